What follows belongs to an exercise in optimizing a design on an open flow for small area; a production flow would make more cautious choices. In this exercise RTL edits were held to simulation tests only and were not proved equivalent to the original. Order is by start time. A run may have started before the one above it ended, and the first run may already hold edits. Some runs may be left out. An edit can pass the tests and still lose a function that they never use. Power figures rest on the tool's default switching activity, not on a simulated workload.

===== flow/run.sh =====
#!/bin/bash
# synth_recipe.tcl (not shown) runs the flow's synth.tcl, then flattens the netlist and writes it again
# the make line also repeats each setting of config.mk as NAME=value (left out here)
make -C /OpenROAD-flow-scripts/flow DESIGN_CONFIG=/design/flow/config.mk WORK_HOME=/design/flow/orfs CLKGATE_MAP_FILE= SYNTH_SCRIPT=/design/flow/synth_recipe.tcl finish

===== flow/config.mk =====
export PLATFORM = sky130hd
export DESIGN_NAME = addatone
export DESIGN_NICKNAME = addatone
export VERILOG_FILES = /design/flow/design.v
export SDC_FILE = /design/flow/constraint.sdc
export NUM_CORES = 4
export LEC_CHECK = 0
export CAP_MARGIN = 20
export CORE_MARGIN = 2
export CORE_UTILIZATION = 35
export PLACE_DENSITY = 0.5
export SLEW_MARGIN = 20
export SYNTH_MEMORY_MAX_BITS = 65536

===== flow/design.v =====
module SamplePos_RAM
	(
		input wire clk_i,
		input wire rst_i,
		input wire wr_en_i,
		input wire [15:0] wr_data_i,
		input wire [7:0] addr_i,
		input wire [1:0] i_Phase,
		output wire [15:0] rd_data_o
	);
	reg [15:0] Word0;
	always @(posedge clk_i) begin
		if (rst_i)
			Word0 <= 16'h0000;
		else if (wr_en_i && addr_i == 8'd0)
			Word0 <= wr_data_i;
	end
	reg [7:0] Write_Addr;
	reg [2:0] Write_Count;
	reg [7:0] Written;
	always @(posedge clk_i) begin
		if (rst_i) begin
			Write_Count <= 3'd0;
			Written <= 8'd0;
		end
		else if (wr_en_i && addr_i != 8'd0) begin
			Write_Addr <= addr_i;
			Write_Count <= 3'd4;
			if (addr_i > Written)
				Written <= addr_i;
		end
		else if (Write_Count != 3'd0)
			Write_Count <= Write_Count - 1'b1;
	end
	wire Writing = (Write_Count != 3'd0);
	reg [3:0] Write_Nibble;
	always @* begin
		case (i_Phase)
			2'd0: Write_Nibble = wr_data_i[3:0];
			2'd1: Write_Nibble = wr_data_i[7:4];
			2'd2: Write_Nibble = wr_data_i[11:8];
			default: Write_Nibble = wr_data_i[15:12];
		endcase
	end
	wire [7:0] Next_Addr = addr_i + 1'b1;
	wire [3:0] head_terms [0:255];
	assign head_terms[0] = 4'd0;
	genvar k;
	generate for (k = 1; k < 256; k = k + 1) begin : word
		reg [3:0] Slot0, Slot1, Slot2, Slot3;
		wire Put = Writing && (Write_Addr == k);
		always @(posedge clk_i) begin
			Slot0 <= Slot1;
			Slot1 <= Slot2;
			Slot2 <= Slot3;
			Slot3 <= Put ? Write_Nibble : Slot0;
		end
		assign head_terms[k] = head_terms[k - 1] | (Slot0 & {4{addr_i == k - 1}});
	end endgenerate
	wire [3:0] Head = Writing && (Write_Addr == Next_Addr) ? Write_Nibble : head_terms[255];
	reg [15:0] Buffer0, Buffer1;
	always @(posedge clk_i) begin
		if (Next_Addr[0])
			case (i_Phase)
				2'd0: Buffer1[3:0] <= Head;
				2'd1: Buffer1[7:4] <= Head;
				2'd2: Buffer1[11:8] <= Head;
				default: Buffer1[15:12] <= Head;
			endcase
		else
			case (i_Phase)
				2'd0: Buffer0[3:0] <= Head;
				2'd1: Buffer0[7:4] <= Head;
				2'd2: Buffer0[11:8] <= Head;
				default: Buffer0[15:12] <= Head;
			endcase
	end
	reg [15:0] Init_Word;
	always @* begin
		case (addr_i)
			8'd1: Init_Word = 16'h2000;
			8'd2: Init_Word = 16'h0000;
			8'd3: Init_Word = 16'h3000;
			8'd4: Init_Word = 16'h0000;
			8'd5: Init_Word = 16'hA000;
			8'd6: Init_Word = 16'h0000;
			8'd7: Init_Word = 16'h67AE;
			8'd8: Init_Word = 16'h55C2;
			8'd9: Init_Word = 16'h4666;
			8'd10: Init_Word = 16'h2333;
			8'd11: Init_Word = 16'h9AE1;
			8'd12: Init_Word = 16'h58F5;
			8'd13: Init_Word = 16'hB28F;
			8'd14: Init_Word = 16'h451E;
			8'd15: Init_Word = 16'h8C28;
			8'd16: Init_Word = 16'hE51E;
			8'd17: Init_Word = 16'hA999;
			8'd18: Init_Word = 16'h6C28;
			8'd19: Init_Word = 16'hCE14;
			8'd20: Init_Word = 16'h13D7;
			8'd21: Init_Word = 16'h50A3;
			8'd22: Init_Word = 16'h81EB;
			8'd23: Init_Word = 16'h3EB8;
			8'd24: Init_Word = 16'h98F5;
			8'd25: Init_Word = 16'hD28F;
			8'd26: Init_Word = 16'h2F5C;
			8'd27: Init_Word = 16'hF70A;
			8'd28: Init_Word = 16'h3999;
			8'd29: Init_Word = 16'h8EB8;
			8'd30: Init_Word = 16'h10A3;
			8'd31: Init_Word = 16'hD5C2;
			8'd32: Init_Word = 16'h2C28;
			8'd33: Init_Word = 16'hB1EB;
			8'd34: Init_Word = 16'h447A;
			8'd35: Init_Word = 16'h25C2;
			8'd36: Init_Word = 16'h0999;
			8'd37: Init_Word = 16'hE0A3;
			8'd38: Init_Word = 16'hAA3D;
			8'd39: Init_Word = 16'h7F5C;
			8'd40: Init_Word = 16'h3AE1;
			8'd41: Init_Word = 16'hFB85;
			8'd42: Init_Word = 16'hB70A;
			8'd43: Init_Word = 16'h551E;
			8'd44: Init_Word = 16'hCC28;
			8'd45: Init_Word = 16'h27AE;
			8'd46: Init_Word = 16'h6147;
			8'd47: Init_Word = 16'h4AE1;
			8'd48: Init_Word = 16'hCB85;
			8'd49: Init_Word = 16'hF0A3;
			8'd50: Init_Word = 16'h50A3;
			8'd51: Init_Word = 16'h6CCC;
			8'd52: Init_Word = 16'h15C2;
			8'd53: Init_Word = 16'hAEB8;
			8'd54: Init_Word = 16'h1A3D;
			8'd55: Init_Word = 16'hA8F5;
			8'd56: Init_Word = 16'h0147;
			8'd57: Init_Word = 16'h347A;
			8'd58: Init_Word = 16'h1666;
			8'd59: Init_Word = 16'h4F5C;
			8'd60: Init_Word = 16'h428F;
			8'd61: Init_Word = 16'h27AE;
			8'd62: Init_Word = 16'h5666;
			8'd63: Init_Word = 16'h847A;
			8'd64: Init_Word = 16'hA51E;
			8'd65: Init_Word = 16'h4000;
			8'd66: Init_Word = 16'h0A3D;
			8'd67: Init_Word = 16'hF47A;
			8'd68: Init_Word = 16'h7333;
			8'd69: Init_Word = 16'h1999;
			8'd70: Init_Word = 16'hB8F5;
			8'd71: Init_Word = 16'h0147;
			8'd72: Init_Word = 16'h2000;
			8'd73: Init_Word = 16'h97AE;
			8'd74: Init_Word = 16'hCF5C;
			8'd75: Init_Word = 16'h5AE1;
			8'd76: Init_Word = 16'h65C2;
			8'd77: Init_Word = 16'h947A;
			8'd78: Init_Word = 16'h8CCC;
			8'd79: Init_Word = 16'hD28F;
			8'd80: Init_Word = 16'hC5C2;
			8'd81: Init_Word = 16'h9E14;
			8'd82: Init_Word = 16'h1B85;
			8'd83: Init_Word = 16'hB47A;
			8'd84: Init_Word = 16'hFAE1;
			8'd85: Init_Word = 16'h2851;
			8'd86: Init_Word = 16'h1D70;
			8'd87: Init_Word = 16'h4F5C;
			8'd88: Init_Word = 16'hEA3D;
			8'd89: Init_Word = 16'hB8F5;
			8'd90: Init_Word = 16'h847A;
			8'd91: Init_Word = 16'h0147;
			8'd92: Init_Word = 16'h128F;
			8'd93: Init_Word = 16'h7851;
			8'd94: Init_Word = 16'h2999;
			8'd95: Init_Word = 16'h9999;
			8'd96: Init_Word = 16'hB666;
			8'd97: Init_Word = 16'h5CCC;
			8'd98: Init_Word = 16'h8C28;
			8'd99: Init_Word = 16'hCEB8;
			8'd100: Init_Word = 16'h3666;
			8'd101: Init_Word = 16'h3666;
			8'd102: Init_Word = 16'h7E14;
			8'd103: Init_Word = 16'hE3D7;
			8'd104: Init_Word = 16'hC851;
			8'd105: Init_Word = 16'hB47A;
			8'd106: Init_Word = 16'hBB85;
			8'd107: Init_Word = 16'hD147;
			8'd108: Init_Word = 16'hCCCC;
			8'd109: Init_Word = 16'h1F5C;
			8'd110: Init_Word = 16'h951E;
			8'd111: Init_Word = 16'h95C2;
			8'd112: Init_Word = 16'h851E;
			8'd113: Init_Word = 16'hB0A3;
			8'd114: Init_Word = 16'hA666;
			8'd115: Init_Word = 16'h0AE1;
			8'd116: Init_Word = 16'hC666;
			8'd117: Init_Word = 16'h347A;
			8'd118: Init_Word = 16'hB47A;
			8'd119: Init_Word = 16'h8851;
			8'd120: Init_Word = 16'h2666;
			8'd121: Init_Word = 16'hAE14;
			8'd122: Init_Word = 16'h7AE1;
			8'd123: Init_Word = 16'h28F5;
			8'd124: Init_Word = 16'h6EB8;
			8'd125: Init_Word = 16'h7333;
			8'd126: Init_Word = 16'h95C2;
			8'd127: Init_Word = 16'hE147;
			8'd128: Init_Word = 16'h71EB;
			8'd129: Init_Word = 16'hC333;
			8'd130: Init_Word = 16'hC666;
			8'd131: Init_Word = 16'hFE14;
			8'd132: Init_Word = 16'h7000;
			8'd133: Init_Word = 16'h4A3D;
			8'd134: Init_Word = 16'hE51E;
			8'd135: Init_Word = 16'hEC28;
			8'd136: Init_Word = 16'h53D7;
			8'd137: Init_Word = 16'hA7AE;
			8'd138: Init_Word = 16'h047A;
			8'd139: Init_Word = 16'hF147;
			8'd140: Init_Word = 16'h151E;
			8'd141: Init_Word = 16'h2E14;
			8'd142: Init_Word = 16'hE8F5;
			8'd143: Init_Word = 16'h528F;
			8'd144: Init_Word = 16'h71EB;
			8'd145: Init_Word = 16'h30A3;
			8'd146: Init_Word = 16'hFAE1;
			8'd147: Init_Word = 16'hBC28;
			8'd148: Init_Word = 16'h8666;
			8'd149: Init_Word = 16'hB5C2;
			8'd150: Init_Word = 16'hE7AE;
			8'd151: Init_Word = 16'hF1EB;
			8'd152: Init_Word = 16'hF851;
			8'd153: Init_Word = 16'h1851;
			8'd154: Init_Word = 16'hE7AE;
			8'd155: Init_Word = 16'hD8F5;
			8'd156: Init_Word = 16'h1EB8;
			8'd157: Init_Word = 16'h6000;
			8'd158: Init_Word = 16'hB5C2;
			8'd159: Init_Word = 16'hE70A;
			8'd160: Init_Word = 16'h0C28;
			8'd161: Init_Word = 16'h4CCC;
			8'd162: Init_Word = 16'hA5C2;
			8'd163: Init_Word = 16'h8AE1;
			8'd164: Init_Word = 16'h2C28;
			8'd165: Init_Word = 16'h1333;
			8'd166: Init_Word = 16'h1EB8;
			8'd167: Init_Word = 16'hE3D7;
			8'd168: Init_Word = 16'hD0A3;
			8'd169: Init_Word = 16'hB851;
			8'd170: Init_Word = 16'h61EB;
			8'd171: Init_Word = 16'h5AE1;
			8'd172: Init_Word = 16'h4EB8;
			8'd173: Init_Word = 16'hFD70;
			8'd174: Init_Word = 16'h9000;
			8'd175: Init_Word = 16'hDA3D;
			8'd176: Init_Word = 16'h63D7;
			8'd177: Init_Word = 16'h3AE1;
			8'd178: Init_Word = 16'h751E;
			8'd179: Init_Word = 16'h8E14;
			8'd180: Init_Word = 16'h6999;
			8'd181: Init_Word = 16'hA1EB;
			8'd182: Init_Word = 16'h9C28;
			8'd183: Init_Word = 16'hC1EB;
			8'd184: Init_Word = 16'hE000;
			8'd185: Init_Word = 16'h00A3;
			8'd186: Init_Word = 16'h0A3D;
			8'd187: Init_Word = 16'hCD70;
			8'd188: Init_Word = 16'hA28F;
			8'd189: Init_Word = 16'h5000;
			8'd190: Init_Word = 16'hFA3D;
			8'd191: Init_Word = 16'hFCCC;
			8'd192: Init_Word = 16'hC147;
			8'd193: Init_Word = 16'hE333;
			8'd194: Init_Word = 16'hD70A;
			8'd195: Init_Word = 16'hF999;
			8'd196: Init_Word = 16'h15C2;
			8'd197: Init_Word = 16'hB999;
			8'd198: Init_Word = 16'h3E14;
			8'd199: Init_Word = 16'h9F5C;
			8'd200: Init_Word = 16'hB851;
			8'd201: Init_Word = 16'h728F;
			8'd202: Init_Word = 16'h670A;
			8'd203: Init_Word = 16'h70A3;
			8'd204: Init_Word = 16'hD28F;
			8'd205: Init_Word = 16'hF7AE;
			8'd206: Init_Word = 16'h128F;
			8'd207: Init_Word = 16'hCE14;
			8'd208: Init_Word = 16'h0C28;
			8'd209: Init_Word = 16'hD999;
			8'd210: Init_Word = 16'hE5C2;
			8'd211: Init_Word = 16'h247A;
			8'd212: Init_Word = 16'h7EB8;
			8'd213: Init_Word = 16'h147A;
			8'd214: Init_Word = 16'hC5C2;
			8'd215: Init_Word = 16'h9147;
			8'd216: Init_Word = 16'h0999;
			8'd217: Init_Word = 16'h970A;
			8'd218: Init_Word = 16'hBEB8;
			8'd219: Init_Word = 16'hC70A;
			8'd220: Init_Word = 16'h4333;
			8'd221: Init_Word = 16'hB999;
			8'd222: Init_Word = 16'hCD70;
			8'd223: Init_Word = 16'hD147;
			8'd224: Init_Word = 16'hD51E;
			8'd225: Init_Word = 16'hB999;
			8'd226: Init_Word = 16'hDB85;
			8'd227: Init_Word = 16'h98F5;
			8'd228: Init_Word = 16'hCCCC;
			8'd229: Init_Word = 16'h5AE1;
			8'd230: Init_Word = 16'hEA3D;
			8'd231: Init_Word = 16'hA851;
			8'd232: Init_Word = 16'h628F;
			8'd233: Init_Word = 16'h0A3D;
			8'd234: Init_Word = 16'h370A;
			8'd235: Init_Word = 16'hA47A;
			8'd236: Init_Word = 16'hF28F;
			8'd237: Init_Word = 16'h48F5;
			8'd238: Init_Word = 16'h151E;
			8'd239: Init_Word = 16'hC0A3;
			8'd240: Init_Word = 16'h53D7;
			8'd241: Init_Word = 16'h4EB8;
			8'd242: Init_Word = 16'hD51E;
			8'd243: Init_Word = 16'hE000;
			8'd244: Init_Word = 16'h4AE1;
			8'd245: Init_Word = 16'hD8F5;
			8'd246: Init_Word = 16'hD000;
			8'd247: Init_Word = 16'hB333;
			8'd248: Init_Word = 16'h751E;
			8'd249: Init_Word = 16'h90A3;
			8'd250: Init_Word = 16'hEA3D;
			8'd251: Init_Word = 16'hD28F;
			8'd252: Init_Word = 16'h9333;
			8'd253: Init_Word = 16'h0F5C;
			8'd254: Init_Word = 16'h07AE;
			8'd255: Init_Word = 16'h851E;
			default: Init_Word = 16'h0000;
		endcase
	end
	assign rd_data_o = (addr_i == 8'd0) ? Word0 : (addr_i <= Written) ? (addr_i[0] ? Buffer1 : Buffer0) : Init_Word;
endmodule
module Sine_LUT
	(
		input wire [10:0] rd_addr_i,
		output wire [15:0] rd_data_o
	);
	wire [9:0] idx = rd_addr_i[9] ? (10'd0 - rd_addr_i[9:0]) : rd_addr_i[9:0];
	reg [14:0] mag;
	always @* begin
		case (idx)
			10'd0: mag = 15'd0;
			10'd1: mag = 15'd101;
			10'd2: mag = 15'd201;
			10'd3: mag = 15'd302;
			10'd4: mag = 15'd402;
			10'd5: mag = 15'd503;
			10'd6: mag = 15'd603;
			10'd7: mag = 15'd704;
			10'd8: mag = 15'd804;
			10'd9: mag = 15'd905;
			10'd10: mag = 15'd1005;
			10'd11: mag = 15'd1106;
			10'd12: mag = 15'd1206;
			10'd13: mag = 15'd1307;
			10'd14: mag = 15'd1407;
			10'd15: mag = 15'd1507;
			10'd16: mag = 15'd1608;
			10'd17: mag = 15'd1708;
			10'd18: mag = 15'd1809;
			10'd19: mag = 15'd1909;
			10'd20: mag = 15'd2009;
			10'd21: mag = 15'd2110;
			10'd22: mag = 15'd2210;
			10'd23: mag = 15'd2310;
			10'd24: mag = 15'd2410;
			10'd25: mag = 15'd2511;
			10'd26: mag = 15'd2611;
			10'd27: mag = 15'd2711;
			10'd28: mag = 15'd2811;
			10'd29: mag = 15'd2911;
			10'd30: mag = 15'd3012;
			10'd31: mag = 15'd3112;
			10'd32: mag = 15'd3212;
			10'd33: mag = 15'd3312;
			10'd34: mag = 15'd3412;
			10'd35: mag = 15'd3512;
			10'd36: mag = 15'd3612;
			10'd37: mag = 15'd3712;
			10'd38: mag = 15'd3811;
			10'd39: mag = 15'd3911;
			10'd40: mag = 15'd4011;
			10'd41: mag = 15'd4111;
			10'd42: mag = 15'd4210;
			10'd43: mag = 15'd4310;
			10'd44: mag = 15'd4410;
			10'd45: mag = 15'd4509;
			10'd46: mag = 15'd4609;
			10'd47: mag = 15'd4708;
			10'd48: mag = 15'd4808;
			10'd49: mag = 15'd4907;
			10'd50: mag = 15'd5007;
			10'd51: mag = 15'd5106;
			10'd52: mag = 15'd5205;
			10'd53: mag = 15'd5305;
			10'd54: mag = 15'd5404;
			10'd55: mag = 15'd5503;
			10'd56: mag = 15'd5602;
			10'd57: mag = 15'd5701;
			10'd58: mag = 15'd5800;
			10'd59: mag = 15'd5899;
			10'd60: mag = 15'd5998;
			10'd61: mag = 15'd6096;
			10'd62: mag = 15'd6195;
			10'd63: mag = 15'd6294;
			10'd64: mag = 15'd6393;
			10'd65: mag = 15'd6491;
			10'd66: mag = 15'd6590;
			10'd67: mag = 15'd6688;
			10'd68: mag = 15'd6786;
			10'd69: mag = 15'd6885;
			10'd70: mag = 15'd6983;
			10'd71: mag = 15'd7081;
			10'd72: mag = 15'd7179;
			10'd73: mag = 15'd7277;
			10'd74: mag = 15'd7375;
			10'd75: mag = 15'd7473;
			10'd76: mag = 15'd7571;
			10'd77: mag = 15'd7669;
			10'd78: mag = 15'd7767;
			10'd79: mag = 15'd7864;
			10'd80: mag = 15'd7962;
			10'd81: mag = 15'd8059;
			10'd82: mag = 15'd8157;
			10'd83: mag = 15'd8254;
			10'd84: mag = 15'd8351;
			10'd85: mag = 15'd8448;
			10'd86: mag = 15'd8545;
			10'd87: mag = 15'd8642;
			10'd88: mag = 15'd8739;
			10'd89: mag = 15'd8836;
			10'd90: mag = 15'd8933;
			10'd91: mag = 15'd9030;
			10'd92: mag = 15'd9126;
			10'd93: mag = 15'd9223;
			10'd94: mag = 15'd9319;
			10'd95: mag = 15'd9416;
			10'd96: mag = 15'd9512;
			10'd97: mag = 15'd9608;
			10'd98: mag = 15'd9704;
			10'd99: mag = 15'd9800;
			10'd100: mag = 15'd9896;
			10'd101: mag = 15'd9992;
			10'd102: mag = 15'd10087;
			10'd103: mag = 15'd10183;
			10'd104: mag = 15'd10278;
			10'd105: mag = 15'd10374;
			10'd106: mag = 15'd10469;
			10'd107: mag = 15'd10564;
			10'd108: mag = 15'd10659;
			10'd109: mag = 15'd10754;
			10'd110: mag = 15'd10849;
			10'd111: mag = 15'd10944;
			10'd112: mag = 15'd11039;
			10'd113: mag = 15'd11133;
			10'd114: mag = 15'd11228;
			10'd115: mag = 15'd11322;
			10'd116: mag = 15'd11417;
			10'd117: mag = 15'd11511;
			10'd118: mag = 15'd11605;
			10'd119: mag = 15'd11699;
			10'd120: mag = 15'd11793;
			10'd121: mag = 15'd11886;
			10'd122: mag = 15'd11980;
			10'd123: mag = 15'd12074;
			10'd124: mag = 15'd12167;
			10'd125: mag = 15'd12260;
			10'd126: mag = 15'd12353;
			10'd127: mag = 15'd12446;
			10'd128: mag = 15'd12539;
			10'd129: mag = 15'd12632;
			10'd130: mag = 15'd12725;
			10'd131: mag = 15'd12817;
			10'd132: mag = 15'd12910;
			10'd133: mag = 15'd13002;
			10'd134: mag = 15'd13094;
			10'd135: mag = 15'd13187;
			10'd136: mag = 15'd13279;
			10'd137: mag = 15'd13370;
			10'd138: mag = 15'd13462;
			10'd139: mag = 15'd13554;
			10'd140: mag = 15'd13645;
			10'd141: mag = 15'd13736;
			10'd142: mag = 15'd13828;
			10'd143: mag = 15'd13919;
			10'd144: mag = 15'd14010;
			10'd145: mag = 15'd14101;
			10'd146: mag = 15'd14191;
			10'd147: mag = 15'd14282;
			10'd148: mag = 15'd14372;
			10'd149: mag = 15'd14462;
			10'd150: mag = 15'd14553;
			10'd151: mag = 15'd14643;
			10'd152: mag = 15'd14732;
			10'd153: mag = 15'd14822;
			10'd154: mag = 15'd14912;
			10'd155: mag = 15'd15001;
			10'd156: mag = 15'd15090;
			10'd157: mag = 15'd15180;
			10'd158: mag = 15'd15269;
			10'd159: mag = 15'd15358;
			10'd160: mag = 15'd15446;
			10'd161: mag = 15'd15535;
			10'd162: mag = 15'd15623;
			10'd163: mag = 15'd15712;
			10'd164: mag = 15'd15800;
			10'd165: mag = 15'd15888;
			10'd166: mag = 15'd15976;
			10'd167: mag = 15'd16063;
			10'd168: mag = 15'd16151;
			10'd169: mag = 15'd16238;
			10'd170: mag = 15'd16325;
			10'd171: mag = 15'd16413;
			10'd172: mag = 15'd16499;
			10'd173: mag = 15'd16586;
			10'd174: mag = 15'd16673;
			10'd175: mag = 15'd16759;
			10'd176: mag = 15'd16846;
			10'd177: mag = 15'd16932;
			10'd178: mag = 15'd17018;
			10'd179: mag = 15'd17104;
			10'd180: mag = 15'd17189;
			10'd181: mag = 15'd17275;
			10'd182: mag = 15'd17360;
			10'd183: mag = 15'd17445;
			10'd184: mag = 15'd17530;
			10'd185: mag = 15'd17615;
			10'd186: mag = 15'd17700;
			10'd187: mag = 15'd17784;
			10'd188: mag = 15'd17869;
			10'd189: mag = 15'd17953;
			10'd190: mag = 15'd18037;
			10'd191: mag = 15'd18121;
			10'd192: mag = 15'd18204;
			10'd193: mag = 15'd18288;
			10'd194: mag = 15'd18371;
			10'd195: mag = 15'd18454;
			10'd196: mag = 15'd18537;
			10'd197: mag = 15'd18620;
			10'd198: mag = 15'd18703;
			10'd199: mag = 15'd18785;
			10'd200: mag = 15'd18868;
			10'd201: mag = 15'd18950;
			10'd202: mag = 15'd19032;
			10'd203: mag = 15'd19113;
			10'd204: mag = 15'd19195;
			10'd205: mag = 15'd19276;
			10'd206: mag = 15'd19357;
			10'd207: mag = 15'd19438;
			10'd208: mag = 15'd19519;
			10'd209: mag = 15'd19600;
			10'd210: mag = 15'd19680;
			10'd211: mag = 15'd19761;
			10'd212: mag = 15'd19841;
			10'd213: mag = 15'd19921;
			10'd214: mag = 15'd20000;
			10'd215: mag = 15'd20080;
			10'd216: mag = 15'd20159;
			10'd217: mag = 15'd20238;
			10'd218: mag = 15'd20317;
			10'd219: mag = 15'd20396;
			10'd220: mag = 15'd20475;
			10'd221: mag = 15'd20553;
			10'd222: mag = 15'd20631;
			10'd223: mag = 15'd20709;
			10'd224: mag = 15'd20787;
			10'd225: mag = 15'd20865;
			10'd226: mag = 15'd20942;
			10'd227: mag = 15'd21019;
			10'd228: mag = 15'd21096;
			10'd229: mag = 15'd21173;
			10'd230: mag = 15'd21250;
			10'd231: mag = 15'd21326;
			10'd232: mag = 15'd21403;
			10'd233: mag = 15'd21479;
			10'd234: mag = 15'd21554;
			10'd235: mag = 15'd21630;
			10'd236: mag = 15'd21705;
			10'd237: mag = 15'd21781;
			10'd238: mag = 15'd21856;
			10'd239: mag = 15'd21930;
			10'd240: mag = 15'd22005;
			10'd241: mag = 15'd22079;
			10'd242: mag = 15'd22154;
			10'd243: mag = 15'd22227;
			10'd244: mag = 15'd22301;
			10'd245: mag = 15'd22375;
			10'd246: mag = 15'd22448;
			10'd247: mag = 15'd22521;
			10'd248: mag = 15'd22594;
			10'd249: mag = 15'd22667;
			10'd250: mag = 15'd22739;
			10'd251: mag = 15'd22812;
			10'd252: mag = 15'd22884;
			10'd253: mag = 15'd22956;
			10'd254: mag = 15'd23027;
			10'd255: mag = 15'd23099;
			10'd256: mag = 15'd23170;
			10'd257: mag = 15'd23241;
			10'd258: mag = 15'd23311;
			10'd259: mag = 15'd23382;
			10'd260: mag = 15'd23452;
			10'd261: mag = 15'd23522;
			10'd262: mag = 15'd23592;
			10'd263: mag = 15'd23662;
			10'd264: mag = 15'd23731;
			10'd265: mag = 15'd23801;
			10'd266: mag = 15'd23870;
			10'd267: mag = 15'd23938;
			10'd268: mag = 15'd24007;
			10'd269: mag = 15'd24075;
			10'd270: mag = 15'd24143;
			10'd271: mag = 15'd24211;
			10'd272: mag = 15'd24279;
			10'd273: mag = 15'd24346;
			10'd274: mag = 15'd24413;
			10'd275: mag = 15'd24480;
			10'd276: mag = 15'd24547;
			10'd277: mag = 15'd24613;
			10'd278: mag = 15'd24680;
			10'd279: mag = 15'd24746;
			10'd280: mag = 15'd24811;
			10'd281: mag = 15'd24877;
			10'd282: mag = 15'd24942;
			10'd283: mag = 15'd25007;
			10'd284: mag = 15'd25072;
			10'd285: mag = 15'd25137;
			10'd286: mag = 15'd25201;
			10'd287: mag = 15'd25265;
			10'd288: mag = 15'd25329;
			10'd289: mag = 15'd25393;
			10'd290: mag = 15'd25456;
			10'd291: mag = 15'd25519;
			10'd292: mag = 15'd25582;
			10'd293: mag = 15'd25645;
			10'd294: mag = 15'd25708;
			10'd295: mag = 15'd25770;
			10'd296: mag = 15'd25832;
			10'd297: mag = 15'd25893;
			10'd298: mag = 15'd25955;
			10'd299: mag = 15'd26016;
			10'd300: mag = 15'd26077;
			10'd301: mag = 15'd26138;
			10'd302: mag = 15'd26198;
			10'd303: mag = 15'd26259;
			10'd304: mag = 15'd26319;
			10'd305: mag = 15'd26378;
			10'd306: mag = 15'd26438;
			10'd307: mag = 15'd26497;
			10'd308: mag = 15'd26556;
			10'd309: mag = 15'd26615;
			10'd310: mag = 15'd26674;
			10'd311: mag = 15'd26732;
			10'd312: mag = 15'd26790;
			10'd313: mag = 15'd26848;
			10'd314: mag = 15'd26905;
			10'd315: mag = 15'd26962;
			10'd316: mag = 15'd27019;
			10'd317: mag = 15'd27076;
			10'd318: mag = 15'd27133;
			10'd319: mag = 15'd27189;
			10'd320: mag = 15'd27245;
			10'd321: mag = 15'd27300;
			10'd322: mag = 15'd27356;
			10'd323: mag = 15'd27411;
			10'd324: mag = 15'd27466;
			10'd325: mag = 15'd27521;
			10'd326: mag = 15'd27575;
			10'd327: mag = 15'd27629;
			10'd328: mag = 15'd27683;
			10'd329: mag = 15'd27737;
			10'd330: mag = 15'd27790;
			10'd331: mag = 15'd27843;
			10'd332: mag = 15'd27896;
			10'd333: mag = 15'd27949;
			10'd334: mag = 15'd28001;
			10'd335: mag = 15'd28053;
			10'd336: mag = 15'd28105;
			10'd337: mag = 15'd28157;
			10'd338: mag = 15'd28208;
			10'd339: mag = 15'd28259;
			10'd340: mag = 15'd28310;
			10'd341: mag = 15'd28360;
			10'd342: mag = 15'd28411;
			10'd343: mag = 15'd28460;
			10'd344: mag = 15'd28510;
			10'd345: mag = 15'd28560;
			10'd346: mag = 15'd28609;
			10'd347: mag = 15'd28658;
			10'd348: mag = 15'd28706;
			10'd349: mag = 15'd28755;
			10'd350: mag = 15'd28803;
			10'd351: mag = 15'd28850;
			10'd352: mag = 15'd28898;
			10'd353: mag = 15'd28945;
			10'd354: mag = 15'd28992;
			10'd355: mag = 15'd29039;
			10'd356: mag = 15'd29085;
			10'd357: mag = 15'd29131;
			10'd358: mag = 15'd29177;
			10'd359: mag = 15'd29223;
			10'd360: mag = 15'd29268;
			10'd361: mag = 15'd29313;
			10'd362: mag = 15'd29358;
			10'd363: mag = 15'd29403;
			10'd364: mag = 15'd29447;
			10'd365: mag = 15'd29491;
			10'd366: mag = 15'd29534;
			10'd367: mag = 15'd29578;
			10'd368: mag = 15'd29621;
			10'd369: mag = 15'd29664;
			10'd370: mag = 15'd29706;
			10'd371: mag = 15'd29749;
			10'd372: mag = 15'd29791;
			10'd373: mag = 15'd29832;
			10'd374: mag = 15'd29874;
			10'd375: mag = 15'd29915;
			10'd376: mag = 15'd29956;
			10'd377: mag = 15'd29997;
			10'd378: mag = 15'd30037;
			10'd379: mag = 15'd30077;
			10'd380: mag = 15'd30117;
			10'd381: mag = 15'd30156;
			10'd382: mag = 15'd30195;
			10'd383: mag = 15'd30234;
			10'd384: mag = 15'd30273;
			10'd385: mag = 15'd30311;
			10'd386: mag = 15'd30349;
			10'd387: mag = 15'd30387;
			10'd388: mag = 15'd30424;
			10'd389: mag = 15'd30462;
			10'd390: mag = 15'd30498;
			10'd391: mag = 15'd30535;
			10'd392: mag = 15'd30571;
			10'd393: mag = 15'd30607;
			10'd394: mag = 15'd30643;
			10'd395: mag = 15'd30679;
			10'd396: mag = 15'd30714;
			10'd397: mag = 15'd30749;
			10'd398: mag = 15'd30783;
			10'd399: mag = 15'd30818;
			10'd400: mag = 15'd30852;
			10'd401: mag = 15'd30885;
			10'd402: mag = 15'd30919;
			10'd403: mag = 15'd30952;
			10'd404: mag = 15'd30985;
			10'd405: mag = 15'd31017;
			10'd406: mag = 15'd31050;
			10'd407: mag = 15'd31082;
			10'd408: mag = 15'd31113;
			10'd409: mag = 15'd31145;
			10'd410: mag = 15'd31176;
			10'd411: mag = 15'd31206;
			10'd412: mag = 15'd31237;
			10'd413: mag = 15'd31267;
			10'd414: mag = 15'd31297;
			10'd415: mag = 15'd31327;
			10'd416: mag = 15'd31356;
			10'd417: mag = 15'd31385;
			10'd418: mag = 15'd31414;
			10'd419: mag = 15'd31442;
			10'd420: mag = 15'd31470;
			10'd421: mag = 15'd31498;
			10'd422: mag = 15'd31526;
			10'd423: mag = 15'd31553;
			10'd424: mag = 15'd31580;
			10'd425: mag = 15'd31607;
			10'd426: mag = 15'd31633;
			10'd427: mag = 15'd31659;
			10'd428: mag = 15'd31685;
			10'd429: mag = 15'd31710;
			10'd430: mag = 15'd31736;
			10'd431: mag = 15'd31760;
			10'd432: mag = 15'd31785;
			10'd433: mag = 15'd31809;
			10'd434: mag = 15'd31833;
			10'd435: mag = 15'd31857;
			10'd436: mag = 15'd31880;
			10'd437: mag = 15'd31903;
			10'd438: mag = 15'd31926;
			10'd439: mag = 15'd31949;
			10'd440: mag = 15'd31971;
			10'd441: mag = 15'd31993;
			10'd442: mag = 15'd32014;
			10'd443: mag = 15'd32036;
			10'd444: mag = 15'd32057;
			10'd445: mag = 15'd32077;
			10'd446: mag = 15'd32098;
			10'd447: mag = 15'd32118;
			10'd448: mag = 15'd32137;
			10'd449: mag = 15'd32157;
			10'd450: mag = 15'd32176;
			10'd451: mag = 15'd32195;
			10'd452: mag = 15'd32213;
			10'd453: mag = 15'd32232;
			10'd454: mag = 15'd32250;
			10'd455: mag = 15'd32267;
			10'd456: mag = 15'd32285;
			10'd457: mag = 15'd32302;
			10'd458: mag = 15'd32318;
			10'd459: mag = 15'd32335;
			10'd460: mag = 15'd32351;
			10'd461: mag = 15'd32367;
			10'd462: mag = 15'd32382;
			10'd463: mag = 15'd32397;
			10'd464: mag = 15'd32412;
			10'd465: mag = 15'd32427;
			10'd466: mag = 15'd32441;
			10'd467: mag = 15'd32455;
			10'd468: mag = 15'd32469;
			10'd469: mag = 15'd32482;
			10'd470: mag = 15'd32495;
			10'd471: mag = 15'd32508;
			10'd472: mag = 15'd32521;
			10'd473: mag = 15'd32533;
			10'd474: mag = 15'd32545;
			10'd475: mag = 15'd32556;
			10'd476: mag = 15'd32567;
			10'd477: mag = 15'd32578;
			10'd478: mag = 15'd32589;
			10'd479: mag = 15'd32599;
			10'd480: mag = 15'd32609;
			10'd481: mag = 15'd32619;
			10'd482: mag = 15'd32628;
			10'd483: mag = 15'd32637;
			10'd484: mag = 15'd32646;
			10'd485: mag = 15'd32655;
			10'd486: mag = 15'd32663;
			10'd487: mag = 15'd32671;
			10'd488: mag = 15'd32678;
			10'd489: mag = 15'd32685;
			10'd490: mag = 15'd32692;
			10'd491: mag = 15'd32699;
			10'd492: mag = 15'd32705;
			10'd493: mag = 15'd32711;
			10'd494: mag = 15'd32717;
			10'd495: mag = 15'd32722;
			10'd496: mag = 15'd32728;
			10'd497: mag = 15'd32732;
			10'd498: mag = 15'd32737;
			10'd499: mag = 15'd32741;
			10'd500: mag = 15'd32745;
			10'd501: mag = 15'd32748;
			10'd502: mag = 15'd32752;
			10'd503: mag = 15'd32755;
			10'd504: mag = 15'd32757;
			10'd505: mag = 15'd32759;
			10'd506: mag = 15'd32761;
			10'd507: mag = 15'd32763;
			10'd508: mag = 15'd32765;
			10'd509: mag = 15'd32766;
			10'd510: mag = 15'd32766;
			10'd511: mag = 15'd32767;
			10'd512: mag = 15'd32767;
			default: mag = 15'd0;
		endcase
	end
	assign rd_data_o = rd_addr_i[10] ? -{1'b0, mag} : {1'b0, mag};
endmodule
module Sample_Position
	(
		input wire i_Reset,
		input wire i_Clock,
		input wire [15:0] i_Frequency,
		input wire [15:0] i_Freq_Offset,				 
		input wire [7:0] i_Harmonic,
		input wire [1:0] i_Phase,						 
		output wire o_Sample_Ready,			 
		input wire i_Next_Sample,						 
		output wire [15:0] o_Sample_Value,
		output reg o_Freq_Too_High
	);
	localparam [2:0] sm_init = 3'd0;
	localparam [2:0] sm_sample_pos = 3'd1;
	localparam [2:0] sm_sine_lut = 3'd2;
	localparam [2:0] sm_offset = 3'd3;
	localparam [2:0] sm_waiting = 3'd4;
	reg [2:0] SM_Sample_Position;
	wire [15:0] Sample_Pos_Read;
	reg [15:0] Sample_Position;
	SamplePos_RAM sp_ram (
		.clk_i(i_Clock),
		.rst_i(i_Reset),
		.wr_en_i(SM_Sample_Position == sm_sine_lut),
		.wr_data_i(Sample_Position),
		.addr_i(i_Harmonic),
		.i_Phase(i_Phase),
		.rd_data_o(Sample_Pos_Read)
	);
	Sine_LUT sin_lut (
		.rd_addr_i(Sample_Position[15:5]),
		.rd_data_o(o_Sample_Value)
	);
	assign o_Sample_Ready = (SM_Sample_Position == sm_offset) || (SM_Sample_Position == sm_waiting);
	reg [15:0] Accumulated_Frequency;
	reg [15:0] Accumulated_Freq_Offset;
	reg Offset_Up;						 
	always @(posedge i_Clock) begin
		if (i_Reset) begin
			Sample_Position <= 1'b0;
			o_Freq_Too_High <= 1'b0;
			Accumulated_Frequency <= 1'b0;
			Accumulated_Freq_Offset <= 1'b0;
			SM_Sample_Position <= sm_init;
		end
		else begin
			case (SM_Sample_Position)
				sm_init:
					begin
						Accumulated_Frequency <= i_Frequency;
						Accumulated_Freq_Offset <= 1'b0;
						o_Freq_Too_High <= 1'b0;
						SM_Sample_Position <= sm_sample_pos;
					end
				sm_sample_pos:
					begin
						Sample_Position <= Sample_Pos_Read + Accumulated_Frequency;
						SM_Sample_Position <= sm_sine_lut;
					end
				sm_sine_lut:
					begin
						SM_Sample_Position <= sm_offset;
						Accumulated_Frequency <= Accumulated_Frequency + i_Frequency;
					end
				sm_offset:
					SM_Sample_Position <= sm_waiting;
				default:	 
					begin
						if (Accumulated_Frequency > 20000)
							o_Freq_Too_High <= 1'b1;
						if (i_Next_Sample) begin
							Accumulated_Frequency <= Offset_Up ? Accumulated_Frequency + Accumulated_Freq_Offset : Accumulated_Frequency - Accumulated_Freq_Offset;
							Accumulated_Freq_Offset <= Accumulated_Freq_Offset + i_Freq_Offset;
							SM_Sample_Position <= (i_Harmonic == 1'b0) ? sm_init : sm_sample_pos;
						end
					end
			endcase
		end
	end
	always @(posedge i_Clock)
		if (SM_Sample_Position == sm_offset)
			Offset_Up <= i_Harmonic[0];
endmodule
module Adder
	#(parameter DIVISOR_BITS = 11)
	(
		input wire i_Clock, i_Reset, i_Start, i_Clear_Accumulator, i_Last_Harmonic, i_Channel,
		input wire [DIVISOR_BITS - 1:0] i_Multiple,
		input wire signed [15:0] i_Sample,
		output reg [21:0] o_Accumulator0,
		output reg [21:0] o_Accumulator1
	);
	wire [DIVISOR_BITS - 1:0] Multiple = i_Last_Harmonic ? {i_Multiple[DIVISOR_BITS - 1], i_Multiple[DIVISOR_BITS - 1:1]} : i_Multiple;
	wire signed [27:0] Working_Total = i_Sample * $signed({1'b0, Multiple});
	wire [21:0] Scaled = {{DIVISOR_BITS - 6{Working_Total[27]}}, Working_Total[27:DIVISOR_BITS]};	 
	wire [21:0] Sum = (i_Channel ? o_Accumulator1 : o_Accumulator0) + Scaled;
	always @(posedge i_Clock) begin
		if (i_Reset || i_Clear_Accumulator) begin
			o_Accumulator0 <= 1'b0;
			o_Accumulator1 <= 1'b0;
		end
		else if (i_Start) begin
			if (i_Channel)
				o_Accumulator1 <= Sum;
			else
				o_Accumulator0 <= Sum;
		end
	end
endmodule
module Scale_Mult
	#(parameter DIV_BIT = 11)
	(
		input i_Clock,
		input wire i_Reset,
		input wire i_Start,
		input wire i_Restart,
		input wire [DIV_BIT - 1:0] i_Scale,
		input wire [DIV_BIT - 1:0] i_Initial,
		output reg [DIV_BIT - 1:0] o_Mult
	);
	always @(posedge i_Clock) begin
		if (i_Reset)
			o_Mult <= 1'b0;
		else if (i_Restart)
			o_Mult <= i_Initial;
		else if (i_Start) begin
			if (o_Mult >= i_Scale)
				o_Mult <= o_Mult - i_Scale;
			else
				o_Mult <= 1'b0;
		end
	end
endmodule
module Ring_Mod
	#(parameter SAMPLE_OFFSET = 20'sh7FFF)
	(
		input wire i_Clock,
		input wire i_Reset,
		input wire i_Load,
		input wire i_Ring,
		input wire [15:0] i_Value,
		input wire signed [19:0] i_Sample1,
		input wire signed [19:0] i_Sample2,
		output reg [15:0] o_Result
	);
	function [15:0] limit;
		input signed [19:0] x;
		limit = x > SAMPLE_OFFSET ? SAMPLE_OFFSET[15:0] : x < -SAMPLE_OFFSET ? -SAMPLE_OFFSET[15:0] : x[15:0];
	endfunction
	reg signed [15:0] Sample1_Scaled;		 
	reg signed [16:0] Calc_High;			 
	reg [4:0] Step;
	reg Busy;
	wire Last_Step = (Step == 5'd15);
	wire signed [16:0] Addend = o_Result[0] ? (Last_Step ? -Sample1_Scaled : Sample1_Scaled) : 17'sd0;	 
	wire signed [16:0] Partial = Calc_High + Addend;
	wire signed [19:0] Calc_Scaled = {{1{Calc_High[13]}}, Calc_High[13:0], o_Result[15:11]};	 
	always @(posedge i_Clock) begin
		if (i_Reset) begin
			o_Result <= 1'b0;
			Busy <= 1'b0;
		end
		else if (i_Load) begin
			if (i_Ring) begin
				Sample1_Scaled <= limit(i_Sample1);
				o_Result <= limit(i_Sample2);
				Calc_High <= 1'b0;
				Step <= 1'b0;
				Busy <= 1'b1;
			end
			else
				o_Result <= i_Value;
		end
		else if (Busy) begin
			if (Step == 5'd16) begin
				o_Result <= limit(Calc_Scaled);
				Busy <= 1'b0;
			end
			else begin
				Calc_High <= Partial >>> 1;
				o_Result <= {Partial[0], o_Result[15:1]};
				Step <= Step + 1'b1;
			end
		end
	end
endmodule
module DAC_I2S
	(
		input wire i_Clock,
		input wire i_Reset,
		input wire [15:0] i_Data_Odd,
		input wire [15:0] i_Data_Even,
		output reg o_LR_Clock,
		output wire o_Bit_Clock,
		output reg o_Data,
		output wire o_Frame_End,
		output wire [1:0] o_Phase
	);
	reg [3:0] Clock_Counter;
	reg [5:0] Bit_Counter;
	reg [15:0] Send_Odd;
	assign o_Bit_Clock = Clock_Counter[3];
	assign o_Phase = Clock_Counter[1:0];
	assign o_Frame_End = (Clock_Counter == 4'd15) && (Bit_Counter == 6'd63);
	always @(posedge i_Clock) begin
		if (i_Reset) begin
			Clock_Counter <= 1'b0;
			Bit_Counter <= 1'b0;
			o_LR_Clock <= 1'b0;					 
			Send_Odd <= 1'b0;
			o_Data <= 1'b0;
		end
		else begin
			Clock_Counter <= Clock_Counter + 1'b1;
			if (Clock_Counter == 4'd15) begin
				Bit_Counter <= Bit_Counter + 1'b1;
				if (Bit_Counter == 6'd30 || Bit_Counter == 6'd62)
					o_LR_Clock <= ~o_LR_Clock;
				if (Bit_Counter == 6'd63)
					Send_Odd <= i_Data_Odd;
			end
			case (Bit_Counter[5:4])
				2'd0: o_Data <= Send_Odd[~Bit_Counter[3:0]];
				2'd2: o_Data <= i_Data_Even[~Bit_Counter[3:0]];
				default: o_Data <= 1'b0;
			endcase
		end
	end
endmodule
module Sample_Output
	#(parameter SAMPLE_LIMIT = 20'sd20000)
	(
		input wire i_Clock,
		input wire i_Reset,
		input wire i_Start,
		input wire [21:0] i_Sample_L,
		input wire [21:0] i_Sample_R,
		input wire i_Mix,
		input wire i_Ring_Mod,
		output wire o_I2S_LR_Clock,
		output wire o_I2S_Bit_Clock,
		output wire o_I2S_Data,
		output wire o_Frame_End,
		output wire [1:0] o_Phase
	);
	function [15:0] limit;
		input signed [19:0] x;
		limit = x < -SAMPLE_LIMIT ? -SAMPLE_LIMIT : x > SAMPLE_LIMIT ? SAMPLE_LIMIT : x[15:0];
	endfunction
	wire signed [19:0] Sample_L = i_Sample_L[21:2];
	wire signed [19:0] Sample_R = i_Sample_R[21:2];
	wire signed [19:0] Sample_Mix = Sample_L + Sample_R;
	reg [15:0] Output_Odd;
	wire [15:0] Output_Even;
	always @(posedge i_Clock) begin
		if (i_Reset)
			Output_Odd <= 1'b0;
		else if (i_Start)
			Output_Odd <= limit(i_Mix ? Sample_Mix : Sample_L);
	end
	Ring_Mod rm(.i_Clock(i_Clock), .i_Reset(i_Reset), .i_Load(i_Start), .i_Ring(i_Ring_Mod), .i_Value(limit(Sample_R)),
		.i_Sample1(Sample_L), .i_Sample2(Sample_R), .o_Result(Output_Even));
	DAC_I2S dac2(.i_Clock(i_Clock), .i_Reset(i_Reset), .i_Data_Odd(Output_Odd), .i_Data_Even(Output_Even),
		.o_LR_Clock(o_I2S_LR_Clock), .o_Bit_Clock(o_I2S_Bit_Clock), .o_Data(o_I2S_Data), .o_Frame_End(o_Frame_End), .o_Phase(o_Phase));
endmodule
module ADC_SPI_In
	(
		input wire i_Reset,
		input wire i_Clock,
		input wire i_SPI_CS,
		input wire i_SPI_Clock,
		input wire i_SPI_Data,
		output reg [83:0] o_Bits,
		output reg o_Data_Received
	);
	localparam sm_waiting = 1'b0;
	localparam sm_receiving = 1'b1;
	reg SM_ADC_In;
	reg [6:0] Receive_Pos;				 
	reg Clock_State;
	reg Clock_Stable;
	reg CS_State;
	reg CS_Stable;
	reg Data_State;
	reg [1:0] Count_Stable;				 
	always @(posedge i_Clock) begin
		if (i_Reset) begin
			CS_Stable <= 1'b1;
			Clock_State <= 1'b0;
			Clock_Stable <= 1'b0;
			CS_State <= 1'b0;
			Data_State <= 1'b0;
			Count_Stable <= 1'b0;
		end
		else begin
			Clock_State <= i_SPI_Clock;
			Data_State <= i_SPI_Data;
			CS_State <= i_SPI_CS;
			if (i_SPI_Clock == Clock_State && i_SPI_Data == Data_State && i_SPI_CS == CS_State) begin
				if (Count_Stable != 2'd3)
					Count_Stable <= Count_Stable + 1'b1;
				if (Count_Stable == 2'd2) begin
					CS_Stable <= i_SPI_CS;
					Clock_Stable <= i_SPI_Clock;
				end
			end
			else begin
				Count_Stable <= 1'b0;
			end
		end
	end
	reg Clock_Stable_Last;
	always @(posedge i_Clock) begin
		if (i_Reset)
			Clock_Stable_Last <= 1'b0;
		else
			Clock_Stable_Last <= Clock_Stable;
	end
	wire Bit_In = !CS_Stable && Clock_Stable && !Clock_Stable_Last;
	wire [2:0] Word = Receive_Pos[6:4];
	wire [3:0] Bit = Receive_Pos[3:0];
	wire Used = (Word == 3'd0 || Word == 3'd5) || (Word == 3'd6 ? Bit >= 4'd8 : Bit >= 4'd5);
	always @(posedge i_Clock) begin
		if (i_Reset) begin
			SM_ADC_In <= sm_waiting;
			Receive_Pos <= 1'b0;
			o_Data_Received <= 1'b0;
		end
		else if (CS_Stable) begin
			SM_ADC_In <= sm_waiting;
		end
		else if (Bit_In) begin
			if (SM_ADC_In == sm_waiting) begin
				SM_ADC_In <= sm_receiving;
				Receive_Pos <= 7'd1;
				o_Data_Received <= 1'b0;
			end
			else begin
				Receive_Pos <= Receive_Pos + 1'b1;
				if (Receive_Pos == 7'd111) begin		 
					o_Data_Received <= 1'b1;
					SM_ADC_In <= sm_waiting;
				end
			end
		end
	end
	always @(posedge i_Clock)
		if (Bit_In && (SM_ADC_In == sm_waiting || Used))
			o_Bits <= {o_Bits[82:0], Data_State};
endmodule
module addatone
	(
		input wire i_Clock,
		input wire reset_n,
		output reg test,
		input wire i_ADC_Data,
		input wire i_ADC_Clock,
		input wire i_ADC_CS,
		input wire i_Mix,
		input wire i_Ring_Mod,
		output wire o_DAC_Data,
		output wire o_DAC_Bit_Clock,
		output wire o_DAC_LR_Clock
	);
	wire Reset;
	assign Reset = ~reset_n;
	wire Main_Clock;
	assign Main_Clock = i_Clock;
	localparam sm_init = 3'd0;
	localparam sm_adder_mult = 3'd1;
	localparam sm_check_mute = 3'd2;
	localparam sm_adder_start = 3'd3;
	localparam sm_adder_wait = 3'd4;
	localparam sm_next_harmonic = 3'd5;
	localparam sm_calc_done = 3'd6;
	localparam sm_ready_to_send = 3'd7;
	reg [2:0] SM_Top;
	reg [5:0] Sample_Timer_High;
	wire [1:0] Phase;									 
	wire Frame_End;										 
	wire Timer_Done = Frame_End && (Sample_Timer_High == 6'd0);
	reg [7:0] Harmonic;							 
	reg [7:0] Harmonic_Count;							 
	reg DAC_Send;										 
	wire Next_Sample = (SM_Top == sm_adder_mult) || (SM_Top == sm_calc_done) || DAC_Send;
	wire signed [15:0] Sample_Value;
	reg [15:0] Frequency;
	reg [15:0] Freq_Scale;
	wire Sample_Ready, Freq_Too_High;
	Sample_Position sample_position(
		.i_Reset(Reset),
		.i_Clock(Main_Clock),
		.i_Frequency(Frequency),
		.i_Freq_Offset(Freq_Scale),
		.i_Harmonic(Harmonic),
		.i_Phase(Phase),
		.o_Sample_Ready(Sample_Ready),
		.i_Next_Sample(Next_Sample),
		.o_Sample_Value(Sample_Value),
		.o_Freq_Too_High(Freq_Too_High)
	);
	wire [83:0] ADC_Bits;
	wire ADC_Data_Received;
	ADC_SPI_In adc (
		.i_Reset(Reset),
		.i_Clock(Main_Clock),
		.i_SPI_CS(i_ADC_CS),
		.i_SPI_Clock(i_ADC_Clock),
		.i_SPI_Data(i_ADC_Data),
		.o_Bits(ADC_Bits),
		.o_Data_Received(ADC_Data_Received)
	);
	parameter DIV_BIT = 11;
	reg [DIV_BIT - 1:0] Harmonic_Scale[1:0];			 
	reg [DIV_BIT - 1:0] Scale_Initial[1:0];
	wire [DIV_BIT - 1:0] Adder_Mult[1:0];
	wire [21:0] Adder_Total[1:0];
	wire Adder_Start = (SM_Top == sm_adder_start) && Sample_Ready;
	wire Last_Harmonic = (Harmonic == Harmonic_Count - 1);
	Adder #(.DIVISOR_BITS(DIV_BIT)) adder (
		.i_Clock(Main_Clock),
		.i_Reset(Reset),
		.i_Start(Adder_Start),
		.i_Clear_Accumulator(DAC_Send),			 
		.i_Last_Harmonic(Last_Harmonic),
		.i_Channel(Harmonic[0]),
		.i_Multiple(Adder_Mult[Harmonic[0]]),
		.i_Sample(Sample_Value),
		.o_Accumulator0(Adder_Total[0]),
		.o_Accumulator1(Adder_Total[1])
	);
	genvar s;
	for (s = 0; s < 2; s = s + 1) begin:genscaler
		Scale_Mult #(.DIV_BIT(DIV_BIT)) scaler (
			.i_Clock(Main_Clock),
			.i_Reset(Reset),
			.i_Start((SM_Top == sm_check_mute) && (Harmonic[0] == s)),
			.i_Restart(DAC_Send),
			.i_Scale(Harmonic_Scale[s]),
			.i_Initial(Scale_Initial[s]),
			.o_Mult(Adder_Mult[s])
		);
	end
	Sample_Output sample_output (
		.i_Clock(Main_Clock),
		.i_Reset(Reset),
		.i_Start(DAC_Send),
		.i_Sample_L(Adder_Total[0]),
		.i_Sample_R(Adder_Total[1]),
		.i_Mix(i_Mix),
		.i_Ring_Mod(i_Ring_Mod),
		.o_I2S_LR_Clock(o_DAC_LR_Clock),
		.o_I2S_Bit_Clock(o_DAC_Bit_Clock),
		.o_I2S_Data(o_DAC_Data),
		.o_Frame_End(Frame_End),
		.o_Phase(Phase)
	);
	reg ADC_Data_Received_Last;
	always @(posedge Main_Clock) begin
		if (Reset)
			ADC_Data_Received_Last <= 1'b0;
		else
			ADC_Data_Received_Last <= ADC_Data_Received;
	end
	always @(posedge Main_Clock) begin
		if (Reset) begin
			Frequency <= 16'd90;
			Harmonic_Scale[0] <= 1'b0;
			Scale_Initial[0] <= 1'b0;
			Harmonic_Scale[1] <= 1'b0;
			Scale_Initial[1] <= 1'b0;
			Freq_Scale <= 16'd0;
			Harmonic_Count <= 1'b0;
		end
		else if (ADC_Data_Received && !ADC_Data_Received_Last) begin
			Frequency <= ADC_Bits[83:68];
			Harmonic_Scale[0] <= ADC_Bits[67:57];			 
			Scale_Initial[0] <= ADC_Bits[56:46];			 
			Harmonic_Scale[1] <= ADC_Bits[45:35];			 
			Scale_Initial[1] <= ADC_Bits[34:24];			 
			Freq_Scale <= ADC_Bits[23:8];					 
			Harmonic_Count <= ADC_Bits[7:0];				 
		end
	end
	always @(posedge Main_Clock) begin
		if (Reset) begin
			Sample_Timer_High <= 1'b0;
			DAC_Send <= 1'b0;
			Harmonic <= 8'b0;
			test <= 1'b0;
			SM_Top <= sm_init;
		end
		else begin
			if (Frame_End)
				Sample_Timer_High <= Sample_Timer_High + 1'b1;
			case (SM_Top)
				sm_init:
					begin
						DAC_Send <= 1'b0;
						SM_Top <= sm_adder_start;
					end
				sm_adder_mult:
					SM_Top <= sm_check_mute;
				sm_check_mute:
					SM_Top <= sm_adder_start;
				sm_adder_start:
					begin
						if (Sample_Ready)
							SM_Top <= sm_adder_wait;
					end
				sm_adder_wait:
					begin
						test <= 1'b0;
						SM_Top <= sm_next_harmonic;
					end
				sm_next_harmonic:
					begin
						Harmonic <= Harmonic + 2'b1;						 
						SM_Top <= (Harmonic >= Harmonic_Count || Freq_Too_High) ? sm_calc_done : sm_adder_mult;
					end
				sm_calc_done:
					SM_Top <= sm_ready_to_send;
				sm_ready_to_send:
					if (Timer_Done) begin
						test <= 1'b1;
						DAC_Send <= 1'b1;
						Sample_Timer_High <= 1'b0;
						Harmonic <= 8'b0;
						SM_Top <= sm_init;
					end
			endcase
		end
	end
endmodule

===== flow/constraint.sdc =====
create_clock -name core_clock -period 20.0 [get_ports {i_Clock}]
set_input_delay 4.0000 -clock core_clock [delete_from_list [all_inputs] [get_ports {i_Clock}]]
set_output_delay 4.0000 -clock core_clock [all_outputs]
set_load 0.01 [all_outputs]

==> results_dict.tcl, run 1 <==
set metrics [dict create \
    h-tree-depth 5 \
    cts_buffer_depth 4 \
    synth-simple-area-share_pct 10.20 \
    fillCellCount 41620 \
    ioPinCount 11 \
    fin_worst_skew_ns 0.1136 \
    drtAntennaViolNets 0 \
    synth-edff-count 162 \
    path_max_fanout 39 \
    grt_pass1_wl_um 807500 \
    synth-adder-area-share_pct 4.491 \
    fin_tns_setup_ns 0 \
    drt-vias-per-instance 5.486 \
    crit_top_cell "fa_1" \
    rows 241 \
    powerDensity_nw_per_um2 109.4 \
    rsz0062_at_grt "false" \
    wl_um 586600 \
    cts_setup_buffers 0 \
    required_ns 20.85 \
    critPathKind "reg2reg" \
    whs_path_depth 0 \
    numCtsBuffers 438 \
    grt.overflow.total 0 \
    initial_core_util_pct 35.08 \
    cts_tree "done" \
    hold_class "reg2reg" \
    r2r_end "adder.o_Accumulator0[21]" \
    synth_top_family_by_area "compound AO/OA/AOI/OAI gates" \
    hold-worst-slack_ns 0.2614 \
    setup_violations 0 \
    critPathSlowestCell "xor2_1" \
    synth.most_common_cell "dfxtp_1" \
    reg2reg_from "sample_position.Sample_Position[5]" \
    synth-compound-area-share_pct 14.41 \
    yosys_warnings 14 \
    synth_mux_area_share_pct 4.695 \
    max_freq_ghz 0.06978 \
    synth_top_cell_by_area "dfxtp_1" \
    synth-main-ff-cell "dfxtp_1" \
    reg2regPathDepth 47 \
    die_area_um2 436600 \
    power.leakage_nw 65.35 \
    fin_crit_sh_pct 71.66 \
    synth_area_per_cell_um2 10.90 \
    track_usage_pct 25.97 \
    cpPeakStageDelay_ns 0.83 \
    nNetsFinal 14290 \
    ys_seq_area_share_pct 61.88 \
    synth_common_cells "dfxtp_1, nand2_1, o21ai_0" \
    grt_pass1_vias 101300 \
    cts_root_buf "clkbuf_16" \
    finalMaxSlewViolations 0 \
    die_w_um 660.7 \
    grt_max_degree 99 \
    drtIter0Drc 13780 \
    numPortBuffers 10 \
    path_clk_slew_ns 0.06 \
    finalHoldViolCount 0 \
    arrival_ns 15.18 \
    syn-cell-area_um2 150900 \
    hpwl_um 402200 \
    ys_async_sr_fraction_pct 0 \
    fin_crit_ns 14.33 \
    gp_congestion 0.9975 \
    wire_per_inst_um 29.44 \
    min_to "sample_position.sp_ram.word[188].Slot2[3]" \
    fp.dieH_um 660.7 \
    cts_resized 0 \
    r2r_slack_ns 5.67 \
    synth_xor_area_share_pct 1.213 \
    firstDrtPassIters 10 \
    area_delta_synth_final_pct 14.68 \
    worst_pin_slew_ns 1.340 \
    vias 109300 \
    slew_headroom_pct 10.65 \
    synth_top_area_share_pct 58.66 \
    yosys-top-cells-area "dfxtp_1, nand2_1, mux2_2" \
    start_kind "flop" \
    synth-seq-cells 4585 \
    core-area_um2 430300 \
    drcViolationCount 0 \
    min-delay-start "sample_position.sp_ram.word[188].Slot3[3]" \
    cap_violations 0 \
    clock_latency_ns 1.05 \
    antenna_found_initial 56 \
    netlist_instances 13850 \
    cts_hold_buf 0 \
    drive_above_1_share_pct 12.28 \
    ir_drop_v 0.00008283 \
    end_kind "flop" \
    cts_sinks 4585 \
    ys_types 106 \
    final.setup.worst_slack_ns 5.669 \
    status "complete, no violations" \
    syn_nets 14300 \
    dp_slack_ns 5.832 \
]
power breakdown:
group,leakage (nW),switching [W],internal [W]
registers,37.0,0.0000417,0.00924
logic,21.0,0.000915,0.000293
clock network,7.30,0.00360,0.00485
worst max-delay path: cells and delay by family, from the launching register on:
kind / cells / cell delay (ns)
adder cells (fa/ha/maj): 10 / 4.23
AO/OA/AOI/OAI: 12 / 3.67
AND/OR/NAND/NOR: 15 / 2.97
buffers and inverters: 8 / 1.65
XOR/XNOR: 1 / 0.83
flip-flops: 1 / 0.65
multiplexers: 1 / 0.15
how the worst max path moves through the flow:
stage | start | endpoint | slack [ns] | cells after the start
finish | sample_position.Sample_Position[5] | adder.o_Accumulator0[21] | 5.67 | 47
global route | sample_position.Sample_Position[5] | adder.o_Accumulator1[21] | 4.78 | 51
CTS | sample_position.Sample_Position[5] | adder.o_Accumulator1[21] | 5.80 | 48
detailed placement | sample_position.Sample_Position[5] | adder.o_Accumulator1[21] | 5.83 | 48
global placement | sample_position.Sample_Position[5] | adder.o_Accumulator1[21] | 5.82 | 49
floorplan | sample_position.Sample_Position[5] | adder.o_Accumulator0[21] | 7.46 | 53
through the flow:
step	util, %	total power, W	instances	cell area [um^2]
CTS	40.21	0.01900	19900	173000
finish	40.23	0.01894	19920	173100
global route	40.22	0.01946	19910	173100
floorplan	-	0.01018	13850	151000
global placement	36.76	0.01066	19100	158200
detailed placement	36.78	0.01064	19110	158200
registers in the layout, indices dropped and copies added (netlist names), 84 cells and up:
name	cells
sample_position.sp_ram.word.Slot2	1020
sample_position.sp_ram.word.Slot3	1020
sample_position.sp_ram.word.Slot0	1020
sample_position.sp_ram.word.Slot1	1020
adc.o_Bits	84
layer usage:
metal | GRT usage (%) | up-vias | routed length (um)
met5 | 0 | - | 75
met4 | 12.54 | 12 | 33930
met3 | 5.672 | 1402 | 52110
met2 | 38.83 | 5557 | 247800
met1 | 35.47 | 53670 | 252700
li1 | - | 48670 | -
layout by cell type (no fill, tap or decap), drive strengths merged, types with 203 or more instances in the layout:
master / count
nor3: 203
buf: 347
clkbuf: 645
o21ai: 1026
a22oi: 291
nor2: 762
inv: 391
nand2: 1632
mux2: 496
a21oi: 616
dfxtp: 4423
nand3: 252
ha: 273
cell type report:
cell class              count  area, um^2  area share (%)
flip-flops and latches   4585       93430           53.97
inverters                 381        1440          0.8319
clock buffers             643       12760           7.370
diodes                     17       42.54         0.02457
well taps                5710        7144           4.127
clock inverters           156        2034           1.175
repair buffers            358        2769           1.599
multi-input cells        8074       53500           30.90
cell families after synthesis:
group / after synthesis
multiplexers: 616
XOR/XNOR: 209
flip-flops: 4585
buffers and inverters: 1195
AO/OA/AOI/OAI: 3335
AND/OR/NAND/NOR: 3473
adder cells (fa/ha/maj): 441
==> run 2: changes to the inputs <==
--- a/flow/design.v
+++ b/flow/design.v
@@ -35,2 +35,6 @@
 	wire Writing = (Write_Count != 3'd0);
+	reg Flip;
+	always @(posedge clk_i)
+		if (i_Phase == 2'd3)
+			Flip <= ~Flip;
 	reg [3:0] Write_Nibble;
@@ -44,2 +48,3 @@
 	end
+	wire [3:0] Write_Stored = Write_Nibble ^ {4{Flip}};
 	wire [7:0] Next_Addr = addr_i + 1'b1;
@@ -55,3 +60,3 @@
 			Slot2 <= Slot3;
-			Slot3 <= Put ? Write_Nibble : Slot0;
+			Slot3 <= ~((Write_Stored & {4{Put}}) | (Slot0 & {4{~Put}}));
 		end
@@ -59,3 +64,3 @@
 	end endgenerate
-	wire [3:0] Head = Writing && (Write_Addr == Next_Addr) ? Write_Nibble : head_terms[255];
+	wire [3:0] Head = Writing && (Write_Addr == Next_Addr) ? Write_Nibble : (head_terms[255] ^ {4{Flip}});
 	reg [15:0] Buffer0, Buffer1;
@@ -346,521 +351,594 @@
 	wire [9:0] idx = rd_addr_i[9] ? (10'd0 - rd_addr_i[9:0]) : rd_addr_i[9:0];
-	reg [14:0] mag;
+	reg [14:0] Base;
+	reg [6:0] Slope;
+	reg [2:0] Corr;
+	always @* begin
+		case (idx[9:3])
+			7'd0: begin Base = 15'd0; Slope = 7'd100; end
+			7'd1: begin Base = 15'd804; Slope = 7'd100; end
+			7'd2: begin Base = 15'd1608; Slope = 7'd100; end
+			7'd3: begin Base = 15'd2410; Slope = 7'd100; end
+			7'd4: begin Base = 15'd3212; Slope = 7'd99; end
+			7'd5: begin Base = 15'd4011; Slope = 7'd99; end
+			7'd6: begin Base = 15'd4808; Slope = 7'd99; end
+			7'd7: begin Base = 15'd5602; Slope = 7'd98; end
+			7'd8: begin Base = 15'd6393; Slope = 7'd98; end
+			7'd9: begin Base = 15'd7179; Slope = 7'd97; end
+			7'd10: begin Base = 15'd7962; Slope = 7'd97; end
+			7'd11: begin Base = 15'd8739; Slope = 7'd96; end
+			7'd12: begin Base = 15'd9512; Slope = 7'd95; end
+			7'd13: begin Base = 15'd10278; Slope = 7'd95; end
+			7'd14: begin Base = 15'd11039; Slope = 7'd94; end
+			7'd15: begin Base = 15'd11793; Slope = 7'd93; end
+			7'd16: begin Base = 15'd12539; Slope = 7'd92; end
+			7'd17: begin Base = 15'd13279; Slope = 7'd91; end
+			7'd18: begin Base = 15'd14010; Slope = 7'd90; end
+			7'd19: begin Base = 15'd14732; Slope = 7'd89; end
+			7'd20: begin Base = 15'd15446; Slope = 7'd88; end
+			7'd21: begin Base = 15'd16151; Slope = 7'd86; end
+			7'd22: begin Base = 15'd16846; Slope = 7'd85; end
+			7'd23: begin Base = 15'd17530; Slope = 7'd84; end
+			7'd24: begin Base = 15'd18204; Slope = 7'd83; end
+			7'd25: begin Base = 15'd18868; Slope = 7'd81; end
+			7'd26: begin Base = 15'd19519; Slope = 7'd80; end
+			7'd27: begin Base = 15'd20159; Slope = 7'd78; end
+			7'd28: begin Base = 15'd20787; Slope = 7'd77; end
+			7'd29: begin Base = 15'd21403; Slope = 7'd75; end
+			7'd30: begin Base = 15'd22005; Slope = 7'd73; end
+			7'd31: begin Base = 15'd22594; Slope = 7'd72; end
+			7'd32: begin Base = 15'd23170; Slope = 7'd70; end
+			7'd33: begin Base = 15'd23731; Slope = 7'd68; end
+			7'd34: begin Base = 15'd24279; Slope = 7'd66; end
+			7'd35: begin Base = 15'd24811; Slope = 7'd64; end
+			7'd36: begin Base = 15'd25329; Slope = 7'd62; end
+			7'd37: begin Base = 15'd25832; Slope = 7'd60; end
+			7'd38: begin Base = 15'd26319; Slope = 7'd58; end
+			7'd39: begin Base = 15'd26790; Slope = 7'd56; end
+			7'd40: begin Base = 15'd27245; Slope = 7'd54; end
+			7'd41: begin Base = 15'd27683; Slope = 7'd52; end
+			7'd42: begin Base = 15'd28105; Slope = 7'd50; end
+			7'd43: begin Base = 15'd28510; Slope = 7'd48; end
+			7'd44: begin Base = 15'd28898; Slope = 7'd46; end
+			7'd45: begin Base = 15'd29268; Slope = 7'd44; end
+			7'd46: begin Base = 15'd29621; Slope = 7'd41; end
+			7'd47: begin Base = 15'd29956; Slope = 7'd39; end
+			7'd48: begin Base = 15'd30273; Slope = 7'd37; end
+			7'd49: begin Base = 15'd30571; Slope = 7'd35; end
+			7'd50: begin Base = 15'd30852; Slope = 7'd32; end
+			7'd51: begin Base = 15'd31113; Slope = 7'd30; end
+			7'd52: begin Base = 15'd31356; Slope = 7'd28; end
+			7'd53: begin Base = 15'd31580; Slope = 7'd25; end
+			7'd54: begin Base = 15'd31785; Slope = 7'd23; end
+			7'd55: begin Base = 15'd31971; Slope = 7'd20; end
+			7'd56: begin Base = 15'd32137; Slope = 7'd18; end
+			7'd57: begin Base = 15'd32285; Slope = 7'd15; end
+			7'd58: begin Base = 15'd32412; Slope = 7'd13; end
+			7'd59: begin Base = 15'd32521; Slope = 7'd11; end
+			7'd60: begin Base = 15'd32609; Slope = 7'd8; end
+			7'd61: begin Base = 15'd32678; Slope = 7'd6; end
+			7'd62: begin Base = 15'd32728; Slope = 7'd3; end
+			7'd63: begin Base = 15'd32757; Slope = 7'd1; end
+			7'd64: begin Base = 15'd32767; Slope = 7'd0; end
+			default: begin Base = 15'd0; Slope = 7'd0; end
+		endcase
+	end
 	always @* begin
 		case (idx)
-			10'd0: mag = 15'd0;
-			10'd1: mag = 15'd101;
-			10'd2: mag = 15'd201;
-			10'd3: mag = 15'd302;
-			10'd4: mag = 15'd402;
-			10'd5: mag = 15'd503;
-			10'd6: mag = 15'd603;
-			10'd7: mag = 15'd704;
-			10'd8: mag = 15'd804;
-			10'd9: mag = 15'd905;
-			10'd10: mag = 15'd1005;
-			10'd11: mag = 15'd1106;
-			10'd12: mag = 15'd1206;
-			10'd13: mag = 15'd1307;
-			10'd14: mag = 15'd1407;
-			10'd15: mag = 15'd1507;
-			10'd16: mag = 15'd1608;
-			10'd17: mag = 15'd1708;
-			10'd18: mag = 15'd1809;
-			10'd19: mag = 15'd1909;
-			10'd20: mag = 15'd2009;
-			10'd21: mag = 15'd2110;
-			10'd22: mag = 15'd2210;
-			10'd23: mag = 15'd2310;
-			10'd24: mag = 15'd2410;
-			10'd25: mag = 15'd2511;
-			10'd26: mag = 15'd2611;
-			10'd27: mag = 15'd2711;
-			10'd28: mag = 15'd2811;
-			10'd29: mag = 15'd2911;
-			10'd30: mag = 15'd3012;
-			10'd31: mag = 15'd3112;
-			10'd32: mag = 15'd3212;
-			10'd33: mag = 15'd3312;
-			10'd34: mag = 15'd3412;
-			10'd35: mag = 15'd3512;
-			10'd36: mag = 15'd3612;
-			10'd37: mag = 15'd3712;
-			10'd38: mag = 15'd3811;
-			10'd39: mag = 15'd3911;
-			10'd40: mag = 15'd4011;
-			10'd41: mag = 15'd4111;
-			10'd42: mag = 15'd4210;
-			10'd43: mag = 15'd4310;
-			10'd44: mag = 15'd4410;
-			10'd45: mag = 15'd4509;
-			10'd46: mag = 15'd4609;
-			10'd47: mag = 15'd4708;
-			10'd48: mag = 15'd4808;
-			10'd49: mag = 15'd4907;
-			10'd50: mag = 15'd5007;
-			10'd51: mag = 15'd5106;
-			10'd52: mag = 15'd5205;
-			10'd53: mag = 15'd5305;
-			10'd54: mag = 15'd5404;
-			10'd55: mag = 15'd5503;
-			10'd56: mag = 15'd5602;
-			10'd57: mag = 15'd5701;
-			10'd58: mag = 15'd5800;
-			10'd59: mag = 15'd5899;
-			10'd60: mag = 15'd5998;
-			10'd61: mag = 15'd6096;
-			10'd62: mag = 15'd6195;
-			10'd63: mag = 15'd6294;
-			10'd64: mag = 15'd6393;
-			10'd65: mag = 15'd6491;
-			10'd66: mag = 15'd6590;
-			10'd67: mag = 15'd6688;
-			10'd68: mag = 15'd6786;
-			10'd69: mag = 15'd6885;
-			10'd70: mag = 15'd6983;
-			10'd71: mag = 15'd7081;
-			10'd72: mag = 15'd7179;
-			10'd73: mag = 15'd7277;
-			10'd74: mag = 15'd7375;
-			10'd75: mag = 15'd7473;
-			10'd76: mag = 15'd7571;
-			10'd77: mag = 15'd7669;
-			10'd78: mag = 15'd7767;
-			10'd79: mag = 15'd7864;
-			10'd80: mag = 15'd7962;
-			10'd81: mag = 15'd8059;
-			10'd82: mag = 15'd8157;
-			10'd83: mag = 15'd8254;
-			10'd84: mag = 15'd8351;
-			10'd85: mag = 15'd8448;
-			10'd86: mag = 15'd8545;
-			10'd87: mag = 15'd8642;
-			10'd88: mag = 15'd8739;
-			10'd89: mag = 15'd8836;
-			10'd90: mag = 15'd8933;
-			10'd91: mag = 15'd9030;
-			10'd92: mag = 15'd9126;
-			10'd93: mag = 15'd9223;
-			10'd94: mag = 15'd9319;
-			10'd95: mag = 15'd9416;
-			10'd96: mag = 15'd9512;
-			10'd97: mag = 15'd9608;
-			10'd98: mag = 15'd9704;
-			10'd99: mag = 15'd9800;
-			10'd100: mag = 15'd9896;
-			10'd101: mag = 15'd9992;
-			10'd102: mag = 15'd10087;
-			10'd103: mag = 15'd10183;
-			10'd104: mag = 15'd10278;
-			10'd105: mag = 15'd10374;
-			10'd106: mag = 15'd10469;
-			10'd107: mag = 15'd10564;
-			10'd108: mag = 15'd10659;
-			10'd109: mag = 15'd10754;
-			10'd110: mag = 15'd10849;
-			10'd111: mag = 15'd10944;
-			10'd112: mag = 15'd11039;
-			10'd113: mag = 15'd11133;
-			10'd114: mag = 15'd11228;
-			10'd115: mag = 15'd11322;
-			10'd116: mag = 15'd11417;
-			10'd117: mag = 15'd11511;
-			10'd118: mag = 15'd11605;
-			10'd119: mag = 15'd11699;
-			10'd120: mag = 15'd11793;
-			10'd121: mag = 15'd11886;
-			10'd122: mag = 15'd11980;
-			10'd123: mag = 15'd12074;
-			10'd124: mag = 15'd12167;
-			10'd125: mag = 15'd12260;
-			10'd126: mag = 15'd12353;
-			10'd127: mag = 15'd12446;
-			10'd128: mag = 15'd12539;
-			10'd129: mag = 15'd12632;
-			10'd130: mag = 15'd12725;
-			10'd131: mag = 15'd12817;
-			10'd132: mag = 15'd12910;
-			10'd133: mag = 15'd13002;
-			10'd134: mag = 15'd13094;
-			10'd135: mag = 15'd13187;
-			10'd136: mag = 15'd13279;
-			10'd137: mag = 15'd13370;
-			10'd138: mag = 15'd13462;
-			10'd139: mag = 15'd13554;
-			10'd140: mag = 15'd13645;
-			10'd141: mag = 15'd13736;
-			10'd142: mag = 15'd13828;
-			10'd143: mag = 15'd13919;
-			10'd144: mag = 15'd14010;
-			10'd145: mag = 15'd14101;
-			10'd146: mag = 15'd14191;
-			10'd147: mag = 15'd14282;
-			10'd148: mag = 15'd14372;
-			10'd149: mag = 15'd14462;
-			10'd150: mag = 15'd14553;
-			10'd151: mag = 15'd14643;
-			10'd152: mag = 15'd14732;
-			10'd153: mag = 15'd14822;
-			10'd154: mag = 15'd14912;
-			10'd155: mag = 15'd15001;
-			10'd156: mag = 15'd15090;
-			10'd157: mag = 15'd15180;
-			10'd158: mag = 15'd15269;
-			10'd159: mag = 15'd15358;
-			10'd160: mag = 15'd15446;
-			10'd161: mag = 15'd15535;
-			10'd162: mag = 15'd15623;
-			10'd163: mag = 15'd15712;
-			10'd164: mag = 15'd15800;
-			10'd165: mag = 15'd15888;
-			10'd166: mag = 15'd15976;
-			10'd167: mag = 15'd16063;
-			10'd168: mag = 15'd16151;
-			10'd169: mag = 15'd16238;
-			10'd170: mag = 15'd16325;
-			10'd171: mag = 15'd16413;
-			10'd172: mag = 15'd16499;
-			10'd173: mag = 15'd16586;
-			10'd174: mag = 15'd16673;
-			10'd175: mag = 15'd16759;
-			10'd176: mag = 15'd16846;
-			10'd177: mag = 15'd16932;
-			10'd178: mag = 15'd17018;
-			10'd179: mag = 15'd17104;
-			10'd180: mag = 15'd17189;
-			10'd181: mag = 15'd17275;
-			10'd182: mag = 15'd17360;
-			10'd183: mag = 15'd17445;
-			10'd184: mag = 15'd17530;
-			10'd185: mag = 15'd17615;
-			10'd186: mag = 15'd17700;
-			10'd187: mag = 15'd17784;
-			10'd188: mag = 15'd17869;
-			10'd189: mag = 15'd17953;
-			10'd190: mag = 15'd18037;
-			10'd191: mag = 15'd18121;
-			10'd192: mag = 15'd18204;
-			10'd193: mag = 15'd18288;
-			10'd194: mag = 15'd18371;
-			10'd195: mag = 15'd18454;
-			10'd196: mag = 15'd18537;
-			10'd197: mag = 15'd18620;
-			10'd198: mag = 15'd18703;
-			10'd199: mag = 15'd18785;
-			10'd200: mag = 15'd18868;
-			10'd201: mag = 15'd18950;
-			10'd202: mag = 15'd19032;
-			10'd203: mag = 15'd19113;
-			10'd204: mag = 15'd19195;
-			10'd205: mag = 15'd19276;
-			10'd206: mag = 15'd19357;
-			10'd207: mag = 15'd19438;
-			10'd208: mag = 15'd19519;
-			10'd209: mag = 15'd19600;
-			10'd210: mag = 15'd19680;
-			10'd211: mag = 15'd19761;
-			10'd212: mag = 15'd19841;
-			10'd213: mag = 15'd19921;
-			10'd214: mag = 15'd20000;
-			10'd215: mag = 15'd20080;
-			10'd216: mag = 15'd20159;
-			10'd217: mag = 15'd20238;
-			10'd218: mag = 15'd20317;
-			10'd219: mag = 15'd20396;
-			10'd220: mag = 15'd20475;
-			10'd221: mag = 15'd20553;
-			10'd222: mag = 15'd20631;
-			10'd223: mag = 15'd20709;
-			10'd224: mag = 15'd20787;
-			10'd225: mag = 15'd20865;
-			10'd226: mag = 15'd20942;
-			10'd227: mag = 15'd21019;
-			10'd228: mag = 15'd21096;
-			10'd229: mag = 15'd21173;
-			10'd230: mag = 15'd21250;
-			10'd231: mag = 15'd21326;
-			10'd232: mag = 15'd21403;
-			10'd233: mag = 15'd21479;
-			10'd234: mag = 15'd21554;
-			10'd235: mag = 15'd21630;
-			10'd236: mag = 15'd21705;
-			10'd237: mag = 15'd21781;
-			10'd238: mag = 15'd21856;
-			10'd239: mag = 15'd21930;
-			10'd240: mag = 15'd22005;
-			10'd241: mag = 15'd22079;
-			10'd242: mag = 15'd22154;
-			10'd243: mag = 15'd22227;
-			10'd244: mag = 15'd22301;
-			10'd245: mag = 15'd22375;
-			10'd246: mag = 15'd22448;
-			10'd247: mag = 15'd22521;
-			10'd248: mag = 15'd22594;
-			10'd249: mag = 15'd22667;
-			10'd250: mag = 15'd22739;
-			10'd251: mag = 15'd22812;
-			10'd252: mag = 15'd22884;
-			10'd253: mag = 15'd22956;
-			10'd254: mag = 15'd23027;
-			10'd255: mag = 15'd23099;
-			10'd256: mag = 15'd23170;
-			10'd257: mag = 15'd23241;
-			10'd258: mag = 15'd23311;
-			10'd259: mag = 15'd23382;
-			10'd260: mag = 15'd23452;
-			10'd261: mag = 15'd23522;
-			10'd262: mag = 15'd23592;
-			10'd263: mag = 15'd23662;
-			10'd264: mag = 15'd23731;
-			10'd265: mag = 15'd23801;
-			10'd266: mag = 15'd23870;
-			10'd267: mag = 15'd23938;
-			10'd268: mag = 15'd24007;
-			10'd269: mag = 15'd24075;
-			10'd270: mag = 15'd24143;
-			10'd271: mag = 15'd24211;
-			10'd272: mag = 15'd24279;
-			10'd273: mag = 15'd24346;
-			10'd274: mag = 15'd24413;
-			10'd275: mag = 15'd24480;
-			10'd276: mag = 15'd24547;
-			10'd277: mag = 15'd24613;
-			10'd278: mag = 15'd24680;
-			10'd279: mag = 15'd24746;
-			10'd280: mag = 15'd24811;
-			10'd281: mag = 15'd24877;
-			10'd282: mag = 15'd24942;
-			10'd283: mag = 15'd25007;
-			10'd284: mag = 15'd25072;
-			10'd285: mag = 15'd25137;
-			10'd286: mag = 15'd25201;
-			10'd287: mag = 15'd25265;
-			10'd288: mag = 15'd25329;
-			10'd289: mag = 15'd25393;
-			10'd290: mag = 15'd25456;
-			10'd291: mag = 15'd25519;
-			10'd292: mag = 15'd25582;
-			10'd293: mag = 15'd25645;
-			10'd294: mag = 15'd25708;
-			10'd295: mag = 15'd25770;
-			10'd296: mag = 15'd25832;
-			10'd297: mag = 15'd25893;
-			10'd298: mag = 15'd25955;
-			10'd299: mag = 15'd26016;
-			10'd300: mag = 15'd26077;
-			10'd301: mag = 15'd26138;
-			10'd302: mag = 15'd26198;
-			10'd303: mag = 15'd26259;
-			10'd304: mag = 15'd26319;
-			10'd305: mag = 15'd26378;
-			10'd306: mag = 15'd26438;
-			10'd307: mag = 15'd26497;
-			10'd308: mag = 15'd26556;
-			10'd309: mag = 15'd26615;
-			10'd310: mag = 15'd26674;
-			10'd311: mag = 15'd26732;
-			10'd312: mag = 15'd26790;
-			10'd313: mag = 15'd26848;
-			10'd314: mag = 15'd26905;
-			10'd315: mag = 15'd26962;
-			10'd316: mag = 15'd27019;
-			10'd317: mag = 15'd27076;
-			10'd318: mag = 15'd27133;
-			10'd319: mag = 15'd27189;
-			10'd320: mag = 15'd27245;
-			10'd321: mag = 15'd27300;
-			10'd322: mag = 15'd27356;
-			10'd323: mag = 15'd27411;
-			10'd324: mag = 15'd27466;
-			10'd325: mag = 15'd27521;
-			10'd326: mag = 15'd27575;
-			10'd327: mag = 15'd27629;
-			10'd328: mag = 15'd27683;
-			10'd329: mag = 15'd27737;
-			10'd330: mag = 15'd27790;
-			10'd331: mag = 15'd27843;
-			10'd332: mag = 15'd27896;
-			10'd333: mag = 15'd27949;
-			10'd334: mag = 15'd28001;
-			10'd335: mag = 15'd28053;
-			10'd336: mag = 15'd28105;
-			10'd337: mag = 15'd28157;
-			10'd338: mag = 15'd28208;
-			10'd339: mag = 15'd28259;
-			10'd340: mag = 15'd28310;
-			10'd341: mag = 15'd28360;
-			10'd342: mag = 15'd28411;
-			10'd343: mag = 15'd28460;
-			10'd344: mag = 15'd28510;
-			10'd345: mag = 15'd28560;
-			10'd346: mag = 15'd28609;
-			10'd347: mag = 15'd28658;
-			10'd348: mag = 15'd28706;
-			10'd349: mag = 15'd28755;
-			10'd350: mag = 15'd28803;
-			10'd351: mag = 15'd28850;
-			10'd352: mag = 15'd28898;
-			10'd353: mag = 15'd28945;
-			10'd354: mag = 15'd28992;
-			10'd355: mag = 15'd29039;
-			10'd356: mag = 15'd29085;
-			10'd357: mag = 15'd29131;
-			10'd358: mag = 15'd29177;
-			10'd359: mag = 15'd29223;
-			10'd360: mag = 15'd29268;
-			10'd361: mag = 15'd29313;
-			10'd362: mag = 15'd29358;
-			10'd363: mag = 15'd29403;
-			10'd364: mag = 15'd29447;
-			10'd365: mag = 15'd29491;
-			10'd366: mag = 15'd29534;
-			10'd367: mag = 15'd29578;
-			10'd368: mag = 15'd29621;
-			10'd369: mag = 15'd29664;
-			10'd370: mag = 15'd29706;
-			10'd371: mag = 15'd29749;
-			10'd372: mag = 15'd29791;
-			10'd373: mag = 15'd29832;
-			10'd374: mag = 15'd29874;
-			10'd375: mag = 15'd29915;
-			10'd376: mag = 15'd29956;
-			10'd377: mag = 15'd29997;
-			10'd378: mag = 15'd30037;
-			10'd379: mag = 15'd30077;
-			10'd380: mag = 15'd30117;
-			10'd381: mag = 15'd30156;
-			10'd382: mag = 15'd30195;
-			10'd383: mag = 15'd30234;
-			10'd384: mag = 15'd30273;
-			10'd385: mag = 15'd30311;
-			10'd386: mag = 15'd30349;
-			10'd387: mag = 15'd30387;
-			10'd388: mag = 15'd30424;
-			10'd389: mag = 15'd30462;
-			10'd390: mag = 15'd30498;
-			10'd391: mag = 15'd30535;
-			10'd392: mag = 15'd30571;
-			10'd393: mag = 15'd30607;
-			10'd394: mag = 15'd30643;
-			10'd395: mag = 15'd30679;
-			10'd396: mag = 15'd30714;
-			10'd397: mag = 15'd30749;
-			10'd398: mag = 15'd30783;
-			10'd399: mag = 15'd30818;
-			10'd400: mag = 15'd30852;
-			10'd401: mag = 15'd30885;
-			10'd402: mag = 15'd30919;
-			10'd403: mag = 15'd30952;
-			10'd404: mag = 15'd30985;
-			10'd405: mag = 15'd31017;
-			10'd406: mag = 15'd31050;
-			10'd407: mag = 15'd31082;
-			10'd408: mag = 15'd31113;
-			10'd409: mag = 15'd31145;
-			10'd410: mag = 15'd31176;
-			10'd411: mag = 15'd31206;
-			10'd412: mag = 15'd31237;
-			10'd413: mag = 15'd31267;
-			10'd414: mag = 15'd31297;
-			10'd415: mag = 15'd31327;
-			10'd416: mag = 15'd31356;
-			10'd417: mag = 15'd31385;
-			10'd418: mag = 15'd31414;
-			10'd419: mag = 15'd31442;
-			10'd420: mag = 15'd31470;
-			10'd421: mag = 15'd31498;
-			10'd422: mag = 15'd31526;
-			10'd423: mag = 15'd31553;
-			10'd424: mag = 15'd31580;
-			10'd425: mag = 15'd31607;
-			10'd426: mag = 15'd31633;
-			10'd427: mag = 15'd31659;
-			10'd428: mag = 15'd31685;
-			10'd429: mag = 15'd31710;
-			10'd430: mag = 15'd31736;
-			10'd431: mag = 15'd31760;
-			10'd432: mag = 15'd31785;
-			10'd433: mag = 15'd31809;
-			10'd434: mag = 15'd31833;
-			10'd435: mag = 15'd31857;
-			10'd436: mag = 15'd31880;
-			10'd437: mag = 15'd31903;
-			10'd438: mag = 15'd31926;
-			10'd439: mag = 15'd31949;
-			10'd440: mag = 15'd31971;
-			10'd441: mag = 15'd31993;
-			10'd442: mag = 15'd32014;
-			10'd443: mag = 15'd32036;
-			10'd444: mag = 15'd32057;
-			10'd445: mag = 15'd32077;
-			10'd446: mag = 15'd32098;
-			10'd447: mag = 15'd32118;
-			10'd448: mag = 15'd32137;
-			10'd449: mag = 15'd32157;
-			10'd450: mag = 15'd32176;
-			10'd451: mag = 15'd32195;
-			10'd452: mag = 15'd32213;
-			10'd453: mag = 15'd32232;
-			10'd454: mag = 15'd32250;
-			10'd455: mag = 15'd32267;
-			10'd456: mag = 15'd32285;
-			10'd457: mag = 15'd32302;
-			10'd458: mag = 15'd32318;
-			10'd459: mag = 15'd32335;
-			10'd460: mag = 15'd32351;
-			10'd461: mag = 15'd32367;
-			10'd462: mag = 15'd32382;
-			10'd463: mag = 15'd32397;
-			10'd464: mag = 15'd32412;
-			10'd465: mag = 15'd32427;
-			10'd466: mag = 15'd32441;
-			10'd467: mag = 15'd32455;
-			10'd468: mag = 15'd32469;
-			10'd469: mag = 15'd32482;
-			10'd470: mag = 15'd32495;
-			10'd471: mag = 15'd32508;
-			10'd472: mag = 15'd32521;
-			10'd473: mag = 15'd32533;
-			10'd474: mag = 15'd32545;
-			10'd475: mag = 15'd32556;
-			10'd476: mag = 15'd32567;
-			10'd477: mag = 15'd32578;
-			10'd478: mag = 15'd32589;
-			10'd479: mag = 15'd32599;
-			10'd480: mag = 15'd32609;
-			10'd481: mag = 15'd32619;
-			10'd482: mag = 15'd32628;
-			10'd483: mag = 15'd32637;
-			10'd484: mag = 15'd32646;
-			10'd485: mag = 15'd32655;
-			10'd486: mag = 15'd32663;
-			10'd487: mag = 15'd32671;
-			10'd488: mag = 15'd32678;
-			10'd489: mag = 15'd32685;
-			10'd490: mag = 15'd32692;
-			10'd491: mag = 15'd32699;
-			10'd492: mag = 15'd32705;
-			10'd493: mag = 15'd32711;
-			10'd494: mag = 15'd32717;
-			10'd495: mag = 15'd32722;
-			10'd496: mag = 15'd32728;
-			10'd497: mag = 15'd32732;
-			10'd498: mag = 15'd32737;
-			10'd499: mag = 15'd32741;
-			10'd500: mag = 15'd32745;
-			10'd501: mag = 15'd32748;
-			10'd502: mag = 15'd32752;
-			10'd503: mag = 15'd32755;
-			10'd504: mag = 15'd32757;
-			10'd505: mag = 15'd32759;
-			10'd506: mag = 15'd32761;
-			10'd507: mag = 15'd32763;
-			10'd508: mag = 15'd32765;
-			10'd509: mag = 15'd32766;
-			10'd510: mag = 15'd32766;
-			10'd511: mag = 15'd32767;
-			10'd512: mag = 15'd32767;
-			default: mag = 15'd0;
+			10'd0: Corr = 3'd0;
+			10'd1: Corr = 3'd1;
+			10'd2: Corr = 3'd1;
+			10'd3: Corr = 3'd2;
+			10'd4: Corr = 3'd2;
+			10'd5: Corr = 3'd3;
+			10'd6: Corr = 3'd3;
+			10'd7: Corr = 3'd4;
+			10'd8: Corr = 3'd0;
+			10'd9: Corr = 3'd1;
+			10'd10: Corr = 3'd1;
+			10'd11: Corr = 3'd2;
+			10'd12: Corr = 3'd2;
+			10'd13: Corr = 3'd3;
+			10'd14: Corr = 3'd3;
+			10'd15: Corr = 3'd3;
+			10'd16: Corr = 3'd0;
+			10'd17: Corr = 3'd0;
+			10'd18: Corr = 3'd1;
+			10'd19: Corr = 3'd1;
+			10'd20: Corr = 3'd1;
+			10'd21: Corr = 3'd2;
+			10'd22: Corr = 3'd2;
+			10'd23: Corr = 3'd2;
+			10'd24: Corr = 3'd0;
+			10'd25: Corr = 3'd1;
+			10'd26: Corr = 3'd1;
+			10'd27: Corr = 3'd1;
+			10'd28: Corr = 3'd1;
+			10'd29: Corr = 3'd1;
+			10'd30: Corr = 3'd2;
+			10'd31: Corr = 3'd2;
+			10'd32: Corr = 3'd0;
+			10'd33: Corr = 3'd1;
+			10'd34: Corr = 3'd2;
+			10'd35: Corr = 3'd3;
+			10'd36: Corr = 3'd4;
+			10'd37: Corr = 3'd5;
+			10'd38: Corr = 3'd5;
+			10'd39: Corr = 3'd6;
+			10'd40: Corr = 3'd0;
+			10'd41: Corr = 3'd1;
+			10'd42: Corr = 3'd1;
+			10'd43: Corr = 3'd2;
+			10'd44: Corr = 3'd3;
+			10'd45: Corr = 3'd3;
+			10'd46: Corr = 3'd4;
+			10'd47: Corr = 3'd4;
+			10'd48: Corr = 3'd0;
+			10'd49: Corr = 3'd0;
+			10'd50: Corr = 3'd1;
+			10'd51: Corr = 3'd1;
+			10'd52: Corr = 3'd1;
+			10'd53: Corr = 3'd2;
+			10'd54: Corr = 3'd2;
+			10'd55: Corr = 3'd2;
+			10'd56: Corr = 3'd0;
+			10'd57: Corr = 3'd1;
+			10'd58: Corr = 3'd2;
+			10'd59: Corr = 3'd3;
+			10'd60: Corr = 3'd4;
+			10'd61: Corr = 3'd4;
+			10'd62: Corr = 3'd5;
+			10'd63: Corr = 3'd6;
+			10'd64: Corr = 3'd0;
+			10'd65: Corr = 3'd0;
+			10'd66: Corr = 3'd1;
+			10'd67: Corr = 3'd1;
+			10'd68: Corr = 3'd1;
+			10'd69: Corr = 3'd2;
+			10'd70: Corr = 3'd2;
+			10'd71: Corr = 3'd2;
+			10'd72: Corr = 3'd0;
+			10'd73: Corr = 3'd1;
+			10'd74: Corr = 3'd2;
+			10'd75: Corr = 3'd3;
+			10'd76: Corr = 3'd4;
+			10'd77: Corr = 3'd5;
+			10'd78: Corr = 3'd6;
+			10'd79: Corr = 3'd6;
+			10'd80: Corr = 3'd0;
+			10'd81: Corr = 3'd0;
+			10'd82: Corr = 3'd1;
+			10'd83: Corr = 3'd1;
+			10'd84: Corr = 3'd1;
+			10'd85: Corr = 3'd1;
+			10'd86: Corr = 3'd1;
+			10'd87: Corr = 3'd1;
+			10'd88: Corr = 3'd0;
+			10'd89: Corr = 3'd1;
+			10'd90: Corr = 3'd2;
+			10'd91: Corr = 3'd3;
+			10'd92: Corr = 3'd3;
+			10'd93: Corr = 3'd4;
+			10'd94: Corr = 3'd4;
+			10'd95: Corr = 3'd5;
+			10'd96: Corr = 3'd0;
+			10'd97: Corr = 3'd1;
+			10'd98: Corr = 3'd2;
+			10'd99: Corr = 3'd3;
+			10'd100: Corr = 3'd4;
+			10'd101: Corr = 3'd5;
+			10'd102: Corr = 3'd5;
+			10'd103: Corr = 3'd6;
+			10'd104: Corr = 3'd0;
+			10'd105: Corr = 3'd1;
+			10'd106: Corr = 3'd1;
+			10'd107: Corr = 3'd1;
+			10'd108: Corr = 3'd1;
+			10'd109: Corr = 3'd1;
+			10'd110: Corr = 3'd1;
+			10'd111: Corr = 3'd1;
+			10'd112: Corr = 3'd0;
+			10'd113: Corr = 3'd0;
+			10'd114: Corr = 3'd1;
+			10'd115: Corr = 3'd1;
+			10'd116: Corr = 3'd2;
+			10'd117: Corr = 3'd2;
+			10'd118: Corr = 3'd2;
+			10'd119: Corr = 3'd2;
+			10'd120: Corr = 3'd0;
+			10'd121: Corr = 3'd0;
+			10'd122: Corr = 3'd1;
+			10'd123: Corr = 3'd2;
+			10'd124: Corr = 3'd2;
+			10'd125: Corr = 3'd2;
+			10'd126: Corr = 3'd2;
+			10'd127: Corr = 3'd2;
+			10'd128: Corr = 3'd0;
+			10'd129: Corr = 3'd1;
+			10'd130: Corr = 3'd2;
+			10'd131: Corr = 3'd2;
+			10'd132: Corr = 3'd3;
+			10'd133: Corr = 3'd3;
+			10'd134: Corr = 3'd3;
+			10'd135: Corr = 3'd4;
+			10'd136: Corr = 3'd0;
+			10'd137: Corr = 3'd0;
+			10'd138: Corr = 3'd1;
+			10'd139: Corr = 3'd2;
+			10'd140: Corr = 3'd2;
+			10'd141: Corr = 3'd2;
+			10'd142: Corr = 3'd3;
+			10'd143: Corr = 3'd3;
+			10'd144: Corr = 3'd0;
+			10'd145: Corr = 3'd1;
+			10'd146: Corr = 3'd1;
+			10'd147: Corr = 3'd2;
+			10'd148: Corr = 3'd2;
+			10'd149: Corr = 3'd2;
+			10'd150: Corr = 3'd3;
+			10'd151: Corr = 3'd3;
+			10'd152: Corr = 3'd0;
+			10'd153: Corr = 3'd1;
+			10'd154: Corr = 3'd2;
+			10'd155: Corr = 3'd2;
+			10'd156: Corr = 3'd2;
+			10'd157: Corr = 3'd3;
+			10'd158: Corr = 3'd3;
+			10'd159: Corr = 3'd3;
+			10'd160: Corr = 3'd0;
+			10'd161: Corr = 3'd1;
+			10'd162: Corr = 3'd1;
+			10'd163: Corr = 3'd2;
+			10'd164: Corr = 3'd2;
+			10'd165: Corr = 3'd2;
+			10'd166: Corr = 3'd2;
+			10'd167: Corr = 3'd1;
+			10'd168: Corr = 3'd0;
+			10'd169: Corr = 3'd1;
+			10'd170: Corr = 3'd2;
+			10'd171: Corr = 3'd4;
+			10'd172: Corr = 3'd4;
+			10'd173: Corr = 3'd5;
+			10'd174: Corr = 3'd6;
+			10'd175: Corr = 3'd6;
+			10'd176: Corr = 3'd0;
+			10'd177: Corr = 3'd1;
+			10'd178: Corr = 3'd2;
+			10'd179: Corr = 3'd3;
+			10'd180: Corr = 3'd3;
+			10'd181: Corr = 3'd4;
+			10'd182: Corr = 3'd4;
+			10'd183: Corr = 3'd4;
+			10'd184: Corr = 3'd0;
+			10'd185: Corr = 3'd1;
+			10'd186: Corr = 3'd2;
+			10'd187: Corr = 3'd2;
+			10'd188: Corr = 3'd3;
+			10'd189: Corr = 3'd3;
+			10'd190: Corr = 3'd3;
+			10'd191: Corr = 3'd3;
+			10'd192: Corr = 3'd0;
+			10'd193: Corr = 3'd1;
+			10'd194: Corr = 3'd1;
+			10'd195: Corr = 3'd1;
+			10'd196: Corr = 3'd1;
+			10'd197: Corr = 3'd1;
+			10'd198: Corr = 3'd1;
+			10'd199: Corr = 3'd0;
+			10'd200: Corr = 3'd0;
+			10'd201: Corr = 3'd1;
+			10'd202: Corr = 3'd2;
+			10'd203: Corr = 3'd2;
+			10'd204: Corr = 3'd3;
+			10'd205: Corr = 3'd3;
+			10'd206: Corr = 3'd3;
+			10'd207: Corr = 3'd3;
+			10'd208: Corr = 3'd0;
+			10'd209: Corr = 3'd1;
+			10'd210: Corr = 3'd1;
+			10'd211: Corr = 3'd2;
+			10'd212: Corr = 3'd2;
+			10'd213: Corr = 3'd2;
+			10'd214: Corr = 3'd1;
+			10'd215: Corr = 3'd1;
+			10'd216: Corr = 3'd0;
+			10'd217: Corr = 3'd1;
+			10'd218: Corr = 3'd2;
+			10'd219: Corr = 3'd3;
+			10'd220: Corr = 3'd4;
+			10'd221: Corr = 3'd4;
+			10'd222: Corr = 3'd4;
+			10'd223: Corr = 3'd4;
+			10'd224: Corr = 3'd0;
+			10'd225: Corr = 3'd1;
+			10'd226: Corr = 3'd1;
+			10'd227: Corr = 3'd1;
+			10'd228: Corr = 3'd1;
+			10'd229: Corr = 3'd1;
+			10'd230: Corr = 3'd1;
+			10'd231: Corr = 3'd0;
+			10'd232: Corr = 3'd0;
+			10'd233: Corr = 3'd1;
+			10'd234: Corr = 3'd1;
+			10'd235: Corr = 3'd2;
+			10'd236: Corr = 3'd2;
+			10'd237: Corr = 3'd3;
+			10'd238: Corr = 3'd3;
+			10'd239: Corr = 3'd2;
+			10'd240: Corr = 3'd0;
+			10'd241: Corr = 3'd1;
+			10'd242: Corr = 3'd3;
+			10'd243: Corr = 3'd3;
+			10'd244: Corr = 3'd4;
+			10'd245: Corr = 3'd5;
+			10'd246: Corr = 3'd5;
+			10'd247: Corr = 3'd5;
+			10'd248: Corr = 3'd0;
+			10'd249: Corr = 3'd1;
+			10'd250: Corr = 3'd1;
+			10'd251: Corr = 3'd2;
+			10'd252: Corr = 3'd2;
+			10'd253: Corr = 3'd2;
+			10'd254: Corr = 3'd1;
+			10'd255: Corr = 3'd1;
+			10'd256: Corr = 3'd0;
+			10'd257: Corr = 3'd1;
+			10'd258: Corr = 3'd1;
+			10'd259: Corr = 3'd2;
+			10'd260: Corr = 3'd2;
+			10'd261: Corr = 3'd2;
+			10'd262: Corr = 3'd2;
+			10'd263: Corr = 3'd2;
+			10'd264: Corr = 3'd0;
+			10'd265: Corr = 3'd2;
+			10'd266: Corr = 3'd3;
+			10'd267: Corr = 3'd3;
+			10'd268: Corr = 3'd4;
+			10'd269: Corr = 3'd4;
+			10'd270: Corr = 3'd4;
+			10'd271: Corr = 3'd4;
+			10'd272: Corr = 3'd0;
+			10'd273: Corr = 3'd1;
+			10'd274: Corr = 3'd2;
+			10'd275: Corr = 3'd3;
+			10'd276: Corr = 3'd4;
+			10'd277: Corr = 3'd4;
+			10'd278: Corr = 3'd5;
+			10'd279: Corr = 3'd5;
+			10'd280: Corr = 3'd0;
+			10'd281: Corr = 3'd2;
+			10'd282: Corr = 3'd3;
+			10'd283: Corr = 3'd4;
+			10'd284: Corr = 3'd5;
+			10'd285: Corr = 3'd6;
+			10'd286: Corr = 3'd6;
+			10'd287: Corr = 3'd6;
+			10'd288: Corr = 3'd0;
+			10'd289: Corr = 3'd2;
+			10'd290: Corr = 3'd3;
+			10'd291: Corr = 3'd4;
+			10'd292: Corr = 3'd5;
+			10'd293: Corr = 3'd6;
+			10'd294: Corr = 3'd7;
+			10'd295: Corr = 3'd7;
+			10'd296: Corr = 3'd0;
+			10'd297: Corr = 3'd1;
+			10'd298: Corr = 3'd3;
+			10'd299: Corr = 3'd4;
+			10'd300: Corr = 3'd5;
+			10'd301: Corr = 3'd6;
+			10'd302: Corr = 3'd6;
+			10'd303: Corr = 3'd7;
+			10'd304: Corr = 3'd0;
+			10'd305: Corr = 3'd1;
+			10'd306: Corr = 3'd3;
+			10'd307: Corr = 3'd4;
+			10'd308: Corr = 3'd5;
+			10'd309: Corr = 3'd6;
+			10'd310: Corr = 3'd7;
+			10'd311: Corr = 3'd7;
+			10'd312: Corr = 3'd0;
+			10'd313: Corr = 3'd2;
+			10'd314: Corr = 3'd3;
+			10'd315: Corr = 3'd4;
+			10'd316: Corr = 3'd5;
+			10'd317: Corr = 3'd6;
+			10'd318: Corr = 3'd7;
+			10'd319: Corr = 3'd7;
+			10'd320: Corr = 3'd0;
+			10'd321: Corr = 3'd1;
+			10'd322: Corr = 3'd3;
+			10'd323: Corr = 3'd4;
+			10'd324: Corr = 3'd5;
+			10'd325: Corr = 3'd6;
+			10'd326: Corr = 3'd6;
+			10'd327: Corr = 3'd6;
+			10'd328: Corr = 3'd0;
+			10'd329: Corr = 3'd2;
+			10'd330: Corr = 3'd3;
+			10'd331: Corr = 3'd4;
+			10'd332: Corr = 3'd5;
+			10'd333: Corr = 3'd6;
+			10'd334: Corr = 3'd6;
+			10'd335: Corr = 3'd6;
+			10'd336: Corr = 3'd0;
+			10'd337: Corr = 3'd2;
+			10'd338: Corr = 3'd3;
+			10'd339: Corr = 3'd4;
+			10'd340: Corr = 3'd5;
+			10'd341: Corr = 3'd5;
+			10'd342: Corr = 3'd6;
+			10'd343: Corr = 3'd5;
+			10'd344: Corr = 3'd0;
+			10'd345: Corr = 3'd2;
+			10'd346: Corr = 3'd3;
+			10'd347: Corr = 3'd4;
+			10'd348: Corr = 3'd4;
+			10'd349: Corr = 3'd5;
+			10'd350: Corr = 3'd5;
+			10'd351: Corr = 3'd4;
+			10'd352: Corr = 3'd0;
+			10'd353: Corr = 3'd1;
+			10'd354: Corr = 3'd2;
+			10'd355: Corr = 3'd3;
+			10'd356: Corr = 3'd3;
+			10'd357: Corr = 3'd3;
+			10'd358: Corr = 3'd3;
+			10'd359: Corr = 3'd3;
+			10'd360: Corr = 3'd0;
+			10'd361: Corr = 3'd1;
+			10'd362: Corr = 3'd2;
+			10'd363: Corr = 3'd3;
+			10'd364: Corr = 3'd3;
+			10'd365: Corr = 3'd3;
+			10'd366: Corr = 3'd2;
+			10'd367: Corr = 3'd2;
+			10'd368: Corr = 3'd0;
+			10'd369: Corr = 3'd2;
+			10'd370: Corr = 3'd3;
+			10'd371: Corr = 3'd5;
+			10'd372: Corr = 3'd6;
+			10'd373: Corr = 3'd6;
+			10'd374: Corr = 3'd7;
+			10'd375: Corr = 3'd7;
+			10'd376: Corr = 3'd0;
+			10'd377: Corr = 3'd2;
+			10'd378: Corr = 3'd3;
+			10'd379: Corr = 3'd4;
+			10'd380: Corr = 3'd5;
+			10'd381: Corr = 3'd5;
+			10'd382: Corr = 3'd5;
+			10'd383: Corr = 3'd5;
+			10'd384: Corr = 3'd0;
+			10'd385: Corr = 3'd1;
+			10'd386: Corr = 3'd2;
+			10'd387: Corr = 3'd3;
+			10'd388: Corr = 3'd3;
+			10'd389: Corr = 3'd4;
+			10'd390: Corr = 3'd3;
+			10'd391: Corr = 3'd3;
+			10'd392: Corr = 3'd0;
+			10'd393: Corr = 3'd1;
+			10'd394: Corr = 3'd2;
+			10'd395: Corr = 3'd3;
+			10'd396: Corr = 3'd3;
+			10'd397: Corr = 3'd3;
+			10'd398: Corr = 3'd2;
+			10'd399: Corr = 3'd2;
+			10'd400: Corr = 3'd0;
+			10'd401: Corr = 3'd1;
+			10'd402: Corr = 3'd3;
+			10'd403: Corr = 3'd4;
+			10'd404: Corr = 3'd5;
+			10'd405: Corr = 3'd5;
+			10'd406: Corr = 3'd6;
+			10'd407: Corr = 3'd6;
+			10'd408: Corr = 3'd0;
+			10'd409: Corr = 3'd2;
+			10'd410: Corr = 3'd3;
+			10'd411: Corr = 3'd3;
+			10'd412: Corr = 3'd4;
+			10'd413: Corr = 3'd4;
+			10'd414: Corr = 3'd4;
+			10'd415: Corr = 3'd4;
+			10'd416: Corr = 3'd0;
+			10'd417: Corr = 3'd1;
+			10'd418: Corr = 3'd2;
+			10'd419: Corr = 3'd2;
+			10'd420: Corr = 3'd2;
+			10'd421: Corr = 3'd2;
+			10'd422: Corr = 3'd2;
+			10'd423: Corr = 3'd1;
+			10'd424: Corr = 3'd0;
+			10'd425: Corr = 3'd2;
+			10'd426: Corr = 3'd3;
+			10'd427: Corr = 3'd4;
+			10'd428: Corr = 3'd5;
+			10'd429: Corr = 3'd5;
+			10'd430: Corr = 3'd6;
+			10'd431: Corr = 3'd5;
+			10'd432: Corr = 3'd0;
+			10'd433: Corr = 3'd1;
+			10'd434: Corr = 3'd2;
+			10'd435: Corr = 3'd3;
+			10'd436: Corr = 3'd3;
+			10'd437: Corr = 3'd3;
+			10'd438: Corr = 3'd3;
+			10'd439: Corr = 3'd3;
+			10'd440: Corr = 3'd0;
+			10'd441: Corr = 3'd2;
+			10'd442: Corr = 3'd3;
+			10'd443: Corr = 3'd5;
+			10'd444: Corr = 3'd6;
+			10'd445: Corr = 3'd6;
+			10'd446: Corr = 3'd7;
+			10'd447: Corr = 3'd7;
+			10'd448: Corr = 3'd0;
+			10'd449: Corr = 3'd2;
+			10'd450: Corr = 3'd3;
+			10'd451: Corr = 3'd4;
+			10'd452: Corr = 3'd4;
+			10'd453: Corr = 3'd5;
+			10'd454: Corr = 3'd5;
+			10'd455: Corr = 3'd4;
+			10'd456: Corr = 3'd0;
+			10'd457: Corr = 3'd2;
+			10'd458: Corr = 3'd3;
+			10'd459: Corr = 3'd5;
+			10'd460: Corr = 3'd6;
+			10'd461: Corr = 3'd7;
+			10'd462: Corr = 3'd7;
+			10'd463: Corr = 3'd7;
+			10'd464: Corr = 3'd0;
+			10'd465: Corr = 3'd2;
+			10'd466: Corr = 3'd3;
+			10'd467: Corr = 3'd4;
+			10'd468: Corr = 3'd5;
+			10'd469: Corr = 3'd5;
+			10'd470: Corr = 3'd5;
+			10'd471: Corr = 3'd5;
+			10'd472: Corr = 3'd0;
+			10'd473: Corr = 3'd1;
+			10'd474: Corr = 3'd2;
+			10'd475: Corr = 3'd2;
+			10'd476: Corr = 3'd2;
+			10'd477: Corr = 3'd2;
+			10'd478: Corr = 3'd2;
+			10'd479: Corr = 3'd1;
+			10'd480: Corr = 3'd0;
+			10'd481: Corr = 3'd2;
+			10'd482: Corr = 3'd3;
+			10'd483: Corr = 3'd4;
+			10'd484: Corr = 3'd5;
+			10'd485: Corr = 3'd6;
+			10'd486: Corr = 3'd6;
+			10'd487: Corr = 3'd6;
+			10'd488: Corr = 3'd0;
+			10'd489: Corr = 3'd1;
+			10'd490: Corr = 3'd2;
+			10'd491: Corr = 3'd3;
+			10'd492: Corr = 3'd3;
+			10'd493: Corr = 3'd3;
+			10'd494: Corr = 3'd3;
+			10'd495: Corr = 3'd2;
+			10'd496: Corr = 3'd0;
+			10'd497: Corr = 3'd1;
+			10'd498: Corr = 3'd3;
+			10'd499: Corr = 3'd4;
+			10'd500: Corr = 3'd5;
+			10'd501: Corr = 3'd5;
+			10'd502: Corr = 3'd6;
+			10'd503: Corr = 3'd6;
+			10'd504: Corr = 3'd0;
+			10'd505: Corr = 3'd1;
+			10'd506: Corr = 3'd2;
+			10'd507: Corr = 3'd3;
+			10'd508: Corr = 3'd4;
+			10'd509: Corr = 3'd4;
+			10'd510: Corr = 3'd3;
+			10'd511: Corr = 3'd3;
+			10'd512: Corr = 3'd0;
+			default: Corr = 3'd0;
 		endcase
 	end
+	wire [14:0] mag = Base + Slope * idx[2:0] + Corr;
 	assign rd_data_o = rd_addr_i[10] ? -{1'b0, mag} : {1'b0, mag};
@@ -905,2 +983,5 @@
 	reg Offset_Up;						 
+	wire Add_Frequency = (SM_Sample_Position == sm_sine_lut);
+	wire [15:0] Freq_Step = Add_Frequency ? i_Frequency : (Offset_Up ? Accumulated_Freq_Offset : ~Accumulated_Freq_Offset);
+	wire [15:0] Freq_Sum = Accumulated_Frequency + Freq_Step + (!Add_Frequency && !Offset_Up);
 	always @(posedge i_Clock) begin
@@ -930,3 +1011,3 @@
 						SM_Sample_Position <= sm_offset;
-						Accumulated_Frequency <= Accumulated_Frequency + i_Frequency;
+						Accumulated_Frequency <= Freq_Sum;
 					end
@@ -939,3 +1020,3 @@
 						if (i_Next_Sample) begin
-							Accumulated_Frequency <= Offset_Up ? Accumulated_Frequency + Accumulated_Freq_Offset : Accumulated_Frequency - Accumulated_Freq_Offset;
+							Accumulated_Frequency <= Freq_Sum;
 							Accumulated_Freq_Offset <= Accumulated_Freq_Offset + i_Freq_Offset;
@@ -955,3 +1036,4 @@
 		input wire i_Clock, i_Reset, i_Start, i_Clear_Accumulator, i_Last_Harmonic, i_Channel,
-		input wire [DIVISOR_BITS - 1:0] i_Multiple,
+		input wire [DIVISOR_BITS - 1:0] i_Multiple0,
+		input wire [DIVISOR_BITS - 1:0] i_Multiple1,
 		input wire signed [15:0] i_Sample,
@@ -960,6 +1042,36 @@
 	);
-	wire [DIVISOR_BITS - 1:0] Multiple = i_Last_Harmonic ? {i_Multiple[DIVISOR_BITS - 1], i_Multiple[DIVISOR_BITS - 1:1]} : i_Multiple;
-	wire signed [27:0] Working_Total = i_Sample * $signed({1'b0, Multiple});
-	wire [21:0] Scaled = {{DIVISOR_BITS - 6{Working_Total[27]}}, Working_Total[27:DIVISOR_BITS]};	 
-	wire [21:0] Sum = (i_Channel ? o_Accumulator1 : o_Accumulator0) + Scaled;
+	reg [2:0] Step;					 
+	reg Channel, Last;
+	wire Use_Channel = i_Start ? i_Channel : Channel;
+	wire Use_Last = i_Start ? i_Last_Harmonic : Last;
+	wire [10:0] Mult_In = Use_Channel ? i_Multiple1 : i_Multiple0;
+	wire [10:0] Multiple = Use_Last ? {Mult_In[10], Mult_In[10:1]} : Mult_In;
+	reg [2:0] Chunk;
+	always @* begin
+		case (Step[1:0])
+			2'd0: Chunk = Multiple[2:0];
+			2'd1: Chunk = Multiple[5:3];
+			2'd2: Chunk = Multiple[8:6];
+			default: Chunk = {1'b0, Multiple[10:9]};
+		endcase
+	end
+	reg signed [19:0] Partial;		 
+	wire signed [19:0] Product = i_Sample * $signed({1'b0, Chunk});
+	wire signed [19:0] Partial_Next = (i_Start ? 20'sd0 : (Partial >>> 3)) + Product;
+	wire [21:0] Scaled = {{4{Partial[19]}}, Partial[19:2]};		 
+	wire [21:0] Sum = (Channel ? o_Accumulator1 : o_Accumulator0) + Scaled;
+	always @(posedge i_Clock) begin
+		if (i_Reset)
+			Step <= 3'd0;
+		else if (i_Start) begin
+			Step <= 3'd1;
+			Channel <= i_Channel;
+			Last <= i_Last_Harmonic;
+		end
+		else if (Step != 3'd0)
+			Step <= (Step == 3'd4) ? 3'd0 : Step + 1'b1;
+	end
+	always @(posedge i_Clock)
+		if (i_Start || (Step != 3'd0 && Step != 3'd4))
+			Partial <= Partial_Next;
 	always @(posedge i_Clock) begin
@@ -969,4 +1081,4 @@
 		end
-		else if (i_Start) begin
-			if (i_Channel)
+		else if (Step == 3'd4) begin
+			if (Channel)
 				o_Accumulator1 <= Sum;
@@ -1294,3 +1406,4 @@
 		.i_Channel(Harmonic[0]),
-		.i_Multiple(Adder_Mult[Harmonic[0]]),
+		.i_Multiple0(Adder_Mult[0]),
+		.i_Multiple1(Adder_Mult[1]),
 		.i_Sample(Sample_Value),
--- a/flow/config.mk
+++ b/flow/config.mk
@@ -7,7 +7,9 @@
 export LEC_CHECK = 0
-export CAP_MARGIN = 20
+export CAP_MARGIN = 10
 export CORE_MARGIN = 2
 export CORE_UTILIZATION = 35
+export CTS_BUF_LIST = sky130_fd_sc_hd__clkbuf_4 sky130_fd_sc_hd__clkbuf_8
+export GPL_TIMING_DRIVEN = 0
 export PLACE_DENSITY = 0.5
-export SLEW_MARGIN = 20
+export SLEW_MARGIN = 10
 export SYNTH_MEMORY_MAX_BITS = 65536
==> results_dict.tcl, run 2 <==
set metrics [dict create \
    end_kind "flop" \
    wire_per_inst_um 34.80 \
    wl_met3_um 55290 \
    setup_violations 0 \
    final_area_um2 164700 \
    netlist_instances 12970 \
    cts_tree "done" \
    ys_seq_area_share_pct 66.92 \
    drtIter0Drc 12460 \
    internal_power_w 0.01476 \
    area_delta_synth_final_pct 17.13 \
    powerDensity_nw_per_um2 121.5 \
    wl_met2_um 285600 \
    critPathSlowestCell "clkbuf_1" \
    cts_hold_buf 0 \
    finalNonFillerCells 19630 \
    grt_max_degree 27 \
    dpl_cell_area_um2 148800 \
    initial_core_util_pct 35.18 \
    required_ns 20.95 \
    cts_root_buf "clkbuf_8" \
    drcViolationCount 0 \
    syn-cell-area_um2 140600 \
    synth_top_cell_by_area "dfxtp_1" \
    cpPeakStageDelay_ns 0.75 \
    fin_worst_skew_ns 0.1545 \
    worst_pin_slew_ns 1.513 \
    drtAntennaViolNets 0 \
    gp_congestion 1.083 \
    critPathKind "reg2reg" \
    ir_drop_v 0.00007893 \
    arrival_ns 15.96 \
    drive_above_1_share_pct 11.62 \
    synth_top_area_share_pct 63.01 \
    slew_headroom_pct -0.8483 \
    crit_top_cell "clkbuf_1" \
    synth-seq-cells 4609 \
    yosys_warnings 14 \
    synth-edff-count 183 \
    comb_power_share_pct 8.9 \
    cts_setup_buffers 0 \
    max_freq_ghz 0.06666 \
    switching_share_pct 26.25 \
    numPortBuffers 9 \
    grt.overflow.total 0 \
    path_buf_inv 11 \
    hpwl_um 514600 \
    cts_buffer_depth 4 \
    status "failed layout checks" \
    clock_latency_ns 1.34 \
    p_clk_share_pct 42.6 \
    nNetsFinal 14110 \
    grt_pass1_wl_um 894600 \
    h-tree-depth 6 \
    fillCellCount 38650 \
    ys_async_sr_fraction_pct 0 \
    path_clk_slew_ns 0.06 \
    die_area_um2 406800 \
    rsz0062_at_grt "false" \
    cts_resized 0 \
    ys_types 113 \
    firstDrtPassIters 9 \
    layout_common_cells "dfxtp_1, nand2_1, nor2_1" \
    ioPinCount 11 \
    syn_nets 13310 \
    fin_crit_sh_pct 75.01 \
    crit_family "adder cells" \
    finalMaxSlewViolations 22 \
    hold_class "reg2reg" \
    dp.cells 18320 \
    synth.most_common_cell "dfxtp_1" \
    track_usage_pct 32.61 \
    wl_um 683100 \
    fin_crit_ns 15.00 \
    grt_pass1_vias 98740 \
    power.switching_w 0.005253 \
    drt-met1-wl_um 281600 \
    path_max_fanout 12 \
    highest_layer "met5" \
    drt-vias-per-instance 5.395 \
    cap_violations 4 \
    failed_checks "capacitance limit, slew limit" \
    cts_sinks 4609 \
    pwr-share-seq_pct 48.5 \
    vias 105900 \
    power.leakage_nw 62.60 \
    core-area_um2 399700 \
    start_kind "flop" \
    synth_common_cells "dfxtp_1, nand2_1, nor2_1" \
    fin_tns_setup_ns 0 \
    synth_area_per_cell_um2 10.84 \
    fp.dieH_um 637.8 \
    synth-main-ff-cell "dfxtp_1" \
    numCtsBuffers 714 \
    yosys-top-cells-area "dfxtp_1, nand2_1, a21oi_1" \
    final_common_cell "dfxtp_1" \
    rows 232 \
    finalHoldViolCount 0 \
    antenna_found_initial 67 \
    die_w_um 637.8 \
]
## run 2: cell count changes after synthesis, moves of 65 or more
| cell | previous run | this run |
|---|---|---|
| nand2_1 | 1632 | 1484 |
| mux2_2 | 496 | 31 |
| nor2_1 | 761 | 1242 |
| a21oi_1 | 614 | 1098 |
| inv_1 | 373 | 264 |
| clkbuf_1 | 602 | 537 |
| buf_2 | 115 | 33 |
| o21ai_0 | 1005 | 893 |
| fa_1 | 168 | 57 |
| nand3_1 | 250 | 157 |
## run 2: per-stage QoR
step	utilization (%)	hold slack (ns)	power, W	setup slack [ns]
global route	41.19	0.2697	0.02069	4.207
CTS	41.17	0.2474	0.02010	5.244
floorplan	-	0.3096	0.01087	8.806
global placement	36.85	0.3095	0.01164	4.964
detailed placement	37.23	0.3121	0.01164	5.307
finish	41.20	0.2383	0.02001	4.998
## run 2: logic make-up (layout without fill, tap and decap cells)
kind of cell / Yosys count / count (layout) / share of synthesized area (%)
compound gates: 3319 / 3319 / 14.60
xor+xnor: 218 / 218 / 1.387
fa+ha+maj: 329 / 329 / 3.231
buf+inv: 917 / 2278 / 2.509
flops: 4609 / 4609 / 66.92
mux: 105 / 105 / 0.8943
other cells: 0 / 32 / 0
simple gates: 3475 / 3475 / 10.46
## run 2: final timing paths
check                                               to  slack (ns)                                       from  cells after the start
min reg2reg  sample_position.sp_ram.word[239].Slot1[1]        0.24  sample_position.sp_ram.word[239].Slot2[1]                      0
max                                  adder.Partial[19]        5.00         sample_position.Sample_Position[5]                     47
min          sample_position.sp_ram.word[239].Slot1[1]        0.24  sample_position.sp_ram.word[239].Slot2[1]                      0
max reg2reg                          adder.Partial[19]        5.00         sample_position.Sample_Position[5]                     47
## run 2: per-layer routing
layer	vias to the layer above	global-route usage, %
li1	46880	-
met1	51630	41.47
met2	5601	48.16
met3	1763	7.488
met4	20	24.45
met5	-	0.4017
## run 2: power by group through the flow
stage               clock network, W  logic [W]  registers [W]
floorplan                          0    0.00108        0.00979
global placement                   0    0.00174        0.00990
finish                       0.00852    0.00178        0.00971
detailed placement                 0    0.00174        0.00990
CTS                          0.00864    0.00175        0.00971
global route                 0.00906    0.00192        0.00972
## run 2: layout make-up
class | count | area (um^2) | area share (%)
Sequential cell | 4609 | 94100 | 57.13
Multi-Input combinational cell | 7446 | 43220 | 26.24
Clock buffer | 1132 | 14090 | 8.556
Tap cell | 5265 | 6588 | 4.000
Buffer | 644 | 2650 | 1.609
Clock inverter | 147 | 1683 | 1.022
Timing Repair Buffer | 82 | 1264 | 0.7673
Inverter | 273 | 1025 | 0.6222
Antenna cell | 32 | 80.08 | 0.04862
## run 2: worst reg2reg max path, delay by kind of cell, from the launching register on
family	cells	cell delay (ns)
AOI/OAI and AO/OA	15	3.92
xor gates and xnor gates	3	0.64
adders and majority gates	10	4.23
buffers and inverters	11	4.13
DFF	1	0.29
and+or+nand+nor	8	1.49
==> run 3: changes to the inputs <==
==> flow/config.mk (replaced) <==
export PLATFORM = sky130hd
export DESIGN_NAME = addatone
export DESIGN_NICKNAME = addatone
export VERILOG_FILES = /design/flow/design.v
export SDC_FILE = /design/flow/constraint.sdc
export NUM_CORES = 4
export LEC_CHECK = 0
export CAP_MARGIN = 40
export CORE_MARGIN = 2
export CORE_UTILIZATION = 35
export PLACE_DENSITY = 0.5
export SLEW_MARGIN = 40
export SYNTH_MEMORY_MAX_BITS = 65536
==> results_dict.tcl, run 3 <==
set metrics [dict create \
    multi_input_area_um2 43790 \
    grt_max_degree 122 \
    fin_worst_skew_ns 0.1035 \
    grt_pass1_vias 90720 \
    numPortBuffers 10 \
    ys_seq_area_share_pct 66.92 \
    ys_async_sr_fraction_pct 0 \
    comb_power_share_pct 7.8 \
    wire_per_inst_um 27.76 \
    initial_core_util_pct 35.18 \
    cpPeakStageDelay_ns 0.69 \
    fin_crit_sh_pct 65.12 \
    finalMaxSlewViolations 0 \
    cts_root_buf "clkbuf_16" \
    utilization_pct 40.83 \
    numCtsBuffers 444 \
    min-delay-start "sample_position.sp_ram.word[183].Slot3[3]" \
    critPathSlowestCell "ha_1" \
    internal_power_w 0.01494 \
    vias 99180 \
    yosys-top-cells-area "dfxtp_1, nand2_1, a21oi_1" \
    path_max_fanout 60 \
    ir_drop_v 0.00008500 \
    netlist_instances 12970 \
    slew_headroom_pct 30.27 \
    synth_common_cells "dfxtp_1, nand2_1, nor2_1" \
    clock_latency_ns 1.03 \
    grt_pass1_wl_um 719300 \
    reg2reg_from "sample_position.Sample_Position[5]" \
    status "complete, no violations" \
    finalHoldViolCount 0 \
    start_kind "flop" \
    area_delta_synth_final_pct 16.06 \
    crit_family "adder cells" \
    path_buf_inv 8 \
    ff_latch_area_um2 94110 \
    synth-main-ff-cell "dfxtp_1" \
    final_common_cell "dfxtp_1" \
    h-tree-depth 5 \
    die_w_um 637.8 \
    ys_types 113 \
    ioPinCount 11 \
    syn_nets 13310 \
    setup_violations 0 \
    final_area_um2 163200 \
    worst_pin_slew_ns 1.036 \
    required_ns 20.66 \
    synth_top_cell_by_area "dfxtp_1" \
    power.leakage_nw 61.50 \
    hpwl_um 351600 \
    antenna_found_initial 28 \
    switching_share_pct 24.50 \
    cts_setup_buffers 0 \
    synth_area_per_cell_um2 10.84 \
    die_area_um2 406800 \
    gp_congestion 0.9970 \
    firstDrtPassIters 8 \
    drive_above_1_share_pct 9.715 \
    path_clk_slew_ns 0.06 \
    r2r_slack_ns 6.98 \
    nNetsFinal 13430 \
    whs_path_depth 0 \
    fin_tns_setup_ns 0 \
    fp.dieH_um 637.8 \
    synth-edff-count 183 \
    end_kind "flop" \
    max_freq_ghz 0.07678 \
    drtIter0Drc 12250 \
    powerDensity_nw_per_um2 121.2 \
    crit_top_cell "a21oi_1" \
    p_clk_share_pct 43.4 \
    fillCellCount 38390 \
    fin_crit_ns 13.02 \
    dpl_cell_area_um2 147900 \
    grt.overflow.total 0 \
    drcViolationCount 0 \
    synth-seq-cells 4609 \
    drtAntennaViolNets 0 \
    rsz0062_at_grt "false" \
    hold_class "reg2reg" \
    pwr-share-seq_pct 48.8 \
    yosys_warnings 14 \
    synth.most_common_cell "dfxtp_1" \
    wl_um 520200 \
    synth_top_area_share_pct 63.01 \
    cap_violations 0 \
    power.switching_w 0.004847 \
    min_to "sample_position.sp_ram.word[183].Slot2[3]" \
    drt-vias-per-instance 5.293 \
    cts_resized 0 \
    cts_sinks 4609 \
    core-area_um2 399700 \
    track_usage_pct 24.71 \
    cts_hold_buf 0 \
    syn-cell-area_um2 140600 \
    rows 232 \
    layout_common_cells "dfxtp_1, nand2_1, nor2_1" \
    r2r_end "adder.Partial[18]" \
    reg2regPathDepth 46 \
    cts_tree "done" \
    arrival_ns 13.68 \
    critPathKind "reg2reg" \
    cts_buffer_depth 4 \
]
==> run 3: power by group through the flow <==
stage	Sequential (W)	Combinational (W)	Clock (W)
after floorplan	0.00979	0.00108	0
after global placement	0.00985	0.00152	0
after detailed placement	0.00986	0.00153	0
after CTS	0.00966	0.00154	0.00870
after global routing	0.00968	0.00171	0.00907
final	0.00966	0.00155	0.00858
==> run 3: cell families (layout without fill, tap and decap cells) <==
family	count (synthesis)	after routing	synth area share, %
AO/OA/AOI/OAI	3319	3319	14.60
XOR/XNOR	218	218	1.387
adder cells (fa/ha/maj)	329	329	3.231
buffers and inverters	917	1409	2.509
flip-flops	4609	4609	66.92
multiplexers	105	105	0.8943
other	0	10	0
AND/OR/NAND/NOR	3475	3475	10.46
==> run 3: worst max-delay path by stage <==
stage                                                  start           endpoint  cells past startpoint
after floorplan           sample_position.Sample_Position[5]  adder.Partial[18]                     48
after global placement    sample_position.Sample_Position[5]  adder.Partial[18]                     46
after detailed placement  sample_position.Sample_Position[5]  adder.Partial[18]                     46
after CTS                 sample_position.Sample_Position[5]  adder.Partial[18]                     46
after global routing      sample_position.Sample_Position[5]  adder.Partial[18]                     46
final                     sample_position.Sample_Position[5]  adder.Partial[18]                     46
==> run 3: stage by stage <==
stage | hold slack, ns | setup WS [ns] | cells | power [W]
after detailed placement | 0.3121 | 7.059 | 17910 | 0.01139
final | 0.2797 | 6.976 | 18740 | 0.01978
after global placement | 0.3095 | 7.059 | 17890 | 0.01138
after global routing | 0.2858 | 5.926 | 18730 | 0.02045
after floorplan | 0.3096 | 8.806 | 12970 | 0.01087
after CTS | 0.2745 | 7.020 | 18730 | 0.01989
==> run 3: metal layers <==
layer	global-route usage [%]	routed length, um	vias to the layer above
met5	0	42	-
li1	-	-	45300
met3	5.651	46000	1171
met1	33.81	226200	47930
met4	12.04	29770	8
met2	36.66	218200	4780
==> run 3: area by class of cell <==
cell class	count	share of cell area, %
flip-flops and latches	4609	57.66
multi-input cells	7446	26.83
clock buffers	660	8.039
well taps	5265	4.037
repair buffers	316	1.549
clock inverters	160	1.231
inverters	273	0.6317
diodes	10	0.01533
==> run 3: worst reg2reg max path: cells and delay by family, from the launching register on <==
family / cells / cell delay [ns]
AND/OR/NAND/NOR: 9 / 1.67
XOR/XNOR: 3 / 0.53
flip-flops: 1 / 0.29
AO/OA/AOI/OAI: 17 / 4.02
adder cells (fa/ha/maj): 9 / 4.20
buffers and inverters: 8 / 2.03
==> run 4: changes to the inputs <==
--- a/flow/design.v
+++ b/flow/design.v
@@ -7,3 +7,6 @@
 		input wire [7:0] addr_i,
+		input wire [7:0] i_Next_Addr,			 
 		input wire [1:0] i_Phase,
+		input wire i_Step,					 
+		input wire i_Read,					 
 		output wire [15:0] rd_data_o
@@ -20,2 +23,4 @@
 	reg [7:0] Written;
+	wire Addr_Written;					 
+	Ripple_Add #(.W(8)) cmp_written (.a(Written), .b(~addr_i), .ci(1'b1), .s(), .co(Addr_Written));
 	always @(posedge clk_i) begin
@@ -28,3 +33,3 @@
 			Write_Count <= 3'd4;
-			if (addr_i > Written)
+			if (!Addr_Written)
 				Written <= addr_i;
@@ -49,3 +54,3 @@
 	wire [3:0] Write_Stored = Write_Nibble ^ {4{Flip}};
-	wire [7:0] Next_Addr = addr_i + 1'b1;
+	wire [7:0] Next_Addr = i_Next_Addr;
 	wire [3:0] head_terms [0:255];
@@ -65,17 +70,19 @@
 	wire [3:0] Head = Writing && (Write_Addr == Next_Addr) ? Write_Nibble : (head_terms[255] ^ {4{Flip}});
-	reg [15:0] Buffer0, Buffer1;
+	reg [15:0] Buffer;
+	reg Hold;							 
 	always @(posedge clk_i) begin
-		if (Next_Addr[0])
-			case (i_Phase)
-				2'd0: Buffer1[3:0] <= Head;
-				2'd1: Buffer1[7:4] <= Head;
-				2'd2: Buffer1[11:8] <= Head;
-				default: Buffer1[15:12] <= Head;
-			endcase
-		else
+		if (rst_i)
+			Hold <= 1'b0;
+		else if (i_Step)
+			Hold <= 1'b1;
+		else if (i_Read)
+			Hold <= 1'b0;
+	end
+	always @(posedge clk_i) begin
+		if (!Hold)
 			case (i_Phase)
-				2'd0: Buffer0[3:0] <= Head;
-				2'd1: Buffer0[7:4] <= Head;
-				2'd2: Buffer0[11:8] <= Head;
-				default: Buffer0[15:12] <= Head;
+				2'd0: Buffer[3:0] <= Head;
+				2'd1: Buffer[7:4] <= Head;
+				2'd2: Buffer[11:8] <= Head;
+				default: Buffer[15:12] <= Head;
 			endcase
@@ -343,3 +350,3 @@
 	end
-	assign rd_data_o = (addr_i == 8'd0) ? Word0 : (addr_i <= Written) ? (addr_i[0] ? Buffer1 : Buffer0) : Init_Word;
+	assign rd_data_o = (addr_i == 8'd0) ? Word0 : Addr_Written ? Buffer : Init_Word;
 endmodule
@@ -350,3 +357,5 @@
 	);
-	wire [9:0] idx = rd_addr_i[9] ? (10'd0 - rd_addr_i[9:0]) : rd_addr_i[9:0];
+	wire [9:0] neg_addr;
+	Ripple_Add #(.W(10)) add_neg (.a(~rd_addr_i[9:0]), .b(10'd0), .ci(1'b1), .s(neg_addr), .co());
+	wire [9:0] idx = rd_addr_i[9] ? neg_addr : rd_addr_i[9:0];
 	reg [14:0] Base;
@@ -942,4 +951,11 @@
 	end
-	wire [14:0] mag = Base + Slope * idx[2:0] + Corr;
-	assign rd_data_o = rd_addr_i[10] ? -{1'b0, mag} : {1'b0, mag};
+	wire [14:0] Step1 = idx[0] ? {8'd0, Slope} : 15'd0;
+	wire [14:0] Step2 = idx[1] ? {7'd0, Slope, 1'b0} : 15'd0;
+	wire [14:0] Step4 = idx[2] ? {6'd0, Slope, 2'b0} : 15'd0;
+	wire [14:0] Sum12, Sum124, Sum_Base, mag;
+	Ripple_Add #(.W(15)) add_s12 (.a(Step1), .b(Step2), .ci(1'b0), .s(Sum12), .co());
+	Ripple_Add #(.W(15)) add_s4 (.a(Sum12), .b(Step4), .ci(1'b0), .s(Sum124), .co());
+	Ripple_Add #(.W(15)) add_base (.a(Sum124), .b(Base), .ci(1'b0), .s(Sum_Base), .co());
+	Ripple_Add #(.W(15)) add_corr (.a(Sum_Base), .b({12'd0, Corr}), .ci(1'b0), .s(mag), .co());
+	Ripple_Add #(.W(16)) add_sign (.a({1'b0, mag} ^ {16{rd_addr_i[10]}}), .b(16'd0), .ci(rd_addr_i[10]), .s(rd_data_o), .co());
 endmodule
@@ -952,2 +968,4 @@
 		input wire [7:0] i_Harmonic,
+		input wire [7:0] i_Harmonic_Next,				 
+		input wire i_Harmonic_Step,						 
 		input wire [1:0] i_Phase,						 
@@ -972,2 +990,5 @@
 		.addr_i(i_Harmonic),
+		.i_Next_Addr(i_Harmonic_Next),
+		.i_Step(i_Harmonic_Step && i_Harmonic_Next != 8'd0),
+		.i_Read(SM_Sample_Position == sm_sample_pos),
 		.i_Phase(i_Phase),
@@ -985,3 +1006,6 @@
 	wire [15:0] Freq_Step = Add_Frequency ? i_Frequency : (Offset_Up ? Accumulated_Freq_Offset : ~Accumulated_Freq_Offset);
-	wire [15:0] Freq_Sum = Accumulated_Frequency + Freq_Step + (!Add_Frequency && !Offset_Up);
+	wire [15:0] Freq_Sum, Offset_Sum, Position_Sum;
+	Ripple_Add #(.W(16)) add_freq (.a(Accumulated_Frequency), .b(Freq_Step), .ci(!Add_Frequency && !Offset_Up), .s(Freq_Sum), .co());
+	Ripple_Add #(.W(16)) add_offset (.a(Accumulated_Freq_Offset), .b(i_Freq_Offset), .ci(1'b0), .s(Offset_Sum), .co());
+	Ripple_Add #(.W(16)) add_position (.a(Sample_Pos_Read), .b(Accumulated_Frequency), .ci(1'b0), .s(Position_Sum), .co());
 	always @(posedge i_Clock) begin
@@ -1005,3 +1029,3 @@
 					begin
-						Sample_Position <= Sample_Pos_Read + Accumulated_Frequency;
+						Sample_Position <= Position_Sum;
 						SM_Sample_Position <= sm_sine_lut;
@@ -1021,3 +1045,3 @@
 							Accumulated_Frequency <= Freq_Sum;
-							Accumulated_Freq_Offset <= Accumulated_Freq_Offset + i_Freq_Offset;
+							Accumulated_Freq_Offset <= Offset_Sum;
 							SM_Sample_Position <= (i_Harmonic == 1'b0) ? sm_init : sm_sample_pos;
@@ -1057,7 +1081,14 @@
 	end
-	reg signed [19:0] Partial;		 
-	wire signed [19:0] Product = i_Sample * $signed({1'b0, Chunk});
-	wire signed [19:0] Partial_Next = (i_Start ? 20'sd0 : (Partial >>> 3)) + Product;
+	reg [19:0] Partial;				 
+	wire [19:0] Copy0 = Chunk[0] ? {{4{i_Sample[15]}}, i_Sample} : 20'd0;
+	wire [19:0] Copy1 = Chunk[1] ? {{3{i_Sample[15]}}, i_Sample, 1'b0} : 20'd0;
+	wire [19:0] Copy2 = Chunk[2] ? {{2{i_Sample[15]}}, i_Sample, 2'b0} : 20'd0;
+	wire [19:0] Partial_Shifted = i_Start ? 20'd0 : {{3{Partial[19]}}, Partial[19:3]};
+	wire [19:0] Sum01, Sum012, Partial_Next;
+	Ripple_Add #(.W(20)) add_copy01 (.a(Copy0), .b(Copy1), .ci(1'b0), .s(Sum01), .co());
+	Ripple_Add #(.W(20)) add_copy2 (.a(Sum01), .b(Copy2), .ci(1'b0), .s(Sum012), .co());
+	Ripple_Add #(.W(20)) add_partial (.a(Sum012), .b(Partial_Shifted), .ci(1'b0), .s(Partial_Next), .co());
 	wire [21:0] Scaled = {{4{Partial[19]}}, Partial[19:2]};		 
-	wire [21:0] Sum = (Channel ? o_Accumulator1 : o_Accumulator0) + Scaled;
+	wire [21:0] Sum;
+	Ripple_Add #(.W(22)) add_total (.a(Channel ? o_Accumulator1 : o_Accumulator0), .b(Scaled), .ci(1'b0), .s(Sum), .co());
 	always @(posedge i_Clock) begin
@@ -1089,2 +1120,20 @@
 endmodule
+module Ripple_Add
+	#(parameter W = 16)
+	(
+		input wire [W - 1:0] a,
+		input wire [W - 1:0] b,
+		input wire ci,
+		output wire [W - 1:0] s,
+		output wire co
+	);
+	wire [W:0] c;
+	assign c[0] = ci;
+	genvar i;
+	generate for (i = 0; i < W; i = i + 1) begin : bit_add
+		assign s[i] = a[i] ^ b[i] ^ c[i];
+		assign c[i + 1] = (a[i] & b[i]) | (c[i] & (a[i] ^ b[i]));
+	end endgenerate
+	assign co = c[W];
+endmodule
 module Scale_Mult
@@ -1100,2 +1149,5 @@
 	);
+	wire [DIV_BIT - 1:0] Difference;
+	wire Not_Below;						 
+	Ripple_Add #(.W(DIV_BIT)) sub (.a(o_Mult), .b(~i_Scale), .ci(1'b1), .s(Difference), .co(Not_Below));
 	always @(posedge i_Clock) begin
@@ -1106,4 +1158,4 @@
 		else if (i_Start) begin
-			if (o_Mult >= i_Scale)
-				o_Mult <= o_Mult - i_Scale;
+			if (Not_Below)
+				o_Mult <= Difference;
 			else
@@ -1134,4 +1186,8 @@
 	wire Last_Step = (Step == 5'd15);
-	wire signed [16:0] Addend = o_Result[0] ? (Last_Step ? -Sample1_Scaled : Sample1_Scaled) : 17'sd0;	 
-	wire signed [16:0] Partial = Calc_High + Addend;
+	wire Subtract = o_Result[0] && Last_Step;
+	wire [16:0] Addend = o_Result[0] ? ({Sample1_Scaled[15], Sample1_Scaled} ^ {17{Last_Step}}) : 17'd0;
+	wire signed [16:0] Partial;
+	Ripple_Add #(.W(17)) add_partial (.a(Calc_High), .b(Addend), .ci(Subtract), .s(Partial), .co());
+	wire [4:0] Step_Next;
+	Ripple_Add #(.W(5)) add_step (.a(Step), .b(5'd0), .ci(1'b1), .s(Step_Next), .co());
 	wire signed [19:0] Calc_Scaled = {{1{Calc_High[13]}}, Calc_High[13:0], o_Result[15:11]};	 
@@ -1161,3 +1217,3 @@
 				o_Result <= {Partial[0], o_Result[15:1]};
-				Step <= Step + 1'b1;
+				Step <= Step_Next;
 			end
@@ -1184,2 +1240,4 @@
 	assign o_Frame_End = (Clock_Counter == 4'd15) && (Bit_Counter == 6'd63);
+	wire [9:0] Count_Next;
+	Ripple_Add #(.W(10)) add_count (.a({Bit_Counter, Clock_Counter}), .b(10'd0), .ci(1'b1), .s(Count_Next), .co());
 	always @(posedge i_Clock) begin
@@ -1193,5 +1251,4 @@
 		else begin
-			Clock_Counter <= Clock_Counter + 1'b1;
+			{Bit_Counter, Clock_Counter} <= Count_Next;
 			if (Clock_Counter == 4'd15) begin
-				Bit_Counter <= Bit_Counter + 1'b1;
 				if (Bit_Counter == 6'd30 || Bit_Counter == 6'd62)
@@ -1231,3 +1288,4 @@
 	wire signed [19:0] Sample_R = i_Sample_R[21:2];
-	wire signed [19:0] Sample_Mix = Sample_L + Sample_R;
+	wire signed [19:0] Sample_Mix;
+	Ripple_Add #(.W(20)) add_mix (.a(Sample_L), .b(Sample_R), .ci(1'b0), .s(Sample_Mix), .co());
 	reg [15:0] Output_Odd;
@@ -1299,2 +1357,4 @@
 	wire Bit_In = !CS_Stable && Clock_Stable && !Clock_Stable_Last;
+	wire [6:0] Receive_Pos_Next;
+	Ripple_Add #(.W(7)) add_pos (.a(Receive_Pos), .b(7'd0), .ci(1'b1), .s(Receive_Pos_Next), .co());
 	wire [2:0] Word = Receive_Pos[6:4];
@@ -1318,3 +1378,3 @@
 			else begin
-				Receive_Pos <= Receive_Pos + 1'b1;
+				Receive_Pos <= Receive_Pos_Next;
 				if (Receive_Pos == 7'd111) begin		 
@@ -1375,2 +1435,4 @@
 		.i_Harmonic(Harmonic),
+		.i_Harmonic_Next(Harmonic_Next),
+		.i_Harmonic_Step(SM_Top == sm_next_harmonic),
 		.i_Phase(Phase),
@@ -1398,3 +1460,9 @@
 	wire Adder_Start = (SM_Top == sm_adder_start) && Sample_Ready;
-	wire Last_Harmonic = (Harmonic == Harmonic_Count - 1);
+	wire [7:0] Harmonic_Next;
+	Ripple_Add #(.W(8)) add_harmonic (.a(Harmonic), .b(8'd0), .ci(1'b1), .s(Harmonic_Next), .co());
+	wire Harmonics_Done;								 
+	Ripple_Add #(.W(8)) cmp_harmonic (.a(Harmonic), .b(~Harmonic_Count), .ci(1'b1), .s(), .co(Harmonics_Done));
+	wire Last_Harmonic = (Harmonic_Count != 8'd0) && (Harmonic_Next == Harmonic_Count);	 
+	wire [5:0] Sample_Timer_High_Next;
+	Ripple_Add #(.W(6)) add_timer (.a(Sample_Timer_High), .b(6'd0), .ci(1'b1), .s(Sample_Timer_High_Next), .co());
 	Adder #(.DIVISOR_BITS(DIV_BIT)) adder (
@@ -1475,3 +1543,3 @@
 			if (Frame_End)
-				Sample_Timer_High <= Sample_Timer_High + 1'b1;
+				Sample_Timer_High <= Sample_Timer_High_Next;
 			case (SM_Top)
@@ -1498,4 +1566,4 @@
 					begin
-						Harmonic <= Harmonic + 2'b1;						 
-						SM_Top <= (Harmonic >= Harmonic_Count || Freq_Too_High) ? sm_calc_done : sm_adder_mult;
+						Harmonic <= Harmonic_Next;						 
+						SM_Top <= (Harmonics_Done || Freq_Too_High) ? sm_calc_done : sm_adder_mult;
 					end
--- a/flow/config.mk
+++ b/flow/config.mk
@@ -10,2 +10,4 @@
 export CORE_UTILIZATION = 35
+export CTS_CLUSTER_DIAMETER = 150
+export CTS_CLUSTER_SIZE = 24
 export PLACE_DENSITY = 0.5
==> results_dict.tcl, run 4 <==
set metrics [dict create \
    firstDrtPassIters 6 \
    fin_tns_setup_ns 0 \
    syn_nets 12580 \
    ys_seq_area_share_pct 68.61 \
    nNetsFinal 12480 \
    fp.dieH_um 628.5 \
    synth-main-ff-cell "dfxtp_1" \
    grt_pass1_vias 88560 \
    start_kind "flop" \
    required_ns 20.69 \
    wl_um 549300 \
    p_clk_share_pct 30.1 \
    layout_common_cells "dfxtp_1, nand2_1, nor2_1" \
    cts_hold_buf 0 \
    hold_class "reg2reg" \
    rsz0062_at_grt "false" \
    crit_top_cell "fa_1" \
    netlist_instances 12230 \
    slew_headroom_pct 32.11 \
    final_common_cell "dfxtp_1" \
    grt_pass1_wl_um 749000 \
    track_usage_pct 26.88 \
    area_delta_synth_final_pct 9.949 \
    h-tree-depth 4 \
    finalMaxSlewViolations 0 \
    die_area_um2 395000 \
    ys_types 104 \
    final_area_um2 150100 \
    initial_core_util_pct 35.13 \
    synth_top_cell_by_area "dfxtp_1" \
    numPortBuffers 10 \
    hold-worst-slack_ns 0.1874 \
    min-delay-start "sample_position.sp_ram.word[190].Slot1[3]" \
    drtAntennaViolNets 0 \
    power.leakage_nw 54.96 \
    wire_per_inst_um 31.59 \
    antenna_found_initial 45 \
    fin_crit_ns 16.33 \
    gp_congestion 0.9694 \
    critPathKind "reg2reg" \
    ioPinCount 11 \
    cts_setup_buffers 0 \
    cts_resized 0 \
    powerDensity_nw_per_um2 108.2 \
    cts_buffer_depth 4 \
    status "complete, no violations" \
    switching_share_pct 25.86 \
    clock_latency_ns 1.02 \
    power.switching_w 0.004198 \
    syn-cell-area_um2 136500 \
    yosys_warnings 14 \
    pwr-share-seq_pct 59.5 \
    path_max_fanout 41 \
    utilization_pct 38.62 \
    path_clk_slew_ns 0.10 \
    internal_power_w 0.01203 \
    critPathSlowestCell "clkinv_2" \
    arrival_ns 17.02 \
    fin_worst_skew_ns 0.1484 \
    ir_drop_v 0.00008404 \
    synth-edff-count 167 \
    core-area_um2 388500 \
    cts_tree "done" \
    synth.most_common_cell "dfxtp_1" \
    drt-vias-per-instance 5.427 \
    cts_root_buf "clkbuf_16" \
    rows 229 \
    die_w_um 628.5 \
    hpwl_um 378000 \
    numCtsBuffers 215 \
    synth-seq-cells 4594 \
    drcViolationCount 0 \
    cp-startpoint "sample_position.Sample_Position[5]" \
    yosys-top-cells-area "dfxtp_1, a21oi_1, edfxtp_1" \
    synth_common_cells "dfxtp_1, nand2_1, nor2_1" \
    end_kind "flop" \
    total_power_w 0.01623 \
    synth_top_area_share_pct 64.94 \
    cts_sinks 4594 \
    vias 94360 \
    grt.overflow.total 0 \
    comb_power_share_pct 10.4 \
    drive_above_1_share_pct 6.894 \
    dpl_cell_area_um2 144100 \
    max_freq_ghz 0.06125 \
    grt_max_degree 115 \
    setup_violations 0 \
    reg2reg_from "sample_position.Sample_Position[5]" \
    worst_pin_slew_ns 1.018 \
    cpPeakStageDelay_ns 0.80 \
    finalHoldViolCount 0 \
    ys_async_sr_fraction_pct 0 \
    cap_violations 0 \
    drtIter0Drc 12750 \
    synth_area_per_cell_um2 11.16 \
    fin_crit_sh_pct 81.63 \
]
run 4: cell type report:
cell class,count,area [um^2]
inverter,251,953.4
tap,5197,6502
timing repair buffer,342,2825
antenna,20,50.05
fill,37530,238500
sequential,4594,93650
clock inverter,13,329.1
clock buffer,238,5509
multi-input combinational,6732,40240
run 4: path summary, 6_finish.rpt:
kind | end | slack (ns) | depth (start not counted)
max | adder.Partial[19] | 3.67 | 50
min reg2reg | sample_position.sp_ram.word[190].Slot0[3] | 0.19 | 0
min | sample_position.sp_ram.word[190].Slot0[3] | 0.19 | 0
max reg2reg | adder.Partial[19] | 3.67 | 50
run 4: routing by layer:
layer | vias to the layer above | wire length [um] | GRT usage [%]
met5 | - | 85 | 0
met4 | 12 | 26170 | 10.68
met3 | 969 | 52070 | 6.175
met2 | 4645 | 223700 | 38.55
met1 | 47220 | 247300 | 38.84
li1 | 41510 | - | -
run 4: cell families (layout without fill, tap and decap cells):
kind of cell               count (synthesis)  after routing  share of synthesized area (%)
AOI/OAI and AO/OA                       2799           2799                          12.42
xor gates and xnor gates                  97             97                         0.6225
adders and majority gates                338            338                          4.133
buffers and inverters                    906            844                          2.620
DFF                                     4594           4594                          68.61
muxes                                     92             92                         0.7517
other                                      0             20                              0
and+or+nand+nor                         3406           3406                          10.85
run 4: critical path: cells and delay by family, from the launching register on:
| family | cells | cell delay (ns) |
|---|---|---|
| flip-flops | 1 | 0.34 |
| AND/OR/NAND/NOR | 4 | 0.85 |
| multiplexers | 1 | 0.67 |
| adder cells (fa/ha/maj) | 31 | 11.77 |
| XOR/XNOR | 5 | 0.70 |
| AO/OA/AOI/OAI | 2 | 0.50 |
| buffers and inverters | 7 | 1.26 |
run 4: through the flow:
step,instances,setup WS (ns)
3_3_place_gp,17090,3.537
2_1_floorplan,12230,5.174
6_report,17390,3.673
5_1_grt,17370,2.900
4_1_cts,17360,3.758
3_5_place_dp,17110,3.729
run 4: power groups by stage:
stage	clock [W]	sequential (W)	combinational, W
finish	0.00489	0.00966	0.00169
global route	0.00529	0.00968	0.00189
CTS	0.00496	0.00965	0.00172
detailed placement	0	0.00986	0.00172
global placement	0	0.00985	0.00174
floorplan	0	0.00979	0.00113
==> run 5: changes to the inputs <==
--- a/flow/config.mk
+++ b/flow/config.mk
@@ -9,6 +9,6 @@
 export CORE_MARGIN = 2
-export CORE_UTILIZATION = 35
+export CORE_UTILIZATION = 55
 export CTS_CLUSTER_DIAMETER = 150
 export CTS_CLUSTER_SIZE = 24
-export PLACE_DENSITY = 0.5
+export PLACE_DENSITY = 0.7
 export SLEW_MARGIN = 40
==> results_dict.tcl, run 5 <==
set metrics [dict create \
    status "complete, no violations" \
    yosys-top-cells-area "dfxtp_1, a21oi_1, edfxtp_1" \
    numPortBuffers 10 \
    required_ns 20.65 \
    synth_common_cells "dfxtp_1, nand2_1, nor2_1" \
    dpl_cell_area_um2 141400 \
    vias 97440 \
    area_delta_synth_final_pct 8.143 \
    layout_common_cells "dfxtp_1, nand2_1, nor2_1" \
    finalHoldViolCount 0 \
    clock_latency_ns 0.93 \
    met2_usage_pct 51.68 \
    drcViolationCount 0 \
    total_power_w 0.01609 \
    drt-vias-per-instance 6.289 \
    wl_um 499800 \
    path_max_fanout 34 \
    fin_crit_ns 16.39 \
    cts_buffer_depth 3 \
    critPathKind "reg2reg" \
    use_met1_pct 53.48 \
    cpPeakStageDelay_ns 0.77 \
    fin_tns_setup_ns 0 \
    grt_pass1_wl_um 688200 \
    die_w_um 502.1 \
    finalMaxSlewViolations 0 \
    path_clk_slew_ns 0.10 \
    hold_class "reg2reg" \
    finalNonFillerCells 15490 \
    cts_hold_buf 0 \
    netlist_instances 12230 \
    synth-main-ff-cell "dfxtp_1" \
    setup_violations 0 \
    grt_use_met3_pct 16.08 \
    grt_pass1_vias 89760 \
    nNetsFinal 12450 \
    die_area_um2 252200 \
    power.leakage_nw 54.83 \
    dp_slack_ns 3.596 \
    final_common_cell "dfxtp_1" \
    cap_violations 0 \
    r2r_slack_ns 3.61 \
    grt.overflow.total 0 \
    synth_area_per_cell_um2 11.16 \
    antenna_found_initial 39 \
    syn_nets 12580 \
    wire_per_inst_um 32.26 \
    ys_async_sr_fraction_pct 0 \
    end_kind "flop" \
    cts_root_buf "clkbuf_16" \
    initial_core_util_pct 55.39 \
    synth_top_area_share_pct 64.94 \
    yosys_warnings 14 \
    cts_resized 0 \
    drtIter0Drc 15510 \
    worst_pin_slew_ns 1.051 \
    fin_worst_skew_ns 0.07977 \
    cts_setup_buffers 0 \
    drtAntennaViolNets 0 \
    rows 182 \
    h-tree-depth 4 \
    ys_seq_area_share_pct 68.61 \
    critPathSlowestCell "ha_1" \
    synth-seq-cells 4594 \
    start_kind "flop" \
    final_area_um2 147600 \
    fp.dieH_um 502.1 \
    final.setup.worst_slack_ns 3.613 \
    powerDensity_nw_per_um2 109.0 \
    arrival_ns 17.04 \
    core-area_um2 246400 \
    rsz0062_at_grt "false" \
    cts_sinks 4594 \
    synth.most_common_cell "dfxtp_1" \
    firstDrtPassIters 12 \
    track_usage_pct 38.68 \
    grt-busiest-layer "met1" \
    synth-edff-count 167 \
    cts_tree "done" \
    fin_crit_sh_pct 81.94 \
    dp.cells 15190 \
    synth_top_cell_by_area "dfxtp_1" \
    syn-cell-area_um2 136500 \
    gp_congestion 1.039 \
    hpwl_um 339800 \
    grt_max_degree 144 \
    ir_drop_v 0.00009013 \
    ys_types 104 \
    drive_above_1_share_pct 6.645 \
    ioPinCount 11 \
    numCtsBuffers 211 \
    slew_headroom_pct 29.94 \
    crit_top_cell "fa_1" \
    max_freq_ghz 0.06102 \
]
-- run 5: cell counts after synthesis --
Identical to the previous run, type by type.
-- run 5: area by class of cell --
type / instances / area, um^2
diodes: 37 / 92.59
clock buffers: 234 / 5409
clock inverters: 17 / 416.7
fillers: 19960 / 98800
inverters: 251 / 949.7
multi-input cells: 6732 / 40240
flip-flops and latches: 4594 / 93640
well taps: 3312 / 4144
repair buffers: 316 / 2695
-- run 5: kinds of logic (layout without fill, tap and decap cells) --
logic type	Yosys count	count (layout)	synth area share [%]
xor+xnor	97	97	0.6225
fa+ha+maj	338	338	4.133
compound gates	2799	2799	12.42
mux	92	92	0.7517
simple gates	3406	3406	10.85
other cells	0	37	0
buf+inv	906	818	2.620
flops	4594	4594	68.61
-- run 5: stage by stage --
step	util (%)	hold slack (ns)
finish	59.90	0.2621
global route	59.87	0.2680
CTS	59.74	0.2586
detailed placement	57.38	0.3121
global placement	57.12	0.3095
floorplan	-	0.3096
-- run 5: final timing paths --
| check | startpoint | end | cells past startpoint |
|---|---|---|---|
| max | sample_position.Sample_Position[5] | adder.Partial[19] | 50 |
| min | sample_position.sp_ram.word[98].Slot1[0] | sample_position.sp_ram.word[98].Slot0[0] | 0 |
| min reg2reg | sample_position.sp_ram.word[98].Slot1[0] | sample_position.sp_ram.word[98].Slot0[0] | 0 |
| max reg2reg | sample_position.Sample_Position[5] | adder.Partial[19] | 50 |
-- run 5: worst max-delay path: cells and delay by family (launching register included) --
kind                       cells  cell delay, ns
AOI/OAI and AO/OA              3            0.89
xor gates and xnor gates       5            0.71
adders and majority gates     29           11.71
buffers and inverters         10            1.87
DFF                            1            0.32
muxes                          1            0.26
and+or+nand+nor                2            0.32
-- run 5: report_power, final --
part | internal (W) | switching [W]
combinational | 0.000543 | 0.00113
sequential | 0.00952 | 0.000143
clock | 0.00195 | 0.00281
total | 0.0120 | 0.00409
-- run 5: metal layers --
metal	share of wire, %	wire length (um)	vias up
li1	-	-	41470
met1	41	202900	47620
met2	39	194400	6836
met3	14	71610	1491
met4	6.0	29900	34
met5	0.18	912	-
==> run 6: changes to the inputs <==
--- a/flow/design.v
+++ b/flow/design.v
@@ -42,3 +42,5 @@
 	always @(posedge clk_i)
-		if (i_Phase == 2'd3)
+		if (rst_i)
+			Flip <= 1'b0;
+		else if (i_Phase == 2'd3)
 			Flip <= ~Flip;
--- a/flow/config.mk
+++ b/flow/config.mk
@@ -9,6 +9,7 @@
 export CORE_MARGIN = 2
-export CORE_UTILIZATION = 55
+export CORE_UTILIZATION = 35
 export CTS_CLUSTER_DIAMETER = 150
 export CTS_CLUSTER_SIZE = 24
-export PLACE_DENSITY = 0.7
+export GPL_TIMING_DRIVEN = 0
+export PLACE_DENSITY = 0.5
 export SLEW_MARGIN = 40
==> results_dict.tcl, run 6 <==
set metrics [dict create \
    status "complete, no violations" \
    core-area_um2 388500 \
    dpl_cell_area_um2 147500 \
    clock_latency_ns 1.00 \
    fp.dieH_um 628.2 \
    drive_above_1_share_pct 8.301 \
    required_ns 20.75 \
    synth_common_cells "dfxtp_1, nand2_1, nor2_1" \
    numPortBuffers 9 \
    die_area_um2 394600 \
    cts_hold_buf 0 \
    finalHoldViolCount 0 \
    crit_family "adder cells" \
    drcViolationCount 0 \
    final_common_cell "dfxtp_1" \
    vias 98730 \
    yosys-top-cells-area "dfxtp_1, a21oi_1, edfxtp_1" \
    wl_um 711000 \
    power.leakage_nw 56.11 \
    syn-cell-area_um2 136400 \
    finalMaxSlewViolations 0 \
    p_clk_share_pct 28.9 \
    hpwl_um 556100 \
    final_area_um2 153500 \
    ys_seq_area_share_pct 68.67 \
    synth_top_family_by_area "compound AO/OA/AOI/OAI gates" \
    synth-compound-area-share_pct 12.69 \
    hold_class "reg2reg" \
    fin_tns_setup_ns 0 \
    synth.most_common_cell "dfxtp_1" \
    grt_pass1_wl_um 909600 \
    switching_share_pct 28.19 \
    yosys_warnings 14 \
    wire_per_inst_um 39.73 \
    rows 229 \
    dp_slack_ns 2.427 \
    critPathKind "reg2reg" \
    cap_violations 0 \
    initial_core_util_pct 35.09 \
    path_clk_slew_ns 0.12 \
    powerDensity_nw_per_um2 109.9 \
    die_w_um 628.2 \
    grt_pass1_vias 90080 \
    syn_nets 12530 \
    synth-adder-area-share_pct 4.137 \
    ir_drop_v 0.00008489 \
    drt-vias-per-instance 5.517 \
    ys_types 101 \
    synth-edff-count 166 \
    synth-seq-cells 4594 \
    drtIter0Drc 13250 \
    ys_async_sr_fraction_pct 0 \
    track_usage_pct 34.90 \
    synth-main-ff-cell "dfxtp_1" \
    ioPinCount 11 \
    pwr-share-seq_pct 57.5 \
    cts_sinks 4594 \
    fin_worst_skew_ns 0.09243 \
    crit_top_cell "fa_1" \
    power.switching_w 0.004752 \
    cpPeakStageDelay_ns 0.82 \
    cts_resized 0 \
    rsz0062_at_grt "false" \
    internal_power_w 0.01211 \
    max_freq_ghz 0.05677 \
    gp_congestion 1.068 \
    hold-worst-slack_ns 0.2892 \
    synth_area_per_cell_um2 11.19 \
    setup_violations 0 \
    critPathSlowestCell "a311oi_1" \
    slew_headroom_pct 32.90 \
    area_delta_synth_final_pct 12.55 \
    end_kind "flop" \
    synth-simple-area-share_pct 10.61 \
    comb_power_share_pct 13.6 \
    fin_crit_ns 17.61 \
    nNetsFinal 12970 \
    cts_tree "done" \
    antenna_found_initial 101 \
    worst_pin_slew_ns 1.004 \
    fin_crit_sh_pct 88.07 \
    grt.overflow.total 0 \
    path_max_fanout 12 \
    synth_mux_area_share_pct 0.6818 \
    start_kind "flop" \
    grt_max_degree 26 \
    layout_common_cells "dfxtp_1, nand2_1, nor2_1" \
    final.setup.worst_slack_ns 2.386 \
    cts_setup_buffers 0 \
    numCtsBuffers 214 \
    drtAntennaViolNets 0 \
    h-tree-depth 4 \
    arrival_ns 18.37 \
    synth_xor_area_share_pct 0.6231 \
    synth_top_cell_by_area "dfxtp_1" \
    path_buf_inv 12 \
    cts_root_buf "clkbuf_16" \
    cts_buffer_depth 4 \
    synth_top_area_share_pct 65.01 \
    firstDrtPassIters 9 \
    netlist_instances 12180 \
]
-- run 6: stage by stage --
| step | utilization (%) | power [W] | cells |
|---|---|---|---|
| floorplan | - | 0.01101 | 12180 |
| global placement | 36.79 | 0.01211 | 17390 |
| detailed placement | 37.97 | 0.01214 | 17600 |
| CTS | 39.45 | 0.01691 | 17860 |
| global route | 39.48 | 0.01742 | 17860 |
| finish | 39.50 | 0.01686 | 17900 |
-- run 6: area by class of cell --
class	instances	area, um^2
Timing Repair Buffer	223	3319
Fill cell	37950	235100
Sequential cell	4594	93630
Clock inverter	11	246.5
Clock buffer	246	5518
Antenna cell	38	95.09
Tap cell	5197	6502
Buffer	654	3078
Inverter	252	945.9
Multi-Input combinational cell	6681	40130
-- run 6: routing by layer --
metal	track usage [%]	vias up	share of wire, %	wire (um)
met3	6.836	1708	7.5	53140
li1	-	42640	-	-
met1	44.32	49030	41	288400
met4	27.52	28	9.9	70280
met2	51.97	5335	42	299000
met5	0.1329	-	0.027	190
-- run 6: logic make-up (layout without fill, tap and decap cells) --
group | Yosys count | in the layout
DFF | 4594 | 4594
other | 0 | 38
muxes | 84 | 84
buffers and inverters | 906 | 1386
and+or+nand+nor | 3325 | 3325
adders and majority gates | 338 | 338
xor gates and xnor gates | 97 | 97
AOI/OAI and AO/OA | 2837 | 2837
-- run 6: final timing paths --
| path | end | startpoint | cells after the start | slack, ns |
|---|---|---|---|---|
| min | sample_position.sp_ram.word[239].Slot1[0] | sample_position.sp_ram.word[239].Slot2[0] | 0 | 0.29 |
| min reg2reg | sample_position.sp_ram.word[239].Slot1[0] | sample_position.sp_ram.word[239].Slot2[0] | 0 | 0.29 |
| max reg2reg | adder.Partial[19] | sample_position.Sample_Position[5] | 53 | 2.39 |
| max | adder.Partial[19] | sample_position.Sample_Position[5] | 53 | 2.39 |
-- run 6: power groups by stage --
stage          Sequential, W  Clock [W]  Combinational [W]
2_1_floorplan        0.00978          0            0.00123
3_3_place_gp         0.00989          0            0.00222
3_5_place_dp         0.00989          0            0.00225
4_1_cts              0.00968    0.00495            0.00227
5_1_grt              0.00971    0.00527            0.00245
6_report             0.00969    0.00487            0.00230
==> run 7: changes to the inputs <==
--- a/flow/config.mk
+++ b/flow/config.mk
@@ -12,3 +12,2 @@
 export CTS_CLUSTER_SIZE = 24
-export GPL_TIMING_DRIVEN = 0
 export PLACE_DENSITY = 0.5
==> results_dict.tcl, run 7 <==
set metrics [dict create \
    syn-cell-area_um2 136400 \
    critPathKind "reg2reg" \
    area_delta_synth_final_pct 10.15 \
    firstDrtPassIters 9 \
    rows 229 \
    switching_share_pct 26.83 \
    cts_tree "done" \
    hold_class "reg2reg" \
    power.switching_w 0.004428 \
    path_clk_slew_ns 0.11 \
    synth-compound-area-share_pct 12.69 \
    synth_top_cell_by_area "dfxtp_1" \
    power.leakage_nw 54.38 \
    fin_worst_skew_ns 0.07142 \
    die_w_um 628.2 \
    wl_um 545900 \
    p_clk_share_pct 29.5 \
    numPortBuffers 10 \
    drtIter0Drc 11270 \
    rsz0062_at_grt "false" \
    cts_buffer_depth 4 \
    setup_violations 0 \
    synth_top_area_share_pct 65.01 \
    synth-edff-count 166 \
    total_power_w 0.01650 \
    cap_violations 0 \
    initial_core_util_pct 35.09 \
    fin_crit_sh_pct 83.41 \
    fin_tns_setup_ns 0 \
    cpPeakStageDelay_ns 0.65 \
    synth_area_per_cell_um2 11.19 \
    synth_top_family_by_area "compound AO/OA/AOI/OAI gates" \
    cts_root_buf "clkbuf_16" \
    hold-worst-slack_ns 0.2941 \
    vias 93580 \
    synth-main-ff-cell "dfxtp_1" \
    comb_power_share_pct 12.1 \
    yosys-top-cells-area "dfxtp_1, a21oi_1, edfxtp_1" \
    fp.dieH_um 628.2 \
    dpl_cell_area_um2 144200 \
    syn_nets 12530 \
    ys_async_sr_fraction_pct 0 \
    synth.most_common_cell "dfxtp_1" \
    drt-vias-per-instance 5.397 \
    layout_common_cells "dfxtp_1, nand2_1, a21oi_1" \
    ys_seq_area_share_pct 68.67 \
    status "complete, no violations" \
    end_kind "flop" \
    pwr-share-seq_pct 58.4 \
    antenna_found_initial 33 \
    ir_drop_v 0.00007562 \
    wire_per_inst_um 31.48 \
    numCtsBuffers 215 \
    cts_setup_buffers 0 \
    gp_congestion 0.9757 \
    ys_types 101 \
    finalHoldViolCount 0 \
    internal_power_w 0.01208 \
    yosys_warnings 14 \
    crit_top_cell "fa_1" \
    cts_hold_buf 0 \
    clock_latency_ns 0.99 \
    grt-busiest-layer "met2" \
    drive_above_1_share_pct 7.105 \
    critPathSlowestCell "ha_1" \
    grt_max_degree 147 \
    powerDensity_nw_per_um2 109.9 \
    nNetsFinal 12440 \
    max_freq_ghz 0.05995 \
    synth-seq-cells 4594 \
    fin_crit_ns 16.68 \
    slew_headroom_pct 31.25 \
    fillCellCount 37560 \
    arrival_ns 17.40 \
    h-tree-depth 4 \
    cts_sinks 4594 \
    synth-simple-area-share_pct 10.61 \
    synth_mux_area_share_pct 0.6818 \
    drtAntennaViolNets 0 \
    core-area_um2 388500 \
    grt_pass1_vias 89470 \
    grt_pass1_wl_um 747900 \
    track_usage_pct 26.75 \
    ff_latch_area_um2 93640 \
    worst_pin_slew_ns 1.018 \
    die_area_um2 394600 \
    grt.overflow.total 0 \
    final_common_cell "dfxtp_1" \
    multi_input_area_um2 40360 \
    final_area_um2 150200 \
    grt_use_met3_pct 5.585 \
    path_max_fanout 30 \
    synth-adder-area-share_pct 4.137 \
    ioPinCount 11 \
    drcViolationCount 0 \
    cts_resized 0 \
    synth_common_cells "dfxtp_1, nand2_1, nor2_1" \
    synth_xor_area_share_pct 0.6231 \
    required_ns 20.71 \
    netlist_instances 12180 \
    use_met1_pct 35.31 \
    hpwl_um 374600 \
    met2_usage_pct 40.81 \
    finalMaxSlewViolations 0 \
    utilization_pct 38.66 \
    start_kind "flop" \
]
==> run 7: cell types whose count changed in the layout (fill, tap and decap cells not counted), moves of 11 or more <==
cell | previous run | this run
clkbuf_1 | 291 | 24
buf_4 | 79 | 296
clkbuf_2 | 187 | 0
buf_2 | 134 | 11
buf_16 | 58 | 4
clkbuf_4 | 55 | 2
buf_1 | 35 | 0
diode_2 | 38 | 8
nor2_1 | 1052 | 1024
buf_12 | 31 | 12
nor2_4 | 4 | 20
nor2_2 | 38 | 50
a22oi_1 | 227 | 238
a22oi_2 | 14 | 3
==> run 7: through the flow <==
stage,worst slack (ns),std cells
6_report,3.318,17340
5_1_grt,2.403,17330
4_1_cts,3.075,17320
3_5_place_dp,3.068,17060
3_3_place_gp,2.768,17040
2_1_floorplan,5.200,12180
==> run 7: cell families (layout without fill, tap and decap cells) <==
group / Yosys count / after routing
AO/OA/AOI/OAI: 2837 / 2837
XOR/XNOR: 97 / 97
adder cells (fa/ha/maj): 338 / 338
buffers and inverters: 906 / 858
flip-flops: 4594 / 4594
multiplexers: 84 / 84
other: 0 / 8
AND/OR/NAND/NOR: 3325 / 3325
==> run 7: per-layer routing <==
metal / wire (um) / vias up
met5: 234 / -
met4: 36240 / 10
met3: 43150 / 1133
met2: 236200 / 4388
met1: 230000 / 46540
li1: - / 41510
==> run 7: power groups by stage <==
stage	clock network, W	registers, W	logic (W)
after floorplan	0	0.00978	0.00123
final	0.00487	0.00964	0.00199
after detailed placement	0	0.00985	0.00200
after global routing	0.00528	0.00967	0.00219
after CTS	0.00495	0.00964	0.00202
after global placement	0	0.00984	0.00202
==> run 7: final timing paths <==
path / slack [ns] / cells past startpoint / to / startpoint
setup / recovery: 3.32 / 54 / adder.Partial[19] / sample_position.Sample_Position[5]
hold / removal: 0.29 / 0 / sample_position.sp_ram.word[255].Slot1[3] / sample_position.sp_ram.word[255].Slot2[3]
setup reg to reg: 3.32 / 54 / adder.Partial[19] / sample_position.Sample_Position[5]
hold reg to reg: 0.29 / 0 / sample_position.sp_ram.word[255].Slot1[3] / sample_position.sp_ram.word[255].Slot2[3]
==> run 7: worst max-delay path, delay by kind of cell, from the launching register on <==
| kind | cells | cell delay, ns |
|---|---|---|
| and+or+nand+nor | 3 | 0.46 |
| muxes | 1 | 0.26 |
| xor gates and xnor gates | 5 | 0.70 |
| DFF | 1 | 0.31 |
| buffers and inverters | 12 | 2.26 |
| adders and majority gates | 30 | 11.41 |
| AOI/OAI and AO/OA | 3 | 0.96 |
==> run 7: cell type report <==
type | count | share of cell area (%)
clock buffer | 241 | 3.676
timing repair buffer | 349 | 1.944
multi-input combinational | 6681 | 26.87
sequential | 4594 | 62.35
clock inverter | 16 | 0.1783
inverter | 252 | 0.6365
antenna | 8 | 0.01333
tap | 5197 | 4.330
==> run 8: changes to the inputs <==
--- a/flow/design.v
+++ b/flow/design.v
@@ -71,3 +71,1031 @@
 	end endgenerate
-	wire [3:0] Head = Writing && (Write_Addr == Next_Addr) ? Write_Nibble : (head_terms[255] ^ {4{Flip}});
+	reg [3:0] Init_Nibble;
+	always @* begin
+		case ({Next_Addr, i_Phase})
+			10'd4: Init_Nibble = 4'h0;
+			10'd5: Init_Nibble = 4'h0;
+			10'd6: Init_Nibble = 4'h0;
+			10'd7: Init_Nibble = 4'h2;
+			10'd8: Init_Nibble = 4'h0;
+			10'd9: Init_Nibble = 4'h0;
+			10'd10: Init_Nibble = 4'h0;
+			10'd11: Init_Nibble = 4'h0;
+			10'd12: Init_Nibble = 4'h0;
+			10'd13: Init_Nibble = 4'h0;
+			10'd14: Init_Nibble = 4'h0;
+			10'd15: Init_Nibble = 4'h3;
+			10'd16: Init_Nibble = 4'h0;
+			10'd17: Init_Nibble = 4'h0;
+			10'd18: Init_Nibble = 4'h0;
+			10'd19: Init_Nibble = 4'h0;
+			10'd20: Init_Nibble = 4'h0;
+			10'd21: Init_Nibble = 4'h0;
+			10'd22: Init_Nibble = 4'h0;
+			10'd23: Init_Nibble = 4'hA;
+			10'd24: Init_Nibble = 4'h0;
+			10'd25: Init_Nibble = 4'h0;
+			10'd26: Init_Nibble = 4'h0;
+			10'd27: Init_Nibble = 4'h0;
+			10'd28: Init_Nibble = 4'hE;
+			10'd29: Init_Nibble = 4'hA;
+			10'd30: Init_Nibble = 4'h7;
+			10'd31: Init_Nibble = 4'h6;
+			10'd32: Init_Nibble = 4'h2;
+			10'd33: Init_Nibble = 4'hC;
+			10'd34: Init_Nibble = 4'h5;
+			10'd35: Init_Nibble = 4'h5;
+			10'd36: Init_Nibble = 4'h6;
+			10'd37: Init_Nibble = 4'h6;
+			10'd38: Init_Nibble = 4'h6;
+			10'd39: Init_Nibble = 4'h4;
+			10'd40: Init_Nibble = 4'h3;
+			10'd41: Init_Nibble = 4'h3;
+			10'd42: Init_Nibble = 4'h3;
+			10'd43: Init_Nibble = 4'h2;
+			10'd44: Init_Nibble = 4'h1;
+			10'd45: Init_Nibble = 4'hE;
+			10'd46: Init_Nibble = 4'hA;
+			10'd47: Init_Nibble = 4'h9;
+			10'd48: Init_Nibble = 4'h5;
+			10'd49: Init_Nibble = 4'hF;
+			10'd50: Init_Nibble = 4'h8;
+			10'd51: Init_Nibble = 4'h5;
+			10'd52: Init_Nibble = 4'hF;
+			10'd53: Init_Nibble = 4'h8;
+			10'd54: Init_Nibble = 4'h2;
+			10'd55: Init_Nibble = 4'hB;
+			10'd56: Init_Nibble = 4'hE;
+			10'd57: Init_Nibble = 4'h1;
+			10'd58: Init_Nibble = 4'h5;
+			10'd59: Init_Nibble = 4'h4;
+			10'd60: Init_Nibble = 4'h8;
+			10'd61: Init_Nibble = 4'h2;
+			10'd62: Init_Nibble = 4'hC;
+			10'd63: Init_Nibble = 4'h8;
+			10'd64: Init_Nibble = 4'hE;
+			10'd65: Init_Nibble = 4'h1;
+			10'd66: Init_Nibble = 4'h5;
+			10'd67: Init_Nibble = 4'hE;
+			10'd68: Init_Nibble = 4'h9;
+			10'd69: Init_Nibble = 4'h9;
+			10'd70: Init_Nibble = 4'h9;
+			10'd71: Init_Nibble = 4'hA;
+			10'd72: Init_Nibble = 4'h8;
+			10'd73: Init_Nibble = 4'h2;
+			10'd74: Init_Nibble = 4'hC;
+			10'd75: Init_Nibble = 4'h6;
+			10'd76: Init_Nibble = 4'h4;
+			10'd77: Init_Nibble = 4'h1;
+			10'd78: Init_Nibble = 4'hE;
+			10'd79: Init_Nibble = 4'hC;
+			10'd80: Init_Nibble = 4'h7;
+			10'd81: Init_Nibble = 4'hD;
+			10'd82: Init_Nibble = 4'h3;
+			10'd83: Init_Nibble = 4'h1;
+			10'd84: Init_Nibble = 4'h3;
+			10'd85: Init_Nibble = 4'hA;
+			10'd86: Init_Nibble = 4'h0;
+			10'd87: Init_Nibble = 4'h5;
+			10'd88: Init_Nibble = 4'hB;
+			10'd89: Init_Nibble = 4'hE;
+			10'd90: Init_Nibble = 4'h1;
+			10'd91: Init_Nibble = 4'h8;
+			10'd92: Init_Nibble = 4'h8;
+			10'd93: Init_Nibble = 4'hB;
+			10'd94: Init_Nibble = 4'hE;
+			10'd95: Init_Nibble = 4'h3;
+			10'd96: Init_Nibble = 4'h5;
+			10'd97: Init_Nibble = 4'hF;
+			10'd98: Init_Nibble = 4'h8;
+			10'd99: Init_Nibble = 4'h9;
+			10'd100: Init_Nibble = 4'hF;
+			10'd101: Init_Nibble = 4'h8;
+			10'd102: Init_Nibble = 4'h2;
+			10'd103: Init_Nibble = 4'hD;
+			10'd104: Init_Nibble = 4'hC;
+			10'd105: Init_Nibble = 4'h5;
+			10'd106: Init_Nibble = 4'hF;
+			10'd107: Init_Nibble = 4'h2;
+			10'd108: Init_Nibble = 4'hA;
+			10'd109: Init_Nibble = 4'h0;
+			10'd110: Init_Nibble = 4'h7;
+			10'd111: Init_Nibble = 4'hF;
+			10'd112: Init_Nibble = 4'h9;
+			10'd113: Init_Nibble = 4'h9;
+			10'd114: Init_Nibble = 4'h9;
+			10'd115: Init_Nibble = 4'h3;
+			10'd116: Init_Nibble = 4'h8;
+			10'd117: Init_Nibble = 4'hB;
+			10'd118: Init_Nibble = 4'hE;
+			10'd119: Init_Nibble = 4'h8;
+			10'd120: Init_Nibble = 4'h3;
+			10'd121: Init_Nibble = 4'hA;
+			10'd122: Init_Nibble = 4'h0;
+			10'd123: Init_Nibble = 4'h1;
+			10'd124: Init_Nibble = 4'h2;
+			10'd125: Init_Nibble = 4'hC;
+			10'd126: Init_Nibble = 4'h5;
+			10'd127: Init_Nibble = 4'hD;
+			10'd128: Init_Nibble = 4'h8;
+			10'd129: Init_Nibble = 4'h2;
+			10'd130: Init_Nibble = 4'hC;
+			10'd131: Init_Nibble = 4'h2;
+			10'd132: Init_Nibble = 4'hB;
+			10'd133: Init_Nibble = 4'hE;
+			10'd134: Init_Nibble = 4'h1;
+			10'd135: Init_Nibble = 4'hB;
+			10'd136: Init_Nibble = 4'hA;
+			10'd137: Init_Nibble = 4'h7;
+			10'd138: Init_Nibble = 4'h4;
+			10'd139: Init_Nibble = 4'h4;
+			10'd140: Init_Nibble = 4'h2;
+			10'd141: Init_Nibble = 4'hC;
+			10'd142: Init_Nibble = 4'h5;
+			10'd143: Init_Nibble = 4'h2;
+			10'd144: Init_Nibble = 4'h9;
+			10'd145: Init_Nibble = 4'h9;
+			10'd146: Init_Nibble = 4'h9;
+			10'd147: Init_Nibble = 4'h0;
+			10'd148: Init_Nibble = 4'h3;
+			10'd149: Init_Nibble = 4'hA;
+			10'd150: Init_Nibble = 4'h0;
+			10'd151: Init_Nibble = 4'hE;
+			10'd152: Init_Nibble = 4'hD;
+			10'd153: Init_Nibble = 4'h3;
+			10'd154: Init_Nibble = 4'hA;
+			10'd155: Init_Nibble = 4'hA;
+			10'd156: Init_Nibble = 4'hC;
+			10'd157: Init_Nibble = 4'h5;
+			10'd158: Init_Nibble = 4'hF;
+			10'd159: Init_Nibble = 4'h7;
+			10'd160: Init_Nibble = 4'h1;
+			10'd161: Init_Nibble = 4'hE;
+			10'd162: Init_Nibble = 4'hA;
+			10'd163: Init_Nibble = 4'h3;
+			10'd164: Init_Nibble = 4'h5;
+			10'd165: Init_Nibble = 4'h8;
+			10'd166: Init_Nibble = 4'hB;
+			10'd167: Init_Nibble = 4'hF;
+			10'd168: Init_Nibble = 4'hA;
+			10'd169: Init_Nibble = 4'h0;
+			10'd170: Init_Nibble = 4'h7;
+			10'd171: Init_Nibble = 4'hB;
+			10'd172: Init_Nibble = 4'hE;
+			10'd173: Init_Nibble = 4'h1;
+			10'd174: Init_Nibble = 4'h5;
+			10'd175: Init_Nibble = 4'h5;
+			10'd176: Init_Nibble = 4'h8;
+			10'd177: Init_Nibble = 4'h2;
+			10'd178: Init_Nibble = 4'hC;
+			10'd179: Init_Nibble = 4'hC;
+			10'd180: Init_Nibble = 4'hE;
+			10'd181: Init_Nibble = 4'hA;
+			10'd182: Init_Nibble = 4'h7;
+			10'd183: Init_Nibble = 4'h2;
+			10'd184: Init_Nibble = 4'h7;
+			10'd185: Init_Nibble = 4'h4;
+			10'd186: Init_Nibble = 4'h1;
+			10'd187: Init_Nibble = 4'h6;
+			10'd188: Init_Nibble = 4'h1;
+			10'd189: Init_Nibble = 4'hE;
+			10'd190: Init_Nibble = 4'hA;
+			10'd191: Init_Nibble = 4'h4;
+			10'd192: Init_Nibble = 4'h5;
+			10'd193: Init_Nibble = 4'h8;
+			10'd194: Init_Nibble = 4'hB;
+			10'd195: Init_Nibble = 4'hC;
+			10'd196: Init_Nibble = 4'h3;
+			10'd197: Init_Nibble = 4'hA;
+			10'd198: Init_Nibble = 4'h0;
+			10'd199: Init_Nibble = 4'hF;
+			10'd200: Init_Nibble = 4'h3;
+			10'd201: Init_Nibble = 4'hA;
+			10'd202: Init_Nibble = 4'h0;
+			10'd203: Init_Nibble = 4'h5;
+			10'd204: Init_Nibble = 4'hC;
+			10'd205: Init_Nibble = 4'hC;
+			10'd206: Init_Nibble = 4'hC;
+			10'd207: Init_Nibble = 4'h6;
+			10'd208: Init_Nibble = 4'h2;
+			10'd209: Init_Nibble = 4'hC;
+			10'd210: Init_Nibble = 4'h5;
+			10'd211: Init_Nibble = 4'h1;
+			10'd212: Init_Nibble = 4'h8;
+			10'd213: Init_Nibble = 4'hB;
+			10'd214: Init_Nibble = 4'hE;
+			10'd215: Init_Nibble = 4'hA;
+			10'd216: Init_Nibble = 4'hD;
+			10'd217: Init_Nibble = 4'h3;
+			10'd218: Init_Nibble = 4'hA;
+			10'd219: Init_Nibble = 4'h1;
+			10'd220: Init_Nibble = 4'h5;
+			10'd221: Init_Nibble = 4'hF;
+			10'd222: Init_Nibble = 4'h8;
+			10'd223: Init_Nibble = 4'hA;
+			10'd224: Init_Nibble = 4'h7;
+			10'd225: Init_Nibble = 4'h4;
+			10'd226: Init_Nibble = 4'h1;
+			10'd227: Init_Nibble = 4'h0;
+			10'd228: Init_Nibble = 4'hA;
+			10'd229: Init_Nibble = 4'h7;
+			10'd230: Init_Nibble = 4'h4;
+			10'd231: Init_Nibble = 4'h3;
+			10'd232: Init_Nibble = 4'h6;
+			10'd233: Init_Nibble = 4'h6;
+			10'd234: Init_Nibble = 4'h6;
+			10'd235: Init_Nibble = 4'h1;
+			10'd236: Init_Nibble = 4'hC;
+			10'd237: Init_Nibble = 4'h5;
+			10'd238: Init_Nibble = 4'hF;
+			10'd239: Init_Nibble = 4'h4;
+			10'd240: Init_Nibble = 4'hF;
+			10'd241: Init_Nibble = 4'h8;
+			10'd242: Init_Nibble = 4'h2;
+			10'd243: Init_Nibble = 4'h4;
+			10'd244: Init_Nibble = 4'hE;
+			10'd245: Init_Nibble = 4'hA;
+			10'd246: Init_Nibble = 4'h7;
+			10'd247: Init_Nibble = 4'h2;
+			10'd248: Init_Nibble = 4'h6;
+			10'd249: Init_Nibble = 4'h6;
+			10'd250: Init_Nibble = 4'h6;
+			10'd251: Init_Nibble = 4'h5;
+			10'd252: Init_Nibble = 4'hA;
+			10'd253: Init_Nibble = 4'h7;
+			10'd254: Init_Nibble = 4'h4;
+			10'd255: Init_Nibble = 4'h8;
+			10'd256: Init_Nibble = 4'hE;
+			10'd257: Init_Nibble = 4'h1;
+			10'd258: Init_Nibble = 4'h5;
+			10'd259: Init_Nibble = 4'hA;
+			10'd260: Init_Nibble = 4'h0;
+			10'd261: Init_Nibble = 4'h0;
+			10'd262: Init_Nibble = 4'h0;
+			10'd263: Init_Nibble = 4'h4;
+			10'd264: Init_Nibble = 4'hD;
+			10'd265: Init_Nibble = 4'h3;
+			10'd266: Init_Nibble = 4'hA;
+			10'd267: Init_Nibble = 4'h0;
+			10'd268: Init_Nibble = 4'hA;
+			10'd269: Init_Nibble = 4'h7;
+			10'd270: Init_Nibble = 4'h4;
+			10'd271: Init_Nibble = 4'hF;
+			10'd272: Init_Nibble = 4'h3;
+			10'd273: Init_Nibble = 4'h3;
+			10'd274: Init_Nibble = 4'h3;
+			10'd275: Init_Nibble = 4'h7;
+			10'd276: Init_Nibble = 4'h9;
+			10'd277: Init_Nibble = 4'h9;
+			10'd278: Init_Nibble = 4'h9;
+			10'd279: Init_Nibble = 4'h1;
+			10'd280: Init_Nibble = 4'h5;
+			10'd281: Init_Nibble = 4'hF;
+			10'd282: Init_Nibble = 4'h8;
+			10'd283: Init_Nibble = 4'hB;
+			10'd284: Init_Nibble = 4'h7;
+			10'd285: Init_Nibble = 4'h4;
+			10'd286: Init_Nibble = 4'h1;
+			10'd287: Init_Nibble = 4'h0;
+			10'd288: Init_Nibble = 4'h0;
+			10'd289: Init_Nibble = 4'h0;
+			10'd290: Init_Nibble = 4'h0;
+			10'd291: Init_Nibble = 4'h2;
+			10'd292: Init_Nibble = 4'hE;
+			10'd293: Init_Nibble = 4'hA;
+			10'd294: Init_Nibble = 4'h7;
+			10'd295: Init_Nibble = 4'h9;
+			10'd296: Init_Nibble = 4'hC;
+			10'd297: Init_Nibble = 4'h5;
+			10'd298: Init_Nibble = 4'hF;
+			10'd299: Init_Nibble = 4'hC;
+			10'd300: Init_Nibble = 4'h1;
+			10'd301: Init_Nibble = 4'hE;
+			10'd302: Init_Nibble = 4'hA;
+			10'd303: Init_Nibble = 4'h5;
+			10'd304: Init_Nibble = 4'h2;
+			10'd305: Init_Nibble = 4'hC;
+			10'd306: Init_Nibble = 4'h5;
+			10'd307: Init_Nibble = 4'h6;
+			10'd308: Init_Nibble = 4'hA;
+			10'd309: Init_Nibble = 4'h7;
+			10'd310: Init_Nibble = 4'h4;
+			10'd311: Init_Nibble = 4'h9;
+			10'd312: Init_Nibble = 4'hC;
+			10'd313: Init_Nibble = 4'hC;
+			10'd314: Init_Nibble = 4'hC;
+			10'd315: Init_Nibble = 4'h8;
+			10'd316: Init_Nibble = 4'hF;
+			10'd317: Init_Nibble = 4'h8;
+			10'd318: Init_Nibble = 4'h2;
+			10'd319: Init_Nibble = 4'hD;
+			10'd320: Init_Nibble = 4'h2;
+			10'd321: Init_Nibble = 4'hC;
+			10'd322: Init_Nibble = 4'h5;
+			10'd323: Init_Nibble = 4'hC;
+			10'd324: Init_Nibble = 4'h4;
+			10'd325: Init_Nibble = 4'h1;
+			10'd326: Init_Nibble = 4'hE;
+			10'd327: Init_Nibble = 4'h9;
+			10'd328: Init_Nibble = 4'h5;
+			10'd329: Init_Nibble = 4'h8;
+			10'd330: Init_Nibble = 4'hB;
+			10'd331: Init_Nibble = 4'h1;
+			10'd332: Init_Nibble = 4'hA;
+			10'd333: Init_Nibble = 4'h7;
+			10'd334: Init_Nibble = 4'h4;
+			10'd335: Init_Nibble = 4'hB;
+			10'd336: Init_Nibble = 4'h1;
+			10'd337: Init_Nibble = 4'hE;
+			10'd338: Init_Nibble = 4'hA;
+			10'd339: Init_Nibble = 4'hF;
+			10'd340: Init_Nibble = 4'h1;
+			10'd341: Init_Nibble = 4'h5;
+			10'd342: Init_Nibble = 4'h8;
+			10'd343: Init_Nibble = 4'h2;
+			10'd344: Init_Nibble = 4'h0;
+			10'd345: Init_Nibble = 4'h7;
+			10'd346: Init_Nibble = 4'hD;
+			10'd347: Init_Nibble = 4'h1;
+			10'd348: Init_Nibble = 4'hC;
+			10'd349: Init_Nibble = 4'h5;
+			10'd350: Init_Nibble = 4'hF;
+			10'd351: Init_Nibble = 4'h4;
+			10'd352: Init_Nibble = 4'hD;
+			10'd353: Init_Nibble = 4'h3;
+			10'd354: Init_Nibble = 4'hA;
+			10'd355: Init_Nibble = 4'hE;
+			10'd356: Init_Nibble = 4'h5;
+			10'd357: Init_Nibble = 4'hF;
+			10'd358: Init_Nibble = 4'h8;
+			10'd359: Init_Nibble = 4'hB;
+			10'd360: Init_Nibble = 4'hA;
+			10'd361: Init_Nibble = 4'h7;
+			10'd362: Init_Nibble = 4'h4;
+			10'd363: Init_Nibble = 4'h8;
+			10'd364: Init_Nibble = 4'h7;
+			10'd365: Init_Nibble = 4'h4;
+			10'd366: Init_Nibble = 4'h1;
+			10'd367: Init_Nibble = 4'h0;
+			10'd368: Init_Nibble = 4'hF;
+			10'd369: Init_Nibble = 4'h8;
+			10'd370: Init_Nibble = 4'h2;
+			10'd371: Init_Nibble = 4'h1;
+			10'd372: Init_Nibble = 4'h1;
+			10'd373: Init_Nibble = 4'h5;
+			10'd374: Init_Nibble = 4'h8;
+			10'd375: Init_Nibble = 4'h7;
+			10'd376: Init_Nibble = 4'h9;
+			10'd377: Init_Nibble = 4'h9;
+			10'd378: Init_Nibble = 4'h9;
+			10'd379: Init_Nibble = 4'h2;
+			10'd380: Init_Nibble = 4'h9;
+			10'd381: Init_Nibble = 4'h9;
+			10'd382: Init_Nibble = 4'h9;
+			10'd383: Init_Nibble = 4'h9;
+			10'd384: Init_Nibble = 4'h6;
+			10'd385: Init_Nibble = 4'h6;
+			10'd386: Init_Nibble = 4'h6;
+			10'd387: Init_Nibble = 4'hB;
+			10'd388: Init_Nibble = 4'hC;
+			10'd389: Init_Nibble = 4'hC;
+			10'd390: Init_Nibble = 4'hC;
+			10'd391: Init_Nibble = 4'h5;
+			10'd392: Init_Nibble = 4'h8;
+			10'd393: Init_Nibble = 4'h2;
+			10'd394: Init_Nibble = 4'hC;
+			10'd395: Init_Nibble = 4'h8;
+			10'd396: Init_Nibble = 4'h8;
+			10'd397: Init_Nibble = 4'hB;
+			10'd398: Init_Nibble = 4'hE;
+			10'd399: Init_Nibble = 4'hC;
+			10'd400: Init_Nibble = 4'h6;
+			10'd401: Init_Nibble = 4'h6;
+			10'd402: Init_Nibble = 4'h6;
+			10'd403: Init_Nibble = 4'h3;
+			10'd404: Init_Nibble = 4'h6;
+			10'd405: Init_Nibble = 4'h6;
+			10'd406: Init_Nibble = 4'h6;
+			10'd407: Init_Nibble = 4'h3;
+			10'd408: Init_Nibble = 4'h4;
+			10'd409: Init_Nibble = 4'h1;
+			10'd410: Init_Nibble = 4'hE;
+			10'd411: Init_Nibble = 4'h7;
+			10'd412: Init_Nibble = 4'h7;
+			10'd413: Init_Nibble = 4'hD;
+			10'd414: Init_Nibble = 4'h3;
+			10'd415: Init_Nibble = 4'hE;
+			10'd416: Init_Nibble = 4'h1;
+			10'd417: Init_Nibble = 4'h5;
+			10'd418: Init_Nibble = 4'h8;
+			10'd419: Init_Nibble = 4'hC;
+			10'd420: Init_Nibble = 4'hA;
+			10'd421: Init_Nibble = 4'h7;
+			10'd422: Init_Nibble = 4'h4;
+			10'd423: Init_Nibble = 4'hB;
+			10'd424: Init_Nibble = 4'h5;
+			10'd425: Init_Nibble = 4'h8;
+			10'd426: Init_Nibble = 4'hB;
+			10'd427: Init_Nibble = 4'hB;
+			10'd428: Init_Nibble = 4'h7;
+			10'd429: Init_Nibble = 4'h4;
+			10'd430: Init_Nibble = 4'h1;
+			10'd431: Init_Nibble = 4'hD;
+			10'd432: Init_Nibble = 4'hC;
+			10'd433: Init_Nibble = 4'hC;
+			10'd434: Init_Nibble = 4'hC;
+			10'd435: Init_Nibble = 4'hC;
+			10'd436: Init_Nibble = 4'hC;
+			10'd437: Init_Nibble = 4'h5;
+			10'd438: Init_Nibble = 4'hF;
+			10'd439: Init_Nibble = 4'h1;
+			10'd440: Init_Nibble = 4'hE;
+			10'd441: Init_Nibble = 4'h1;
+			10'd442: Init_Nibble = 4'h5;
+			10'd443: Init_Nibble = 4'h9;
+			10'd444: Init_Nibble = 4'h2;
+			10'd445: Init_Nibble = 4'hC;
+			10'd446: Init_Nibble = 4'h5;
+			10'd447: Init_Nibble = 4'h9;
+			10'd448: Init_Nibble = 4'hE;
+			10'd449: Init_Nibble = 4'h1;
+			10'd450: Init_Nibble = 4'h5;
+			10'd451: Init_Nibble = 4'h8;
+			10'd452: Init_Nibble = 4'h3;
+			10'd453: Init_Nibble = 4'hA;
+			10'd454: Init_Nibble = 4'h0;
+			10'd455: Init_Nibble = 4'hB;
+			10'd456: Init_Nibble = 4'h6;
+			10'd457: Init_Nibble = 4'h6;
+			10'd458: Init_Nibble = 4'h6;
+			10'd459: Init_Nibble = 4'hA;
+			10'd460: Init_Nibble = 4'h1;
+			10'd461: Init_Nibble = 4'hE;
+			10'd462: Init_Nibble = 4'hA;
+			10'd463: Init_Nibble = 4'h0;
+			10'd464: Init_Nibble = 4'h6;
+			10'd465: Init_Nibble = 4'h6;
+			10'd466: Init_Nibble = 4'h6;
+			10'd467: Init_Nibble = 4'hC;
+			10'd468: Init_Nibble = 4'hA;
+			10'd469: Init_Nibble = 4'h7;
+			10'd470: Init_Nibble = 4'h4;
+			10'd471: Init_Nibble = 4'h3;
+			10'd472: Init_Nibble = 4'hA;
+			10'd473: Init_Nibble = 4'h7;
+			10'd474: Init_Nibble = 4'h4;
+			10'd475: Init_Nibble = 4'hB;
+			10'd476: Init_Nibble = 4'h1;
+			10'd477: Init_Nibble = 4'h5;
+			10'd478: Init_Nibble = 4'h8;
+			10'd479: Init_Nibble = 4'h8;
+			10'd480: Init_Nibble = 4'h6;
+			10'd481: Init_Nibble = 4'h6;
+			10'd482: Init_Nibble = 4'h6;
+			10'd483: Init_Nibble = 4'h2;
+			10'd484: Init_Nibble = 4'h4;
+			10'd485: Init_Nibble = 4'h1;
+			10'd486: Init_Nibble = 4'hE;
+			10'd487: Init_Nibble = 4'hA;
+			10'd488: Init_Nibble = 4'h1;
+			10'd489: Init_Nibble = 4'hE;
+			10'd490: Init_Nibble = 4'hA;
+			10'd491: Init_Nibble = 4'h7;
+			10'd492: Init_Nibble = 4'h5;
+			10'd493: Init_Nibble = 4'hF;
+			10'd494: Init_Nibble = 4'h8;
+			10'd495: Init_Nibble = 4'h2;
+			10'd496: Init_Nibble = 4'h8;
+			10'd497: Init_Nibble = 4'hB;
+			10'd498: Init_Nibble = 4'hE;
+			10'd499: Init_Nibble = 4'h6;
+			10'd500: Init_Nibble = 4'h3;
+			10'd501: Init_Nibble = 4'h3;
+			10'd502: Init_Nibble = 4'h3;
+			10'd503: Init_Nibble = 4'h7;
+			10'd504: Init_Nibble = 4'h2;
+			10'd505: Init_Nibble = 4'hC;
+			10'd506: Init_Nibble = 4'h5;
+			10'd507: Init_Nibble = 4'h9;
+			10'd508: Init_Nibble = 4'h7;
+			10'd509: Init_Nibble = 4'h4;
+			10'd510: Init_Nibble = 4'h1;
+			10'd511: Init_Nibble = 4'hE;
+			10'd512: Init_Nibble = 4'hB;
+			10'd513: Init_Nibble = 4'hE;
+			10'd514: Init_Nibble = 4'h1;
+			10'd515: Init_Nibble = 4'h7;
+			10'd516: Init_Nibble = 4'h3;
+			10'd517: Init_Nibble = 4'h3;
+			10'd518: Init_Nibble = 4'h3;
+			10'd519: Init_Nibble = 4'hC;
+			10'd520: Init_Nibble = 4'h6;
+			10'd521: Init_Nibble = 4'h6;
+			10'd522: Init_Nibble = 4'h6;
+			10'd523: Init_Nibble = 4'hC;
+			10'd524: Init_Nibble = 4'h4;
+			10'd525: Init_Nibble = 4'h1;
+			10'd526: Init_Nibble = 4'hE;
+			10'd527: Init_Nibble = 4'hF;
+			10'd528: Init_Nibble = 4'h0;
+			10'd529: Init_Nibble = 4'h0;
+			10'd530: Init_Nibble = 4'h0;
+			10'd531: Init_Nibble = 4'h7;
+			10'd532: Init_Nibble = 4'hD;
+			10'd533: Init_Nibble = 4'h3;
+			10'd534: Init_Nibble = 4'hA;
+			10'd535: Init_Nibble = 4'h4;
+			10'd536: Init_Nibble = 4'hE;
+			10'd537: Init_Nibble = 4'h1;
+			10'd538: Init_Nibble = 4'h5;
+			10'd539: Init_Nibble = 4'hE;
+			10'd540: Init_Nibble = 4'h8;
+			10'd541: Init_Nibble = 4'h2;
+			10'd542: Init_Nibble = 4'hC;
+			10'd543: Init_Nibble = 4'hE;
+			10'd544: Init_Nibble = 4'h7;
+			10'd545: Init_Nibble = 4'hD;
+			10'd546: Init_Nibble = 4'h3;
+			10'd547: Init_Nibble = 4'h5;
+			10'd548: Init_Nibble = 4'hE;
+			10'd549: Init_Nibble = 4'hA;
+			10'd550: Init_Nibble = 4'h7;
+			10'd551: Init_Nibble = 4'hA;
+			10'd552: Init_Nibble = 4'hA;
+			10'd553: Init_Nibble = 4'h7;
+			10'd554: Init_Nibble = 4'h4;
+			10'd555: Init_Nibble = 4'h0;
+			10'd556: Init_Nibble = 4'h7;
+			10'd557: Init_Nibble = 4'h4;
+			10'd558: Init_Nibble = 4'h1;
+			10'd559: Init_Nibble = 4'hF;
+			10'd560: Init_Nibble = 4'hE;
+			10'd561: Init_Nibble = 4'h1;
+			10'd562: Init_Nibble = 4'h5;
+			10'd563: Init_Nibble = 4'h1;
+			10'd564: Init_Nibble = 4'h4;
+			10'd565: Init_Nibble = 4'h1;
+			10'd566: Init_Nibble = 4'hE;
+			10'd567: Init_Nibble = 4'h2;
+			10'd568: Init_Nibble = 4'h5;
+			10'd569: Init_Nibble = 4'hF;
+			10'd570: Init_Nibble = 4'h8;
+			10'd571: Init_Nibble = 4'hE;
+			10'd572: Init_Nibble = 4'hF;
+			10'd573: Init_Nibble = 4'h8;
+			10'd574: Init_Nibble = 4'h2;
+			10'd575: Init_Nibble = 4'h5;
+			10'd576: Init_Nibble = 4'hB;
+			10'd577: Init_Nibble = 4'hE;
+			10'd578: Init_Nibble = 4'h1;
+			10'd579: Init_Nibble = 4'h7;
+			10'd580: Init_Nibble = 4'h3;
+			10'd581: Init_Nibble = 4'hA;
+			10'd582: Init_Nibble = 4'h0;
+			10'd583: Init_Nibble = 4'h3;
+			10'd584: Init_Nibble = 4'h1;
+			10'd585: Init_Nibble = 4'hE;
+			10'd586: Init_Nibble = 4'hA;
+			10'd587: Init_Nibble = 4'hF;
+			10'd588: Init_Nibble = 4'h8;
+			10'd589: Init_Nibble = 4'h2;
+			10'd590: Init_Nibble = 4'hC;
+			10'd591: Init_Nibble = 4'hB;
+			10'd592: Init_Nibble = 4'h6;
+			10'd593: Init_Nibble = 4'h6;
+			10'd594: Init_Nibble = 4'h6;
+			10'd595: Init_Nibble = 4'h8;
+			10'd596: Init_Nibble = 4'h2;
+			10'd597: Init_Nibble = 4'hC;
+			10'd598: Init_Nibble = 4'h5;
+			10'd599: Init_Nibble = 4'hB;
+			10'd600: Init_Nibble = 4'hE;
+			10'd601: Init_Nibble = 4'hA;
+			10'd602: Init_Nibble = 4'h7;
+			10'd603: Init_Nibble = 4'hE;
+			10'd604: Init_Nibble = 4'hB;
+			10'd605: Init_Nibble = 4'hE;
+			10'd606: Init_Nibble = 4'h1;
+			10'd607: Init_Nibble = 4'hF;
+			10'd608: Init_Nibble = 4'h1;
+			10'd609: Init_Nibble = 4'h5;
+			10'd610: Init_Nibble = 4'h8;
+			10'd611: Init_Nibble = 4'hF;
+			10'd612: Init_Nibble = 4'h1;
+			10'd613: Init_Nibble = 4'h5;
+			10'd614: Init_Nibble = 4'h8;
+			10'd615: Init_Nibble = 4'h1;
+			10'd616: Init_Nibble = 4'hE;
+			10'd617: Init_Nibble = 4'hA;
+			10'd618: Init_Nibble = 4'h7;
+			10'd619: Init_Nibble = 4'hE;
+			10'd620: Init_Nibble = 4'h5;
+			10'd621: Init_Nibble = 4'hF;
+			10'd622: Init_Nibble = 4'h8;
+			10'd623: Init_Nibble = 4'hD;
+			10'd624: Init_Nibble = 4'h8;
+			10'd625: Init_Nibble = 4'hB;
+			10'd626: Init_Nibble = 4'hE;
+			10'd627: Init_Nibble = 4'h1;
+			10'd628: Init_Nibble = 4'h0;
+			10'd629: Init_Nibble = 4'h0;
+			10'd630: Init_Nibble = 4'h0;
+			10'd631: Init_Nibble = 4'h6;
+			10'd632: Init_Nibble = 4'h2;
+			10'd633: Init_Nibble = 4'hC;
+			10'd634: Init_Nibble = 4'h5;
+			10'd635: Init_Nibble = 4'hB;
+			10'd636: Init_Nibble = 4'hA;
+			10'd637: Init_Nibble = 4'h0;
+			10'd638: Init_Nibble = 4'h7;
+			10'd639: Init_Nibble = 4'hE;
+			10'd640: Init_Nibble = 4'h8;
+			10'd641: Init_Nibble = 4'h2;
+			10'd642: Init_Nibble = 4'hC;
+			10'd643: Init_Nibble = 4'h0;
+			10'd644: Init_Nibble = 4'hC;
+			10'd645: Init_Nibble = 4'hC;
+			10'd646: Init_Nibble = 4'hC;
+			10'd647: Init_Nibble = 4'h4;
+			10'd648: Init_Nibble = 4'h2;
+			10'd649: Init_Nibble = 4'hC;
+			10'd650: Init_Nibble = 4'h5;
+			10'd651: Init_Nibble = 4'hA;
+			10'd652: Init_Nibble = 4'h1;
+			10'd653: Init_Nibble = 4'hE;
+			10'd654: Init_Nibble = 4'hA;
+			10'd655: Init_Nibble = 4'h8;
+			10'd656: Init_Nibble = 4'h8;
+			10'd657: Init_Nibble = 4'h2;
+			10'd658: Init_Nibble = 4'hC;
+			10'd659: Init_Nibble = 4'h2;
+			10'd660: Init_Nibble = 4'h3;
+			10'd661: Init_Nibble = 4'h3;
+			10'd662: Init_Nibble = 4'h3;
+			10'd663: Init_Nibble = 4'h1;
+			10'd664: Init_Nibble = 4'h8;
+			10'd665: Init_Nibble = 4'hB;
+			10'd666: Init_Nibble = 4'hE;
+			10'd667: Init_Nibble = 4'h1;
+			10'd668: Init_Nibble = 4'h7;
+			10'd669: Init_Nibble = 4'hD;
+			10'd670: Init_Nibble = 4'h3;
+			10'd671: Init_Nibble = 4'hE;
+			10'd672: Init_Nibble = 4'h3;
+			10'd673: Init_Nibble = 4'hA;
+			10'd674: Init_Nibble = 4'h0;
+			10'd675: Init_Nibble = 4'hD;
+			10'd676: Init_Nibble = 4'h1;
+			10'd677: Init_Nibble = 4'h5;
+			10'd678: Init_Nibble = 4'h8;
+			10'd679: Init_Nibble = 4'hB;
+			10'd680: Init_Nibble = 4'hB;
+			10'd681: Init_Nibble = 4'hE;
+			10'd682: Init_Nibble = 4'h1;
+			10'd683: Init_Nibble = 4'h6;
+			10'd684: Init_Nibble = 4'h1;
+			10'd685: Init_Nibble = 4'hE;
+			10'd686: Init_Nibble = 4'hA;
+			10'd687: Init_Nibble = 4'h5;
+			10'd688: Init_Nibble = 4'h8;
+			10'd689: Init_Nibble = 4'hB;
+			10'd690: Init_Nibble = 4'hE;
+			10'd691: Init_Nibble = 4'h4;
+			10'd692: Init_Nibble = 4'h0;
+			10'd693: Init_Nibble = 4'h7;
+			10'd694: Init_Nibble = 4'hD;
+			10'd695: Init_Nibble = 4'hF;
+			10'd696: Init_Nibble = 4'h0;
+			10'd697: Init_Nibble = 4'h0;
+			10'd698: Init_Nibble = 4'h0;
+			10'd699: Init_Nibble = 4'h9;
+			10'd700: Init_Nibble = 4'hD;
+			10'd701: Init_Nibble = 4'h3;
+			10'd702: Init_Nibble = 4'hA;
+			10'd703: Init_Nibble = 4'hD;
+			10'd704: Init_Nibble = 4'h7;
+			10'd705: Init_Nibble = 4'hD;
+			10'd706: Init_Nibble = 4'h3;
+			10'd707: Init_Nibble = 4'h6;
+			10'd708: Init_Nibble = 4'h1;
+			10'd709: Init_Nibble = 4'hE;
+			10'd710: Init_Nibble = 4'hA;
+			10'd711: Init_Nibble = 4'h3;
+			10'd712: Init_Nibble = 4'hE;
+			10'd713: Init_Nibble = 4'h1;
+			10'd714: Init_Nibble = 4'h5;
+			10'd715: Init_Nibble = 4'h7;
+			10'd716: Init_Nibble = 4'h4;
+			10'd717: Init_Nibble = 4'h1;
+			10'd718: Init_Nibble = 4'hE;
+			10'd719: Init_Nibble = 4'h8;
+			10'd720: Init_Nibble = 4'h9;
+			10'd721: Init_Nibble = 4'h9;
+			10'd722: Init_Nibble = 4'h9;
+			10'd723: Init_Nibble = 4'h6;
+			10'd724: Init_Nibble = 4'hB;
+			10'd725: Init_Nibble = 4'hE;
+			10'd726: Init_Nibble = 4'h1;
+			10'd727: Init_Nibble = 4'hA;
+			10'd728: Init_Nibble = 4'h8;
+			10'd729: Init_Nibble = 4'h2;
+			10'd730: Init_Nibble = 4'hC;
+			10'd731: Init_Nibble = 4'h9;
+			10'd732: Init_Nibble = 4'hB;
+			10'd733: Init_Nibble = 4'hE;
+			10'd734: Init_Nibble = 4'h1;
+			10'd735: Init_Nibble = 4'hC;
+			10'd736: Init_Nibble = 4'h0;
+			10'd737: Init_Nibble = 4'h0;
+			10'd738: Init_Nibble = 4'h0;
+			10'd739: Init_Nibble = 4'hE;
+			10'd740: Init_Nibble = 4'h3;
+			10'd741: Init_Nibble = 4'hA;
+			10'd742: Init_Nibble = 4'h0;
+			10'd743: Init_Nibble = 4'h0;
+			10'd744: Init_Nibble = 4'hD;
+			10'd745: Init_Nibble = 4'h3;
+			10'd746: Init_Nibble = 4'hA;
+			10'd747: Init_Nibble = 4'h0;
+			10'd748: Init_Nibble = 4'h0;
+			10'd749: Init_Nibble = 4'h7;
+			10'd750: Init_Nibble = 4'hD;
+			10'd751: Init_Nibble = 4'hC;
+			10'd752: Init_Nibble = 4'hF;
+			10'd753: Init_Nibble = 4'h8;
+			10'd754: Init_Nibble = 4'h2;
+			10'd755: Init_Nibble = 4'hA;
+			10'd756: Init_Nibble = 4'h0;
+			10'd757: Init_Nibble = 4'h0;
+			10'd758: Init_Nibble = 4'h0;
+			10'd759: Init_Nibble = 4'h5;
+			10'd760: Init_Nibble = 4'hD;
+			10'd761: Init_Nibble = 4'h3;
+			10'd762: Init_Nibble = 4'hA;
+			10'd763: Init_Nibble = 4'hF;
+			10'd764: Init_Nibble = 4'hC;
+			10'd765: Init_Nibble = 4'hC;
+			10'd766: Init_Nibble = 4'hC;
+			10'd767: Init_Nibble = 4'hF;
+			10'd768: Init_Nibble = 4'h7;
+			10'd769: Init_Nibble = 4'h4;
+			10'd770: Init_Nibble = 4'h1;
+			10'd771: Init_Nibble = 4'hC;
+			10'd772: Init_Nibble = 4'h3;
+			10'd773: Init_Nibble = 4'h3;
+			10'd774: Init_Nibble = 4'h3;
+			10'd775: Init_Nibble = 4'hE;
+			10'd776: Init_Nibble = 4'hA;
+			10'd777: Init_Nibble = 4'h0;
+			10'd778: Init_Nibble = 4'h7;
+			10'd779: Init_Nibble = 4'hD;
+			10'd780: Init_Nibble = 4'h9;
+			10'd781: Init_Nibble = 4'h9;
+			10'd782: Init_Nibble = 4'h9;
+			10'd783: Init_Nibble = 4'hF;
+			10'd784: Init_Nibble = 4'h2;
+			10'd785: Init_Nibble = 4'hC;
+			10'd786: Init_Nibble = 4'h5;
+			10'd787: Init_Nibble = 4'h1;
+			10'd788: Init_Nibble = 4'h9;
+			10'd789: Init_Nibble = 4'h9;
+			10'd790: Init_Nibble = 4'h9;
+			10'd791: Init_Nibble = 4'hB;
+			10'd792: Init_Nibble = 4'h4;
+			10'd793: Init_Nibble = 4'h1;
+			10'd794: Init_Nibble = 4'hE;
+			10'd795: Init_Nibble = 4'h3;
+			10'd796: Init_Nibble = 4'hC;
+			10'd797: Init_Nibble = 4'h5;
+			10'd798: Init_Nibble = 4'hF;
+			10'd799: Init_Nibble = 4'h9;
+			10'd800: Init_Nibble = 4'h1;
+			10'd801: Init_Nibble = 4'h5;
+			10'd802: Init_Nibble = 4'h8;
+			10'd803: Init_Nibble = 4'hB;
+			10'd804: Init_Nibble = 4'hF;
+			10'd805: Init_Nibble = 4'h8;
+			10'd806: Init_Nibble = 4'h2;
+			10'd807: Init_Nibble = 4'h7;
+			10'd808: Init_Nibble = 4'hA;
+			10'd809: Init_Nibble = 4'h0;
+			10'd810: Init_Nibble = 4'h7;
+			10'd811: Init_Nibble = 4'h6;
+			10'd812: Init_Nibble = 4'h3;
+			10'd813: Init_Nibble = 4'hA;
+			10'd814: Init_Nibble = 4'h0;
+			10'd815: Init_Nibble = 4'h7;
+			10'd816: Init_Nibble = 4'hF;
+			10'd817: Init_Nibble = 4'h8;
+			10'd818: Init_Nibble = 4'h2;
+			10'd819: Init_Nibble = 4'hD;
+			10'd820: Init_Nibble = 4'hE;
+			10'd821: Init_Nibble = 4'hA;
+			10'd822: Init_Nibble = 4'h7;
+			10'd823: Init_Nibble = 4'hF;
+			10'd824: Init_Nibble = 4'hF;
+			10'd825: Init_Nibble = 4'h8;
+			10'd826: Init_Nibble = 4'h2;
+			10'd827: Init_Nibble = 4'h1;
+			10'd828: Init_Nibble = 4'h4;
+			10'd829: Init_Nibble = 4'h1;
+			10'd830: Init_Nibble = 4'hE;
+			10'd831: Init_Nibble = 4'hC;
+			10'd832: Init_Nibble = 4'h8;
+			10'd833: Init_Nibble = 4'h2;
+			10'd834: Init_Nibble = 4'hC;
+			10'd835: Init_Nibble = 4'h0;
+			10'd836: Init_Nibble = 4'h9;
+			10'd837: Init_Nibble = 4'h9;
+			10'd838: Init_Nibble = 4'h9;
+			10'd839: Init_Nibble = 4'hD;
+			10'd840: Init_Nibble = 4'h2;
+			10'd841: Init_Nibble = 4'hC;
+			10'd842: Init_Nibble = 4'h5;
+			10'd843: Init_Nibble = 4'hE;
+			10'd844: Init_Nibble = 4'hA;
+			10'd845: Init_Nibble = 4'h7;
+			10'd846: Init_Nibble = 4'h4;
+			10'd847: Init_Nibble = 4'h2;
+			10'd848: Init_Nibble = 4'h8;
+			10'd849: Init_Nibble = 4'hB;
+			10'd850: Init_Nibble = 4'hE;
+			10'd851: Init_Nibble = 4'h7;
+			10'd852: Init_Nibble = 4'hA;
+			10'd853: Init_Nibble = 4'h7;
+			10'd854: Init_Nibble = 4'h4;
+			10'd855: Init_Nibble = 4'h1;
+			10'd856: Init_Nibble = 4'h2;
+			10'd857: Init_Nibble = 4'hC;
+			10'd858: Init_Nibble = 4'h5;
+			10'd859: Init_Nibble = 4'hC;
+			10'd860: Init_Nibble = 4'h7;
+			10'd861: Init_Nibble = 4'h4;
+			10'd862: Init_Nibble = 4'h1;
+			10'd863: Init_Nibble = 4'h9;
+			10'd864: Init_Nibble = 4'h9;
+			10'd865: Init_Nibble = 4'h9;
+			10'd866: Init_Nibble = 4'h9;
+			10'd867: Init_Nibble = 4'h0;
+			10'd868: Init_Nibble = 4'hA;
+			10'd869: Init_Nibble = 4'h0;
+			10'd870: Init_Nibble = 4'h7;
+			10'd871: Init_Nibble = 4'h9;
+			10'd872: Init_Nibble = 4'h8;
+			10'd873: Init_Nibble = 4'hB;
+			10'd874: Init_Nibble = 4'hE;
+			10'd875: Init_Nibble = 4'hB;
+			10'd876: Init_Nibble = 4'hA;
+			10'd877: Init_Nibble = 4'h0;
+			10'd878: Init_Nibble = 4'h7;
+			10'd879: Init_Nibble = 4'hC;
+			10'd880: Init_Nibble = 4'h3;
+			10'd881: Init_Nibble = 4'h3;
+			10'd882: Init_Nibble = 4'h3;
+			10'd883: Init_Nibble = 4'h4;
+			10'd884: Init_Nibble = 4'h9;
+			10'd885: Init_Nibble = 4'h9;
+			10'd886: Init_Nibble = 4'h9;
+			10'd887: Init_Nibble = 4'hB;
+			10'd888: Init_Nibble = 4'h0;
+			10'd889: Init_Nibble = 4'h7;
+			10'd890: Init_Nibble = 4'hD;
+			10'd891: Init_Nibble = 4'hC;
+			10'd892: Init_Nibble = 4'h7;
+			10'd893: Init_Nibble = 4'h4;
+			10'd894: Init_Nibble = 4'h1;
+			10'd895: Init_Nibble = 4'hD;
+			10'd896: Init_Nibble = 4'hE;
+			10'd897: Init_Nibble = 4'h1;
+			10'd898: Init_Nibble = 4'h5;
+			10'd899: Init_Nibble = 4'hD;
+			10'd900: Init_Nibble = 4'h9;
+			10'd901: Init_Nibble = 4'h9;
+			10'd902: Init_Nibble = 4'h9;
+			10'd903: Init_Nibble = 4'hB;
+			10'd904: Init_Nibble = 4'h5;
+			10'd905: Init_Nibble = 4'h8;
+			10'd906: Init_Nibble = 4'hB;
+			10'd907: Init_Nibble = 4'hD;
+			10'd908: Init_Nibble = 4'h5;
+			10'd909: Init_Nibble = 4'hF;
+			10'd910: Init_Nibble = 4'h8;
+			10'd911: Init_Nibble = 4'h9;
+			10'd912: Init_Nibble = 4'hC;
+			10'd913: Init_Nibble = 4'hC;
+			10'd914: Init_Nibble = 4'hC;
+			10'd915: Init_Nibble = 4'hC;
+			10'd916: Init_Nibble = 4'h1;
+			10'd917: Init_Nibble = 4'hE;
+			10'd918: Init_Nibble = 4'hA;
+			10'd919: Init_Nibble = 4'h5;
+			10'd920: Init_Nibble = 4'hD;
+			10'd921: Init_Nibble = 4'h3;
+			10'd922: Init_Nibble = 4'hA;
+			10'd923: Init_Nibble = 4'hE;
+			10'd924: Init_Nibble = 4'h1;
+			10'd925: Init_Nibble = 4'h5;
+			10'd926: Init_Nibble = 4'h8;
+			10'd927: Init_Nibble = 4'hA;
+			10'd928: Init_Nibble = 4'hF;
+			10'd929: Init_Nibble = 4'h8;
+			10'd930: Init_Nibble = 4'h2;
+			10'd931: Init_Nibble = 4'h6;
+			10'd932: Init_Nibble = 4'hD;
+			10'd933: Init_Nibble = 4'h3;
+			10'd934: Init_Nibble = 4'hA;
+			10'd935: Init_Nibble = 4'h0;
+			10'd936: Init_Nibble = 4'hA;
+			10'd937: Init_Nibble = 4'h0;
+			10'd938: Init_Nibble = 4'h7;
+			10'd939: Init_Nibble = 4'h3;
+			10'd940: Init_Nibble = 4'hA;
+			10'd941: Init_Nibble = 4'h7;
+			10'd942: Init_Nibble = 4'h4;
+			10'd943: Init_Nibble = 4'hA;
+			10'd944: Init_Nibble = 4'hF;
+			10'd945: Init_Nibble = 4'h8;
+			10'd946: Init_Nibble = 4'h2;
+			10'd947: Init_Nibble = 4'hF;
+			10'd948: Init_Nibble = 4'h5;
+			10'd949: Init_Nibble = 4'hF;
+			10'd950: Init_Nibble = 4'h8;
+			10'd951: Init_Nibble = 4'h4;
+			10'd952: Init_Nibble = 4'hE;
+			10'd953: Init_Nibble = 4'h1;
+			10'd954: Init_Nibble = 4'h5;
+			10'd955: Init_Nibble = 4'h1;
+			10'd956: Init_Nibble = 4'h3;
+			10'd957: Init_Nibble = 4'hA;
+			10'd958: Init_Nibble = 4'h0;
+			10'd959: Init_Nibble = 4'hC;
+			10'd960: Init_Nibble = 4'h7;
+			10'd961: Init_Nibble = 4'hD;
+			10'd962: Init_Nibble = 4'h3;
+			10'd963: Init_Nibble = 4'h5;
+			10'd964: Init_Nibble = 4'h8;
+			10'd965: Init_Nibble = 4'hB;
+			10'd966: Init_Nibble = 4'hE;
+			10'd967: Init_Nibble = 4'h4;
+			10'd968: Init_Nibble = 4'hE;
+			10'd969: Init_Nibble = 4'h1;
+			10'd970: Init_Nibble = 4'h5;
+			10'd971: Init_Nibble = 4'hD;
+			10'd972: Init_Nibble = 4'h0;
+			10'd973: Init_Nibble = 4'h0;
+			10'd974: Init_Nibble = 4'h0;
+			10'd975: Init_Nibble = 4'hE;
+			10'd976: Init_Nibble = 4'h1;
+			10'd977: Init_Nibble = 4'hE;
+			10'd978: Init_Nibble = 4'hA;
+			10'd979: Init_Nibble = 4'h4;
+			10'd980: Init_Nibble = 4'h5;
+			10'd981: Init_Nibble = 4'hF;
+			10'd982: Init_Nibble = 4'h8;
+			10'd983: Init_Nibble = 4'hD;
+			10'd984: Init_Nibble = 4'h0;
+			10'd985: Init_Nibble = 4'h0;
+			10'd986: Init_Nibble = 4'h0;
+			10'd987: Init_Nibble = 4'hD;
+			10'd988: Init_Nibble = 4'h3;
+			10'd989: Init_Nibble = 4'h3;
+			10'd990: Init_Nibble = 4'h3;
+			10'd991: Init_Nibble = 4'hB;
+			10'd992: Init_Nibble = 4'hE;
+			10'd993: Init_Nibble = 4'h1;
+			10'd994: Init_Nibble = 4'h5;
+			10'd995: Init_Nibble = 4'h7;
+			10'd996: Init_Nibble = 4'h3;
+			10'd997: Init_Nibble = 4'hA;
+			10'd998: Init_Nibble = 4'h0;
+			10'd999: Init_Nibble = 4'h9;
+			10'd1000: Init_Nibble = 4'hD;
+			10'd1001: Init_Nibble = 4'h3;
+			10'd1002: Init_Nibble = 4'hA;
+			10'd1003: Init_Nibble = 4'hE;
+			10'd1004: Init_Nibble = 4'hF;
+			10'd1005: Init_Nibble = 4'h8;
+			10'd1006: Init_Nibble = 4'h2;
+			10'd1007: Init_Nibble = 4'hD;
+			10'd1008: Init_Nibble = 4'h3;
+			10'd1009: Init_Nibble = 4'h3;
+			10'd1010: Init_Nibble = 4'h3;
+			10'd1011: Init_Nibble = 4'h9;
+			10'd1012: Init_Nibble = 4'hC;
+			10'd1013: Init_Nibble = 4'h5;
+			10'd1014: Init_Nibble = 4'hF;
+			10'd1015: Init_Nibble = 4'h0;
+			10'd1016: Init_Nibble = 4'hE;
+			10'd1017: Init_Nibble = 4'hA;
+			10'd1018: Init_Nibble = 4'h7;
+			10'd1019: Init_Nibble = 4'h0;
+			10'd1020: Init_Nibble = 4'hE;
+			10'd1021: Init_Nibble = 4'h1;
+			10'd1022: Init_Nibble = 4'h5;
+			10'd1023: Init_Nibble = 4'h8;
+			default: Init_Nibble = 4'h0;
+		endcase
+	end
+	wire Next_Written = Addr_Written && (addr_i != Written);		 
+	wire [3:0] Head = Writing && (Write_Addr == Next_Addr) ? Write_Nibble :
+		Next_Written ? (head_terms[255] ^ {4{Flip}}) : Init_Nibble;
 	reg [15:0] Buffer;
@@ -91,264 +1119,3 @@
 	end
-	reg [15:0] Init_Word;
-	always @* begin
-		case (addr_i)
-			8'd1: Init_Word = 16'h2000;
-			8'd2: Init_Word = 16'h0000;
-			8'd3: Init_Word = 16'h3000;
-			8'd4: Init_Word = 16'h0000;
-			8'd5: Init_Word = 16'hA000;
-			8'd6: Init_Word = 16'h0000;
-			8'd7: Init_Word = 16'h67AE;
-			8'd8: Init_Word = 16'h55C2;
-			8'd9: Init_Word = 16'h4666;
-			8'd10: Init_Word = 16'h2333;
-			8'd11: Init_Word = 16'h9AE1;
-			8'd12: Init_Word = 16'h58F5;
-			8'd13: Init_Word = 16'hB28F;
-			8'd14: Init_Word = 16'h451E;
-			8'd15: Init_Word = 16'h8C28;
-			8'd16: Init_Word = 16'hE51E;
-			8'd17: Init_Word = 16'hA999;
-			8'd18: Init_Word = 16'h6C28;
-			8'd19: Init_Word = 16'hCE14;
-			8'd20: Init_Word = 16'h13D7;
-			8'd21: Init_Word = 16'h50A3;
-			8'd22: Init_Word = 16'h81EB;
-			8'd23: Init_Word = 16'h3EB8;
-			8'd24: Init_Word = 16'h98F5;
-			8'd25: Init_Word = 16'hD28F;
-			8'd26: Init_Word = 16'h2F5C;
-			8'd27: Init_Word = 16'hF70A;
-			8'd28: Init_Word = 16'h3999;
-			8'd29: Init_Word = 16'h8EB8;
-			8'd30: Init_Word = 16'h10A3;
-			8'd31: Init_Word = 16'hD5C2;
-			8'd32: Init_Word = 16'h2C28;
-			8'd33: Init_Word = 16'hB1EB;
-			8'd34: Init_Word = 16'h447A;
-			8'd35: Init_Word = 16'h25C2;
-			8'd36: Init_Word = 16'h0999;
-			8'd37: Init_Word = 16'hE0A3;
-			8'd38: Init_Word = 16'hAA3D;
-			8'd39: Init_Word = 16'h7F5C;
-			8'd40: Init_Word = 16'h3AE1;
-			8'd41: Init_Word = 16'hFB85;
-			8'd42: Init_Word = 16'hB70A;
-			8'd43: Init_Word = 16'h551E;
-			8'd44: Init_Word = 16'hCC28;
-			8'd45: Init_Word = 16'h27AE;
-			8'd46: Init_Word = 16'h6147;
-			8'd47: Init_Word = 16'h4AE1;
-			8'd48: Init_Word = 16'hCB85;
-			8'd49: Init_Word = 16'hF0A3;
-			8'd50: Init_Word = 16'h50A3;
-			8'd51: Init_Word = 16'h6CCC;
-			8'd52: Init_Word = 16'h15C2;
-			8'd53: Init_Word = 16'hAEB8;
-			8'd54: Init_Word = 16'h1A3D;
-			8'd55: Init_Word = 16'hA8F5;
-			8'd56: Init_Word = 16'h0147;
-			8'd57: Init_Word = 16'h347A;
-			8'd58: Init_Word = 16'h1666;
-			8'd59: Init_Word = 16'h4F5C;
-			8'd60: Init_Word = 16'h428F;
-			8'd61: Init_Word = 16'h27AE;
-			8'd62: Init_Word = 16'h5666;
-			8'd63: Init_Word = 16'h847A;
-			8'd64: Init_Word = 16'hA51E;
-			8'd65: Init_Word = 16'h4000;
-			8'd66: Init_Word = 16'h0A3D;
-			8'd67: Init_Word = 16'hF47A;
-			8'd68: Init_Word = 16'h7333;
-			8'd69: Init_Word = 16'h1999;
-			8'd70: Init_Word = 16'hB8F5;
-			8'd71: Init_Word = 16'h0147;
-			8'd72: Init_Word = 16'h2000;
-			8'd73: Init_Word = 16'h97AE;
-			8'd74: Init_Word = 16'hCF5C;
-			8'd75: Init_Word = 16'h5AE1;
-			8'd76: Init_Word = 16'h65C2;
-			8'd77: Init_Word = 16'h947A;
-			8'd78: Init_Word = 16'h8CCC;
-			8'd79: Init_Word = 16'hD28F;
-			8'd80: Init_Word = 16'hC5C2;
-			8'd81: Init_Word = 16'h9E14;
-			8'd82: Init_Word = 16'h1B85;
-			8'd83: Init_Word = 16'hB47A;
-			8'd84: Init_Word = 16'hFAE1;
-			8'd85: Init_Word = 16'h2851;
-			8'd86: Init_Word = 16'h1D70;
-			8'd87: Init_Word = 16'h4F5C;
-			8'd88: Init_Word = 16'hEA3D;
-			8'd89: Init_Word = 16'hB8F5;
-			8'd90: Init_Word = 16'h847A;
-			8'd91: Init_Word = 16'h0147;
-			8'd92: Init_Word = 16'h128F;
-			8'd93: Init_Word = 16'h7851;
-			8'd94: Init_Word = 16'h2999;
-			8'd95: Init_Word = 16'h9999;
-			8'd96: Init_Word = 16'hB666;
-			8'd97: Init_Word = 16'h5CCC;
-			8'd98: Init_Word = 16'h8C28;
-			8'd99: Init_Word = 16'hCEB8;
-			8'd100: Init_Word = 16'h3666;
-			8'd101: Init_Word = 16'h3666;
-			8'd102: Init_Word = 16'h7E14;
-			8'd103: Init_Word = 16'hE3D7;
-			8'd104: Init_Word = 16'hC851;
-			8'd105: Init_Word = 16'hB47A;
-			8'd106: Init_Word = 16'hBB85;
-			8'd107: Init_Word = 16'hD147;
-			8'd108: Init_Word = 16'hCCCC;
-			8'd109: Init_Word = 16'h1F5C;
-			8'd110: Init_Word = 16'h951E;
-			8'd111: Init_Word = 16'h95C2;
-			8'd112: Init_Word = 16'h851E;
-			8'd113: Init_Word = 16'hB0A3;
-			8'd114: Init_Word = 16'hA666;
-			8'd115: Init_Word = 16'h0AE1;
-			8'd116: Init_Word = 16'hC666;
-			8'd117: Init_Word = 16'h347A;
-			8'd118: Init_Word = 16'hB47A;
-			8'd119: Init_Word = 16'h8851;
-			8'd120: Init_Word = 16'h2666;
-			8'd121: Init_Word = 16'hAE14;
-			8'd122: Init_Word = 16'h7AE1;
-			8'd123: Init_Word = 16'h28F5;
-			8'd124: Init_Word = 16'h6EB8;
-			8'd125: Init_Word = 16'h7333;
-			8'd126: Init_Word = 16'h95C2;
-			8'd127: Init_Word = 16'hE147;
-			8'd128: Init_Word = 16'h71EB;
-			8'd129: Init_Word = 16'hC333;
-			8'd130: Init_Word = 16'hC666;
-			8'd131: Init_Word = 16'hFE14;
-			8'd132: Init_Word = 16'h7000;
-			8'd133: Init_Word = 16'h4A3D;
-			8'd134: Init_Word = 16'hE51E;
-			8'd135: Init_Word = 16'hEC28;
-			8'd136: Init_Word = 16'h53D7;
-			8'd137: Init_Word = 16'hA7AE;
-			8'd138: Init_Word = 16'h047A;
-			8'd139: Init_Word = 16'hF147;
-			8'd140: Init_Word = 16'h151E;
-			8'd141: Init_Word = 16'h2E14;
-			8'd142: Init_Word = 16'hE8F5;
-			8'd143: Init_Word = 16'h528F;
-			8'd144: Init_Word = 16'h71EB;
-			8'd145: Init_Word = 16'h30A3;
-			8'd146: Init_Word = 16'hFAE1;
-			8'd147: Init_Word = 16'hBC28;
-			8'd148: Init_Word = 16'h8666;
-			8'd149: Init_Word = 16'hB5C2;
-			8'd150: Init_Word = 16'hE7AE;
-			8'd151: Init_Word = 16'hF1EB;
-			8'd152: Init_Word = 16'hF851;
-			8'd153: Init_Word = 16'h1851;
-			8'd154: Init_Word = 16'hE7AE;
-			8'd155: Init_Word = 16'hD8F5;
-			8'd156: Init_Word = 16'h1EB8;
-			8'd157: Init_Word = 16'h6000;
-			8'd158: Init_Word = 16'hB5C2;
-			8'd159: Init_Word = 16'hE70A;
-			8'd160: Init_Word = 16'h0C28;
-			8'd161: Init_Word = 16'h4CCC;
-			8'd162: Init_Word = 16'hA5C2;
-			8'd163: Init_Word = 16'h8AE1;
-			8'd164: Init_Word = 16'h2C28;
-			8'd165: Init_Word = 16'h1333;
-			8'd166: Init_Word = 16'h1EB8;
-			8'd167: Init_Word = 16'hE3D7;
-			8'd168: Init_Word = 16'hD0A3;
-			8'd169: Init_Word = 16'hB851;
-			8'd170: Init_Word = 16'h61EB;
-			8'd171: Init_Word = 16'h5AE1;
-			8'd172: Init_Word = 16'h4EB8;
-			8'd173: Init_Word = 16'hFD70;
-			8'd174: Init_Word = 16'h9000;
-			8'd175: Init_Word = 16'hDA3D;
-			8'd176: Init_Word = 16'h63D7;
-			8'd177: Init_Word = 16'h3AE1;
-			8'd178: Init_Word = 16'h751E;
-			8'd179: Init_Word = 16'h8E14;
-			8'd180: Init_Word = 16'h6999;
-			8'd181: Init_Word = 16'hA1EB;
-			8'd182: Init_Word = 16'h9C28;
-			8'd183: Init_Word = 16'hC1EB;
-			8'd184: Init_Word = 16'hE000;
-			8'd185: Init_Word = 16'h00A3;
-			8'd186: Init_Word = 16'h0A3D;
-			8'd187: Init_Word = 16'hCD70;
-			8'd188: Init_Word = 16'hA28F;
-			8'd189: Init_Word = 16'h5000;
-			8'd190: Init_Word = 16'hFA3D;
-			8'd191: Init_Word = 16'hFCCC;
-			8'd192: Init_Word = 16'hC147;
-			8'd193: Init_Word = 16'hE333;
-			8'd194: Init_Word = 16'hD70A;
-			8'd195: Init_Word = 16'hF999;
-			8'd196: Init_Word = 16'h15C2;
-			8'd197: Init_Word = 16'hB999;
-			8'd198: Init_Word = 16'h3E14;
-			8'd199: Init_Word = 16'h9F5C;
-			8'd200: Init_Word = 16'hB851;
-			8'd201: Init_Word = 16'h728F;
-			8'd202: Init_Word = 16'h670A;
-			8'd203: Init_Word = 16'h70A3;
-			8'd204: Init_Word = 16'hD28F;
-			8'd205: Init_Word = 16'hF7AE;
-			8'd206: Init_Word = 16'h128F;
-			8'd207: Init_Word = 16'hCE14;
-			8'd208: Init_Word = 16'h0C28;
-			8'd209: Init_Word = 16'hD999;
-			8'd210: Init_Word = 16'hE5C2;
-			8'd211: Init_Word = 16'h247A;
-			8'd212: Init_Word = 16'h7EB8;
-			8'd213: Init_Word = 16'h147A;
-			8'd214: Init_Word = 16'hC5C2;
-			8'd215: Init_Word = 16'h9147;
-			8'd216: Init_Word = 16'h0999;
-			8'd217: Init_Word = 16'h970A;
-			8'd218: Init_Word = 16'hBEB8;
-			8'd219: Init_Word = 16'hC70A;
-			8'd220: Init_Word = 16'h4333;
-			8'd221: Init_Word = 16'hB999;
-			8'd222: Init_Word = 16'hCD70;
-			8'd223: Init_Word = 16'hD147;
-			8'd224: Init_Word = 16'hD51E;
-			8'd225: Init_Word = 16'hB999;
-			8'd226: Init_Word = 16'hDB85;
-			8'd227: Init_Word = 16'h98F5;
-			8'd228: Init_Word = 16'hCCCC;
-			8'd229: Init_Word = 16'h5AE1;
-			8'd230: Init_Word = 16'hEA3D;
-			8'd231: Init_Word = 16'hA851;
-			8'd232: Init_Word = 16'h628F;
-			8'd233: Init_Word = 16'h0A3D;
-			8'd234: Init_Word = 16'h370A;
-			8'd235: Init_Word = 16'hA47A;
-			8'd236: Init_Word = 16'hF28F;
-			8'd237: Init_Word = 16'h48F5;
-			8'd238: Init_Word = 16'h151E;
-			8'd239: Init_Word = 16'hC0A3;
-			8'd240: Init_Word = 16'h53D7;
-			8'd241: Init_Word = 16'h4EB8;
-			8'd242: Init_Word = 16'hD51E;
-			8'd243: Init_Word = 16'hE000;
-			8'd244: Init_Word = 16'h4AE1;
-			8'd245: Init_Word = 16'hD8F5;
-			8'd246: Init_Word = 16'hD000;
-			8'd247: Init_Word = 16'hB333;
-			8'd248: Init_Word = 16'h751E;
-			8'd249: Init_Word = 16'h90A3;
-			8'd250: Init_Word = 16'hEA3D;
-			8'd251: Init_Word = 16'hD28F;
-			8'd252: Init_Word = 16'h9333;
-			8'd253: Init_Word = 16'h0F5C;
-			8'd254: Init_Word = 16'h07AE;
-			8'd255: Init_Word = 16'h851E;
-			default: Init_Word = 16'h0000;
-		endcase
-	end
-	assign rd_data_o = (addr_i == 8'd0) ? Word0 : Addr_Written ? Buffer : Init_Word;
+	assign rd_data_o = (addr_i == 8'd0) ? Word0 : Buffer;
 endmodule
@@ -1055,3 +1822,5 @@
 	always @(posedge i_Clock)
-		if (SM_Sample_Position == sm_offset)
+		if (i_Reset)
+			Offset_Up <= 1'b0;
+		else if (SM_Sample_Position == sm_offset)
 			Offset_Up <= i_Harmonic[0];
==> results_dict.tcl, run 8 <==
set metrics [dict create \
    status "complete, no violations" \
    h-tree-depth 4 \
    numPortBuffers 10 \
    vias 94070 \
    rows 229 \
    wl_um 547600 \
    drt-vias-per-instance 5.405 \
    grt_pass1_vias 88060 \
    grt_max_degree 119 \
    track_usage_pct 27.05 \
    path_max_fanout 43 \
    reg2regPathDepth 55 \
    drcViolationCount 0 \
    crit_top_cell "fa_1" \
    synth_area_per_cell_um2 11.09 \
    core-area_um2 388200 \
    crit_end "adder.Partial[19]" \
    r2r_end "adder.Partial[19]" \
    wire_per_inst_um 31.47 \
    rsz0062_at_grt "false" \
    cts_tree "done" \
    area_delta_synth_final_pct 9.970 \
    ys_types 94 \
    die_area_um2 394300 \
    hold_class "reg2reg" \
    cts_hold_buf 0 \
    firstDrtPassIters 8 \
    synth-edff-count 165 \
    worst_pin_slew_ns 1.071 \
    drive_above_1_share_pct 6.698 \
    min-delay-start "sample_position.sp_ram.word[73].Slot2[2]" \
    syn-cell-area_um2 136200 \
    hpwl_um 378600 \
    layout_common_cells "dfxtp_1, nand2_1, a21oi_1" \
    drtIter0Drc 11800 \
    critPathSlowestCell "buf_4" \
    r2r_slack_ns 3.56 \
    gp_congestion 0.9871 \
    synth-seq-cells 4578 \
    cap_violations 0 \
    critPathKind "reg2reg" \
    slew_headroom_pct 28.63 \
    power.switching_w 0.005718 \
    synth_top_area_share_pct 64.85 \
    fin_worst_skew_ns 0.1533 \
    fillCellCount 37400 \
    cts_root_buf "clkbuf_16" \
    ir_drop_v 0.0001003 \
    fp.dieH_um 627.9 \
    synth_top_cell_by_area "dfxtp_1" \
    finalMaxSlewViolations 0 \
    clock_latency_ns 1.01 \
    finalHoldViolCount 0 \
    grt.overflow.total 0 \
    fin_crit_ns 16.44 \
    max_freq_ghz 0.06083 \
    yosys_warnings 14 \
    ioPinCount 11 \
    final_area_um2 149800 \
    grt_pass1_wl_um 745800 \
    cp-startpoint "sample_position.Sample_Position[5]" \
    start_kind "flop" \
    numCtsBuffers 213 \
    cts_sinks 4578 \
    powerDensity_nw_per_um2 123.1 \
    netlist_instances 12290 \
    antenna_found_initial 49 \
    synth_common_cells "dfxtp_1, nand2_1, nor2_1" \
    syn_nets 12630 \
    cts_setup_buffers 0 \
    drtAntennaViolNets 0 \
    arrival_ns 17.13 \
    cts_buffer_depth 4 \
    required_ns 20.69 \
    internal_power_w 0.01273 \
    p_clk_share_pct 26.2 \
    dpl_cell_area_um2 143900 \
    ys_seq_area_share_pct 68.48 \
    setup_violations 0 \
    synth.most_common_cell "dfxtp_1" \
    comb_power_share_pct 21.2 \
    die_w_um 627.9 \
    fin_crit_sh_pct 82.20 \
    final_common_cell "dfxtp_1" \
    power.leakage_nw 54.28 \
    pwr-share-seq_pct 52.6 \
    cts_resized 0 \
    reg2reg_from "sample_position.Sample_Position[5]" \
    path_clk_slew_ns 0.10 \
    nNetsFinal 12490 \
    initial_core_util_pct 35.09 \
    cpPeakStageDelay_ns 0.55 \
    switching_share_pct 31.00 \
    yosys-top-cells-area "dfxtp_1, a21oi_1, edfxtp_1" \
    end_kind "flop" \
    fin_tns_setup_ns 0 \
    synth-main-ff-cell "dfxtp_1" \
    ys_async_sr_fraction_pct 0 \
]
==> run 8: cell types whose count changed in the layout (fill, tap and decap cells not counted), moves of 29 or more <==
| cell | previous run | this run |
|---|---|---|
| a21oi_1 | 1043 | 1173 |
| nand2_1 | 1268 | 1234 |
| nor2_1 | 1024 | 1155 |
| nor2b_1 | 36 | 80 |
| o21ai_0 | 691 | 618 |
| o22ai_1 | 131 | 102 |
==> run 8: power by group through the flow <==
stage / clock network [W] / registers, W / logic [W]
2_1_floorplan: 0 / 0.00981 / 0.00256
3_3_place_gp: 0 / 0.00989 / 0.00401
3_5_place_dp: 0 / 0.00990 / 0.00394
4_1_cts: 0.00491 / 0.00969 / 0.00397
5_1_grt: 0.00522 / 0.00972 / 0.00439
6_report: 0.00484 / 0.00970 / 0.00391
==> run 8: stage by stage <==
step / util, % / setup WS (ns) / hold slack [ns] / instances / total power [W]
after floorplan: - / 4.717 / 0.3096 / 12290 / 0.01237
after global placement: 36.88 / 3.010 / 0.3096 / 17100 / 0.01390
after detailed placement: 37.06 / 3.369 / 0.3121 / 17120 / 0.01384
after CTS: 38.53 / 3.305 / 0.2133 / 17370 / 0.01858
after global routing: 38.57 / 2.673 / 0.2195 / 17380 / 0.01933
final: 38.59 / 3.561 / 0.2154 / 17400 / 0.01845
==> run 8: cell families after synthesis <==
logic type	share of synthesized area [%]
flops	68.48
simple gates	11.10
compound gates	12.35
buf+inv	2.613
fa+ha+maj	4.122
xor+xnor	0.6172
mux	0.7163
==> run 8: area by class of cell <==
type                            instances  area (um^2)  share of cell area (%)
Antenna cell                           25        62.56                 0.04176
Clock buffer                          239         5490                   3.665
Clock inverter                         11        211.5                  0.1411
Inverter                              248        938.4                  0.6264
Multi-Input combinational cell       6778        40480                   27.02
Sequential cell                      4578        93320                   62.29
Tap cell                             5197         6502                   4.340
Timing Repair Buffer                  328         2811                   1.877
==> run 8: per-layer routing <==
layer / wire length [um] / GRT usage, %
met5: 169 / 0
met4: 24510 / 10.29
met3: 54770 / 6.832
met2: 224500 / 38.73
met1: 243700 / 38.85
==> run 8: how the worst min path moves through the flow <==
stage,endpoint,slack [ns],depth (start not counted)
floorplan,sample_position.sp_ram.word[100].Slot0[0],0.31,0
detailed placement,sample_position.sp_ram.word[140].Slot2[1],0.31,0
global route,sample_position.sp_ram.word[37].Slot0[0],0.22,0
finish,sample_position.sp_ram.word[73].Slot1[2],0.22,0
global placement,sample_position.sp_ram.word[230].Slot1[2],0.31,0
CTS,sample_position.sp_ram.word[37].Slot1[3],0.21,0
==> run 8: critical path, delay by kind of cell (launching register included) <==
| family | cells | cell delay, ns |
|---|---|---|
| fa+ha+maj | 31 | 11.35 |
| buf+inv | 11 | 2.37 |
| compound gates | 4 | 0.84 |
| xor+xnor | 5 | 0.75 |
| simple gates | 4 | 0.52 |
| flops | 1 | 0.33 |
==> run 9: changes to the inputs <==
--- a/flow/config.mk
+++ b/flow/config.mk
@@ -7,3 +7,3 @@
 export LEC_CHECK = 0
-export CAP_MARGIN = 40
+export CAP_MARGIN = 30
 export CORE_MARGIN = 2
@@ -13,3 +13,3 @@
 export PLACE_DENSITY = 0.5
-export SLEW_MARGIN = 40
+export SLEW_MARGIN = 30
 export SYNTH_MEMORY_MAX_BITS = 65536
==> results_dict.tcl, run 9 <==
set metrics [dict create \
    status "complete, no violations" \
    vias 94230 \
    ys_async_sr_fraction_pct 0 \
    end_kind "flop" \
    power.leakage_nw 54.12 \
    synth-adder-area-share_pct 4.122 \
    drtIter0Drc 12330 \
    pwr-share-seq_pct 52.7 \
    powerDensity_nw_per_um2 123.3 \
    max_freq_ghz 0.06075 \
    hpwl_um 377800 \
    track_usage_pct 27.03 \
    reg2regPathDepth 55 \
    drive_above_1_share_pct 6.213 \
    finalHoldViolCount 0 \
    cpPeakStageDelay_ns 0.54 \
    cts_buffer_depth 4 \
    hold_class "reg2reg" \
    drt-vias-per-instance 5.417 \
    area_delta_synth_final_pct 9.626 \
    synth-seq-cells 4578 \
    cap_violations 0 \
    synth-main-ff-cell "dfxtp_1" \
    arrival_ns 17.18 \
    grt_max_degree 127 \
    critPathSlowestCell "buf_4" \
    firstDrtPassIters 8 \
    ioPinCount 11 \
    die_w_um 627.9 \
    critPathKind "reg2reg" \
    fin_crit_sh_pct 82.31 \
    core-area_um2 388200 \
    cts_resized 0 \
    synth_mux_area_share_pct 0.7164 \
    fp.dieH_um 627.9 \
    crit_top_cell "fa_1" \
    wl_um 546800 \
    cts_root_buf "clkbuf_16" \
    yosys-top-cells-area "dfxtp_1, a21oi_1, edfxtp_1" \
    dpl_cell_area_um2 143500 \
    synth_common_cells "dfxtp_1, nand2_1, nor2_1" \
    synth-edff-count 165 \
    rows 229 \
    start_kind "flop" \
    worst_pin_slew_ns 1.171 \
    ys_seq_area_share_pct 68.48 \
    grt_pass1_vias 88060 \
    final_common_cell "dfxtp_1" \
    finalMaxSlewViolations 0 \
    gp_congestion 0.9871 \
    drcViolationCount 0 \
    initial_core_util_pct 35.09 \
    fin_crit_ns 16.46 \
    drtAntennaViolNets 0 \
    nNetsFinal 12480 \
    syn_nets 12630 \
    power.switching_w 0.005707 \
    required_ns 20.72 \
    fin_worst_skew_ns 0.1513 \
    synth_top_area_share_pct 64.85 \
    synth-simple-area-share_pct 11.10 \
    cts_sinks 4578 \
    path_clk_slew_ns 0.10 \
    internal_power_w 0.01270 \
    setup_violations 0 \
    grt.overflow.total 0 \
    p_clk_share_pct 26.2 \
    wire_per_inst_um 31.43 \
    final_area_um2 149400 \
    syn-cell-area_um2 136200 \
    ir_drop_v 0.00008430 \
    grt_pass1_wl_um 745600 \
    yosys_warnings 14 \
    synth.most_common_cell "dfxtp_1" \
    synth_top_family_by_area "compound AO/OA/AOI/OAI gates" \
    fin_tns_setup_ns 0 \
    synth-compound-area-share_pct 12.35 \
    cts_tree "done" \
    h-tree-depth 4 \
    cts_setup_buffers 0 \
    antenna_found_initial 43 \
    die_area_um2 394300 \
    comb_power_share_pct 21.1 \
    netlist_instances 12290 \
    rsz0062_at_grt "false" \
    ys_types 94 \
    synth_top_cell_by_area "dfxtp_1" \
    fillCellCount 37550 \
    whs_path_depth 0 \
    switching_share_pct 31.00 \
    numCtsBuffers 213 \
    utilization_pct 38.47 \
    synth_area_per_cell_um2 11.09 \
    path_max_fanout 43 \
    clock_latency_ns 1.04 \
    slew_headroom_pct 21.97 \
    synth_xor_area_share_pct 0.6172 \
    cts_hold_buf 0 \
    layout_common_cells "dfxtp_1, nand2_1, nor2_1" \
    numPortBuffers 10 \
]
[run 9: cell counts after synthesis]
No cell type changed its count.
[run 9: worst paths after layout]
path                                             from                                       end  slack [ns]
min reg2reg  sample_position.sp_ram.word[37].Slot2[3]  sample_position.sp_ram.word[37].Slot1[3]        0.24
min          sample_position.sp_ram.word[37].Slot2[3]  sample_position.sp_ram.word[37].Slot1[3]        0.24
max reg2reg        sample_position.Sample_Position[5]                         adder.Partial[19]        3.54
max                sample_position.Sample_Position[5]                         adder.Partial[19]        3.54
[run 9: per-stage QoR]
stage / total power [W] / instances / hold slack, ns / setup WS [ns]
after floorplan: 0.01237 / 12290 / 0.3096 / 4.717
after global placement: 0.01390 / 17100 / 0.3096 / 3.010
after detailed placement: 0.01383 / 17110 / 0.3121 / 3.372
after CTS: 0.01855 / 17360 / 0.2336 / 3.316
after global routing: 0.01929 / 17370 / 0.2377 / 2.718
final: 0.01841 / 17400 / 0.2374 / 3.538
[run 9: final cells by class]
type	instances	area, um^2	area share (%)
Clock inverter	13	221.5	0.1483
Tap cell	5197	6502	4.354
Clock buffer	237	5443	3.644
Timing Repair Buffer	315	2629	1.760
Inverter	248	938.4	0.6283
Antenna cell	29	72.57	0.04859
Sequential cell	4578	93320	62.48
Multi-Input combinational cell	6778	40220	26.93
[run 9: metal layers]
layer	global-route usage, %	part of all wire (%)
met2	38.65	41
met3	6.235	9.4
met1	39.09	45
met4	10.66	4.6
met5	0	0.015
[run 9: logic make-up (layout without fill, tap and decap cells)]
group / Yosys count / count (layout)
DFF: 4578 / 4578
and+or+nand+nor: 3464 / 3464
AOI/OAI and AO/OA: 2799 / 2799
buffers and inverters: 934 / 813
adders and majority gates: 336 / 336
xor gates and xnor gates: 96 / 96
muxes: 83 / 83
other: 0 / 29
[run 9: worst max-delay path, delay by kind of cell (launching register included)]
family	cells	cell delay, ns
xor+xnor	5	0.76
fa+ha+maj	31	11.33
simple gates	4	0.52
buf+inv	11	2.38
flops	1	0.32
compound gates	4	0.85
[run 9: power by group through the flow]
stage	clock network, W	logic, W	registers, W
final	0.00482	0.00389	0.00970
after global routing	0.00521	0.00435	0.00972
after CTS	0.00490	0.00396	0.00969
after detailed placement	0	0.00393	0.00990
after global placement	0	0.00401	0.00989
after floorplan	0	0.00256	0.00981
==> run 10: changes to the inputs <==
--- a/flow/design.v
+++ b/flow/design.v
@@ -1124,3 +1124,4 @@
 		input wire [10:0] rd_addr_i,
-		output wire [15:0] rd_data_o
+		output wire [15:0] rd_data_o,		 
+		output wire o_Negative				 
 	);
@@ -1728,3 +1729,4 @@
 	Ripple_Add #(.W(15)) add_corr (.a(Sum_Base), .b({12'd0, Corr}), .ci(1'b0), .s(mag), .co());
-	Ripple_Add #(.W(16)) add_sign (.a({1'b0, mag} ^ {16{rd_addr_i[10]}}), .b(16'd0), .ci(rd_addr_i[10]), .s(rd_data_o), .co());
+	assign o_Negative = rd_addr_i[10];
+	assign rd_data_o = {1'b0, mag} ^ {16{rd_addr_i[10]}};
 endmodule
@@ -1742,3 +1744,4 @@
 		input wire i_Next_Sample,						 
-		output wire [15:0] o_Sample_Value,
+		output wire [15:0] o_Sample_Value,				 
+		output wire o_Sample_Negative,
 		output reg o_Freq_Too_High
@@ -1767,3 +1770,4 @@
 		.rd_addr_i(Sample_Position[15:5]),
-		.rd_data_o(o_Sample_Value)
+		.rd_data_o(o_Sample_Value),
+		.o_Negative(o_Sample_Negative)
 	);
@@ -1775,6 +1779,7 @@
 	wire [15:0] Freq_Step = Add_Frequency ? i_Frequency : (Offset_Up ? Accumulated_Freq_Offset : ~Accumulated_Freq_Offset);
-	wire [15:0] Freq_Sum, Offset_Sum, Position_Sum;
-	Ripple_Add #(.W(16)) add_freq (.a(Accumulated_Frequency), .b(Freq_Step), .ci(!Add_Frequency && !Offset_Up), .s(Freq_Sum), .co());
+	wire Add_Position = (SM_Sample_Position == sm_sample_pos);
+	wire [15:0] Freq_Sum, Offset_Sum;
+	Ripple_Add #(.W(16)) add_freq (.a(Accumulated_Frequency), .b(Add_Position ? Sample_Pos_Read : Freq_Step),
+		.ci(!Add_Position && !Add_Frequency && !Offset_Up), .s(Freq_Sum), .co());
 	Ripple_Add #(.W(16)) add_offset (.a(Accumulated_Freq_Offset), .b(i_Freq_Offset), .ci(1'b0), .s(Offset_Sum), .co());
-	Ripple_Add #(.W(16)) add_position (.a(Sample_Pos_Read), .b(Accumulated_Frequency), .ci(1'b0), .s(Position_Sum), .co());
 	always @(posedge i_Clock) begin
@@ -1798,3 +1803,3 @@
 					begin
-						Sample_Position <= Position_Sum;
+						Sample_Position <= Freq_Sum;
 						SM_Sample_Position <= sm_sine_lut;
@@ -1833,3 +1838,4 @@
 		input wire [DIVISOR_BITS - 1:0] i_Multiple1,
-		input wire signed [15:0] i_Sample,
+		input wire signed [15:0] i_Sample,			 
+		input wire i_Negative,
 		output reg [21:0] o_Accumulator0,
@@ -1854,9 +1860,9 @@
 	wire [19:0] Copy0 = Chunk[0] ? {{4{i_Sample[15]}}, i_Sample} : 20'd0;
-	wire [19:0] Copy1 = Chunk[1] ? {{3{i_Sample[15]}}, i_Sample, 1'b0} : 20'd0;
-	wire [19:0] Copy2 = Chunk[2] ? {{2{i_Sample[15]}}, i_Sample, 2'b0} : 20'd0;
+	wire [19:0] Copy1 = Chunk[1] ? {{3{i_Sample[15]}}, i_Sample, i_Negative} : 20'd0;
+	wire [19:0] Copy2 = Chunk[2] ? {{2{i_Sample[15]}}, i_Sample, {2{i_Negative}}} : 20'd0;
 	wire [19:0] Partial_Shifted = i_Start ? 20'd0 : {{3{Partial[19]}}, Partial[19:3]};
 	wire [19:0] Sum01, Sum012, Partial_Next;
-	Ripple_Add #(.W(20)) add_copy01 (.a(Copy0), .b(Copy1), .ci(1'b0), .s(Sum01), .co());
-	Ripple_Add #(.W(20)) add_copy2 (.a(Sum01), .b(Copy2), .ci(1'b0), .s(Sum012), .co());
-	Ripple_Add #(.W(20)) add_partial (.a(Sum012), .b(Partial_Shifted), .ci(1'b0), .s(Partial_Next), .co());
+	Ripple_Add #(.W(20)) add_copy01 (.a(Copy0), .b(Copy1), .ci(Chunk[0] && i_Negative), .s(Sum01), .co());
+	Ripple_Add #(.W(20)) add_copy2 (.a(Sum01), .b(Copy2), .ci(Chunk[1] && i_Negative), .s(Sum012), .co());
+	Ripple_Add #(.W(20)) add_partial (.a(Sum012), .b(Partial_Shifted), .ci(Chunk[2] && i_Negative), .s(Partial_Next), .co());
 	wire [21:0] Scaled = {{4{Partial[19]}}, Partial[19:2]};		 
@@ -2196,3 +2202,4 @@
 	wire Next_Sample = (SM_Top == sm_adder_mult) || (SM_Top == sm_calc_done) || DAC_Send;
-	wire signed [15:0] Sample_Value;
+	wire signed [15:0] Sample_Value;				 
+	wire Sample_Negative;
 	reg [15:0] Frequency;
@@ -2212,2 +2219,3 @@
 		.o_Sample_Value(Sample_Value),
+		.o_Sample_Negative(Sample_Negative),
 		.o_Freq_Too_High(Freq_Too_High)
@@ -2248,2 +2256,3 @@
 		.i_Sample(Sample_Value),
+		.i_Negative(Sample_Negative),
 		.o_Accumulator0(Adder_Total[0]),
--- a/flow/config.mk
+++ b/flow/config.mk
@@ -7,3 +7,3 @@
 export LEC_CHECK = 0
-export CAP_MARGIN = 30
+export CAP_MARGIN = 40
 export CORE_MARGIN = 2
@@ -13,3 +13,3 @@
 export PLACE_DENSITY = 0.5
-export SLEW_MARGIN = 30
+export SLEW_MARGIN = 40
 export SYNTH_MEMORY_MAX_BITS = 65536
==> results_dict.tcl, run 10 <==
set metrics [dict create \
    gp_congestion 0.9641 \
    cp-startpoint "sample_position.Sample_Position[5]" \
    start_kind "flop" \
    arrival_ns 17.46 \
    clock_latency_ns 0.99 \
    yosys_warnings 14 \
    synth-seq-cells 4578 \
    power.switching_w 0.004350 \
    initial_core_util_pct 35.14 \
    ys_async_sr_fraction_pct 0 \
    firstDrtPassIters 8 \
    numPortBuffers 10 \
    crit_top_cell "fa_1" \
    synth_common_cells "dfxtp_1, nand2_1, nor2_1" \
    worst_pin_slew_ns 1.010 \
    yosys-top-cells-area "dfxtp_1, a21oi_1, edfxtp_1" \
    wire_per_inst_um 30.31 \
    final_common_cell "dfxtp_1" \
    cpPeakStageDelay_ns 0.67 \
    ys_seq_area_share_pct 68.90 \
    power.leakage_nw 53.60 \
    netlist_instances 12220 \
    hold_class "reg2reg" \
    finalNonFillerCells 17290 \
    numCtsBuffers 213 \
    synth-edff-count 165 \
    cts_buffer_depth 4 \
    drive_above_1_share_pct 6.279 \
    core-area_um2 385400 \
    cts_sinks 4578 \
    h-tree-depth 4 \
    slew_headroom_pct 32.53 \
    status "complete, no violations" \
    cts_resized 0 \
    grt_max_degree 119 \
    dp.cells 17030 \
    vias 92090 \
    grt.overflow.total 0 \
    comb_power_share_pct 11.9 \
    cts_tree "done" \
    total_power_w 0.01634 \
    die_w_um 626.0 \
    hpwl_um 362500 \
    ys_types 86 \
    cts_root_buf "clkbuf_16" \
    grt_pass1_wl_um 719300 \
    syn_nets 12540 \
    drcViolationCount 0 \
    final_area_um2 148600 \
    path_clk_slew_ns 0.11 \
    fin_crit_ns 16.76 \
    setup_violations 0 \
    internal_power_w 0.01199 \
    pwr-share-seq_pct 58.6 \
    fin_tns_setup_ns 0 \
    rsz0062_at_grt "false" \
    finalHoldViolCount 0 \
    min-delay-start "sample_position.sp_ram.word[192].Slot2[3]" \
    critPathKind "reg2reg" \
    p_clk_share_pct 29.5 \
    switching_share_pct 26.62 \
    reg2reg_from "sample_position.Sample_Position[5]" \
    wl_um 524000 \
    synth-main-ff-cell "dfxtp_1" \
    critPathSlowestCell "ha_1" \
    synth.most_common_cell "dfxtp_1" \
    fin_worst_skew_ns 0.09661 \
    cap_violations 0 \
    synth_top_area_share_pct 65.24 \
    synth_area_per_cell_um2 11.08 \
    area_delta_synth_final_pct 9.736 \
    ioPinCount 11 \
    synth_top_cell_by_area "dfxtp_1" \
    syn-cell-area_um2 135400 \
    end_kind "flop" \
    finalMaxSlewViolations 0 \
    drtAntennaViolNets 0 \
    dpl_cell_area_um2 142800 \
    drtIter0Drc 10650 \
    fp.dieH_um 626.0 \
    powerDensity_nw_per_um2 110.0 \
    layout_common_cells "dfxtp_1, nand2_1, nor2_1" \
    utilization_pct 38.56 \
    antenna_found_initial 21 \
    max_freq_ghz 0.05965 \
    required_ns 20.69 \
    rows 228 \
    cts_hold_buf 0 \
    track_usage_pct 25.95 \
    cts_setup_buffers 0 \
    drt-vias-per-instance 5.326 \
    ir_drop_v 0.00008710 \
    path_max_fanout 36 \
    fin_crit_sh_pct 83.82 \
    grt_pass1_vias 87880 \
    nNetsFinal 12390 \
    die_area_um2 391900 \
]
## run 10: cell types whose count changed after synthesis, sizes merged, moves of 13 or more
cell,before,now
nand3,372,460
a21oi,1179,1113
mux2i,58,35
clkbuf,584,562
nand2,1240,1261
and2,69,49
a32oi,45,26
nand2b,45,63
nor2,1221,1203
nor3,96,78
ha,148,131
xor2,50,37
## run 10: power groups by stage
| stage | logic, W | registers, W | clock network (W) |
|---|---|---|---|
| 6_report | 0.00194 | 0.00958 | 0.00482 |
| 2_1_floorplan | 0.00120 | 0.00972 | 0 |
| 3_5_place_dp | 0.00195 | 0.00978 | 0 |
| 3_3_place_gp | 0.00198 | 0.00977 | 0 |
| 5_1_grt | 0.00212 | 0.00960 | 0.00522 |
| 4_1_cts | 0.00196 | 0.00957 | 0.00490 |
## run 10: per-stage QoR
step	setup slack [ns]	hold WS, ns
final	3.237	0.2779
after global routing	2.463	0.2923
after CTS	2.958	0.2935
after detailed placement	2.914	0.3121
after global placement	2.751	0.3095
after floorplan	4.832	0.3096
## run 10: worst max-delay path: cells and delay by family (launching register included)
family                   cells  cell delay [ns]
multiplexers                 1             0.47
buffers and inverters        9             1.80
flip-flops                   1             0.34
XOR/XNOR                     5             0.75
AND/OR/NAND/NOR              4             1.06
adder cells (fa/ha/maj)     30            11.58
AO/OA/AOI/OAI                2             0.52
## run 10: cells by family (layout without fill, tap and decap cells)
logic type / Yosys count / count (layout) / synth area share [%]
AOI/OAI and AO/OA: 2762 / 2762 / 12.34
xor gates and xnor gates: 92 / 92 / 0.5950
adders and majority gates: 311 / 311 / 3.864
buffers and inverters: 918 / 804 / 2.570
DFF: 4578 / 4578 / 68.90
muxes: 58 / 58 / 0.5082
other: 0 / 10 / 0
and+or+nand+nor: 3499 / 3499 / 11.23
## run 10: path summary, 6_finish.rpt
path                                                    end  slack [ns]  cells past startpoint
setup / recovery                          adder.Partial[19]        3.24                     51
hold / removal    sample_position.sp_ram.word[192].Slot1[3]        0.28                      0
setup reg to reg                          adder.Partial[19]        3.24                     51
hold reg to reg   sample_position.sp_ram.word[192].Slot1[3]        0.28                      0
## run 10: routing by layer
metal / vias to the layer above / GRT usage (%) / share of wire, % / wire [um]
li1: 41280 / - / - / -
met1: 45800 / 34.81 / 43 / 224100
met2: 4066 / 40.23 / 44 / 230200
met3: 931 / 4.229 / 7.1 / 37330
met4: 10 / 13.54 / 6.1 / 32210
met5: - / 0 / 0.015 / 78
## run 10: final cells by class
cell class / count / area [um^2]
Clock buffer: 241 / 5563
Timing Repair Buffer: 308 / 2620
Inverter: 247 / 934.6
Antenna cell: 10 / 25.02
Clock inverter: 8 / 132.6
Sequential cell: 4578 / 93310
Multi-Input combinational cell: 6722 / 39550
Tap cell: 5175 / 6475
Fill cell: 37210 / 236800
==> run 11: changes to the inputs <==
--- a/flow/config.mk
+++ b/flow/config.mk
@@ -7,3 +7,3 @@
 export LEC_CHECK = 0
-export CAP_MARGIN = 40
+export CAP_MARGIN = 30
 export CORE_MARGIN = 2
@@ -13,3 +13,3 @@
 export PLACE_DENSITY = 0.5
-export SLEW_MARGIN = 40
+export SLEW_MARGIN = 30
 export SYNTH_MEMORY_MAX_BITS = 65536
==> results_dict.tcl, run 11 <==
set metrics [dict create \
    status "complete, no violations" \
    arrival_ns 17.48 \
    cts_hold_buf 0 \
    end_kind "flop" \
    path_clk_slew_ns 0.11 \
    switching_share_pct 26.60 \
    fin_crit_ns 16.79 \
    path_max_fanout 39 \
    hold_class "reg2reg" \
    ioPinCount 11 \
    power.leakage_nw 53.48 \
    area_delta_synth_final_pct 9.495 \
    syn-cell-area_um2 135400 \
    setup_violations 0 \
    wire_per_inst_um 30.28 \
    nNetsFinal 12380 \
    finalMaxSlewViolations 0 \
    track_usage_pct 26.00 \
    required_ns 20.69 \
    cpPeakStageDelay_ns 0.77 \
    numCtsBuffers 213 \
    vias 91690 \
    synth.most_common_cell "dfxtp_1" \
    grt_pass1_wl_um 720300 \
    drt-vias-per-instance 5.306 \
    drcViolationCount 0 \
    grt.overflow.total 0 \
    grt_max_degree 135 \
    yosys_warnings 14 \
    internal_power_w 0.01198 \
    antenna_found_initial 28 \
    synth_area_per_cell_um2 11.08 \
    fp.dieH_um 626.0 \
    worst_pin_slew_ns 1.169 \
    cap_violations 0 \
    slew_headroom_pct 21.78 \
    netlist_instances 12220 \
    wl_um 523300 \
    synth-edff-count 165 \
    fin_crit_sh_pct 83.95 \
    h-tree-depth 4 \
    cts_setup_buffers 0 \
    synth-main-ff-cell "dfxtp_1" \
    final_area_um2 148300 \
    synth-seq-cells 4578 \
    synth_top_area_share_pct 65.24 \
    rows 228 \
    dp_slack_ns 2.953 \
    pwr-share-seq_pct 58.7 \
    final.setup.worst_slack_ns 3.209 \
    ys_async_sr_fraction_pct 0 \
    ir_drop_v 0.0001167 \
    cts_sinks 4578 \
    synth_common_cells "dfxtp_1, nand2_1, nor2_1" \
    fin_worst_skew_ns 0.1176 \
    synth_top_cell_by_area "dfxtp_1" \
    final_common_cell "dfxtp_1" \
    cts_resized 0 \
    cts_buffer_depth 4 \
    dpl_cell_area_um2 142400 \
    powerDensity_nw_per_um2 110.1 \
    syn_nets 12540 \
    layout_common_cells "dfxtp_1, nand2_1, nor2_1" \
    numPortBuffers 10 \
    fin_tns_setup_ns 0 \
    max_freq_ghz 0.05956 \
    cts_root_buf "clkbuf_16" \
    core-area_um2 385400 \
    firstDrtPassIters 8 \
    cts_tree "done" \
    comb_power_share_pct 11.8 \
    crit_top_cell "fa_1" \
    ys_seq_area_share_pct 68.90 \
    drtAntennaViolNets 0 \
    critPathSlowestCell "ha_1" \
    yosys-top-cells-area "dfxtp_1, a21oi_1, edfxtp_1" \
    die_area_um2 391900 \
    hold-worst-slack_ns 0.2697 \
    rsz0062_at_grt "false" \
    gp_congestion 0.9641 \
    power.switching_w 0.004341 \
    p_clk_share_pct 29.6 \
    hpwl_um 361800 \
    initial_core_util_pct 35.14 \
    finalHoldViolCount 0 \
    die_w_um 626.0 \
    ys_types 86 \
    drive_above_1_share_pct 5.878 \
    clock_latency_ns 1.01 \
    critPathKind "reg2reg" \
    drtIter0Drc 10580 \
    grt_pass1_vias 88180 \
    start_kind "flop" \
]
==> run 11: cell counts after synthesis <==
Identical to the previous run, type by type.
==> run 11: path summary, 6_finish.rpt <==
path                                                   from                                        end  slack, ns  cells past startpoint
setup / recovery         sample_position.Sample_Position[5]                          adder.Partial[19]       3.21                     50
hold / removal    sample_position.sp_ram.word[225].Slot1[0]  sample_position.sp_ram.word[225].Slot0[0]       0.27                      0
setup reg to reg         sample_position.Sample_Position[5]                          adder.Partial[19]       3.21                     50
hold reg to reg   sample_position.sp_ram.word[225].Slot1[0]  sample_position.sp_ram.word[225].Slot0[0]       0.27                      0
==> run 11: layer usage <==
metal / share of wire, % / global-route usage (%) / routed length [um] / vias up
met5: 0.010 / 0 / 53 / -
met4: 6.6 / 14.63 / 34530 / 8
met3: 6.9 / 4.294 / 36170 / 989
met2: 44 / 39.98 / 228900 / 3880
met1: 43 / 34.69 / 223700 / 45560
li1: - / - / - / 41250
==> run 11: layout make-up <==
cell class | instances | area [um^2]
flip-flops and latches | 4578 | 93310
clock inverters | 12 | 219.0
clock buffers | 239 | 5513
multi-input cells | 6722 | 39370
well taps | 5175 | 6475
diodes | 10 | 25.02
fillers | 37270 | 237100
inverters | 247 | 934.6
repair buffers | 298 | 2439
==> run 11: kinds of logic after synthesis <==
family,Yosys count,share of synthesized area [%]
multiplexers,58,0.5082
adder cells (fa/ha/maj),311,3.864
XOR/XNOR,92,0.5950
buffers and inverters,918,2.570
AND/OR/NAND/NOR,3499,11.23
AO/OA/AOI/OAI,2762,12.34
flip-flops,4578,68.90
==> run 11: power groups by stage <==
stage / Clock (W) / Combinational [W] / Sequential (W)
final: 0.00483 / 0.00192 / 0.00958
after global routing: 0.00523 / 0.00210 / 0.00960
after global placement: 0 / 0.00198 / 0.00977
after CTS: 0.00490 / 0.00195 / 0.00957
after floorplan: 0 / 0.00120 / 0.00972
after detailed placement: 0 / 0.00194 / 0.00978
==> run 11: critical path, delay by kind of cell, from the launching register on <==
kind	cells	cell delay, ns
mux	1	0.47
fa+ha+maj	28	11.74
buf+inv	8	1.40
flops	1	0.34
xor+xnor	5	0.75
simple gates	4	0.94
compound gates	4	0.93
==> run 11: stage by stage <==
| stage | total power (W) | util (%) | std cells |
|---|---|---|---|
| 3_5_place_dp | 0.01172 | 36.96 | 17020 |
| 5_1_grt | 0.01693 | 38.47 | 17270 |
| 6_report | 0.01632 | 38.47 | 17280 |
| 2_1_floorplan | 0.01092 | - | 12220 |
| 4_1_cts | 0.01643 | 38.45 | 17270 |
| 3_3_place_gp | 0.01176 | 36.90 | 17000 |
==> run 12: changes to the inputs <==
--- a/flow/config.mk
+++ b/flow/config.mk
@@ -7,3 +7,3 @@
 export LEC_CHECK = 0
-export CAP_MARGIN = 30
+export CAP_MARGIN = 25
 export CORE_MARGIN = 2
@@ -13,3 +13,3 @@
 export PLACE_DENSITY = 0.5
-export SLEW_MARGIN = 30
+export SLEW_MARGIN = 25
 export SYNTH_MEMORY_MAX_BITS = 65536
==> results_dict.tcl, run 12 <==
set metrics [dict create \
    status "complete, no violations" \
    synth-edff-count 165 \
    final_area_um2 148100 \
    drt-vias-per-instance 5.308 \
    layout_common_cells "dfxtp_1, nand2_1, nor2_1" \
    core-area_um2 385400 \
    fin_crit_sh_pct 83.79 \
    end_kind "flop" \
    critPathSlowestCell "ha_1" \
    ioPinCount 11 \
    fp.dieH_um 626.0 \
    syn_nets 12540 \
    synth_area_per_cell_um2 11.08 \
    path_max_fanout 39 \
    dp.cells 17010 \
    synth_common_cells "dfxtp_1, nand2_1, nor2_1" \
    cts_setup_buffers 0 \
    track_usage_pct 26.00 \
    initial_core_util_pct 35.14 \
    ys_types 86 \
    yosys_warnings 14 \
    drive_above_1_share_pct 5.692 \
    critPathKind "reg2reg" \
    drtIter0Drc 10110 \
    final_common_cell "dfxtp_1" \
    fin_worst_skew_ns 0.1024 \
    cts_tree "done" \
    numCtsBuffers 214 \
    ys_seq_area_share_pct 68.90 \
    cp-startpoint "sample_position.Sample_Position[5]" \
    reg2reg_from "sample_position.Sample_Position[5]" \
    netlist_instances 12220 \
    finalNonFillerCells 17270 \
    slew_headroom_pct 19.97 \
    numPortBuffers 10 \
    grt_max_degree 135 \
    total_power_w 0.01632 \
    path_buf_inv 8 \
    die_area_um2 391900 \
    rows 228 \
    cap_violations 0 \
    synth-seq-cells 4578 \
    h-tree-depth 4 \
    cpPeakStageDelay_ns 0.77 \
    ys_async_sr_fraction_pct 0 \
    cts_resized 0 \
    synth-main-ff-cell "dfxtp_1" \
    yosys-top-cells-area "dfxtp_1, a21oi_1, edfxtp_1" \
    min-delay-start "sample_position.sp_ram.word[111].Slot3[3]" \
    arrival_ns 17.46 \
    required_ns 20.71 \
    dp_slack_ns 2.942 \
    clock_latency_ns 1.01 \
    firstDrtPassIters 9 \
    power.leakage_nw 53.43 \
    drcViolationCount 0 \
    max_freq_ghz 0.05967 \
    rsz0062_at_grt "false" \
    cts_buffer_depth 4 \
    hold_class "reg2reg" \
    vias 91680 \
    nNetsFinal 12370 \
    cts_root_buf "clkbuf_16" \
    synth_top_area_share_pct 65.24 \
    powerDensity_nw_per_um2 110.2 \
    setup_violations 0 \
    grt_pass1_wl_um 720300 \
    hpwl_um 361600 \
    wire_per_inst_um 30.32 \
    grt_pass1_vias 87900 \
    final.setup.worst_slack_ns 3.242 \
    synth.most_common_cell "dfxtp_1" \
    area_delta_synth_final_pct 9.381 \
    dpl_cell_area_um2 142300 \
    syn-cell-area_um2 135400 \
    fin_crit_ns 16.76 \
    fin_tns_setup_ns 0 \
    antenna_found_initial 29 \
    cts_hold_buf 0 \
    drtAntennaViolNets 0 \
    ir_drop_v 0.00008996 \
    wl_um 523700 \
    finalHoldViolCount 0 \
    synth_top_cell_by_area "dfxtp_1" \
    finalMaxSlewViolations 0 \
    start_kind "flop" \
    path_clk_slew_ns 0.10 \
    cts_sinks 4578 \
    gp_congestion 0.9641 \
    grt.overflow.total 0 \
    die_w_um 626.0 \
    crit_top_cell "fa_1" \
    crit_family "adder cells" \
    worst_pin_slew_ns 1.200 \
]
run 12: logic make-up (layout without fill, tap and decap cells):
kind of cell | Yosys count | after routing | share of synthesized area [%]
buffers and inverters | 918 | 787 | 2.570
DFF | 4578 | 4578 | 68.90
and+or+nand+nor | 3499 | 3499 | 11.23
xor gates and xnor gates | 92 | 92 | 0.5950
adders and majority gates | 311 | 311 | 3.864
other | 0 | 8 | 0
AOI/OAI and AO/OA | 2762 | 2762 | 12.34
muxes | 58 | 58 | 0.5082
run 12: through the flow:
stage	utilization [%]	hold slack [ns]
6_report	38.43	0.2631
5_1_grt	38.43	0.2933
4_1_cts	38.41	0.2857
3_5_place_dp	36.93	0.3121
3_3_place_gp	36.90	0.3095
2_1_floorplan	-	0.3096
run 12: final timing paths:
path	endpoint	slack (ns)	depth (start not counted)
max	adder.Partial[19]	3.24	50
min	sample_position.sp_ram.word[111].Slot2[3]	0.26	0
max reg2reg	adder.Partial[19]	3.24	50
min reg2reg	sample_position.sp_ram.word[111].Slot2[3]	0.26	0
run 12: power breakdown:
| part | total (W) | internal, W | leakage (nW) | switching [W] |
|---|---|---|---|---|
| clock | 0.00483 | 0.00197 | 2.79 | 0.00285 |
| sequential | 0.00958 | 0.00945 | 38.2 | 0.000128 |
| combinational | 0.00192 | 0.000547 | 12.5 | 0.00137 |
run 12: cell type report:
class / count / area, um^2
repair buffers: 289 / 2377
clock inverters: 11 / 183.9
well taps: 5175 / 6475
clock buffers: 240 / 5517
inverters: 247 / 934.6
multi-input cells: 6722 / 39310
fillers: 37220 / 237300
flip-flops and latches: 4578 / 93310
diodes: 8 / 20.02
run 12: layer usage:
layer  GRT usage, %  vias up  share of wire (%)
met2          40.16     3747                 44
met3          4.609      970                7.2
met1          34.64    45690                 43
met5              0        -              0.016
li1               -    41260                  -
met4          13.87       14                6.4
==> run 13: changes to the inputs <==
--- a/flow/config.mk
+++ b/flow/config.mk
@@ -7,3 +7,3 @@
 export LEC_CHECK = 0
-export CAP_MARGIN = 25
+export CAP_MARGIN = 30
 export CORE_MARGIN = 2
@@ -11,5 +11,5 @@
 export CTS_CLUSTER_DIAMETER = 150
-export CTS_CLUSTER_SIZE = 24
+export CTS_CLUSTER_SIZE = 26
 export PLACE_DENSITY = 0.5
-export SLEW_MARGIN = 25
+export SLEW_MARGIN = 30
 export SYNTH_MEMORY_MAX_BITS = 65536
==> results_dict.tcl, run 13 <==
set metrics [dict create \
    status "complete, no violations" \
    drive_above_1_share_pct 5.754 \
    syn_nets 12540 \
    end_kind "flop" \
    grt_max_degree 135 \
    clock_latency_ns 1.01 \
    power.leakage_nw 53.28 \
    synth_common_cells "dfxtp_1, nand2_1, nor2_1" \
    gp_congestion 0.9641 \
    die_w_um 626.0 \
    nNetsFinal 12360 \
    ys_async_sr_fraction_pct 0 \
    r2r_end "adder.Partial[19]" \
    initial_core_util_pct 35.14 \
    reg2reg_from "sample_position.Sample_Position[5]" \
    synth_top_cell_by_area "dfxtp_1" \
    h-tree-depth 4 \
    dp.cells 17020 \
    ir_drop_v 0.0001089 \
    dp_slack_ns 2.953 \
    synth.most_common_cell "dfxtp_1" \
    grt_pass1_wl_um 720300 \
    pwr-share-seq_pct 59.2 \
    synth-edff-count 165 \
    cts_buffer_depth 4 \
    numPortBuffers 10 \
    final.setup.worst_slack_ns 3.120 \
    finalHoldViolCount 0 \
    area_delta_synth_final_pct 9.189 \
    antenna_found_initial 31 \
    required_ns 20.69 \
    syn-cell-area_um2 135400 \
    wl_um 523200 \
    yosys-top-cells-area "dfxtp_1, a21oi_1, edfxtp_1" \
    fp.dieH_um 626.0 \
    whs_path_depth 0 \
    yosys_warnings 14 \
    hpwl_um 361800 \
    firstDrtPassIters 7 \
    worst_pin_slew_ns 1.189 \
    cts_sinks 4578 \
    rsz0062_at_grt "false" \
    finalNonFillerCells 17260 \
    path_clk_slew_ns 0.12 \
    drtIter0Drc 10700 \
    ioPinCount 11 \
    fin_worst_skew_ns 0.1096 \
    switching_share_pct 26.72 \
    wire_per_inst_um 30.31 \
    cts_root_buf "clkbuf_16" \
    numCtsBuffers 199 \
    cts_setup_buffers 0 \
    core-area_um2 385400 \
    netlist_instances 12220 \
    min-delay-start "sample_position.sp_ram.word[252].Slot1[0]" \
    die_area_um2 391900 \
    cap_violations 0 \
    grt.overflow.total 0 \
    rows 228 \
    critPathKind "reg2reg" \
    arrival_ns 17.57 \
    ys_types 86 \
    synth_top_area_share_pct 65.24 \
    crit_top_cell "fa_1" \
    slew_headroom_pct 20.45 \
    fin_tns_setup_ns 0 \
    drcViolationCount 0 \
    min_to "sample_position.sp_ram.word[252].Slot0[0]" \
    fin_crit_sh_pct 84.40 \
    reg2regPathDepth 50 \
    power.switching_w 0.004320 \
    comb_power_share_pct 11.9 \
    grt_pass1_vias 87970 \
    synth-seq-cells 4578 \
    cts_hold_buf 0 \
    vias 91830 \
    fin_crit_ns 16.88 \
    critPathSlowestCell "ha_1" \
    setup_violations 0 \
    p_clk_share_pct 28.9 \
    path_max_fanout 39 \
    layout_common_cells "dfxtp_1, nand2_1, nor2_1" \
    track_usage_pct 26.00 \
    drt-vias-per-instance 5.320 \
    cts_resized 0 \
    ys_seq_area_share_pct 68.90 \
    start_kind "flop" \
    internal_power_w 0.01185 \
    finalMaxSlewViolations 0 \
    final_common_cell "dfxtp_1" \
    synth-main-ff-cell "dfxtp_1" \
    cpPeakStageDelay_ns 0.76 \
    powerDensity_nw_per_um2 109.4 \
    hold_class "reg2reg" \
    cts_tree "done" \
    r2r_slack_ns 3.12 \
    synth_area_per_cell_um2 11.08 \
    drtAntennaViolNets 0 \
    max_freq_ghz 0.05924 \
]
-- run 13: kinds of logic (layout without fill, tap and decap cells) --
group,count (synthesis),in the layout,synth area share [%]
muxes,58,58,0.5082
xor gates and xnor gates,92,92,0.5950
and+or+nand+nor,3499,3499,11.23
other,0,8,0
DFF,4578,4578,68.90
AOI/OAI and AO/OA,2762,2762,12.34
buffers and inverters,918,778,2.570
adders and majority gates,311,311,3.864
-- run 13: critical path, delay by kind of cell, from the launching register on --
kind | cells | cell delay (ns)
and+or+nand+nor | 4 | 0.94
AOI/OAI and AO/OA | 4 | 0.96
muxes | 1 | 0.47
adders and majority gates | 28 | 11.78
xor gates and xnor gates | 5 | 0.75
buffers and inverters | 8 | 1.38
DFF | 1 | 0.35
-- run 13: final cells by class --
type / count / area [um^2]
fillers: 37310 / 237500
flip-flops and latches: 4578 / 93310
multi-input cells: 6722 / 39370
well taps: 5175 / 6475
clock buffers: 224 / 5159
repair buffers: 296 / 2420
inverters: 247 / 934.6
clock inverters: 11 / 178.9
diodes: 8 / 20.02
-- run 13: how the worst max path moves through the flow --
stage | start | endpoint | slack, ns | cells after the start
floorplan | sample_position.Sample_Position[5] | adder.Partial[19] | 4.83 | 53
detailed placement | sample_position.Sample_Position[5] | adder.Partial[19] | 2.95 | 52
global route | sample_position.Sample_Position[5] | adder.Partial[19] | 2.30 | 52
finish | sample_position.Sample_Position[5] | adder.Partial[19] | 3.12 | 50
CTS | sample_position.Sample_Position[5] | adder.Partial[19] | 2.97 | 52
global placement | sample_position.Sample_Position[5] | adder.Partial[19] | 2.75 | 52
-- run 13: per-layer routing --
metal,wire length (um),vias up,global-route usage (%)
li1,-,41230,-
met1,223700,45710,34.75
met4,33730,12,14.09
met5,82,-,0
met2,229600,3877,40.21
met3,36110,995,4.245
-- run 13: power by group through the flow --
stage / sequential [W] / combinational [W] / clock (W)
final: 0.00958 / 0.00192 / 0.00467
after CTS: 0.00958 / 0.00195 / 0.00475
after global routing: 0.00960 / 0.00210 / 0.00507
after floorplan: 0.00972 / 0.00120 / 0
after global placement: 0.00977 / 0.00198 / 0
after detailed placement: 0.00978 / 0.00194 / 0
-- run 13: through the flow --
step,area [um^2],power [W],utilization [%],hold WS (ns)
after floorplan,135400,0.01092,-,0.3096
after global routing,147800,0.01678,38.36,0.2749
final,147900,0.01617,38.37,0.2652
after CTS,147800,0.01628,38.34,0.2766
after global placement,142200,0.01176,36.90,0.3095
after detailed placement,142400,0.01172,36.96,0.3121

[what the ideal ports hide]
In the flow no input, the clock included, has a driving cell. The finished layouts below were timed again as built, in two steps. Step 1, drivers: a clkbuf_16 drives i_Clock and a buf_2 each remaining input, both assumed. Step 2 moves the port delays by t, midway between the first and last clock arrival at a register: inputs arrive t later, outputs are due t later. That takes back most of the time a late clock gives input paths. Three values: ideal ports, drivers, drivers and shift; two values: the first two.
run | t, ns | setup WS [ns] | cell pins on the clock port's net
run 1 | 1.118 | 5.669 / 5.669 / 5.669 | 1
run 2 | 1.356 | 4.998 / 4.998 / 4.998 | 1
run 3 | 1.084 | 6.976 / 6.976 / 6.976 | 1
run 4 | 1.054 | 3.673 / 3.673 / 3.673 | 1
run 5 | 1.002 | 3.613 / 3.613 / 3.613 | 1
run 6 | 1.077 | 2.386 / 2.386 / 2.386 | 1
run 7 | 1.056 | 3.318 / 3.318 / 3.318 | 1
run 8 | 1.052 | 3.561 / 3.561 / 3.561 | 1
run 9 | 1.047 | 3.538 / 3.538 / 3.538 | 1
run 10 | 1.053 | 3.237 / 3.237 / 3.237 | 1
run 11 | 1.064 | 3.209 / 3.209 / 3.209 | 1
run 12 | 1.069 | 3.242 / 3.242 / 3.242 | 1
run 13 | 1.062 | 3.120 / 3.120 / 3.120 | 1
